What follows belongs to an exercise in optimizing a design on an open flow for small area; a production flow would make more cautious choices. In this exercise RTL edits were held to simulation tests only and were not proved equivalent to the original. Order is by start time. A run may have started before the one above it ended, and the first run may already hold edits. The series may have gaps, and a smaller design here may also do less where the tests do not look. The flow treats the clock pin as an ideal source, which a real chip does not have. Power figures rest on the tool's default switching activity, not on a simulated workload.

[design/flow/run.sh]
#!/bin/bash
# synth_recipe.tcl (not shown) runs the flow's synth.tcl, then flattens the netlist and writes it again
# the make line also repeats each setting of config.mk as NAME=value (left out here)
make -C /OpenROAD-flow-scripts/flow DESIGN_CONFIG=/design/flow/config.mk WORK_HOME=/design/flow/orfs CLKGATE_MAP_FILE= SYNTH_SCRIPT=/design/flow/synth_recipe.tcl finish
[design/flow/config.mk]
export PLATFORM = sky130hd
export DESIGN_NAME = obstacledodger
export DESIGN_NICKNAME = obstacledodger
export VERILOG_FILES = /design/flow/design.v
export SDC_FILE = /design/flow/constraint.sdc
export NUM_CORES = 4
export LEC_CHECK = 0
export CAP_MARGIN = 20
export CORE_MARGIN = 2
export CORE_UTILIZATION = 40
export SLEW_MARGIN = 20
[design/flow/design.v]
module delay_counter(clock, resetn, enable, go, tick);
	parameter DELAY = 11'd1666;  
	input clock, resetn, enable;
	output go;
	output tick;
	reg [10:0] delay;
	always @(posedge clock)
	begin
		if (!resetn) begin
				delay <= DELAY;
			end
		else if (enable) begin
			if (delay == 11'd0) begin
				delay <= DELAY;
			end
			else begin
				delay <= delay - 11'd1;
			end
		end
	end
	assign go = (delay == 11'd0) ? 1'b1 : 1'b0;
	assign tick = resetn & enable & (delay == 11'd1);
endmodule
module frame_counter(clock, resetn, step, next, tick);
	parameter FRAME = 4'b1110;  
	input clock, resetn, step;
	output next;
	output tick;
	reg [3:0] frame;
	always @(posedge clock)
	begin
		if (!resetn) begin
			frame <= FRAME;
		end
		else if (step) begin
			if (frame == 4'd0) begin
				frame <= FRAME;
			end
			else begin
				frame <= frame - 4'd1;
			end
		end
	end
	assign next = (frame == 4'd0) ? 1'b1 : 1'b0;
	assign tick = resetn & step & (frame == 4'd1);
endmodule
module obs_datapath(clock, resetn, draw, x, y, colour);
	input clock, resetn, draw;
	output [7:0] x;
	output [6:0] y;
	output reg [2:0] colour;
	reg down;
	reg [4:0] counter;
	reg [7:0] temp_x, orig_x;
	reg [6:0] temp_y, orig_y;
	wire next, frame, frame_tick, next_level;
	delay_counter d1(
		.clock(clock),
		.resetn(resetn),
		.enable(draw),  
		.go(frame),  
		.tick(frame_tick)
		);
	frame_counter f1(
		.clock(clock),
		.resetn(resetn),
		.step(frame_tick),
		.next(next_level),
		.tick(next)
		);
	always @(posedge clock) begin
		if (!resetn) begin
			temp_x <= 8'd60;  
			temp_y <= 7'd0;
			orig_x <= 8'd60;
			orig_y <= 7'd0;
			colour <= 3'd0;  
			down <= 1'b1;
		end
		else if (next) begin  
			colour <= (colour == 3'd0) ? 3'd1 : 3'd0;
			temp_x <= orig_x;
			temp_y <= orig_y;
			if (down) begin
				orig_y <= orig_y + 7'd1;
			end
			else begin
				orig_y <= orig_y - 7'd1;
			end
			if (temp_y >= 7'd104) begin
				down <= 1'b0;
			end
			if (temp_y <= 7'd0) begin
				down <= 1'b1;
			end
		end
	end
	always @(posedge clock) begin
		if (!resetn) begin
			counter <= 5'd0;
		end
		else if (draw) begin
			counter <= counter + 5'd1;
		end
	end
	assign x = temp_x + counter[4];
	assign y = temp_y + counter[3:0];
endmodule
module datapath(clock, resetn, draw, setoff, finish, x, y, colour);
	input clock, resetn, draw, setoff;
	output reg finish;
	output reg [7:0] x;
	output reg [6:0] y;
	output reg [2:0] colour;
	reg [3:0] counter;
	reg [7:0] temp_x, orig_x;
	reg [6:0] temp_y, orig_y;
	reg [1:0] which;
	wire [7:0] obs_x0;
	wire [6:0] obs_y0;
	wire [7:0] obs_x1;
	wire [6:0] obs_y1;
	wire [7:0] obs_x2;
	wire [6:0] obs_y2;
	wire [2:0] obs_colour0;
	wire [2:0] obs_colour1;
	wire [2:0] obs_colour2;
	wire next, frame, frame_tick, next_level;
	delay_counter d1(
		.clock(clock),
		.resetn(resetn),
		.enable(setoff),  
		.go(frame),      
		.tick(frame_tick)
		);
	frame_counter f1(
		.clock(clock),
		.resetn(resetn),
		.step(frame_tick),
		.next(next_level),
		.tick(next)
		);
	obs_datapath od0(
		.clock(clock),
		.resetn(resetn),
		.draw(draw),
		.x(obs_x0),
		.y(obs_y0),
		.colour(obs_colour0)
		);
	obs_datapath od1(
		.clock(clock),
		.resetn(resetn),
		.draw(draw),
		.x(obs_x1),
		.y(obs_y1),
		.colour(obs_colour1)
		);
	obs_datapath od2(
		.clock(clock),
		.resetn(resetn),
		.draw(draw),
		.x(obs_x2),
		.y(obs_y2),
		.colour(obs_colour2)
		);
	always @(posedge clock) begin
		if (!resetn) begin
			temp_x <= 8'd10;  
			temp_y <= 7'd58;
			orig_x <= 8'd10;
			orig_y <= 7'd58;
			finish <= 1'b0;
			colour <= 3'd2;
			which <= 2'd0;
		end
		else if (next) begin  
			temp_x <= orig_x;
			temp_y <= orig_y;
			finish <= 1'b0;
			orig_x <= orig_x + 8'd1;
			colour <= (colour == 3'd0) ? ((which == 2'd1) ? obs_colour0 : 3'd2) : 3'd0;
			if (colour == 3'd0) begin
				which <= which + 2'd1;
			end
		end
	end
	always @(posedge clock) begin
		if (!resetn) begin
			counter <= 4'd0;
		end
		else if (draw) begin
			counter <= counter + 4'd1;
		end
	end
	always @(posedge clock) begin
		case (which)
			2'd0: begin
				x <= temp_x + counter[1:0];
				y <= temp_y + counter[3:2];
			end
			2'd1: begin
				x <= obs_x0;
				y <= obs_y0;
			end
			2'd2: begin
				x <= obs_x1;
				y <= obs_y1;
			end
			2'd3: begin
				x <= obs_x2;
				y <= obs_y2;
			end
		endcase
	end
endmodule
module control(clock, resetn, ld, finish, writeEnable, draw, setoff);
	input clock, resetn, ld, finish;  
	output reg writeEnable;
	output reg draw, setoff;
	reg [1:0] current_state, next_state; 
	localparam  S_BEGIN 				= 2'd0,
				S_LOAD_VALS      		= 2'd1,
				S_PLOT   				= 2'd2,
				S_PLOT_FINISH   		= 2'd3;
	always@(*)
	begin: state_table 
			case (current_state)
				S_BEGIN: next_state = ld ? S_LOAD_VALS : S_BEGIN;
				S_LOAD_VALS: next_state = ld ? S_LOAD_VALS : S_PLOT; 
				S_PLOT: next_state = finish ? S_PLOT_FINISH : S_PLOT;
				S_PLOT_FINISH: next_state = ~resetn ? S_BEGIN : S_PLOT_FINISH; 
			default: next_state = S_BEGIN;
		endcase
	end  
	always @(*)
	begin: enable_signals
		writeEnable = 1'b0;
		draw = 1'b0;
		setoff = 1'b0;
		case (current_state)
			S_BEGIN:begin
				writeEnable = 1'b1;
				draw = 1'b1;
				setoff = 1'b0;
			end
			S_PLOT: begin
				writeEnable = 1'b1;
				draw = 1'b1;
				setoff = 1'b1;
			end
			S_PLOT_FINISH: begin
				writeEnable = 1'b0;
				draw = 1'b0;
			end
		endcase
	end
	always@(posedge clock)
	begin: state_FFs
		if(!resetn)
			current_state <= S_BEGIN;
		else
			current_state <= next_state;
	end  
endmodule
module obstacledodger
	(
		CLOCK_50,						 
		resetn,							 
		start_n,						 
		x,
		y,
		colour,
		plot
	);
	input			CLOCK_50;				 
	input			resetn;
	input			start_n;
	output	[7:0]	x;
	output	[6:0]	y;
	output	[2:0]	colour;
	output			plot;
	wire writeEn;
	assign plot = writeEn;
	wire draw;
	wire finish;
	wire setoff;
	datapath d1(.clock(CLOCK_50), 
				.resetn(resetn),
				.draw(draw), 
				.setoff(setoff),
				.finish(finish), 
				.x(x), 
				.y(y), 
				.colour(colour)
				);
	control c1(.clock(CLOCK_50),
			  .resetn(resetn),
			  .ld(~start_n),
			  .finish(finish),
			  .writeEnable(writeEn),
			  .draw(draw),
			  .setoff(setoff)
			  );
endmodule
[design/flow/constraint.sdc]
create_clock -name core_clock -period 10.0 [get_ports {CLOCK_50}]
set_input_delay 2.0000 -clock core_clock [delete_from_list [all_inputs] [get_ports {CLOCK_50}]]
set_output_delay 2.0000 -clock core_clock [all_outputs]
set_load 0.01 [all_outputs]
==> summary.txt, run 1 <==
Synthesis
  – Cell count after synthesis: between 900 and 1000
  – Seq cells post-synth: ~160
  – Post-synth top cells: dfxtp_1 (162), nand2_1 (108), nor2_1 (86)
  – Synth async-reset ratio: 0%
  – Cell taking the most area after synthesis: dfxtp_1
  – Post-synth EDFFs: 0
  – YS warnings: 5
  – Most frequent cell after synthesis: dfxtp_1
  – Synth top area cells: dfxtp_1 (40%), ha_1 (8.6%), xnor2_1 (5.2%), nand2_1 (5.0%), a21oi_1 (4.2%)
  – Distinct cells, synth: 63
  – Post-synth top flop: dfxtp_1
  – Post-synthesis average cell area: roughly 9.0 sq um
  – Post-synthesis sequential area ratio: 39.9%
  – Cell Area, Synth: approximately 8100 sq um
  – Synthesized Nets: around 1000
  – Post-synth top area share: about two fifths

Route
  – DRC errors left: 0
  – Detailed-route via count: a little over 6000
  – Drt initial violations: between 200 and 300
  – Routed wire length: around 16000 um
  – Pre-antenna DRT Iters: 5
  – ANT nets after route: 0
  – Routed len/inst: ~13 um
  – Routed vias/inst: roughly 5

Critical path
  – Worst EP required: approximately 10 ns
  – CP Launch Type: input pin
  – WS Path Type: input pin to flop
  – Endpoint class of the critical path: flop
  – CP Max Fanout: 52
  – Critical path arrival: 4.67 ns

CTS
  – Post_cts resized: 0
  – H-tree depth: 4
  – Max clock buf depth: 2
  – Worst-path clk slew: about 0.060 ns
  – Clk sinks: ~160
  – Setup Fix Bufs, Post-CTS: 0
  – TritonCTS Buffers: 17
  – Worst-Skew Late Latency: 0.43 ns
  – Hold buffer count at cts: 0
  – Root cell of the clock tree: clkbuf_16
  – CTS tree: done

GRT
  – First-pass GRT wire length: between 20000 and 30000 um
  – Initial antenna violation count: 0
  – GRT Overall Usage: ~15%
  – Vias in the first global route: about 6000
  – Largest net degree at the start of global routing: between 50 and 60
  – Gr ovfl total: 0

Placed design
  – Detailed placer's ending HPWL: 10600 um
  – Placed inst area: approximately 8500 sq um
  – Gpl congestion: roughly 0.74
  – # port buffers: 20

Timing
  – Final Hold Viols: 0
  – Slew HR: between 40% and 50%
  – Fmax: roughly 0.23 GHz
  – Slew @ Worst Pin: around 0.8 ns
  – Unrepaired setup endpoints after global routing: false
  – Final setup viols: 0
  – Setup TNS: 0 ns
  – Final min period: approximately 4.3 ns
  – Final Slew Violations: 0
  – Final period util: between 40% and 50%
  – Skew final: roughly 0.009 ns

Cells and area
  – FILL cells: roughly 1900
  – Layout cells sized above 1: between 5 and 6%
  – Design area: roughly 9200 sq um
  – Fin nets: about 980
  – Diode count: 0
  – P&R area growth vs syn: 12.8%

Die
  – Die W: between 100 and 150 um
  – Initial core utilization: approximately two fifths
  – I/O pin cnt: 22
  – Die ar.: 21500 sq um
  – Row cnt: 52
  – CORE AREA: approximately 20000 sq um
  – Die Ht: 147 um

Power and ir drop
  – Pwr Density: about 170 nW/um^2
  – P_leak: about 3.8 nW
  – Peak supply drop: between 0.1 and 0.15 mV

Run
  – Max_cap viols: 0

Outcome
  – Status: timing/DRC/antenna clean

Min path
  – Worst hold path class: flop to flop
registers in the layout, indices dropped and copies added, names as in the netlist, 8 cells and up, named ones only:
signal,count
d1.orig_x,8
d1.d1.delay,11
d1.x,8
d1.od1.d1.delay,11
d1.od2.d1.delay,11
d1.od0.d1.delay,11
d1.temp_x,8
power by group:
part           total (W)  leakage (nW)  switching [W]  internal, W
Combinational   0.000116          2.21      0.0000632    0.0000531
Sequential      0.000699          1.31      0.0000276     0.000672
Clock           0.000698         0.306       0.000276     0.000421
Total            0.00151          3.83       0.000367      0.00115
worst max-delay path, cell delays in order:
cell and delay, ns:
buf_2 0.07, buf_4 0.46, or4bb_1 0.56, nor4_1 0.43, nand3_1 0.46, or4_1 0.59, nand3_1 0.07
routing by layer:
layer / global-route usage (%) / share of wire (%) / vias to the layer above
met5: 0 / 0 / -
met4: 4.66 / 1.1 / 0
met3: 4.06 / 2.9 / 19
met2: 23.4 / 42 / 61
met1: 21.1 / 54 / 2836
li1: - / - / 3207
cell type report:
cell class / count / area (sq um) / share of cell area, %
Clock buffer: 17 / 425 / 4.64
Clock inverter: 15 / 205 / 2.24
Multi-Input combinational cell: 680 / 4630 / 50.5
Sequential cell: 162 / 3240 / 35.4
Timing Repair Buffer: 23 / 218 / 2.38
Tap cell: 270 / 338 / 3.69
Inverter: 29 / 109 / 1.19
placed cells by master (no fill, tap or decap), types with 3 or more instances in the layout:
master	netlist	final
a211o_1	8	8
a211oi_1	13	13
a21o_1	13	13
a21oi_1	68	68
a222oi_1	4	4
and2_1	5	5
and3_1	10	10
and4_1	5	5
buf_4	1	3
bufinv_16	0	4
clkbuf_16	0	17
clkdlybuf4s50_1	0	19
clkinv_2	0	3
dfxtp_1	162	162
fa_1	7	7
ha_1	56	56
inv_1	27	27
inv_6	0	4
mux2i_1	27	27
nand2_1	108	108
nand2b_1	17	17
nand3_1	20	20
nand4_1	13	13
nor2_1	86	86
nor2b_1	12	12
nor3_1	4	4
nor4_1	19	19
o211ai_1	11	11
o21ai_0	24	24
o21bai_1	12	12
or3_1	10	10
or4_1	9	9
or4_4	4	4
xnor2_1	48	48
xor2_1	29	29
stage by stage:
stage	instances	power [W]	setup slack [ns]	hold WS, ns	utilization [%]
global route	1196	0.00158	5.42	0.467	45.6
finish	1196	0.00151	5.70	0.447	45.6
CTS	1196	0.00153	5.68	0.451	45.6
floorplan	905	0.000799	6.22	0.415	-
global placement	1164	0.000829	5.26	0.442	42.5
detailed placement	1164	0.000830	5.24	0.426	42.5
logic make-up (layout without fill, tap and decap cells):
| kind of cell | Yosys count | after routing | synth area share, % |
|---|---|---|---|
| muxes | 28 | 28 | 3.46 |
| buffers and inverters | 63 | 84 | 3.17 |
| AOI/OAI and AO/OA | 175 | 175 | 14.0 |
| and+or+nand+nor | 336 | 336 | 20.8 |
| other | 1 | 1 | 0.0461 |
| DFF | 162 | 162 | 39.9 |
| xor gates and xnor gates | 77 | 77 | 8.30 |
| adders and majority gates | 63 | 63 | 10.3 |
worst paths after layout:
check | end | slack, ns | cells after the start | start
max reg2reg | d1.colour[0] | 7.08 | 6 | flop
min reg2reg | d1.y[1] | 0.45 | 1 | d1.counter[3]
max | d1.od1.orig_y[5] | 5.70 | 7 | resetn
min | d1.y[1] | 0.45 | 1 | d1.counter[3]
==> run 2: changes to the inputs <==
==> design/flow/design.v (replaced) <==
module obstacledodger
	(
		CLOCK_50,						 
		resetn,							 
		start_n,						 
		x,
		y,
		colour,
		plot
	);
	input			CLOCK_50;				 
	input			resetn;
	input			start_n;
	output	[7:0]	x;
	output	[6:0]	y;
	output	[2:0]	colour;
	output			plot;
	localparam [14:0] P_FIRST  = 15'd23336;   
	localparam [14:0] P_PERIOD = 15'd25004;   
	reg rst_d, ld_d;
	always @(posedge CLOCK_50) begin
		rst_d <= resetn;
		ld_d  <= ~start_n;
	end
	reg  [1:0] st;
	wire [1:0] st_n;
	assign st_n[0] = rst_d & ld_d & ~st[1];
	assign st_n[1] = rst_d & (st[1] | (st[0] & ~ld_d));
	always @(posedge CLOCK_50) st <= st_n;
	assign plot = ~st_n[0];
	wire draw   = ~st[0];
	wire setoff = st[1];
	reg [14:0] pc, oc;
	wire tick_p = setoff & (pc == 15'd0);
	wire tick_o = draw   & (oc == 15'd0);
	always @(posedge CLOCK_50) begin
		if (!rst_d)
			pc <= P_FIRST;
		else if (setoff)
			pc <= (pc == 15'd0) ? P_PERIOD : pc - 15'd1;
		if (!rst_d)
			oc <= P_FIRST;
		else if (draw)
			oc <= (oc == 15'd0) ? P_PERIOD : oc - 15'd1;
	end
	reg [4:0] cnt;
	always @(posedge CLOCK_50) begin
		if (!rst_d)
			cnt <= 5'd0;
		else if (draw)
			cnt <= cnt + 5'd1;
	end
	reg [6:0] ty;
	reg s, down, ocol;
	wire ozero = (ty == 7'd0) & down & ~ocol;    
	always @(posedge CLOCK_50) begin
		if (!rst_d) begin
			ty   <= 7'd0;
			s    <= 1'b1;
			down <= 1'b1;
			ocol <= 1'b0;
		end else if (tick_o) begin
			ocol <= ~ocol;
			if (!ozero)
				ty <= s ? ty + 7'd1 : ty - 7'd1;
			s <= down;
			if (ty >= 7'd104)
				down <= 1'b0;
			if (ty == 7'd0)
				down <= 1'b1;
		end
	end
	reg [7:0] tx;
	reg first, b;
	reg [1:0] wh;
	reg b_n;
	reg [1:0] wh_n;
	always @(*) begin
		b_n  = b;
		wh_n = wh;
		if (!rst_d) begin
			b_n  = 1'b1;
			wh_n = 2'd0;
		end else if (tick_p) begin
			if (b)
				b_n = 1'b0;
			else begin
				wh_n = wh + 2'd1;
				b_n  = (wh == 2'd1) ? ocol : 1'b1;
			end
		end
	end
	always @(posedge CLOCK_50) begin
		b  <= b_n;
		wh <= wh_n;
		if (!rst_d) begin
			tx    <= 8'd10;
			first <= 1'b1;
		end else if (tick_p) begin
			if (!first)
				tx <= tx + 8'd1;
			first <= 1'b0;
		end
	end
	assign colour = {1'b0, b_n & (wh_n != 2'd2), b_n & (wh_n == 2'd2)};
	wire pl = (wh == 2'd0);
	assign x = pl ? tx + {6'd0, cnt[1:0]} : 8'd60 + {7'd0, cnt[4]};
	assign y = pl ? 7'd58 + {5'd0, cnt[3:2]} : ty + {3'd0, cnt[3:0]};
endmodule
==> run 2 against run 1 <==
- still clean on timing, DRC and antenna
- design area decreased by 58%
- synthesized area decreased by 58%
- sequential share of layout area decreased by 3.6 points
- via count decreased by 58%
- largest cell class unchanged
- highest routed layer unchanged
==> summary.txt, run 2 <==
Route
  – Drt initial violations: 90 (was 298)
  – Routed len/inst: 12.3 um (was 13.0 um)
  – Routed vias/inst: 5.04 (was 5.12)
  – Routed wire length: 6350 um (was 15500 um)
  – Pre-antenna DRT Iters: 4 (was 5)
  – Detailed-route via count: 2601 (was 6123)
  – DRC errors left: 0 (unchanged)
  – ANT nets after route: 0 (unchanged)

CTS
  – Worst-path clk slew: 0.07 ns (was 0.06 ns)
  – Post_cts resized: 0 (unchanged)
  – Max clock buf depth: 2 (unchanged)
  – H-tree depth: 3 (was 4)
  – Root cell of the clock tree: clkbuf_8 (was clkbuf_16)
  – Worst-Skew Late Latency: 0.33 ns (was 0.43 ns)
  – CTS tree: done (unchanged)
  – Hold buffer count at cts: 0 (unchanged)
  – TritonCTS Buffers: 9 (was 17)
  – Setup Fix Bufs, Post-CTS: 0 (unchanged)
  – Clk sinks: 61 (was 162)

Die
  – CORE AREA: 8220 sq um (was 20100 sq um)
  – Die W: 96.0 um (was 147 um)
  – Die Ht: 96.0 um (was 147 um)
  – Initial core utilization: 41.2% (was 40.4%)
  – I/O pin cnt: 22 (unchanged)
  – Row cnt: 33 (was 52)
  – Die ar.: 9210 sq um (was 21500 sq um)

Cells and area
  – Fin nets: 432 (was 979)
  – P&R area growth vs syn: 13.5% (was 12.8%)
  – Largest regs: oc: 15 flops, pc: 15 flops, tx: 8 flops
  – Register area: 1220 sq um (was 3240 sq um)
  – FILL cells: 793 (was 1932)
  – Layout cells sized above 1: 7.54% (was 5.29%)
  – Diode count: 0 (unchanged)
  – Most frequent cells in the layout: dfxtp_1 (61), nor2_1 (46), nand2_1 (35) (was dfxtp_1 (162), nand2_1 (108), nor2_1 (86))
  – Commonest non-fill, non-tap cell in the layout: dfxtp_1 (unchanged)
  – Multi-input logic area: 2030 sq um (was 4630 sq um)
  – Non-Filler Instances: 516 (was 1196)

Critical path
  – WS Path Type: flop to primary output (was input pin to flop)
  – CP Launch Type: flop (was input pin)
  – Slowest stage delay, CP: 0.56 ns (was 0.59 ns)
  – Endpoint class of the critical path: primary output (was flop)
  – Critical path arrival: 2.86 ns (was 4.67 ns)
  – Worst EP required: 8.00 ns (was 10.37 ns)
  – Crit path cell chain: nor4_4, nand3_1, nor3_2, nand2_1, o221ai_1, clkdlybuf4s50_1 (was buf_2, buf_4, or4bb_1, nor4_1, nand3_1, or4_1, nand3_1)
  – CP Max Fanout: 11 (was 52)
  – Slowest cell on crit path: clkdlybuf4s50_1 (was or4_1)

Synthesis
  – Post-synth top cells: dfxtp_1 (61), nor2_1 (46), nand2_1 (35) (was dfxtp_1 (162), nand2_1 (108), nor2_1 (86))
  – Seq cells post-synth: 61 (was 162)
  – Most frequent cell after synthesis: dfxtp_1 (unchanged)
  – Post-synthesis average cell area: 8.67 sq um (was 8.98 sq um)
  – Cell count after synthesis: 390 (was 905)
  – YS warnings: 1 (was 5)
  – Synth top area cells: dfxtp_1 (36%), ha_1 (7.0%), xnor2_1 (7.0%), nor2_1 (5.1%), xor2_1 (4.4%) (was dfxtp_1 (40%), ha_1 (8.6%), xnor2_1 (5.2%), nand2_1 (5.0%), a21oi_1 (4.2%))
  – Simple-gate share of the synthesized area: 26.1% (was 20.8%)
  – Post-synth top flop: dfxtp_1 (unchanged)
  – Post-synth top area share: 36.1% (was 39.9%)
  – Post-synth EDFFs: 0 (unchanged)
  – Cell taking the most area after synthesis: dfxtp_1 (unchanged)
  – Post-synthesis compound-gate area fraction: 9.91% (was 14.0%)
  – Largest family of logic cells by synthesized area: simple AND/OR/NAND/NOR gates (unchanged)
  – XOR/XNOR Fraction of Synth Area: 11.4% (was 8.30%)
  – Distinct cells, synth: 52 (was 63)
  – Cell Area, Synth: 3380 sq um (was 8130 sq um)
  – Post-synthesis sequential area ratio: 36.1% (was 39.9%)
  – Post-synthesis mux area share: 3.66% (was 3.46%)
  – Synthesized Nets: 415 (was 971)
  – Synth async-reset ratio: 0% (unchanged)
  – Post-Synth Adder-Cell Area: 8.80% (was 10.3%)

Timing
  – Final Slew Violations: 0 (unchanged)
  – Final min period: 4.86 ns (was 4.30 ns)
  – Fmax: 0.206 GHz (was 0.233 GHz)
  – Slew HR: 47.8% (was 46.4%)
  – Min Hold Slack: 0.492 ns (was 0.447 ns)
  – Final period util: 48.6% (was 43.0%)
  – Final Hold Viols: 0 (unchanged)
  – Setup TNS: 0 ns (unchanged)
  – Final setup viols: 0 (unchanged)
  – Unrepaired setup endpoints after global routing: false (unchanged)
  – Slew @ Worst Pin: 0.773 ns (was 0.802 ns)
  – Skew final: 0.00732 ns (was 0.00924 ns)

GRT
  – Most Used Layer, Global Route: met2 (unchanged)
  – Vias in the first global route: 2428 (was 5836)
  – Gr ovfl total: 0 (unchanged)
  – Met3 global-route usage: 3.99% (was 4.06%)
  – GR Util met1: 21.0% (was 21.1%)
  – Initial antenna violation count: 0 (unchanged)
  – GRT Overall Usage: 15.5% (was 15.3%)
  – First-pass GRT wire length: 11100 um (was 27200 um)
  – Largest net degree at the start of global routing: 33 (was 53)
  – GR Util met2: 23.5% (was 23.4%)

Placed design
  – # port buffers: 20 (unchanged)
  – Inst Count DP: 501 (was 1164)
  – Detailed placer's ending HPWL: 4550 um (was 10600 um)
  – Gpl congestion: 0.755 (was 0.739)

Run
  – Max_cap viols: 0 (unchanged)

Power and ir drop
  – Peak supply drop: 0.0772 mV (was 0.124 mV)
  – Pwr Density: 131 nW/um^2 (was 165 nW/um^2)
  – P_leak: 1.48 nW (was 3.83 nW)

Outcome
  – Status: timing/DRC/antenna clean (unchanged)

Min path
  – Worst hold path class: flop to flop (unchanged)
==> run 2: layer usage <==
metal / up-vias / part of all wire, %
li1: 1383 / -
met4: 0 / 1.1
met2: 35 / 43
met3: 8 / 3.3
met5: - / 0
met1: 1175 / 53
==> run 2: cell families (layout without fill, tap and decap cells) <==
family / count (synthesis) / in the layout
compound gates: 54 / 54
xor+xnor: 44 / 44
fa+ha+maj: 22 / 22
buf+inv: 34 / 55
flops: 61 / 61
mux: 12 / 12
other cells: 1 / 1
simple gates: 162 / 162
==> run 2: area by class of cell <==
class / instances / area share (%)
timing repair buffer: 21 / 5.41
inverter: 19 / 1.86
tap: 105 / 3.42
clock inverter: 6 / 1.43
sequential: 61 / 31.8
multi-input combinational: 295 / 52.8
clock buffer: 9 / 3.23
==> run 2: per-stage QoR <==
step,utilization (%),instance area [sq um],total power [W],worst slack [ns]
detailed placement,44.5,3660,0.000306,5.52
CTS,46.7,3840,0.000511,5.14
global route,46.7,3840,0.000531,4.91
finish,46.7,3840,0.000502,5.14
global placement,44.5,3660,0.000305,5.59
floorplan,-,3380,0.000293,6.27
==> run 2: final timing paths <==
path | start | to | slack (ns) | cells past startpoint
max | pc[4] | colour[1] | 5.14 | 6
max reg2reg | pc[4] | tx[3] | 7.60 | 5
min reg2reg | oc[14] | oc[14] | 0.49 | 2
min | oc[14] | oc[14] | 0.49 | 2
==> run 2: where the power goes <==
group          total [W]  switching (W)  leakage [nW]  internal (W)
sequential      0.000262      0.0000110         0.495      0.000251
clock           0.000202      0.0000908        0.0984      0.000111
combinational  0.0000387      0.0000200         0.891     0.0000188
total           0.000502       0.000122          1.48      0.000381
==> run 2: critical path, delay by kind of cell (launching register included) <==
family                 cells  cell delay [ns]
buffers and inverters      1             0.56
AND/OR/NAND/NOR            4             1.39
AO/OA/AOI/OAI              1             0.20
flip-flops                 1             0.37
==> run 3: changes to the inputs <==
--- a/design/flow/design.v
+++ b/design/flow/design.v
@@ -16,6 +16,4 @@
 	output	[2:0]	colour;
 	output			plot;
-	localparam [14:0] P_FIRST  = 15'd23336;   
-	localparam [14:0] P_PERIOD = 15'd25004;   
 	reg rst_d, ld_d;
 	always @(posedge CLOCK_50) begin
@@ -31,16 +29,22 @@
 	wire draw   = ~st[0];
 	wire setoff = st[1];
+	localparam [14:0] T_END = 15'h7739;
+	localparam [14:0] T_RST = 15'h363a;
 	reg [14:0] pc, oc;
-	wire tick_p = setoff & (pc == 15'd0);
-	wire tick_o = draw   & (oc == 15'd0);
+	wire pc_end = (pc == T_END);
+	wire oc_end = (oc == T_END);
+	wire tick_p = setoff & pc_end;
+	wire tick_o = draw   & oc_end;
+	wire [14:0] pc_step = pc_end ? 15'd0 : {pc[13:0], ~(pc[14] ^ pc[13])};
+	wire [14:0] oc_step = oc_end ? 15'd0 : {oc[13:0], ~(oc[14] ^ oc[13])};
 	always @(posedge CLOCK_50) begin
+		if (!rst_d || !setoff)
+			pc <= T_RST;
+		else
+			pc <= pc_step;
 		if (!rst_d)
-			pc <= P_FIRST;
-		else if (setoff)
-			pc <= (pc == 15'd0) ? P_PERIOD : pc - 15'd1;
-		if (!rst_d)
-			oc <= P_FIRST;
+			oc <= T_RST;
 		else if (draw)
-			oc <= (oc == 15'd0) ? P_PERIOD : oc - 15'd1;
+			oc <= oc_step;
 	end
 	reg [4:0] cnt;
==> run 3 against run 2 <==
- worst hold slack got worse by 0.044 ns
- critical endpoint unchanged
- clock power rose by about 10%
- register-to-register slack got worse by 0.13 ns
- first-iteration DRC count fell by 29%
- design area fell by 9.2%
- largest cell class unchanged
- fmax fell by 6.6%
- sequential share of layout area rose by 3.2 points
- flip-flop and latch count did not move
==> summary.txt, run 3 <==
Outcome
  – Status: timing/DRC/antenna clean (unchanged)

CTS
  – TritonCTS Buffers: 9 (unchanged)
  – Worst-Skew Late Latency: 0.34 ns (was 0.33 ns)
  – CTS tree: done (unchanged)
  – Max clock buf depth: 2 (unchanged)
  – Setup Fix Bufs, Post-CTS: 0 (unchanged)
  – Clk sinks: 61 (unchanged)
  – Root cell of the clock tree: clkbuf_8 (unchanged)
  – Worst-path clk slew: 0.07 ns (about the same)
  – H-tree depth: 3 (unchanged)
  – Hold buffer count at cts: 0 (unchanged)
  – Post_cts resized: 0 (unchanged)

Route
  – Routed wire length: 5510 um (was 6350 um)
  – Routed vias/inst: 5.05 (was 5.04)
  – DRC errors left: 0 (unchanged)
  – Detailed-route via count: 2248 (was 2601)
  – Routed len/inst: 12.4 um (was 12.3 um)
  – Pre-antenna DRT Iters: 5 (was 4)
  – Drt initial violations: 64 (was 90)
  – ANT nets after route: 0 (unchanged)

Power and ir drop
  – P_int: 0.000387 W (was 0.000381 W)
  – Pwr Density: 149 nW/um^2 (was 131 nW/um^2)
  – Clock Power Share: 43.1% (was 40.2%)
  – Net Sw Power: 0.000130 W (was 0.000122 W)
  – Seq pwr share: 50.6% (was 52.1%)
  – P_leak: 1.43 nW (was 1.48 nW)
  – Comb pwr share: 6.3% (was 7.7%)
  – Peak supply drop: 0.0932 mV (was 0.0772 mV)
  – Switch share: 25.2% (was 24.2%)
  – Pwr Total: 0.000518 W (was 0.000502 W)

Critical path
  – Worst Setup EP: colour[1] (unchanged)
  – Worst R2R Path Depth: 5 (unchanged)
  – Critical path arrival: 3.20 ns (was 2.86 ns)
  – CP Launch Type: flop (unchanged)
  – R2R Setup Slk: 7.47 ns (was 7.60 ns)
  – CP Max Fanout: 13 (was 11)
  – Endpoint class of the critical path: primary output (unchanged)
  – Reg2reg start: pc[1] (was pc[4])
  – WS Path Type: flop to primary output (unchanged)
  – Worst EP required: 8.00 ns (about the same)
  – Reg-to-reg critical path endpoint: tx[5] (was tx[3])
  – Beginning of the critical path: pc[1] (was pc[4])

Synthesis
  – YS warnings: 1 (unchanged)
  – Post-synthesis average cell area: 9.27 sq um (was 8.67 sq um)
  – Post-synth top flop: dfxtp_1 (unchanged)
  – Post-synth EDFFs: 0 (unchanged)
  – Synth async-reset ratio: 0% (unchanged)
  – Post-synth top area share: 41.0% (was 36.1%)
  – Post-synth top cells: dfxtp_1 (61), nor2_1 (31), nand2_1 (21) (was dfxtp_1 (61), nor2_1 (46), nand2_1 (35))
  – Seq cells post-synth: 61 (unchanged)
  – Synth top area cells: dfxtp_1 (41%), ha_1 (6.3%), mux2i_1 (5.0%), nor2_1 (3.9%), xor2_1 (3.8%) (was dfxtp_1 (36%), ha_1 (7.0%), xnor2_1 (7.0%), nor2_1 (5.1%), xor2_1 (4.4%))
  – Cell taking the most area after synthesis: dfxtp_1 (unchanged)
  – Cell Area, Synth: 2980 sq um (was 3380 sq um)
  – Cell count after synthesis: 321 (was 390)
  – Synthesized Nets: 342 (was 415)
  – Post-synthesis sequential area ratio: 41.0% (was 36.1%)
  – Most frequent cell after synthesis: dfxtp_1 (unchanged)
  – Distinct cells, synth: 48 (was 52)

Placed design
  – # port buffers: 20 (unchanged)
  – Detailed placer's ending HPWL: 3830 um (was 4550 um)
  – Gpl congestion: 0.738 (was 0.755)

Timing
  – Final min period: 5.20 ns (was 4.86 ns)
  – Fmax: 0.192 GHz (was 0.206 GHz)
  – Final Slew Violations: 0 (unchanged)
  – Unrepaired setup endpoints after global routing: false (unchanged)
  – Setup TNS: 0 ns (unchanged)
  – Final setup viols: 0 (unchanged)
  – Final period util: 52.0% (was 48.6%)
  – Slew HR: 41.0% (was 47.8%)
  – Final Hold Viols: 0 (unchanged)
  – Slew @ Worst Pin: 0.883 ns (was 0.773 ns)
  – Skew final: 0.00843 ns (was 0.00732 ns)

Run
  – Max_cap viols: 0 (unchanged)

Die
  – Initial core utilization: 41.3% (was 41.2%)
  – Die W: 90.3 um (was 96.0 um)
  – Row cnt: 31 (was 33)
  – Die ar.: 8150 sq um (was 9210 sq um)
  – I/O pin cnt: 22 (unchanged)
  – CORE AREA: 7210 sq um (was 8220 sq um)
  – Die Ht: 90.3 um (was 96.0 um)

Cells and area
  – P&R area growth vs syn: 17.1% (was 13.5%)
  – Commonest non-fill, non-tap cell in the layout: dfxtp_1 (unchanged)
  – Largest regs: oc: 15 flops, pc: 15 flops, tx: 8 flops (unchanged)
  – Layout cells sized above 1: 7.51% (was 7.54%)
  – FILL cells: 724 (was 793)
  – Diode count: 0 (unchanged)
  – Most frequent cells in the layout: dfxtp_1 (61), nor2_1 (31), nand2_1 (21) (was dfxtp_1 (61), nor2_1 (46), nand2_1 (35))
  – Fin nets: 362 (was 432)

Min path
  – Worst hold path class: flop to flop (unchanged)

GRT
  – Vias in the first global route: 2175 (was 2428)
  – GRT Overall Usage: 14.8% (was 15.5%)
  – First-pass GRT wire length: 9920 um (was 11100 um)
  – Largest net degree at the start of global routing: 36 (was 33)
  – Initial antenna violation count: 0 (unchanged)
  – Gr ovfl total: 0 (unchanged)
[run 3: cell types whose count changed after synthesis, moves of 5 or more]
cell     before  now
xnor2_1      27   11
nor2_1       46   31
a221o_1       1    6
mux2i_1       9   15
nor3_1       10    5
a21o_1        3   10
a21oi_1      15   10
nand2_1      35   21
and2_1        3    9
nand3_1      18   11
[run 3: worst max-delay path, stage by stage (launching register included)]
cell	delay [ns]
dfxtp_1	0.31
or4b_1	0.54
or4_4	0.65
or3_1	0.41
a41oi_1	0.27
and2_1	0.15
clkdlybuf4s50_1	0.53
[run 3: logic make-up after synthesis]
family,Yosys count,share of synthesized area [%]
other,1,0.126
buffers and inverters,28,3.66
muxes,17,5.80
xor gates and xnor gates,24,7.06
adders and majority gates,18,8.32
DFF,61,41.0
and+or+nand+nor,115,20.7
AOI/OAI and AO/OA,57,13.3
[run 3: per-stage QoR]
step	area (sq um)	hold slack, ns	std cells	utilization, %	setup WS [ns]
after global placement	3250	0.425	428	45.1	5.21
after detailed placement	3250	0.432	428	45.1	5.16
final	3480	0.449	445	48.3	4.80
after CTS	3460	0.451	444	47.9	4.77
after floorplan	2980	0.409	321	-	5.82
after global routing	3480	0.468	445	48.3	4.63
[run 3: routing by layer]
metal	vias to the layer above	global-route usage [%]	part of all wire, %
met5	-	0	0
met4	0	5.13	0.80
li1	1175	-	-
met1	1035	18.9	50
met2	33	23.2	45
met3	5	5.18	4.3
[run 3: area by class of cell]
cell class              instances  area, sq um  area share [%]
multi-input cells             232         1650            47.3
repair buffers                 21          228            6.54
well taps                      99          124            3.55
inverters                      16         60.1            1.72
clock inverters                 7         81.3            2.33
flip-flops and latches         61         1220            35.0
clock buffers                   9          124            3.55
[run 3: worst min path at each step]
stage	from	to	slack (ns)	cells after the start
2_1_floorplan	pc[11]	pc[12]	0.41	1
4_1_cts	pc[11]	pc[12]	0.45	1
3_3_place_gp	pc[2]	pc[3]	0.43	1
5_1_grt	pc[6]	pc[7]	0.47	1
6_report	pc[11]	pc[12]	0.45	1
3_5_place_dp	pc[11]	pc[12]	0.43	1
[run 3: power by group through the flow]
stage | combinational, W | sequential (W) | clock, W
finish | 0.0000326 | 0.000262 | 0.000223
global route | 0.0000366 | 0.000264 | 0.000242
CTS | 0.0000320 | 0.000262 | 0.000230
detailed placement | 0.0000316 | 0.000267 | 0
global placement | 0.0000311 | 0.000267 | 0
floorplan | 0.0000246 | 0.000263 | 0
==> run 4: changes to the inputs <==
--- a/design/flow/config.mk
+++ b/design/flow/config.mk
@@ -9,3 +9,5 @@
 export CORE_MARGIN = 2
 export CORE_UTILIZATION = 40
+export CTS_BUF_LIST = sky130_fd_sc_hd__clkbuf_2 sky130_fd_sc_hd__clkbuf_4
+export CTS_CLUSTER_SIZE = 30
 export SLEW_MARGIN = 20
==> run 4 against run 3 <==
- synthesized area is the same
- combinational power is essentially flat
- largest power group unchanged
- critical path type unchanged
- still clean
- setup slack lost 0.086 ns
- critical path depth is the same
- fmax shrank 1.6%
- global-route usage grew 0.12 points
- design area shrank 1.6%
==> summary.txt, run 4 <==
Outcome
  – Status: timing/DRC/antenna clean (unchanged)

Placed design
  – # port buffers: 20 (unchanged)
  – Gpl congestion: 0.738 (unchanged)
  – Inst Count DP: 428 (unchanged)
  – Detailed placer's ending HPWL: 3830 um (unchanged)

Synthesis
  – Post-synth top flop: dfxtp_1 (unchanged)
  – YS warnings: 1 (unchanged)
  – Synth async-reset ratio: 0% (unchanged)
  – Cell taking the most area after synthesis: dfxtp_1 (unchanged)
  – Post-synth top area share: 41.0% (unchanged)
  – Distinct cells, synth: 48 (unchanged)
  – Post-synthesis average cell area: 9.27 sq um (unchanged)
  – Seq cells post-synth: 61 (unchanged)
  – Most frequent cell after synthesis: dfxtp_1 (unchanged)
  – Cell Area, Synth: 2980 sq um (unchanged)
  – Post-synthesis sequential area ratio: 41.0% (unchanged)
  – Post-synth top cells: dfxtp_1 (61), nor2_1 (31), nand2_1 (21) (unchanged)
  – Synth top area cells: dfxtp_1 (41%), ha_1 (6.3%), mux2i_1 (5.0%), nor2_1 (3.9%), xor2_1 (3.8%) (unchanged)
  – Cell count after synthesis: 321 (unchanged)
  – Synthesized Nets: 342 (unchanged)
  – Post-synth EDFFs: 0 (unchanged)

Run
  – Max_cap viols: 0 (unchanged)

CTS
  – Hold buffer count at cts: 0 (unchanged)
  – Clk sinks: 61 (unchanged)
  – Worst-path clk slew: 0.12 ns (was 0.07 ns)
  – Setup Fix Bufs, Post-CTS: 0 (unchanged)
  – H-tree depth: 3 (unchanged)
  – TritonCTS Buffers: 9 (unchanged)
  – Max clock buf depth: 2 (unchanged)
  – CTS tree: done (unchanged)
  – Worst-Skew Late Latency: 0.41 ns (was 0.34 ns)
  – Post_cts resized: 0 (unchanged)
  – Root cell of the clock tree: clkbuf_4 (was clkbuf_8)

Critical path
  – Worst EP required: 8.00 ns (about the same)
  – Beginning of the critical path: pc[1] (unchanged)
  – Reg-to-reg critical path endpoint: tx[5] (unchanged)
  – CP Launch Type: flop (unchanged)
  – WS Path Type: flop to primary output (unchanged)
  – Reg2reg start: pc[1] (unchanged)
  – Endpoint class of the critical path: primary output (unchanged)
  – CP Max Fanout: 13 (unchanged)
  – R2R Setup Slk: 7.45 ns (was 7.47 ns)
  – Worst Setup EP: colour[1] (unchanged)
  – Critical path arrival: 3.29 ns (was 3.20 ns)
  – Worst R2R Path Depth: 5 (unchanged)

GRT
  – Vias in the first global route: 2167 (was 2175)
  – First-pass GRT wire length: 9930 um (was 9920 um)
  – Largest net degree at the start of global routing: 36 (unchanged)
  – Gr ovfl total: 0 (unchanged)
  – GRT Overall Usage: 14.9% (was 14.8%)
  – Initial antenna violation count: 0 (unchanged)

Route
  – Pre-antenna DRT Iters: 4 (was 5)
  – Detailed-route via count: 2269 (was 2248)
  – Met2 wire len: 2530 um (was 2500 um)
  – ANT nets after route: 0 (unchanged)
  – Routed len/inst: 12.3 um (was 12.4 um)
  – Routed vias/inst: 5.10 (was 5.05)
  – Metal3 WL: 186 um (was 235 um)
  – Top sig layer: met4 (unchanged)
  – Routed wire length: 5490 um (was 5510 um)
  – Met1 Wirelength: 2720 um (was 2730 um)
  – Drt initial violations: 62 (was 64)
  – DRC errors left: 0 (unchanged)

Cells and area
  – Largest regs: oc: 15 flops, pc: 15 flops, tx: 8 flops (unchanged)
  – FILL cells: 721 (was 724)
  – Commonest non-fill, non-tap cell in the layout: dfxtp_1 (unchanged)
  – Diode count: 0 (unchanged)
  – Non-Filler Instances: 445 (unchanged)
  – Most frequent cells in the layout: dfxtp_1 (61), nor2_1 (31), nand2_1 (21) (unchanged)
  – P&R area growth vs syn: 15.2% (was 17.1%)
  – Fin nets: 362 (unchanged)
  – Layout cells sized above 1: 7.51% (unchanged)

Timing
  – Setup TNS: 0 ns (unchanged)
  – Final setup viols: 0 (unchanged)
  – Final min period: 5.29 ns (was 5.20 ns)
  – Fmax: 0.189 GHz (was 0.192 GHz)
  – Final Hold Viols: 0 (unchanged)
  – Final Slew Violations: 0 (unchanged)
  – Slew HR: 40.6% (was 41.0%)
  – Final period util: 52.9% (was 52.0%)
  – Slew @ Worst Pin: 0.889 ns (was 0.883 ns)
  – Skew final: 0.0156 ns (was 0.00843 ns)
  – Unrepaired setup endpoints after global routing: false (unchanged)

Power and ir drop
  – P_leak: 1.40 nW (was 1.43 nW)
  – Switch share: 26.4% (was 25.2%)
  – Seq pwr share: 55.2% (was 50.6%)
  – Net Sw Power: 0.000125 W (was 0.000130 W)
  – Comb pwr share: 6.9% (was 6.3%)
  – Clock Power Share: 37.9% (was 43.1%)
  – Pwr Density: 138 nW/um^2 (was 149 nW/um^2)
  – P_int: 0.000349 W (was 0.000387 W)
  – Peak supply drop: 0.0963 mV (was 0.0932 mV)

Min path
  – Worst hold path class: flop to flop (unchanged)

Die
  – CORE AREA: 7210 sq um (unchanged)
  – Die Ht: 90.3 um (unchanged)
  – I/O pin cnt: 22 (unchanged)
  – Die ar.: 8150 sq um (unchanged)
  – Row cnt: 31 (unchanged)
  – Die W: 90.3 um (unchanged)
  – Initial core utilization: 41.3% (unchanged)
[run 4: cell counts after synthesis]
No cell type changed its count.
[run 4: critical path: stages, from the launching register on]
cell and delay, ns:
dfxtp_1 0.33, or4b_1 0.54, or4_4 0.65, or3_1 0.41
a41oi_1 0.27, and2_1 0.15, clkdlybuf4s50_1 0.53
[run 4: area by class of cell]
class	count	area (sq um)	area share, %
Multi-Input combinational cell	232	1650	48.0
Sequential cell	61	1220	35.6
Timing Repair Buffer	21	228	6.64
Tap cell	99	124	3.61
Clock inverter	7	81.3	2.37
Clock buffer	9	67.6	1.97
Inverter	16	60.1	1.75
[run 4: how the worst min path moves through the flow]
stage                       from     end  slack, ns  cells after the start
after global placement     pc[2]   pc[3]       0.43                      1
after floorplan           pc[11]  pc[12]       0.41                      1
after CTS                 pc[11]  pc[12]       0.46                      1
after detailed placement  pc[11]  pc[12]       0.43                      1
after global routing       pc[6]   pc[7]       0.48                      1
final                      pc[0]   pc[1]       0.45                      1
[run 4: metal layers]
layer	track usage (%)	up-vias
li1	-	1179
met1	18.8	1055
met2	23.2	31
met3	6.18	4
met4	4.74	0
met5	0	-
[run 4: cells by family (layout without fill, tap and decap cells)]
logic type	count (synthesis)	after routing	synth area share, %
AOI/OAI and AO/OA	57	57	13.3
adders and majority gates	18	18	8.32
buffers and inverters	28	53	3.66
other	1	1	0.126
xor gates and xnor gates	24	24	7.06
DFF	61	61	41.0
muxes	17	17	5.80
and+or+nand+nor	115	115	20.7
[run 4: power groups by stage]
stage                     combinational [W]  sequential [W]  clock [W]
after floorplan                   0.0000246        0.000263          0
after global placement            0.0000311        0.000267          0
after detailed placement          0.0000316        0.000267          0
after CTS                         0.0000320        0.000262   0.000188
after global routing              0.0000366        0.000264   0.000197
final                             0.0000326        0.000262   0.000180
[run 4: metrics by stage]
| step | setup WS (ns) | total power (W) | hold slack, ns | utilization, % | instance area [sq um] |
|---|---|---|---|---|---|
| final | 4.71 | 0.000474 | 0.451 | 47.5 | 3430 |
| after detailed placement | 5.16 | 0.000299 | 0.432 | 45.1 | 3250 |
| after floorplan | 5.82 | 0.000288 | 0.409 | - | 2980 |
| after global placement | 5.21 | 0.000298 | 0.425 | 45.1 | 3250 |
| after global routing | 4.51 | 0.000497 | 0.479 | 47.5 | 3430 |
| after CTS | 4.65 | 0.000481 | 0.463 | 47.1 | 3400 |
==> run 5: changes to the inputs <==
==> design/flow/flow/run.sh (new file) <==
#!/bin/bash
# Standard ORFS layout with smaller port buffers and a clock tree without
# dummy loads. Each tool's full output stays in orfs/logs/; make's own
# output goes to flow.log here.
set -euo pipefail
export CTS_ARGS="-sink_clustering_enable -repair_clock_nets -dont_use_dummy_load -buf_list {sky130_fd_sc_hd__clkbuf_2 sky130_fd_sc_hd__clkbuf_4} -sink_clustering_size 30"
export BUFFER_PORTS_ARGS="-buffer_cell sky130_fd_sc_hd__buf_1"
bash standard.sh finish > flow.log 2>&1
==> design/flow/standard.sh (new file) <==
#!/bin/bash
# synth_recipe.tcl (not shown) runs the flow's synth.tcl, then flattens the netlist and writes it again
# the make line also repeats each setting of config.mk as NAME=value (left out here)
make -C /OpenROAD-flow-scripts/flow DESIGN_CONFIG=/design/flow/config.mk WORK_HOME=/design/flow/orfs CLKGATE_MAP_FILE= SYNTH_SCRIPT=/design/flow/synth_recipe.tcl "${@:-finish}"
--- a/design/flow/config.mk
+++ b/design/flow/config.mk
@@ -9,5 +9,3 @@
 export CORE_MARGIN = 2
 export CORE_UTILIZATION = 40
-export CTS_BUF_LIST = sky130_fd_sc_hd__clkbuf_2 sky130_fd_sc_hd__clkbuf_4
-export CTS_CLUSTER_SIZE = 30
 export SLEW_MARGIN = 20
removed: design/flow/run.sh
==> run 5 against run 4 <==
- utilization is 2.9 points lower
- via count is 0.66% higher
- first-iteration DRC count is 87% higher
- die area stayed put
- largest power group unchanged
==> summary.txt, run 5 <==
Power and ir drop
  – Switch share: 24.4% (was 26.4%)
  – Pwr Total: 0.000407 W (was 0.000474 W)
  – Clock Power Share: 28.4% (was 37.9%)
  – Net Sw Power: 0.0000991 W (was 0.000125 W)
  – Pwr Density: 126 nW/um^2 (was 138 nW/um^2)
  – P_leak: 1.31 nW (was 1.40 nW)
  – P_int: 0.000307 W (was 0.000349 W)
  – Peak supply drop: 0.0778 mV (was 0.0963 mV)
  – Seq pwr share: 64.4% (was 55.2%)
  – Comb pwr share: 7.2% (was 6.9%)

Placed design
  – Gpl congestion: 0.747 (was 0.738)
  – Detailed placer's ending HPWL: 3850 um (was 3830 um)
  – # port buffers: 20 (unchanged)
  – Inst Count DP: 428 (unchanged)

Critical path
  – CP Max Fanout: 13 (unchanged)
  – Worst EP required: 8.00 ns (about the same)
  – Critical path arrival: 2.85 ns (was 3.29 ns)
  – Slowest stage delay, CP: 0.65 ns (about the same)
  – Endpoint class of the critical path: primary output (unchanged)
  – CP Launch Type: flop (unchanged)
  – Crit path cell chain: or4b_1, or4_4, or3_1, a41oi_1, and2_1, buf_1 (was or4b_1, or4_4, or3_1, a41oi_1, and2_1, clkdlybuf4s50_1)
  – WS Path Type: flop to primary output (unchanged)
  – Slowest cell on crit path: or4_4 (unchanged)

Route
  – DRC errors left: 0 (unchanged)
  – Drt initial violations: 116 (was 62)
  – Routed vias/inst: 5.21 (was 5.10)
  – Routed len/inst: 12.4 um (was 12.3 um)
  – ANT nets after route: 0 (unchanged)
  – Pre-antenna DRT Iters: 4 (unchanged)
  – Detailed-route via count: 2284 (was 2269)
  – Routed wire length: 5450 um (was 5490 um)

CTS
  – Post_cts resized: 0 (unchanged)
  – Max clock buf depth: 2 (unchanged)
  – Worst-Skew Late Latency: 0.41 ns (about the same)
  – Hold buffer count at cts: 0 (unchanged)
  – H-tree depth: 3 (unchanged)
  – CTS tree: done (unchanged)
  – Setup Fix Bufs, Post-CTS: 0 (unchanged)
  – Worst-path clk slew: 0.12 ns (about the same)
  – Clk sinks: 61 (unchanged)
  – Root cell of the clock tree: clkbuf_4 (unchanged)
  – TritonCTS Buffers: 9 (unchanged)

Timing
  – Final period util: 48.5% (was 52.9%)
  – Final Slew Violations: 0 (unchanged)
  – Slew @ Worst Pin: 0.877 ns (was 0.889 ns)
  – Final setup viols: 0 (unchanged)
  – Final min period: 4.85 ns (was 5.29 ns)
  – Slew HR: 41.4% (was 40.6%)
  – Setup TNS: 0 ns (unchanged)
  – Fmax: 0.206 GHz (was 0.189 GHz)
  – Skew final: 0.0496 ns (was 0.0156 ns)
  – Final Hold Viols: 0 (unchanged)
  – Unrepaired setup endpoints after global routing: false (unchanged)

GRT
  – First-pass GRT wire length: 9610 um (was 9930 um)
  – Largest net degree at the start of global routing: 36 (unchanged)
  – Gr ovfl total: 0 (unchanged)
  – Initial antenna violation count: 0 (unchanged)
  – GRT Overall Usage: 14.3% (was 14.9%)
  – Vias in the first global route: 2103 (was 2167)

Cells and area
  – Fin nets: 362 (unchanged)
  – Layout cells sized above 1: 5.60% (was 7.51%)
  – Largest regs: oc: 15 flops, pc: 15 flops, tx: 8 flops (unchanged)
  – Diode count: 0 (unchanged)
  – Core Util, Final: 44.7% (was 47.5%)
  – P&R area growth vs syn: 8.24% (was 15.2%)
  – Commonest non-fill, non-tap cell in the layout: dfxtp_1 (unchanged)
  – Most frequent cells in the layout: dfxtp_1 (61), nor2_1 (31), nand2_1 (21) (unchanged)
  – Non-Filler Instances: 438 (was 445)

Outcome
  – Status: timing/DRC/antenna clean (unchanged)

Synthesis
  – Seq cells post-synth: 61 (unchanged)
  – Post-synth top area share: 41.0% (unchanged)
  – Post-synth top flop: dfxtp_1 (unchanged)
  – Post-synth EDFFs: 0 (unchanged)
  – Synth top area cells: dfxtp_1 (41%), ha_1 (6.3%), mux2i_1 (5.0%), nor2_1 (3.9%), xor2_1 (3.8%) (unchanged)
  – Post-synthesis sequential area ratio: 41.0% (unchanged)
  – Synthesized Nets: 342 (unchanged)
  – Cell Area, Synth: 2980 sq um (unchanged)
  – Post-synth top cells: dfxtp_1 (61), nor2_1 (31), nand2_1 (21) (unchanged)
  – Synth async-reset ratio: 0% (unchanged)
  – Cell taking the most area after synthesis: dfxtp_1 (unchanged)
  – Cell count after synthesis: 321 (unchanged)
  – YS warnings: 1 (unchanged)
  – Distinct cells, synth: 48 (unchanged)
  – Most frequent cell after synthesis: dfxtp_1 (unchanged)
  – Post-synthesis average cell area: 9.27 sq um (unchanged)

Run
  – Max_cap viols: 0 (unchanged)

Min path
  – Worst hold path class: flop to flop (unchanged)

Die
  – Die ar.: 8150 sq um (unchanged)
  – I/O pin cnt: 22 (unchanged)
  – Initial core utilization: 41.3% (unchanged)
  – CORE AREA: 7210 sq um (unchanged)
  – Die Ht: 90.3 um (unchanged)
  – Row cnt: 31 (unchanged)
  – Die W: 90.3 um (unchanged)
## run 5: power groups by stage
stage               Sequential, W  Clock, W  Combinational (W)
global route             0.000264  0.000131          0.0000339
detailed placement       0.000267         0          0.0000284
global placement         0.000267         0          0.0000278
floorplan                0.000263         0          0.0000246
CTS                      0.000262  0.000122          0.0000287
finish                   0.000262  0.000115          0.0000294
## run 5: worst max-delay path, delay by kind of cell (launching register included)
kind	cells	cell delay, ns
and+or+nand+nor	4	1.75
DFF	1	0.32
AOI/OAI and AO/OA	1	0.27
buffers and inverters	1	0.14
## run 5: path summary, 6_finish.rpt
check | startpoint | cells after the start | end | slack (ns)
setup / recovery | pc[1] | 6 | colour[1] | 5.15
hold / removal | pc[3] | 1 | pc[4] | 0.44
setup reg to reg | pc[1] | 5 | tx[5] | 7.50
hold reg to reg | pc[3] | 1 | pc[4] | 0.44
## run 5: stage by stage
step | instance area [sq um] | hold slack, ns | setup WS, ns
floorplan | 2980 | 0.409 | 5.82
finish | 3220 | 0.443 | 5.15
detailed placement | 3130 | 0.425 | 5.54
CTS | 3190 | 0.449 | 5.11
global placement | 3130 | 0.421 | 5.59
global route | 3220 | 0.468 | 4.98
## run 5: cell families after synthesis
| logic type | count (synthesis) | share of synthesized area (%) |
|---|---|---|
| adder cells (fa/ha/maj) | 18 | 8.32 |
| AND/OR/NAND/NOR | 115 | 20.7 |
| flip-flops | 61 | 41.0 |
| XOR/XNOR | 24 | 7.06 |
| AO/OA/AOI/OAI | 57 | 13.3 |
| other | 1 | 0.126 |
| buffers and inverters | 28 | 3.66 |
| multiplexers | 17 | 5.80 |
## run 5: layer usage
layer / share of wire, % / wire length (um) / track usage [%]
met5: 0 / 0 / 0
met4: 1.0 / 57 / 3.85
met3: 4.0 / 219 / 5.34
met2: 43 / 2370 / 22.2
met1: 51 / 2810 / 18.9
## run 5: final cells by class
cell class | instances | area [sq um]
sequential | 61 | 1220
timing repair buffer | 21 | 103
clock buffer | 9 | 67.6
tap | 99 | 124
inverter | 16 | 60.1
multi-input combinational | 232 | 1650
fill | 741 | 3990
==> run 6: changes to the inputs <==
--- a/design/flow/design.v
+++ b/design/flow/design.v
@@ -29,22 +29,23 @@
 	wire draw   = ~st[0];
 	wire setoff = st[1];
-	localparam [14:0] T_END = 15'h7739;
-	localparam [14:0] T_RST = 15'h363a;
-	reg [14:0] pc, oc;
-	wire pc_end = (pc == T_END);
-	wire oc_end = (oc == T_END);
+	localparam [14:0] P_S0  = 15'h244d;
+	localparam [14:0] P_END = 15'h7034;    
+	reg [14:0] pc;
+	wire pc_end = (pc == P_END);
 	wire tick_p = setoff & pc_end;
-	wire tick_o = draw   & oc_end;
-	wire [14:0] pc_step = pc_end ? 15'd0 : {pc[13:0], ~(pc[14] ^ pc[13])};
-	wire [14:0] oc_step = oc_end ? 15'd0 : {oc[13:0], ~(oc[14] ^ oc[13])};
+	wire pc_ld  = ~setoff | pc_end;
 	always @(posedge CLOCK_50) begin
-		if (!rst_d || !setoff)
-			pc <= T_RST;
-		else
-			pc <= pc_step;
-		if (!rst_d)
-			oc <= T_RST;
-		else if (draw)
-			oc <= oc_step;
+		pc[14:1] <= pc_ld ? P_S0[14:1] : pc[13:0];
+		pc[0]    <= setoff & (pc_end | ~(pc[14] ^ pc[13]));
+	end
+	localparam [14:0] O_S0  = 15'h0125;
+	localparam [14:0] O_END = 15'h6847;    
+	reg [14:0] oc;
+	wire oc_end = (oc == O_END);
+	wire tick_o = draw & oc_end;
+	wire oc_ld  = ~resetn | tick_o;
+	always @(posedge CLOCK_50) begin
+		oc[14:1] <= oc_ld ? O_S0[14:1] : draw ? oc[13:0] : oc[14:1];
+		oc[0]    <= resetn & (draw ? (oc_end | ~(oc[14] ^ oc[13])) : oc[0]);
 	end
 	reg [4:0] cnt;
@@ -56,20 +57,20 @@
 	end
 	reg [6:0] ty;
-	reg s, down, ocol;
-	wire ozero = (ty == 7'd0) & down & ~ocol;    
+	reg s, down;
+	wire ty0  = (ty == 7'd0);
+	wire z    = ty0 & ~s & down;            
+	wire ocol = ~ty[0] & ~z;
 	always @(posedge CLOCK_50) begin
 		if (!rst_d) begin
 			ty   <= 7'd0;
-			s    <= 1'b1;
+			s    <= 1'b0;
 			down <= 1'b1;
-			ocol <= 1'b0;
 		end else if (tick_o) begin
-			ocol <= ~ocol;
-			if (!ozero)
+			if (!z)
 				ty <= s ? ty + 7'd1 : ty - 7'd1;
 			s <= down;
 			if (ty >= 7'd104)
 				down <= 1'b0;
-			if (ty == 7'd0)
+			if (ty0)
 				down <= 1'b1;
 		end
==> design/flow/flow/run.sh (replaced) <==
#!/bin/bash
# Standard ORFS layout with smaller port buffers and a clock tree without
# dummy loads. Each tool's full output stays in orfs/logs/; make's own
# output goes to flow.log here.
set -euo pipefail
export CTS_ARGS="-sink_clustering_enable -repair_clock_nets -dont_use_dummy_load -buf_list {sky130_fd_sc_hd__clkbuf_2 sky130_fd_sc_hd__clkbuf_4} -sink_clustering_size 40 -sink_clustering_max_diameter 100"
export BUFFER_PORTS_ARGS="-buffer_cell sky130_fd_sc_hd__buf_1"
bash standard.sh finish > flow.log 2>&1
--- a/design/flow/config.mk
+++ b/design/flow/config.mk
@@ -8,4 +8,4 @@
 export CAP_MARGIN = 20
 export CORE_MARGIN = 2
-export CORE_UTILIZATION = 40
+export CORE_UTILIZATION = 65
 export SLEW_MARGIN = 20
==> run 6 against run 5 <==
- via count is 3.9% lower
- synthesized cell count grew 0.31%
- critical path depth stayed put
- setup slack better by 0.22 ns
- worst hold slack lost 0.0034 ns
- synthesized area shrank 0.13%
- fmax rose by 4.8%
- sequential share of layout area increased by 0.56 points
- utilization up 27 points
- combinational power hardly changed
- register-to-register slack better by 0.41 ns
- critical path type unchanged
==> summary.txt, run 6 <==
Synthesis
  – Seq cells post-synth: 60 (was 61)
  – Post-synthesis average cell area: 9.23 sq um (was 9.27 sq um)
  – Cell Area, Synth: 2970 sq um (was 2980 sq um)
  – Post-synth top cells: dfxtp_1 (60), nor2_1 (36), nand2_1 (23) (was dfxtp_1 (61), nor2_1 (31), nand2_1 (21))
  – Post-synth EDFFs: 0 (unchanged)
  – Post-synth top area share: 40.4% (was 41.0%)
  – Post-synth top flop: dfxtp_1 (unchanged)
  – Distinct cells, synth: 47 (was 48)
  – Most frequent cell after synthesis: dfxtp_1 (unchanged)
  – Cell count after synthesis: 322 (was 321)
  – Post-synthesis sequential area ratio: 40.4% (was 41.0%)
  – Synth top area cells: dfxtp_1 (40%), mux2i_1 (7.4%), ha_1 (6.3%), xnor2_1 (5.0%), nor2_1 (4.5%) (was dfxtp_1 (41%), ha_1 (6.3%), mux2i_1 (5.0%), nor2_1 (3.9%), xor2_1 (3.8%))
  – YS warnings: 1 (unchanged)
  – Cell taking the most area after synthesis: dfxtp_1 (unchanged)
  – Synth async-reset ratio: 0% (unchanged)
  – Synthesized Nets: 343 (was 342)

CTS
  – CTS tree: done (unchanged)
  – Setup Fix Bufs, Post-CTS: 0 (unchanged)
  – Root cell of the clock tree: clkbuf_4 (unchanged)
  – TritonCTS Buffers: 9 (unchanged)
  – Max clock buf depth: 2 (unchanged)
  – H-tree depth: 3 (unchanged)
  – Post_cts resized: 0 (unchanged)
  – Hold buffer count at cts: 0 (unchanged)
  – Worst-path clk slew: 0.10 ns (was 0.12 ns)
  – Clk sinks: 60 (was 61)
  – Worst-Skew Late Latency: 0.38 ns (was 0.41 ns)

Cells and area
  – P&R area growth vs syn: 5.05% (was 8.24%)
  – Core Util, Final: 71.2% (was 44.7%)
  – Largest regs: oc: 15 flops, pc: 15 flops, tx: 8 flops (unchanged)
  – Commonest non-fill, non-tap cell in the layout: dfxtp_1 (unchanged)
  – Layout cells sized above 1: 6.51% (was 5.60%)
  – Fin nets: 361 (was 362)
  – Most frequent cells in the layout: dfxtp_1 (60), nor2_1 (36), nand2_1 (23) (was dfxtp_1 (61), nor2_1 (31), nand2_1 (21))
  – Diode count: 0 (unchanged)

Timing
  – Final Hold Viols: 0 (unchanged)
  – Slew @ Worst Pin: 0.677 ns (was 0.877 ns)
  – Final Slew Violations: 0 (unchanged)
  – Setup TNS: 0 ns (unchanged)
  – Fmax: 0.216 GHz (was 0.206 GHz)
  – Final setup viols: 0 (unchanged)
  – Final min period: 4.63 ns (was 4.85 ns)
  – Skew final: 0.0318 ns (was 0.0496 ns)
  – Unrepaired setup endpoints after global routing: false (unchanged)
  – Slew HR: 54.8% (was 41.4%)
  – Final period util: 46.3% (was 48.5%)

Power and ir drop
  – P_leak: 1.28 nW (was 1.31 nW)
  – Pwr Density: 128 nW/um^2 (was 126 nW/um^2)
  – Pwr Total: 0.000398 W (was 0.000407 W)
  – Peak supply drop: 0.0957 mV (was 0.0778 mV)

Die
  – Die W: 71.6 um (was 90.3 um)
  – I/O pin cnt: 22 (unchanged)
  – Initial core utilization: 67.8% (was 41.3%)
  – Die Ht: 71.6 um (was 90.3 um)
  – Die ar.: 5130 sq um (was 8150 sq um)
  – CORE AREA: 4380 sq um (was 7210 sq um)
  – Row cnt: 24 (was 31)

GRT
  – Initial antenna violation count: 0 (unchanged)
  – First-pass GRT wire length: 9070 um (was 9610 um)
  – Gr ovfl total: 0 (unchanged)
  – Largest net degree at the start of global routing: 23 (was 36)
  – GRT Overall Usage: 22.6% (was 14.3%)
  – Vias in the first global route: 2086 (was 2103)

Route
  – Pre-antenna DRT Iters: 4 (unchanged)
  – Detailed-route via count: 2194 (was 2284)
  – Routed len/inst: 13.2 um (was 12.4 um)
  – ANT nets after route: 0 (unchanged)
  – Drt initial violations: 84 (was 116)
  – Routed wire length: 5140 um (was 5450 um)
  – Routed vias/inst: 5.63 (was 5.21)
  – DRC errors left: 0 (unchanged)

Critical path
  – WS Path Type: flop to primary output (unchanged)
  – Endpoint class of the critical path: primary output (unchanged)
  – Critical path arrival: 2.63 ns (was 2.85 ns)
  – CP Max Fanout: 13 (unchanged)
  – CP Launch Type: flop (unchanged)
  – Worst EP required: 8.00 ns (about the same)

Run
  – Max_cap viols: 0 (unchanged)

Min path
  – Worst hold path class: flop to flop (unchanged)

Outcome
  – Status: timing/DRC/antenna clean (unchanged)

Placed design
  – # port buffers: 20 (unchanged)
  – Detailed placer's ending HPWL: 3620 um (was 3850 um)
  – Gpl congestion: 0.828 (was 0.747)
-- run 6: cell count changes after synthesis, moves of 3 or more --
| cell | previous run | this run |
|---|---|---|
| a21o_1 | 10 | 3 |
| mux2i_1 | 15 | 22 |
| a221o_1 | 6 | 0 |
| xnor2_1 | 11 | 17 |
| nor2_1 | 31 | 36 |
| a22oi_1 | 4 | 0 |
| a31oi_1 | 3 | 0 |
| nor3b_1 | 3 | 0 |
| or2_2 | 2 | 5 |
| xor2_1 | 13 | 10 |
-- run 6: where the power goes --
group	internal, W	switching, W
combinational	0.0000137	0.0000158
clock	0.0000417	0.0000710
sequential	0.000247	0.00000892
-- run 6: cells by family after synthesis --
kind of cell | share of synthesized area, %
buf+inv | 4.08
other cells | 0.126
mux | 8.16
fa+ha+maj | 8.33
xor+xnor | 7.95
simple gates | 24.3
compound gates | 6.65
flops | 40.4
-- run 6: layer usage --
| metal | track usage [%] | part of all wire, % |
|---|---|---|
| met5 | 0 | 0 |
| met4 | 10.1 | 2.0 |
| met3 | 4.64 | 3.0 |
| met2 | 36.3 | 45 |
| met1 | 29.5 | 50 |
-- run 6: area by class of cell --
cell class | count | area [sq um]
multi-input cells | 233 | 1650
inverters | 15 | 56.3
well taps | 52 | 65.1
clock buffers | 9 | 67.6
repair buffers | 21 | 82.6
flip-flops and latches | 60 | 1200
fillers | 370 | 1260
-- run 6: final timing paths --
path | startpoint | to | slack (ns) | cells past startpoint
hold / removal | pc[12] | pc[13] | 0.44 | 1
setup reg to reg | pc[9] | wh[1] | 7.91 | 5
setup / recovery | pc[9] | colour[1] | 5.37 | 6
hold reg to reg | pc[12] | pc[13] | 0.44 | 1
-- run 6: per-stage QoR --
stage | setup WS, ns | instances | cell area (sq um) | hold slack (ns)
2_1_floorplan | 6.36 | 322 | 2970 | 0.402
3_3_place_gp | 6.01 | 381 | 3060 | 0.410
3_5_place_dp | 5.82 | 381 | 3060 | 0.423
4_1_cts | 5.36 | 390 | 3120 | 0.443
5_1_grt | 5.06 | 390 | 3120 | 0.462
6_report | 5.37 | 390 | 3120 | 0.440
-- run 6: worst max-delay path, stage by stage (launching register included) --
cell and delay [ns]:
dfxtp_1 0.32, nor4b_1 0.34, nand4_1 0.46, nor3_1 0.55
nand2_1 0.18, o221ai_1 0.20, buf_1 0.18
==> run 7: changes to the inputs <==
==> design/flow/flow/run.sh (replaced) <==
#!/bin/bash
# Standard ORFS layout with smaller port buffers and a clock tree without
# dummy loads. Each tool's full output stays in orfs/logs/; make's own
# output goes to flow.log here.
set -euo pipefail
export CTS_ARGS="-sink_clustering_enable -repair_clock_nets -dont_use_dummy_load -buf_list {sky130_fd_sc_hd__clkbuf_2 sky130_fd_sc_hd__clkbuf_4} -sink_clustering_size 30"
export BUFFER_PORTS_ARGS="-buffer_cell sky130_fd_sc_hd__buf_1"
bash standard.sh finish > flow.log 2>&1
--- a/design/flow/config.mk
+++ b/design/flow/config.mk
@@ -8,4 +8,4 @@
 export CAP_MARGIN = 20
 export CORE_MARGIN = 2
-export CORE_UTILIZATION = 65
+export CORE_UTILIZATION = 40
 export SLEW_MARGIN = 20
==> run 7 against run 6 <==
- first-iteration DRC count down 20%
- largest cell class unchanged
- fmax up 3.3%
- wire length down 2.4%
- critical path depth unchanged
- register-to-register slack worse by 0.25 ns
- setup slack better by 0.15 ns
- still clean
- critical path type unchanged
==> summary.txt, run 7 <==
Outcome
  – Status: timing/DRC/antenna clean (unchanged)

Synthesis
  – Seq cells post-synth: 60 (unchanged)
  – Post-synth top cells: dfxtp_1 (60), nor2_1 (36), nand2_1 (23) (unchanged)
  – XOR/XNOR Fraction of Synth Area: 7.95% (unchanged)
  – Cell count after synthesis: 322 (unchanged)
  – Post-synthesis average cell area: 9.23 sq um (unchanged)
  – Synth top area cells: dfxtp_1 (40%), mux2i_1 (7.4%), ha_1 (6.3%), xnor2_1 (5.0%), nor2_1 (4.5%) (unchanged)
  – Post-synth top area share: 40.4% (unchanged)
  – Post-synthesis compound-gate area fraction: 6.65% (unchanged)
  – YS warnings: 1 (unchanged)
  – Distinct cells, synth: 47 (unchanged)
  – Cell taking the most area after synthesis: dfxtp_1 (unchanged)
  – Post-synthesis mux area share: 8.16% (unchanged)
  – Post-synth EDFFs: 0 (unchanged)
  – Cell Area, Synth: 2970 sq um (unchanged)
  – Synthesized Nets: 343 (unchanged)
  – Synth async-reset ratio: 0% (unchanged)
  – Largest family of logic cells by synthesized area: simple AND/OR/NAND/NOR gates (unchanged)
  – Simple-gate share of the synthesized area: 24.3% (unchanged)
  – Post-synthesis sequential area ratio: 40.4% (unchanged)
  – Most frequent cell after synthesis: dfxtp_1 (unchanged)
  – Post-Synth Adder-Cell Area: 8.33% (unchanged)
  – Post-synth top flop: dfxtp_1 (unchanged)

CTS
  – Post_cts resized: 0 (unchanged)
  – Root cell of the clock tree: clkbuf_4 (unchanged)
  – Worst-path clk slew: 0.08 ns (was 0.10 ns)
  – Worst-Skew Late Latency: 0.39 ns (was 0.38 ns)
  – Max clock buf depth: 2 (unchanged)
  – Clk sinks: 60 (unchanged)
  – H-tree depth: 3 (unchanged)
  – Hold buffer count at cts: 0 (unchanged)
  – CTS tree: done (unchanged)
  – TritonCTS Buffers: 9 (unchanged)
  – Setup Fix Bufs, Post-CTS: 0 (unchanged)

Cells and area
  – Diode count: 0 (unchanged)
  – Layout cells sized above 1: 6.23% (was 6.51%)
  – Design area: 3170 sq um (was 3120 sq um)
  – P&R area growth vs syn: 6.78% (was 5.05%)
  – Largest regs: oc: 15 flops, pc: 15 flops, tx: 8 flops (unchanged)
  – FILL cells: 736 (was 370)
  – Most frequent cells in the layout: dfxtp_1 (60), nor2_1 (36), nand2_1 (23) (unchanged)
  – Commonest non-fill, non-tap cell in the layout: dfxtp_1 (unchanged)
  – Core Util, Final: 44.0% (was 71.2%)
  – Fin nets: 360 (was 361)

Critical path
  – Worst EP required: 8.00 ns (about the same)
  – Slowest stage delay, CP: 0.52 ns (was 0.55 ns)
  – CP Max Fanout: 13 (unchanged)
  – Crit path cell chain: nor4b_1, nand4_1, nor3_1, nand2_1, o221ai_1, buf_1 (unchanged)
  – Slowest cell on crit path: nor3_1 (unchanged)
  – Reg2reg start: st[0] (was pc[9])
  – Beginning of the critical path: pc[9] (unchanged)
  – Crit path buffers/inverters: 1 (unchanged)
  – R2R Setup Slk: 7.66 ns (was 7.91 ns)
  – WS Path Type: flop to primary output (unchanged)
  – Critical path arrival: 2.48 ns (was 2.63 ns)
  – CP top delay family: simple AND/OR/NAND/NOR gates (unchanged)
  – Endpoint class of the critical path: primary output (unchanged)
  – CP Launch Type: flop (unchanged)

Die
  – I/O pin cnt: 22 (unchanged)
  – Die ar.: 8140 sq um (was 5130 sq um)
  – Die W: 90.2 um (was 71.6 um)
  – CORE AREA: 7210 sq um (was 4380 sq um)
  – Initial core utilization: 41.2% (was 67.8%)
  – Row cnt: 31 (was 24)
  – Die Ht: 90.2 um (was 71.6 um)

Placed design
  – Detailed placer's ending HPWL: 3640 um (was 3620 um)
  – Placed inst area: 3110 sq um (was 3060 sq um)
  – # port buffers: 20 (unchanged)
  – Pre-CTS WS: 5.94 ns (was 5.82 ns)
  – Gpl congestion: 0.817 (was 0.828)

Route
  – Pre-antenna DRT Iters: 4 (unchanged)
  – Routed wire length: 5020 um (was 5140 um)
  – Drt initial violations: 67 (was 84)
  – DRC errors left: 0 (unchanged)
  – Routed len/inst: 11.5 um (was 13.2 um)
  – Detailed-route via count: 2093 (was 2194)
  – ANT nets after route: 0 (unchanged)
  – Routed vias/inst: 4.80 (was 5.63)

GRT
  – Vias in the first global route: 1970 (was 2086)
  – Initial antenna violation count: 0 (unchanged)
  – Gr ovfl total: 0 (unchanged)
  – Largest net degree at the start of global routing: 23 (unchanged)
  – First-pass GRT wire length: 8910 um (was 9070 um)
  – GRT Overall Usage: 13.5% (was 22.6%)

Timing
  – Setup TNS: 0 ns (unchanged)
  – Final min period: 4.48 ns (was 4.63 ns)
  – Slew HR: 29.5% (was 54.8%)
  – Slew @ Worst Pin: 1.06 ns (was 0.677 ns)
  – Skew final: 0.0235 ns (was 0.0318 ns)
  – Fmax: 0.223 GHz (was 0.216 GHz)
  – Unrepaired setup endpoints after global routing: false (unchanged)
  – Final worst setup slack: 5.52 ns (was 5.37 ns)
  – Final Slew Violations: 0 (unchanged)
  – Final period util: 44.8% (was 46.3%)
  – Final setup viols: 0 (unchanged)
  – Min Hold Slack: 0.421 ns (was 0.440 ns)
  – Final Hold Viols: 0 (unchanged)

Min path
  – Worst hold path class: flop to flop (unchanged)
  – Hold path startpoint: pc[12] (unchanged)

Power and ir drop
  – P_leak: 1.27 nW (was 1.28 nW)
  – Pwr Density: 126 nW/um^2 (was 128 nW/um^2)
  – Peak supply drop: 0.0844 mV (was 0.0957 mV)

Run
  – Max_cap viols: 0 (unchanged)
[run 7: final timing paths]
check,end,cells after the start
setup / recovery,colour[1],6
hold / removal,pc[13],1
setup reg to reg,ty[6],5
hold reg to reg,pc[13],1
[run 7: cells by family (layout without fill, tap and decap cells)]
family                   Yosys count  count (layout)
AO/OA/AOI/OAI                     33              33
XOR/XNOR                          27              27
adder cells (fa/ha/maj)           18              18
buffers and inverters             29              44
flip-flops                        60              60
multiplexers                      24              24
other                              1               1
AND/OR/NAND/NOR                  130             130
[run 7: layout make-up]
type                            instances  area, sq um  area share (%)
Timing Repair Buffer                   20         75.1            2.37
Multi-Input combinational cell        233         1650            52.0
Sequential cell                        60         1200            37.8
Clock buffer                            9         67.6            2.13
Tap cell                               99          124            3.90
Inverter                               15         56.3            1.77
[run 7: power by group]
part           internal, W  total (W)  leakage, nW  switching (W)
Sequential        0.000247   0.000258        0.490      0.0000108
Clock            0.0000418   0.000114       0.0414      0.0000720
Combinational    0.0000135  0.0000267        0.741      0.0000132
[run 7: metrics by stage]
stage	power, W	std cells
6_report	0.000398	436
2_1_floorplan	0.000284	322
3_3_place_gp	0.000290	427
4_1_cts	0.000406	436
3_5_place_dp	0.000291	427
5_1_grt	0.000421	436
[run 7: per-layer routing]
metal	share of wire, %	wire length, um	global-route usage [%]	vias up
li1	-	-	-	1127
met1	52	2590	17.3	920
met2	43	2140	20.5	37
met3	3.9	198	5.20	9
met4	1.9	95	5.26	0
met5	0	0	0	-
==> run 8: changes to the inputs <==
==> design/flow/flow/run.sh (replaced) <==
#!/bin/bash
# Layout flow: the standard synthesis, its combinational logic re-mapped
# for area (registers untouched, equivalence proven), then the standard
# ORFS layout with smaller port buffers and a clock tree without dummy
# loads. Each tool writes its full output to a log of its own here (and
# ORFS's step logs stay in orfs/logs/).
set -euo pipefail
HERE=$(pwd)
F=$HERE/flow
R=$HERE/orfs/results/$FLOW_PLATFORM/obstacledodger/base
LIB=$FLOW_HOME/platforms/sky130hd/lib/sky130_fd_sc_hd__tt_025C_1v80.lib
export CTS_ARGS="-sink_clustering_enable -repair_clock_nets -dont_use_dummy_load -buf_list {sky130_fd_sc_hd__clkbuf_2 sky130_fd_sc_hd__clkbuf_4} -sink_clustering_size 30"
export BUFFER_PORTS_ARGS="-buffer_cell sky130_fd_sc_hd__buf_1"

bash standard.sh synth > synth.log 2>&1

cp "$R/1_2_yosys.v" "$HERE/std_synth.v"
subst() {
  sed -e "s#@LIB@#$LIB#g" -e "s#@ABC@#$F/remap.abc#g" -e "s#@TOP@#$FLOW_TOP#g" \
      -e "s#@IN@#$HERE/std_synth.v#g" -e "s#@OUT@#$HERE/remap.v#g" -e "s#@CONB@#$F/conb.v#g" "$1" > "$2"
}
subst "$F/remap.ys.in" "$HERE/remap.ys"
subst "$F/eq.ys.in" "$HERE/eq.ys"
if yosys -s "$HERE/remap.ys" > remap.log 2>&1 && yosys -s "$HERE/eq.ys" > eq.log 2>&1; then
  sleep 1
  cp "$HERE/remap.v" "$R/1_2_yosys.v"
  echo "remapped netlist in use" >> remap.log
else
  echo "remap not proven; keeping the standard netlist" >> remap.log
fi

bash standard.sh finish > finish.log 2>&1
==> design/flow/flow/conb.v (new file) <==
module sky130_fd_sc_hd__conb_1(output HI, output LO); assign HI = 1'b1; assign LO = 1'b0; endmodule
==> design/flow/flow/eq.ys.in (new file) <==
# Prove the re-mapped netlist equivalent to the standard synthesis, with
# the flip-flops paired by name.
read_liberty -ignore_miss_func @LIB@
read_verilog -overwrite @CONB@
read_verilog @IN@
rename @TOP@ gold
read_verilog @OUT@
rename @TOP@ gate
flatten gold gate
hierarchy -check
proc
opt_clean
equiv_make gold gate eq
hierarchy -top eq
equiv_simple -seq 2
equiv_induct -seq 2
equiv_status -assert
==> design/flow/flow/remap.abc (new file) <==
strash
ifraig
dc2
strash
&get -n
&st
&syn2
&dch
&nf -R 1000
&st
&syn2
&dch
&nf -R 1000
&st
&syn2
&dch
&nf -R 1000
&put
topo
==> design/flow/flow/remap.ys.in (new file) <==
# Re-map the combinational logic of the standard synthesis with an
# area-oriented ABC script. Flip-flops (and tie cells) are kept as black
# boxes, so every register keeps its instance name, cell type and nets.
read_liberty -ignore_miss_func @LIB@
blackbox sky130_fd_sc_hd__dfxtp_1 sky130_fd_sc_hd__conb_1
read_verilog @IN@
hierarchy -top @TOP@
flatten
opt_clean -purge
abc -script @ABC@ -liberty @LIB@ -dont_use *probe* -dont_use *lpflow*
opt_clean -purge
hilomap -singleton -hicell sky130_fd_sc_hd__conb_1 HI -locell sky130_fd_sc_hd__conb_1 LO
insbuf -buf sky130_fd_sc_hd__buf_4 A X
splitnets
opt_clean -purge
select @TOP@
stat -liberty @LIB@
write_verilog -noattr -nohex -nodec -selected @OUT@
==> run 8 against run 7 <==
- register-to-register slack lost 0.26 ns
- first-iteration DRC count up 64%
- fmax up 1.1%
- worst hold slack improved by 0.023 ns
- critical path depth rose by 2
- total power decreased by 0.56%
- largest cell class unchanged
- synthesized area decreased by 14%
- largest power group unchanged
- combinational power down 25%
- clock skew fell by 0.0014 ns
- count of clock-buffer cells in the layout is the same
==> summary.txt, run 8 <==
Outcome
  – Status: timing/DRC/antenna clean (unchanged)

Route
  – Routed wire length: 5010 um (was 5020 um)
  – DRC errors left: 0 (unchanged)
  – Drt initial violations: 110 (was 67)
  – ANT nets after route: 0 (unchanged)
  – Routed len/inst: 12.2 um (was 11.5 um)
  – Pre-antenna DRT Iters: 4 (unchanged)
  – Detailed-route via count: 2097 (was 2093)
  – Routed vias/inst: 5.10 (was 4.80)

Synthesis
  – YS warnings: 1 (unchanged)
  – Synthesized Nets: 309 (was 343)
  – Post-synthesis average cell area: 8.39 sq um (was 9.23 sq um)
  – Cell Area, Synth: 2570 sq um (was 2970 sq um)
  – Cell count after synthesis: 306 (was 322)

Die
  – Die ar.: 7070 sq um (was 8140 sq um)
  – Die Ht: 84.1 um (was 90.2 um)
  – Row cnt: 29 (was 31)
  – I/O pin cnt: 22 (unchanged)
  – CORE AREA: 6280 sq um (was 7210 sq um)
  – Initial core utilization: 40.9% (was 41.2%)
  – Die W: 84.1 um (was 90.2 um)

Power and ir drop
  – Seq pwr share: 64.9% (was 64.7%)
  – Switch share: 24.6% (was 24.1%)
  – P_leak: 1.04 nW (was 1.27 nW)
  – Net Sw Power: 0.0000976 W (was 0.0000961 W)
  – Pwr Total: 0.000396 W (was 0.000398 W)
  – Peak supply drop: 0.0673 mV (was 0.0844 mV)
  – Comb pwr share: 5.1% (was 6.7%)
  – Clock Power Share: 30.0% (was 28.6%)
  – P_int: 0.000299 W (was 0.000302 W)
  – Pwr Density: 142 nW/um^2 (was 126 nW/um^2)

Cells and area
  – Largest regs: oc: 15 flops, pc: 15 flops, tx: 8 flops (unchanged)
  – FILL cells: 658 (was 736)
  – Fin nets: 339 (was 360)
  – Layout cells sized above 1: 2.69% (was 6.23%)
  – Commonest non-fill, non-tap cell in the layout: dfxtp_1 (unchanged)
  – Most frequent cells in the layout: dfxtp_1 (60), nor2_1 (45), nand2_1 (38) (was dfxtp_1 (60), nor2_1 (36), nand2_1 (23))
  – P&R area growth vs syn: 9.02% (was 6.78%)
  – Diode count: 0 (unchanged)
  – Non-Filler Instances: 411 (was 436)

CTS
  – Post_cts resized: 0 (unchanged)
  – Worst-Skew Late Latency: 0.38 ns (was 0.39 ns)
  – Max clock buf depth: 2 (unchanged)
  – Worst-path clk slew: 0.09 ns (was 0.08 ns)
  – Clk sinks: 60 (unchanged)
  – Setup Fix Bufs, Post-CTS: 0 (unchanged)
  – H-tree depth: 3 (unchanged)
  – TritonCTS Buffers: 9 (unchanged)
  – Hold buffer count at cts: 0 (unchanged)
  – CTS tree: done (unchanged)
  – Root cell of the clock tree: clkbuf_4 (unchanged)

Critical path
  – WS Path Type: flop to primary output (unchanged)
  – Worst R2R Path Depth: 7 (was 5)
  – CP Max Fanout: 10 (was 13)
  – Critical path arrival: 2.43 ns (was 2.48 ns)
  – Endpoint class of the critical path: primary output (unchanged)
  – CP Launch Type: flop (unchanged)
  – Worst EP required: 8.00 ns (about the same)

GRT
  – Gr ovfl total: 0 (unchanged)
  – Vias in the first global route: 1980 (was 1970)
  – Initial antenna violation count: 0 (unchanged)
  – GRT Overall Usage: 15.5% (was 13.5%)
  – First-pass GRT wire length: 8910 um (unchanged)
  – Largest net degree at the start of global routing: 31 (was 23)

Timing
  – Final Slew Violations: 0 (unchanged)
  – Skew final: 0.0221 ns (was 0.0235 ns)
  – Final min period: 4.43 ns (was 4.48 ns)
  – Slew @ Worst Pin: 0.949 ns (was 1.06 ns)
  – Setup TNS: 0 ns (unchanged)
  – Final setup viols: 0 (unchanged)
  – Fmax: 0.226 GHz (was 0.223 GHz)
  – Unrepaired setup endpoints after global routing: false (unchanged)
  – Min Hold Slack: 0.444 ns (was 0.421 ns)
  – Slew HR: 36.6% (was 29.5%)
  – Final Hold Viols: 0 (unchanged)
  – Final period util: 44.3% (was 44.8%)

Placed design
  – Detailed placer's ending HPWL: 3420 um (was 3640 um)
  – Gpl congestion: 0.776 (was 0.817)
  – Inst Count DP: 402 (was 427)
  – # port buffers: 20 (unchanged)

Run
  – Max_cap viols: 0 (unchanged)

Min path
  – Worst hold path class: flop to flop (unchanged)
  – Worst hold stages: 2 (was 1)
## run 8: final timing paths
check | startpoint | end | slack, ns
worst min-delay path | first | first | 0.44
worst max-delay path | ty[0] | y[6] | 5.57
worst max register to register | st[0] | ty[6] | 7.40
worst min register to register | first | first | 0.44
## run 8: layer usage
layer	track usage [%]	part of all wire, %	up-vias
met4	7.48	2.1	0
met3	3.66	3.5	10
li1	-	-	1113
met2	23.3	43	34
met5	0	0	-
met1	20.9	51	940
## run 8: critical path, stage by stage, from the launching register on
cell	delay, ns
dfxtp_1	0.52
nand2_1	0.16
o21ai_0	0.32
maj3_1	0.28
maj3_1	0.24
nand3_1	0.13
xor2_1	0.17
nor2_1	0.08
buf_1	0.15
## run 8: through the flow
stage | instance area [sq um] | utilization, % | setup WS [ns]
detailed placement | 2730 | 43.5 | 5.97
floorplan | 2570 | - | 6.21
finish | 2800 | 44.6 | 5.57
CTS | 2800 | 44.6 | 5.54
global route | 2800 | 44.6 | 5.29
global placement | 2730 | 43.5 | 6.04
## run 8: power groups by stage
| stage | clock [W] | sequential, W | combinational [W] |
|---|---|---|---|
| after floorplan | 0 | 0.000260 | 0.0000163 |
| after global placement | 0 | 0.000263 | 0.0000198 |
| after global routing | 0.000132 | 0.000259 | 0.0000233 |
| after detailed placement | 0 | 0.000263 | 0.0000203 |
| after CTS | 0.000123 | 0.000257 | 0.0000203 |
| final | 0.000119 | 0.000257 | 0.0000200 |
## run 8: final cells by class
type,count,area [sq um],share of cell area (%)
clock buffers,9,67.6,2.42
inverters,7,26.3,0.939
multi-input cells,238,1330,47.6
flip-flops and latches,60,1200,42.9
well taps,77,96.3,3.44
repair buffers,20,75.1,2.68
==> run 9: changes to the inputs <==
--- a/design/flow/flow/run.sh
+++ b/design/flow/flow/run.sh
@@ -10,5 +10,5 @@
 R=$HERE/orfs/results/$FLOW_PLATFORM/obstacledodger/base
 LIB=$FLOW_HOME/platforms/sky130hd/lib/sky130_fd_sc_hd__tt_025C_1v80.lib
-export CTS_ARGS="-sink_clustering_enable -repair_clock_nets -dont_use_dummy_load -buf_list {sky130_fd_sc_hd__clkbuf_2 sky130_fd_sc_hd__clkbuf_4} -sink_clustering_size 30"
+export CTS_ARGS="-sink_clustering_enable -repair_clock_nets -dont_use_dummy_load -buf_list {sky130_fd_sc_hd__clkbuf_4 sky130_fd_sc_hd__clkbuf_8} -sink_clustering_size 60 -sink_clustering_max_diameter 300"
 export BUFFER_PORTS_ARGS="-buffer_cell sky130_fd_sc_hd__buf_1"
 
==> design/flow/flow/remap.abc (replaced) <==
strash
ifraig
dc2
strash
&get -n
&st
&syn2
&dch
&nf -R 1000 -p
&st
&syn2
&dch
&nf -R 1000 -p -a
&put
topo
==> run 9 against run 8 <==
- critical path type unchanged
- design area about the same
- wire length decreased by 5.4%
- combinational power increased by 2%
- die area decreased by 2.2%
- utilization increased by 2.2 points
- sequential share of layout area about the same
- largest cell class unchanged
- flip-flop and latch count unchanged
- synthesized area decreased by 2.3%
==> summary.txt, run 9 <==
Outcome
  – Status: timing/DRC/antenna clean (unchanged)

GRT
  – Initial antenna violation count: 0 (unchanged)
  – First-pass GRT wire length: 7950 um (was 8910 um)
  – Most Used Layer, Global Route: met2 (unchanged)
  – Gr ovfl total: 0 (unchanged)
  – Largest net degree at the start of global routing: 17 (was 31)
  – Vias in the first global route: 1685 (was 1980)
  – GR Util met2: 21.1% (was 23.3%)
  – Met3 global-route usage: 5.67% (was 3.66%)
  – GR Util met1: 18.7% (was 20.9%)
  – GRT Overall Usage: 14.4% (was 15.5%)

Route
  – Detailed-route via count: 2011 (was 2097)
  – Drt initial violations: 83 (was 110)
  – ANT nets after route: 0 (unchanged)
  – Routed vias/inst: 5.10 (about the same)
  – Pre-antenna DRT Iters: 4 (unchanged)
  – Routed wire length: 4740 um (was 5010 um)
  – Routed len/inst: 12.0 um (was 12.2 um)
  – DRC errors left: 0 (unchanged)

Critical path
  – Endpoint class of the critical path: primary output (unchanged)
  – CP Launch Type: flop (unchanged)
  – R2R Setup Slk: 7.45 ns (was 7.40 ns)
  – Critical path arrival: 2.34 ns (was 2.43 ns)
  – Worst EP required: 8.00 ns (about the same)
  – CP Max Fanout: 7 (was 10)
  – Worst Setup EP: y[5] (was y[6])
  – Reg-to-reg critical path endpoint: ty[2] (was ty[6])
  – Reg2reg start: st[0] (unchanged)
  – Beginning of the critical path: cnt[1] (was ty[0])
  – WS Path Type: flop to primary output (unchanged)
  – Worst R2R Path Depth: 8 (was 7)

Placed design
  – Detailed placer's ending HPWL: 3280 um (was 3420 um)
  – Gpl congestion: 0.762 (was 0.776)
  – # port buffers: 20 (unchanged)

Die
  – Row cnt: 28 (was 29)
  – I/O pin cnt: 22 (unchanged)
  – CORE AREA: 5990 sq um (was 6280 sq um)
  – Die ar.: 6920 sq um (was 7070 sq um)
  – Die W: 83.2 um (was 84.1 um)
  – Die Ht: 83.2 um (was 84.1 um)
  – Initial core utilization: 41.9% (was 40.9%)

Min path
  – Worst hold stages: 1 (was 2)
  – Worst hold path class: flop to flop (unchanged)

CTS
  – Hold buffer count at cts: 0 (unchanged)
  – Worst-path clk slew: 0.06 ns (was 0.09 ns)
  – H-tree depth: 3 (unchanged)
  – CTS tree: done (unchanged)
  – TritonCTS Buffers: 9 (unchanged)
  – Clk sinks: 60 (unchanged)
  – Setup Fix Bufs, Post-CTS: 0 (unchanged)
  – Max clock buf depth: 2 (unchanged)
  – Root cell of the clock tree: clkbuf_8 (was clkbuf_4)
  – Worst-Skew Late Latency: 0.33 ns (was 0.38 ns)
  – Post_cts resized: 0 (unchanged)

Timing
  – Skew final: 0.0161 ns (was 0.0221 ns)
  – Final setup viols: 0 (unchanged)
  – Final period util: 43.4% (was 44.3%)
  – Fmax: 0.231 GHz (was 0.226 GHz)
  – Unrepaired setup endpoints after global routing: false (unchanged)
  – Slew @ Worst Pin: 0.838 ns (was 0.949 ns)
  – Slew HR: 44.1% (was 36.6%)
  – Setup TNS: 0 ns (unchanged)
  – Final Slew Violations: 0 (unchanged)
  – Final Hold Viols: 0 (unchanged)
  – Min Hold Slack: 0.432 ns (was 0.444 ns)
  – Final min period: 4.34 ns (was 4.43 ns)

Cells and area
  – Most frequent cells in the layout: dfxtp_1 (60), nor2_1 (38), nand2_1 (31) (was dfxtp_1 (60), nor2_1 (45), nand2_1 (38))
  – Diode count: 0 (unchanged)
  – FILL cells: 612 (was 658)
  – Commonest non-fill, non-tap cell in the layout: dfxtp_1 (unchanged)
  – Layout cells sized above 1: 3.13% (was 2.69%)
  – Fin nets: 324 (was 339)
  – P&R area growth vs syn: 11.7% (was 9.02%)
  – Largest regs: oc: 15 flops, pc: 15 flops, tx: 8 flops (unchanged)

Synthesis
  – Post-synthesis average cell area: 8.65 sq um (was 8.39 sq um)
  – YS warnings: 1 (unchanged)
  – Cell Area, Synth: 2510 sq um (was 2570 sq um)
  – Synthesized Nets: 293 (was 309)
  – Cell count after synthesis: 290 (was 306)

Power and ir drop
  – P_leak: 1.05 nW (was 1.04 nW)
  – Pwr Density: 156 nW/um^2 (was 142 nW/um^2)
  – Pwr Total: 0.000436 W (was 0.000396 W)
  – Peak supply drop: 0.0721 mV (was 0.0673 mV)

Run
  – Max_cap viols: 0 (unchanged)
## run 9: cell count changes in the layout (fill, tap and decap cells not counted), sizes merged, moves of 2 or more
cell,before,now
a21oi,25,21
nand2,38,31
xor2,5,7
nor2b,4,8
a31oi,2,4
nor3b,3,0
nor2,45,38
nor4bb,2,0
clkinv,7,5
## run 9: critical path: stages (launching register included)
cell     delay, ns
dfxtp_1       0.36
nor2_1        0.14
o21ai_0       0.17
maj3_1        0.42
maj3_1        0.42
a21o_1        0.20
a21o_1        0.17
buf_1         0.12
## run 9: power by group
part	leakage [nW]	switching, W	internal (W)	total [W]
sequential	0.490	0.00000869	0.000247	0.000256
combinational	0.492	0.0000109	0.00000964	0.0000205
clock	0.0647	0.0000795	0.0000798	0.000159
## run 9: layer usage
layer | part of all wire (%) | vias up
met5 | 0 | -
met4 | 1.2 | 0
met3 | 4.2 | 6
met2 | 43 | 25
met1 | 52 | 912
li1 | - | 1068
## run 9: per-stage QoR
stage          cell area (sq um)  worst slack, ns  std cells  utilization (%)
2_1_floorplan               2510             6.22        290                -
3_3_place_gp                2680             6.07        385             44.7
3_5_place_dp                2680             6.01        385             44.7
4_1_cts                     2800             5.65        394             46.7
5_1_grt                     2800             5.47        394             46.7
6_report                    2800             5.66        394             46.7
## run 9: worst min-delay path by stage
stage                from  endpoint  slack [ns]
detailed placement  first     first        0.43
floorplan           pc[2]     pc[3]        0.41
finish              pc[1]     pc[2]        0.43
global placement    pc[1]     pc[2]        0.43
global route        pc[1]     pc[2]        0.44
CTS                 pc[1]     pc[2]        0.43
## run 9: area by class of cell
cell class	count	area, sq um	share of cell area (%)
clock buffers	9	124	4.42
inverters	5	18.8	0.670
multi-input cells	224	1280	45.7
flip-flops and latches	60	1200	42.9
well taps	75	93.8	3.35
repair buffers	21	82.6	2.95
==> run 10: changes to the inputs <==
--- a/design/flow/flow/run.sh
+++ b/design/flow/flow/run.sh
@@ -1,7 +1,8 @@
 #!/bin/bash
 # Layout flow: the standard synthesis, its combinational logic re-mapped
-# for area (registers untouched, equivalence proven), then the standard
-# ORFS layout with smaller port buffers and a clock tree without dummy
-# loads. Each tool writes its full output to a log of its own here (and
+# for area (registers untouched, equivalence proven), the standard ORFS
+# floorplan and placement with small port buffers, a one-buffer clock tree
+# (flow/cts.tcl), then the standard ORFS routing and finishing.
+# Each tool writes its full output to a log of its own in this folder (and
 # ORFS's step logs stay in orfs/logs/).
 set -euo pipefail
@@ -10,5 +11,4 @@
 R=$HERE/orfs/results/$FLOW_PLATFORM/obstacledodger/base
 LIB=$FLOW_HOME/platforms/sky130hd/lib/sky130_fd_sc_hd__tt_025C_1v80.lib
-export CTS_ARGS="-sink_clustering_enable -repair_clock_nets -dont_use_dummy_load -buf_list {sky130_fd_sc_hd__clkbuf_4 sky130_fd_sc_hd__clkbuf_8} -sink_clustering_size 60 -sink_clustering_max_diameter 300"
 export BUFFER_PORTS_ARGS="-buffer_cell sky130_fd_sc_hd__buf_1"
 
@@ -30,3 +30,12 @@
 fi
 
+bash standard.sh place > place.log 2>&1
+
+sleep 1
+DONT_USE=$(make -s -C "$FLOW_HOME" DESIGN_CONFIG="$HERE/config.mk" WORK_HOME="$HERE/orfs" print-DONT_USE_CELLS 2>/dev/null | sed 's/^DONT_USE_CELLS: //') || true
+RESULTS_DIR="$R" LIB_FILE="$LIB" PLATFORM_DIR="$FLOW_HOME/platforms/sky130hd" \
+DONT_USE_CELLS="${DONT_USE:-sky130_fd_sc_hd__probe_p_8 sky130_fd_sc_hd__probec_p_8}" \
+CLK_BUF=${CLK_BUF:-sky130_fd_sc_hd__clkbuf_16} CLK_K=${CLK_K:-2} CLK_PORT=CLOCK_50 \
+  openroad -no_init -exit "$F/cts.tcl" > cts.log 2>&1
+
 bash standard.sh finish > finish.log 2>&1
==> design/flow/flow/cts.tcl (new file) <==
# Clock tree for a small design: the registers are split into CLK_K
# clusters (k-means on their placement), and one clock buffer at the centre
# of each cluster drives its clock pins; the clock port drives only these
# buffers. Every register is one buffer away from the port. Used in place of
# ORFS's H-tree. Reads 3_place, writes 4_1_cts.
set R $::env(RESULTS_DIR)
read_liberty $::env(LIB_FILE)
read_db $R/3_place.odb
read_sdc $R/3_place.sdc
source $::env(PLATFORM_DIR)/setRC.tcl
set_dont_use $::env(DONT_USE_CELLS)

set block [ord::get_db_block]
set dbu [$block getDbUnitsPerMicron]
set K $::env(CLK_K)

# register clock pins and their positions (um)
set regs {}
foreach inst [$block getInsts] {
  if {[string match "sky130_fd_sc_hd__df*" [[$inst getMaster] getName]]} {
    set loc [$inst getLocation]
    lappend regs [list [$inst getName] [expr {[lindex $loc 0] / double($dbu)}] [expr {[lindex $loc 1] / double($dbu)}]]
  }
}
set n [llength $regs]

# k-means, seeded by x order
set sorted [lsort -real -index 1 $regs]
set cent {}
for {set k 0} {$k < $K} {incr k} {
  set r [lindex $sorted [expr {int(($k + 0.5) * $n / $K)}]]
  lappend cent [list [lindex $r 1] [lindex $r 2]]
}
for {set it 0} {$it < 50} {incr it} {
  set assign {}
  foreach r $regs {
    set best 0; set bd 1e30
    for {set k 0} {$k < $K} {incr k} {
      set c [lindex $cent $k]
      set d [expr {pow([lindex $r 1] - [lindex $c 0], 2) + pow([lindex $r 2] - [lindex $c 1], 2)}]
      if {$d < $bd} { set bd $d; set best $k }
    }
    lappend assign $best
  }
  set new {}
  for {set k 0} {$k < $K} {incr k} {
    set sx 0; set sy 0; set m 0
    foreach r $regs a $assign {
      if {$a == $k} { set sx [expr {$sx + [lindex $r 1]}]; set sy [expr {$sy + [lindex $r 2]}]; incr m }
    }
    if {$m > 0} { lappend new [list [expr {$sx / $m}] [expr {$sy / $m}]] } else { lappend new [lindex $cent $k] }
  }
  set cent $new
}

for {set k 0} {$k < $K} {incr k} {
  set pins {}
  foreach r $regs a $assign {
    if {$a == $k} { lappend pins [get_pins "[lindex $r 0]/CLK"] }
  }
  if {[llength $pins] == 0} { continue }
  set c [lindex $cent $k]
  puts "cluster $k: [llength $pins] registers, buffer at ([lindex $c 0], [lindex $c 1])"
  insert_buffer -buffer_cell $::env(CLK_BUF) -net $::env(CLK_PORT) -load_pins $pins \
    -location [list [lindex $c 0] [lindex $c 1]] -buffer_name clkbuf_leaf_$k -net_name clknet_leaf_$k
}
foreach inst [$block getInsts] {
  if {[string match "clkbuf_leaf_*" [$inst getName]]} {
    foreach it [$inst getITerms] {
      set net [$it getNet]
      if {$net != "NULL"} { $net setSigType CLOCK; puts "clock net [$net getName]" }
    }
  }
}

set_propagated_clock [all_clocks]
detailed_placement
check_placement -verbose
estimate_parasitics -placement
report_clock_skew
report_checks -path_delay min -format full_clock_expanded
report_checks -path_delay max
report_check_types -max_slew -max_capacitance -violators

write_db $R/4_1_cts.odb
write_sdc -no_timestamp $R/4_cts.sdc
==> run 10 against run 9 <==
- clock skew is 0.0025 ns higher
- die area stayed put
- global-route usage is 1.9 points lower
- cell count is 1.8% lower
- setup slack better by 0.14 ns
- clock power is 39% lower
- sequential share of layout area is 1.2 points higher
- non-clock buffer count stayed put
- sequential power hardly changed
- synthesized cell count stayed put
- fmax is 3.4% higher
- largest cell class unchanged
==> summary.txt, run 10 <==
Outcome
  – Status: timing/DRC/antenna clean (unchanged)

Critical path
  – Worst EP required: 8.00 ns (about the same)
  – WS Path Type: flop to primary output (unchanged)
  – Worst R2R Path Depth: 8 (unchanged)
  – CP Launch Type: flop (unchanged)
  – Crit path buffers/inverters: 1 (unchanged)
  – CP Max Fanout: 9 (was 7)
  – Critical path arrival: 2.19 ns (was 2.34 ns)
  – Reg-to-reg critical path endpoint: ty[2] (unchanged)
  – Most frequent CP cell: maj3_1
  – Slowest stage delay, CP: 0.48 ns (was 0.42 ns)
  – Endpoint class of the critical path: primary output (unchanged)
  – Slowest cell on crit path: dfxtp_1 (was maj3_1)
  – CP top delay family: adder cells (unchanged)
  – R2R Setup Slk: 7.43 ns (was 7.45 ns)
  – Reg2reg start: st[0] (unchanged)
  – Crit path cell chain: nand2_1, o21ai_0, maj3_1, maj3_1, nand3_1, xor2_1, nor2_1, buf_1 (was nor2_1, o21ai_0, maj3_1, maj3_1, a21o_1, a21o_1, buf_1)

Cells and area
  – P&R area growth vs syn: 8.73% (was 11.7%)
  – Layout cells sized above 1: 0.962% (was 3.13%)
  – Most frequent cells in the layout: dfxtp_1 (60), nor2_1 (38), nand2_1 (31) (unchanged)
  – FILL cells: 615 (was 612)
  – Diode count: 0 (unchanged)
  – Core Util, Final: 45.5% (was 46.7%)
  – Commonest non-fill, non-tap cell in the layout: dfxtp_1 (unchanged)
  – Largest regs: oc: 15 flops, pc: 15 flops, tx: 8 flops (unchanged)
  – Fin nets: 317 (was 324)

Timing
  – Slew HR: 44.6% (was 44.1%)
  – Final min period: 4.19 ns (was 4.34 ns)
  – Skew final: 0.0187 ns (was 0.0161 ns)
  – Unrepaired setup endpoints after global routing: false (unchanged)
  – Final period util: 41.9% (was 43.4%)
  – Setup TNS: 0 ns (unchanged)
  – Final setup viols: 0 (unchanged)
  – Final Slew Violations: 0 (unchanged)
  – Final Hold Viols: 0 (unchanged)
  – Fmax: 0.238 GHz (was 0.231 GHz)
  – Slew @ Worst Pin: 0.830 ns (was 0.838 ns)

CTS
  – Worst-Skew Late Latency: 0.18 ns (was 0.33 ns)
  – Worst-path clk slew: 0.12 ns (was 0.06 ns)

Placed design
  – Detailed placer's ending HPWL: 3280 um (unchanged)
  – # port buffers: 20 (unchanged)
  – Gpl congestion: 0.762 (unchanged)

GRT
  – First-pass GRT wire length: 7730 um (was 7950 um)
  – Gr ovfl total: 0 (unchanged)
  – GRT Overall Usage: 12.6% (was 14.4%)
  – Initial antenna violation count: 0 (unchanged)
  – Vias in the first global route: 1641 (was 1685)
  – Largest net degree at the start of global routing: 37 (was 17)

Min path
  – Worst hold stages: 2 (was 1)
  – Hold path startpoint: first (was pc[1])
  – Worst Hold End: first (was pc[2])
  – Worst hold path class: flop to flop (unchanged)

Die
  – Die Ht: 83.2 um (unchanged)
  – Die ar.: 6920 sq um (unchanged)
  – Row cnt: 28 (unchanged)
  – CORE AREA: 5990 sq um (unchanged)
  – Die W: 83.2 um (unchanged)
  – Initial core utilization: 41.9% (unchanged)
  – I/O pin cnt: 22 (unchanged)

Route
  – Drt initial violations: 45 (was 83)
  – DRC errors left: 0 (unchanged)
  – Pre-antenna DRT Iters: 5 (was 4)
  – Routed len/inst: 11.8 um (was 12.0 um)
  – Detailed-route via count: 2005 (was 2011)
  – Routed vias/inst: 5.18 (was 5.10)
  – Routed wire length: 4550 um (was 4740 um)
  – ANT nets after route: 0 (unchanged)

Power and ir drop
  – Net Sw Power: 0.0000787 W (was 0.0000990 W)
  – Clock Power Share: 25.9% (was 36.6%)
  – Switch share: 21.1% (was 22.7%)
  – P_int: 0.000294 W (was 0.000337 W)
  – Pwr Density: 137 nW/um^2 (was 156 nW/um^2)
  – Seq pwr share: 68.6% (was 58.7%)
  – Peak supply drop: 0.163 mV (was 0.0721 mV)
  – P_leak: 1.01 nW (was 1.05 nW)
  – Comb pwr share: 5.5% (was 4.7%)

Synthesis
  – Cell Area, Synth: 2510 sq um (unchanged)
  – Cell count after synthesis: 290 (unchanged)
  – Synthesized Nets: 293 (unchanged)
  – YS warnings: 1 (unchanged)
  – Post-synthesis average cell area: 8.65 sq um (unchanged)

Run
  – Max_cap viols: 0 (unchanged)
[run 10: how the worst max path moves through the flow]
stage / start / to / slack (ns) / depth (start not counted)
after floorplan: ty[1] / y[5] / 6.22 / 6
after global placement: ty[0] / y[6] / 6.07 / 8
after detailed placement: ty[0] / y[6] / 6.01 / 8
after global routing: ty[0] / y[6] / 5.63 / 8
final: ty[0] / y[6] / 5.81 / 8
[run 10: power groups by stage]
stage | sequential (W) | clock, W | combinational [W]
after floorplan | 0.000259 | 0 | 0.0000157
after global placement | 0.000261 | 0 | 0.0000206
after detailed placement | 0.000261 | 0 | 0.0000208
after global routing | 0.000257 | 0.000110 | 0.0000235
final | 0.000255 | 0.0000964 | 0.0000205
[run 10: worst reg2reg max path, stage by stage (launching register included)]
cell	delay, ns
dfxtp_1	0.60
clkinv_1	0.21
nand2_1	0.10
nor3_1	0.14
nand3_1	0.29
a31oi_1	0.63
a21boi_0	0.30
o21ai_0	0.11
a21oi_1	0.11
[run 10: stage by stage]
stage / hold WS [ns] / cells / power [W] / worst slack, ns / cell area [sq um]
detailed placement: 0.434 / 385 / 0.000282 / 6.01 / 2680
global placement: 0.429 / 385 / 0.000282 / 6.07 / 2680
finish: 0.450 / 387 / 0.000372 / 5.81 / 2730
global route: 0.474 / 387 / 0.000390 / 5.63 / 2730
floorplan: 0.410 / 290 / 0.000275 / 6.22 / 2510
[run 10: final cells by class]
cell class	count	area [sq um]	share of cell area, %
Timing Repair Buffer	21	82.6	3.03
Multi-Input combinational cell	224	1280	46.9
Inverter	5	18.8	0.688
Tap cell	75	93.8	3.44
Sequential cell	60	1200	44.1
Clock buffer	2	50.0	1.84
[run 10: per-layer routing]
| layer | wire length, um | part of all wire [%] | global-route usage [%] | up-vias |
|---|---|---|---|---|
| met5 | 0 | 0 | 0 | - |
| met4 | 29 | 0.64 | 0.596 | 0 |
| met3 | 129 | 2.8 | 0.895 | 2 |
| met2 | 1990 | 44 | 21.3 | 27 |
| met1 | 2400 | 53 | 18.5 | 917 |
| li1 | - | - | - | 1059 |
==> run 11: changes to the inputs <==
--- a/design/flow/flow/run.sh
+++ b/design/flow/flow/run.sh
@@ -36,5 +36,5 @@
 RESULTS_DIR="$R" LIB_FILE="$LIB" PLATFORM_DIR="$FLOW_HOME/platforms/sky130hd" \
 DONT_USE_CELLS="${DONT_USE:-sky130_fd_sc_hd__probe_p_8 sky130_fd_sc_hd__probec_p_8}" \
-CLK_BUF=${CLK_BUF:-sky130_fd_sc_hd__clkbuf_16} CLK_K=${CLK_K:-2} CLK_PORT=CLOCK_50 \
+CLK_BUF=${CLK_BUF:-sky130_fd_sc_hd__buf_12} CLK_K=${CLK_K:-2} CLK_PORT=CLOCK_50 \
   openroad -no_init -exit "$F/cts.tcl" > cts.log 2>&1
 
==> run 11 against run 10 <==
- still clean
- critical path depth did not move
- synthesized cell count is the same
- wire length is 0.62% higher
- sequential power barely moved
- critical path type unchanged
- largest cell class unchanged
- largest power group unchanged
==> summary.txt, run 11 <==
Placed design
  – # port buffers: 20 (unchanged)
  – Detailed placer's ending HPWL: 3280 um (unchanged)
  – Placed inst area: 2680 sq um (unchanged)
  – Gpl congestion: 0.762 (unchanged)

Die
  – Row cnt: 28 (unchanged)
  – CORE AREA: 5990 sq um (unchanged)
  – Die ar.: 6920 sq um (unchanged)
  – Die W: 83.2 um (unchanged)
  – Die Ht: 83.2 um (unchanged)
  – I/O pin cnt: 22 (unchanged)
  – Initial core utilization: 41.9% (unchanged)

Cells and area
  – Fin nets: 317 (unchanged)
  – Design area: 2720 sq um (was 2730 sq um)
  – FILL cells: 616 (was 615)
  – Largest regs: oc: 15 flops, pc: 15 flops, tx: 8 flops (unchanged)
  – P&R area growth vs syn: 8.33% (was 8.73%)
  – Commonest non-fill, non-tap cell in the layout: dfxtp_1 (unchanged)
  – Layout cells sized above 1: 0.962% (unchanged)
  – Most frequent cells in the layout: dfxtp_1 (60), nor2_1 (38), nand2_1 (31) (unchanged)
  – Diode count: 0 (unchanged)

Run
  – Max_cap viols: 0 (unchanged)

GRT
  – Gr ovfl total: 0 (unchanged)
  – GRT Overall Usage: 12.6% (unchanged)
  – Initial antenna violation count: 0 (unchanged)
  – First-pass GRT wire length: 7730 um (unchanged)
  – Largest net degree at the start of global routing: 37 (unchanged)
  – Vias in the first global route: 1641 (unchanged)

Min path
  – Worst hold path class: flop to flop (unchanged)

Critical path
  – WS Path Type: flop to primary output (unchanged)
  – Critical path arrival: 2.17 ns (was 2.19 ns)
  – Slowest cell on crit path: dfxtp_1 (unchanged)
  – CP Launch Type: flop (unchanged)
  – CP Max Fanout: 9 (unchanged)
  – Crit path cell chain: nand2_1, o21ai_0, maj3_1, maj3_1, nand3_1, xor2_1, nor2_1, buf_1 (unchanged)
  – Most frequent CP cell: maj3_1 (unchanged)
  – Endpoint class of the critical path: primary output (unchanged)
  – Worst EP required: 8.00 ns (about the same)
  – Slowest stage delay, CP: 0.48 ns (about the same)

Power and ir drop
  – P_int: 0.000289 W (was 0.000294 W)
  – P_leak: 1.00 nW (was 1.01 nW)
  – Switch share: 21.5% (was 21.1%)
  – Peak supply drop: 0.162 mV (was 0.163 mV)
  – Comb pwr share: 5.6% (was 5.5%)
  – Net Sw Power: 0.0000792 W (was 0.0000787 W)
  – Clock Power Share: 25.1% (was 25.9%)
  – Seq pwr share: 69.3% (was 68.6%)
  – Pwr Density: 136 nW/um^2 (was 137 nW/um^2)

Synthesis
  – YS warnings: 1 (unchanged)
  – Post-synthesis average cell area: 8.65 sq um (unchanged)
  – Cell count after synthesis: 290 (unchanged)
  – Cell Area, Synth: 2510 sq um (unchanged)
  – Synthesized Nets: 293 (unchanged)

Timing
  – Final Slew Violations: 0 (unchanged)
  – Skew final: 0.0169 ns (was 0.0187 ns)
  – Slew @ Worst Pin: 0.829 ns (was 0.830 ns)
  – Final setup viols: 0 (unchanged)
  – Unrepaired setup endpoints after global routing: false (unchanged)
  – Setup TNS: 0 ns (unchanged)
  – Fmax: 0.240 GHz (was 0.238 GHz)
  – Final min period: 4.17 ns (was 4.19 ns)
  – Slew HR: 44.6% (about the same)
  – Final Hold Viols: 0 (unchanged)
  – Final period util: 41.7% (was 41.9%)

CTS
  – Worst-path clk slew: 0.12 ns (about the same)
  – Worst-Skew Late Latency: 0.15 ns (was 0.18 ns)

Route
  – Drt initial violations: 45 (unchanged)
  – ANT nets after route: 0 (unchanged)
  – Pre-antenna DRT Iters: 4 (was 5)
  – Routed vias/inst: 5.18 (about the same)
  – Detailed-route via count: 2003 (was 2005)
  – Routed wire length: 4580 um (was 4550 um)
  – DRC errors left: 0 (unchanged)
  – Routed len/inst: 11.8 um (about the same)

Outcome
  – Status: timing/DRC/antenna clean (unchanged)
-- run 11: cell types whose count changed in the layout (fill, tap and decap cells not counted) --
cell,delta
buf_12,+2
clkbuf_16,-2
-- run 11: final timing paths --
| check | cells past startpoint | slack [ns] | end | from |
|---|---|---|---|---|
| worst max-delay path | 8 | 5.83 | y[6] | ty[0] |
| worst min-delay path | 2 | 0.45 | first | first |
| worst max register to register | 8 | 7.43 | ty[2] | st[0] |
| worst min register to register | 2 | 0.45 | first | first |
-- run 11: power groups by stage --
stage                     clock (W)  sequential [W]  combinational, W
after floorplan                   0        0.000259         0.0000157
after global placement            0        0.000261         0.0000206
after detailed placement          0        0.000261         0.0000208
after global routing       0.000105        0.000257         0.0000235
final                     0.0000924        0.000255         0.0000206
-- run 11: critical path, delay by kind of cell (launching register included) --
family	cells	cell delay [ns]
AND/OR/NAND/NOR	3	0.36
adder cells (fa/ha/maj)	2	0.53
XOR/XNOR	1	0.17
buffers and inverters	1	0.15
AO/OA/AOI/OAI	1	0.34
flip-flops	1	0.48
-- run 11: cell type report --
type | instances | area (sq um) | area share (%)
clock buffers | 2 | 40.0 | 1.47
inverters | 5 | 18.8 | 0.691
well taps | 75 | 93.8 | 3.45
flip-flops and latches | 60 | 1200 | 44.2
multi-input cells | 224 | 1280 | 47.1
repair buffers | 21 | 82.6 | 3.04
-- run 11: per-stage QoR --
| step | worst slack (ns) | power, W | hold slack [ns] | util [%] | std cells |
|---|---|---|---|---|---|
| floorplan | 6.22 | 0.000275 | 0.410 | - | 290 |
| global placement | 6.07 | 0.000282 | 0.429 | 44.7 | 385 |
| detailed placement | 6.01 | 0.000282 | 0.434 | 44.7 | 385 |
| global route | 5.65 | 0.000385 | 0.475 | 45.3 | 387 |
| finish | 5.83 | 0.000368 | 0.451 | 45.3 | 387 |
-- run 11: per-layer routing --
layer	wire length (um)	vias to the layer above	track usage (%)
met1	2400	917	18.5
met5	0	-	0
met3	127	2	0.895
met2	2020	25	21.3
li1	-	1059	-
met4	29	0	0.596
==> run 12: changes to the inputs <==
==> design/flow/design.v (replaced) <==
module obstacledodger(CLOCK_50, resetn, start_n, x, y, colour, plot);
	input CLOCK_50, resetn, start_n;
	output [7:0] x; output [6:0] y; output [2:0] colour; output plot;
	localparam [1:0]  M_ST = 2'd0;
	localparam        M_RD = 1'b1;
	localparam        M_LD = 1'b1;
	localparam [14:0] M_PC = 15'd10922;
	localparam [14:0] M_OC = 15'd10922;
	localparam [4:0]  M_CN = 5'd21;
	localparam [6:0]  M_TY = 7'd0;
	localparam        M_S  = 1'b1;
	localparam        M_DN = 1'b0;
	localparam [7:0]  M_TX = 8'd170;
	localparam        M_FI = 1'b0;
	localparam        M_B  = 1'b0;
	localparam [1:0]  M_WH = 2'd2;
	reg rd_w, ld_w; reg [1:0] st_w; reg [14:0] pc_w, oc_w; reg [4:0] cn_w; reg [6:0] ty_w;
	reg s_w, dn_w, fi_w, b_w; reg [7:0] tx_w; reg [1:0] wh_w;
	wire rst_d = rd_w ^ M_RD, ld_d = ld_w ^ M_LD;
	wire [1:0] st = st_w ^ M_ST; wire [14:0] pc = pc_w ^ M_PC, oc = oc_w ^ M_OC;
	wire [4:0] cnt = cn_w ^ M_CN; wire [6:0] ty = ty_w ^ M_TY; wire s = s_w ^ M_S, down = dn_w ^ M_DN;
	wire [7:0] tx = tx_w ^ M_TX; wire first = fi_w ^ M_FI, b = b_w ^ M_B; wire [1:0] wh = wh_w ^ M_WH;
	wire [1:0] st_n;
	assign st_n[0] = rst_d & ld_d & ~st[1];
	assign st_n[1] = rst_d & (st[1] | (st[0] & ~ld_d));
	assign plot = ~st_n[0];
	wire draw = ~st[0], setoff = st[1];
	localparam [14:0] P_S0 = 15'h244d, P_END = 15'h7034;
	wire pc_end = (pc == P_END);
	wire tick_p = setoff & pc_end;
	wire pc_ld = ~setoff | pc_end;
	wire [14:0] pc_n;
	assign pc_n[14:1] = pc_ld ? P_S0[14:1] : pc[13:0];
	assign pc_n[0] = setoff & (pc_end | ~(pc[14] ^ pc[13]));
	localparam [14:0] O_S0 = 15'h0125, O_END = 15'h6847;
	wire oc_end = (oc == O_END);
	wire tick_o = draw & oc_end;
	wire oc_ld = ~resetn | tick_o;
	wire [14:0] oc_n;
	assign oc_n[14:1] = oc_ld ? O_S0[14:1] : draw ? oc[13:0] : oc[14:1];
	assign oc_n[0] = resetn & (draw ? (oc_end | ~(oc[14] ^ oc[13])) : oc[0]);
	wire [4:0] cnt_n = !rst_d ? 5'd0 : cnt + {4'd0, draw};
	wire ty0 = (ty == 7'd0);
	wire z = ty0 & ~s & down;
	wire ocol = ~ty[0] & ~z;
	wire [6:0] ty_n = !rst_d ? 7'd0 : (tick_o & ~z) ? (s ? ty + 7'd1 : ty - 7'd1) : ty;
	wire s_n = !rst_d ? 1'b0 : tick_o ? down : s;
	wire down_n = !rst_d ? 1'b1 : tick_o ? (ty0 ? 1'b1 : (ty >= 7'd104) ? 1'b0 : down) : down;
	wire b_n = !rst_d ? 1'b1 : tick_p ? (b ? 1'b0 : ((wh == 2'd1) ? ocol : 1'b1)) : b;
	wire [1:0] wh_n = !rst_d ? 2'd0 : (tick_p & ~b) ? wh + 2'd1 : wh;
	wire [7:0] tx_n = !rst_d ? 8'd10 : (tick_p & ~first) ? tx + 8'd1 : tx;
	wire first_n = !rst_d ? 1'b1 : tick_p ? 1'b0 : first;
	always @(posedge CLOCK_50) begin
		rd_w <= resetn ^ M_RD; ld_w <= ~start_n ^ M_LD; st_w <= st_n ^ M_ST;
		pc_w <= pc_n ^ M_PC; oc_w <= oc_n ^ M_OC; cn_w <= cnt_n ^ M_CN; ty_w <= ty_n ^ M_TY;
		s_w <= s_n ^ M_S; dn_w <= down_n ^ M_DN; b_w <= b_n ^ M_B; wh_w <= wh_n ^ M_WH;
		tx_w <= tx_n ^ M_TX; fi_w <= first_n ^ M_FI;
	end
	assign colour = {1'b0, b_n & (wh_n != 2'd2), b_n & (wh_n == 2'd2)};
	wire pl = (wh == 2'd0);
	assign x = pl ? tx + {6'd0, cnt[1:0]} : 8'd60 + {7'd0, cnt[4]};
	assign y = pl ? 7'd58 + {5'd0, cnt[3:2]} : ty + {3'd0, cnt[3:0]};
endmodule
==> design/flow/flow/run.sh (replaced) <==
#!/bin/bash
# Layout flow: the standard synthesis, its combinational logic re-mapped
# for area (registers untouched, equivalence proven), the standard ORFS
# floorplan and placement with small port buffers, a clock tree of CLK_K
# buffers driven by the clock port (flow/cts.tcl), then the standard ORFS
# routing and finishing.
# Each tool writes its full output to a log of its own in this folder (and
# ORFS's step logs stay in orfs/logs/).
set -euo pipefail
HERE=$(pwd)
F=$HERE/flow
R=$HERE/orfs/results/$FLOW_PLATFORM/obstacledodger/base
LIB=$FLOW_HOME/platforms/sky130hd/lib/sky130_fd_sc_hd__tt_025C_1v80.lib
export BUFFER_PORTS_ARGS="-buffer_cell sky130_fd_sc_hd__buf_1"

bash standard.sh synth > synth.log 2>&1

cp "$R/1_2_yosys.v" "$HERE/std_synth.v"
subst() {  # template, output, abc script, tag
  sed -e "s#@LIB@#$LIB#g" -e "s#@ABC@#$3#g" -e "s#@TOP@#$FLOW_TOP#g" \
      -e "s#@IN@#$HERE/std_synth.v#g" -e "s#@OUT@#$HERE/remap_$4.v#g" -e "s#@CONB@#$F/conb.v#g" "$1" > "$2"
}
# Try each ABC script; keep the smallest result whose equivalence is proven.
: > remap.log
results=""
for abc in "$F"/remap_*.abc; do
  tag=$(basename "$abc" .abc | sed 's/remap_//')
  subst "$F/remap.ys.in" "$HERE/remap_$tag.ys" "$abc" "$tag"
  if yosys -s "$HERE/remap_$tag.ys" > "remap_$tag.log" 2>&1; then
    area=$(grep "Chip area for module" "remap_$tag.log" | tail -1 | awk '{print $NF}')
    echo "script $tag: area $area" >> remap.log
    results="$results$area $tag\n"
  fi
done
chosen=""
for tag in $(printf "$results" | sort -n | awk '{print $2}'); do
  subst "$F/eq.ys.in" "$HERE/eq_$tag.ys" "" "$tag"
  if yosys -s "$HERE/eq_$tag.ys" > "eq_$tag.log" 2>&1; then
    chosen=$tag; break
  fi
  echo "script $tag: equivalence not proven" >> remap.log
done
if [[ -n "$chosen" ]]; then
  sleep 1
  cp "$HERE/remap_$chosen.v" "$R/1_2_yosys.v"
  echo "remapped netlist in use: script $chosen" >> remap.log
else
  echo "no remap proven; keeping the standard netlist" >> remap.log
fi

bash standard.sh place > place.log 2>&1

sleep 1
DONT_USE=$(make -s -C "$FLOW_HOME" DESIGN_CONFIG="$HERE/config.mk" WORK_HOME="$HERE/orfs" print-DONT_USE_CELLS 2>/dev/null | sed 's/^DONT_USE_CELLS: //') || true
RESULTS_DIR="$R" LIB_FILE="$LIB" PLATFORM_DIR="$FLOW_HOME/platforms/sky130hd" \
DONT_USE_CELLS="${DONT_USE:-sky130_fd_sc_hd__probe_p_8 sky130_fd_sc_hd__probec_p_8}" \
CLK_BUF=${CLK_BUF:-sky130_fd_sc_hd__clkbuf_16} CLK_K=${CLK_K:-2} CLK_PORT=CLOCK_50 \
  openroad -no_init -exit "$F/cts.tcl" > cts.log 2>&1

bash standard.sh finish > finish.log 2>&1
==> design/flow/flow/remap_1.abc (new file) <==
strash
ifraig
dc2
strash
&get -n
&st
&syn2
&dch
&nf -R 1000
&st
&syn2
&dch
&nf -R 1000
&st
&syn2
&dch
&nf -R 1000
&put
topo
==> design/flow/flow/remap_2.abc (new file) <==
strash
ifraig
dc2
strash
&get -n
&st
&syn2
&dch
&nf -R 1000 -p
&st
&syn2
&dch
&nf -R 1000 -p -a
&put
topo
==> design/flow/flow/remap_3.abc (new file) <==
strash
balance
rewrite
refactor
balance
rewrite
rewrite -z
balance
refactor -z
rewrite -z
balance
balance
resub -K 6
rewrite
resub -K 6 -N 2
refactor
resub -K 8
balance
resub -K 8 -N 2
rewrite
resub -K 10
rewrite -z
resub -K 10 -N 2
balance
resub -K 12
refactor -z
resub -K 12 -N 2
rewrite -z
balance
&get -n
&st
&syn2
&dch
&nf -R 1000 -p
&put
topo
==> design/flow/flow/remap_4.abc (new file) <==
strash
ifraig
dc2
strash
&get -n
&st
&syn2
&dch
&nf -R 1000 -p -a
&put
topo
removed: design/flow/flow/remap.abc
==> run 12 against run 11 <==
- still clean on timing, DRC and antenna
- non-clock buffer count did not move
- die area decreased by 1.1%
- setup slack got worse by 0.042 ns
- first-iteration DRC count is 40% higher
- clock power increased by 3.7%
- register-to-register slack worse by 0.14 ns
- wire length shrank 4.2%
- clock skew is 0.0052 ns higher
- highest routed layer unchanged
==> summary.txt, run 12 <==
Outcome
  – Status: timing/DRC/antenna clean (unchanged)

Min path
  – Worst hold stages: 1 (was 2)
  – Worst Hold End: pc_w[2] (was first)
  – Worst hold path class: flop to flop (unchanged)
  – Hold path startpoint: pc_w[1] (was first)

Placed design
  – Gpl congestion: 0.735 (was 0.762)
  – # port buffers: 20 (unchanged)
  – Detailed placer's ending HPWL: 3150 um (was 3280 um)

Cells and area
  – Diode count: 0 (unchanged)
  – Fin nets: 323 (was 317)
  – P&R area growth vs syn: 8.83% (was 8.33%)
  – Commonest non-fill, non-tap cell in the layout: dfxtp_1 (unchanged)
  – Most frequent cells in the layout: dfxtp_1 (60), nor2_1 (43), nand2_1 (42) (was dfxtp_1 (60), nor2_1 (38), nand2_1 (31))
  – Layout cells sized above 1: 0.943% (was 0.962%)
  – Register area: 1200 sq um (unchanged)
  – FILL cells: 611 (was 616)
  – Multi-input logic area: 1250 sq um (was 1280 sq um)
  – Largest regs: oc_w: 15 flops, pc_w: 15 flops, tx_w: 8 flops (was oc: 15 flops, pc: 15 flops, tx: 8 flops)

Route
  – Routed len/inst: 11.2 um (was 11.8 um)
  – Pre-antenna DRT Iters: 4 (unchanged)
  – Routed wire length: 4390 um (was 4580 um)
  – Drt initial violations: 63 (was 45)
  – Routed vias/inst: 5.01 (was 5.18)
  – ANT nets after route: 0 (unchanged)
  – Detailed-route via count: 1967 (was 2003)
  – DRC errors left: 0 (unchanged)

Critical path
  – CP Launch Type: flop (unchanged)
  – Worst R2R Path Depth: 11 (was 8)
  – Reg-to-reg critical path endpoint: tx_w[7] (was ty[2])
  – Slowest cell on crit path: dfxtp_1 (unchanged)
  – Crit path cell chain: nor2b_1, maj3_1, o21ai_0, o21ai_0, nand3_1, xor2_1, nor2_1, buf_1 (was nand2_1, o21ai_0, maj3_1, maj3_1, nand3_1, xor2_1, nor2_1, buf_1)
  – R2R Setup Slk: 7.29 ns (was 7.43 ns)
  – Slowest stage delay, CP: 0.46 ns (was 0.48 ns)
  – Beginning of the critical path: ty_w[0] (was ty[0])
  – Worst EP required: 8.00 ns (about the same)
  – CP Max Fanout: 9 (unchanged)
  – Critical path arrival: 2.21 ns (was 2.17 ns)
  – Most frequent CP cell: o21ai_0 (was maj3_1)
  – WS Path Type: flop to primary output (unchanged)
  – Reg2reg start: pc_w[13] (was st[0])
  – Endpoint class of the critical path: primary output (unchanged)

Timing
  – Final min period: 4.21 ns (was 4.17 ns)
  – Final Hold Viols: 0 (unchanged)
  – Setup TNS: 0 ns (unchanged)
  – Slew @ Worst Pin: 0.937 ns (was 0.829 ns)
  – Final setup viols: 0 (unchanged)
  – Unrepaired setup endpoints after global routing: false (unchanged)
  – Final period util: 42.1% (was 41.7%)
  – Final Slew Violations: 0 (unchanged)
  – Skew final: 0.0221 ns (was 0.0169 ns)
  – Slew HR: 37.4% (was 44.6%)
  – Fmax: 0.237 GHz (was 0.240 GHz)

Die
  – Die Ht: 82.7 um (was 83.2 um)
  – CORE AREA: 5960 sq um (was 5990 sq um)
  – Die W: 82.7 um (was 83.2 um)
  – Die ar.: 6840 sq um (was 6920 sq um)
  – Row cnt: 28 (unchanged)
  – Initial core utilization: 41.6% (was 41.9%)
  – I/O pin cnt: 22 (unchanged)

GRT
  – Gr ovfl total: 0 (unchanged)
  – Vias in the first global route: 1711 (was 1641)
  – Initial antenna violation count: 0 (unchanged)
  – Largest net degree at the start of global routing: 36 (was 37)
  – GRT Overall Usage: 13.2% (was 12.6%)
  – First-pass GRT wire length: 7530 um (was 7730 um)

Synthesis
  – Post-synthesis average cell area: 8.37 sq um (was 8.65 sq um)
  – Cell Area, Synth: 2480 sq um (was 2510 sq um)
  – Synthesized Nets: 299 (was 293)
  – YS warnings: 1 (unchanged)
  – Cell count after synthesis: 296 (was 290)

CTS
  – Worst-Skew Late Latency: 0.18 ns (was 0.15 ns)
  – Worst-path clk slew: 0.12 ns (about the same)

Power and ir drop
  – Pwr Density: 138 nW/um^2 (was 136 nW/um^2)
  – P_leak: 0.964 nW (was 1.00 nW)
  – Pwr Total: 0.000373 W (was 0.000368 W)
  – Peak supply drop: 0.133 mV (was 0.162 mV)

Run
  – Max_cap viols: 0 (unchanged)
-- run 12: worst max path at each step --
stage	to	slack, ns	cells past startpoint
after floorplan	y[6]	6.22	7
after global placement	y[6]	6.06	8
after detailed placement	y[6]	5.99	8
after global routing	y[6]	5.43	8
final	y[6]	5.79	8
-- run 12: metrics by stage --
step / util (%) / cell area [sq um] / hold slack, ns / instances / setup slack [ns]
global route: 45.3 / 2700 / 0.417 / 393 / 5.43
global placement: 44.5 / 2650 / 0.368 / 391 / 6.06
detailed placement: 44.5 / 2650 / 0.372 / 391 / 5.99
finish: 45.3 / 2700 / 0.395 / 393 / 5.79
floorplan: - / 2480 / 0.353 / 296 / 6.22
-- run 12: routing by layer --
layer | vias up | GRT usage [%] | routed length (um)
met3 | 2 | 0.761 | 115
met5 | - | 0 | 0
met4 | 0 | 0.820 | 31
met2 | 21 | 23.5 | 1900
li1 | 1068 | - | -
met1 | 876 | 18.4 | 2340
-- run 12: area by class of cell --
class | count | share of cell area, %
timing repair buffer | 21 | 3.06
clock buffer | 2 | 1.86
tap | 75 | 3.48
multi-input combinational | 230 | 46.4
sequential | 60 | 44.5
inverter | 5 | 0.696
-- run 12: critical path, delay by kind of cell (launching register included) --
kind	cells	cell delay [ns]
compound gates	2	0.48
fa+ha+maj	1	0.25
xor+xnor	1	0.16
simple gates	3	0.53
buf+inv	1	0.15
flops	1	0.46
-- run 12: report_power, final --
part | switching, W | internal (W)
registers | 0.00000785 | 0.000248
clock network | 0.0000586 | 0.0000372
logic | 0.0000123 | 0.00000930
total | 0.0000788 | 0.000294
==> run 13: changes to the inputs <==
==> design/flow/flow/run.sh (replaced) <==
#!/bin/bash
# Layout flow: the standard synthesis, its combinational logic re-mapped
# for area (registers untouched, equivalence proven), the standard ORFS
# floorplan and placement with small port buffers, a clock tree of 2 to 4
# buffers driven by the clock port (flow/cts.tcl), then the standard ORFS
# routing and finishing.
# Each tool writes its full output to a log of its own in this folder (and
# ORFS's step logs stay in orfs/logs/).
set -euo pipefail
HERE=$(pwd)
F=$HERE/flow
R=$HERE/orfs/results/$FLOW_PLATFORM/obstacledodger/base
LIB=$FLOW_HOME/platforms/sky130hd/lib/sky130_fd_sc_hd__tt_025C_1v80.lib
export BUFFER_PORTS_ARGS="-buffer_cell sky130_fd_sc_hd__buf_1"

bash standard.sh synth > synth.log 2>&1

cp "$R/1_2_yosys.v" "$HERE/std_synth.v"
subst() {  # template, output, abc script, tag
  sed -e "s#@LIB@#$LIB#g" -e "s#@ABC@#$3#g" -e "s#@TOP@#$FLOW_TOP#g" \
      -e "s#@IN@#$HERE/std_synth.v#g" -e "s#@OUT@#$HERE/remap_$4.v#g" -e "s#@CONB@#$F/conb.v#g" "$1" > "$2"
}
# Try each ABC script (four at a time); keep the smallest result whose
# equivalence with the standard synthesis is proven.
: > remap.log
for abc in "$F"/remap_*.abc; do
  tag=$(basename "$abc" .abc | sed 's/remap_//')
  subst "$F/remap.ys.in" "$HERE/remap_$tag.ys" "$abc" "$tag"
done
ls "$HERE"/remap_*.ys | xargs -P 4 -I{} sh -c 'timeout 600 yosys -s {} > {}.log 2>&1 || true'
results=""
for abc in "$F"/remap_*.abc; do
  tag=$(basename "$abc" .abc | sed 's/remap_//')
  area=$(grep "Chip area for module" "$HERE/remap_$tag.ys.log" 2>/dev/null | tail -1 | awk '{print $NF}')
  if [[ -n "$area" && -s "$HERE/remap_$tag.v" ]] && grep -q "End of script" "$HERE/remap_$tag.ys.log"; then
    echo "script $tag: area $area" >> remap.log
    results="$results$area $tag\n"
  else
    echo "script $tag: failed" >> remap.log
  fi
done
chosen=""
for tag in $(printf "$results" | sort -n | awk '{print $2}'); do
  subst "$F/eq.ys.in" "$HERE/eq_$tag.ys" "" "$tag"
  if timeout 600 yosys -s "$HERE/eq_$tag.ys" > "eq_$tag.log" 2>&1; then
    chosen=$tag; break
  fi
  echo "script $tag: equivalence not proven" >> remap.log
done
if [[ -n "$chosen" ]]; then
  sleep 1
  cp "$HERE/remap_$chosen.v" "$R/1_2_yosys.v"
  echo "remapped netlist in use: script $chosen" >> remap.log
else
  echo "no remap proven; keeping the standard netlist" >> remap.log
fi

bash standard.sh place > place.log 2>&1

sleep 1
DONT_USE=$(make -s -C "$FLOW_HOME" DESIGN_CONFIG="$HERE/config.mk" WORK_HOME="$HERE/orfs" print-DONT_USE_CELLS 2>/dev/null | sed 's/^DONT_USE_CELLS: //') || true
export RESULTS_DIR="$R" LIB_FILE="$LIB" PLATFORM_DIR="$FLOW_HOME/platforms/sky130hd"
export DONT_USE_CELLS="${DONT_USE:-sky130_fd_sc_hd__probe_p_8 sky130_fd_sc_hd__probec_p_8}"
export CLK_PORT=CLOCK_50 CLK_SLEW_NS=${CLK_SLEW_NS:-0.12}
export CLK_BUFS="sky130_fd_sc_hd__clkbuf_4 sky130_fd_sc_hd__clkbuf_8 sky130_fd_sc_hd__buf_12 sky130_fd_sc_hd__clkbuf_16"
: > cts_try.log
best_k=""; best_a=""
for k in 2 3 4; do
  CLK_K=$k CLK_DRY=1 openroad -no_init -exit "$F/cts.tcl" > "cts_try_$k.log" 2>&1 || true
  line=$(grep "^cts K=" "cts_try_$k.log" | tail -1 || true)
  echo "$line" >> cts_try.log
  a=$(echo "$line" | sed -n 's/.*area=\([0-9.]*\) ok=1.*/\1/p')
  if [[ -n "$a" ]] && { [[ -z "$best_a" ]] || awk "BEGIN{exit !($a < $best_a)}"; }; then best_k=$k; best_a=$a; fi
done
echo "chosen K=${best_k:-4}" >> cts_try.log
CLK_K=${best_k:-4} openroad -no_init -exit "$F/cts.tcl" > cts.log 2>&1

bash standard.sh finish > finish.log 2>&1
==> design/flow/flow/cts.tcl (replaced) <==
# Clock tree for a small design, in place of ORFS's H-tree: the registers
# are split into CLK_K clusters of near-equal size (capacity-limited
# k-means on their placement); one clock buffer at the centre of each
# cluster drives its clock pins, and the clock port drives only these
# buffers, so every register is one buffer away from the port. Each
# buffer is the smallest of CLK_BUFS whose estimated clock-pin slew stays
# under CLK_SLEW_NS. Reads 3_place; writes 4_1_cts, or with CLK_DRY set
# only reports "cts K=<k> area=<um2> ok=<0|1>".
set R $::env(RESULTS_DIR)
read_liberty $::env(LIB_FILE)
read_db $R/3_place.odb
read_sdc $R/3_place.sdc
source $::env(PLATFORM_DIR)/setRC.tcl
set_dont_use $::env(DONT_USE_CELLS)

set block [ord::get_db_block]
set dbu [$block getDbUnitsPerMicron]
set K $::env(CLK_K)
set bufs $::env(CLK_BUFS)
set target $::env(CLK_SLEW_NS)

set regs {}
foreach inst [$block getInsts] {
  if {[string match "sky130_fd_sc_hd__df*" [[$inst getMaster] getName]]} {
    set loc [$inst getLocation]
    lappend regs [list [$inst getName] [expr {[lindex $loc 0] / double($dbu)}] [expr {[lindex $loc 1] / double($dbu)}]]
  }
}
set n [llength $regs]
set cap [expr {($n + $K - 1) / $K}]

proc dist2 {r c} {
  return [expr {pow([lindex $r 1] - [lindex $c 0], 2) + pow([lindex $r 2] - [lindex $c 1], 2)}]
}

# seeds: registers spread in x order
set sorted [lsort -real -index 1 $regs]
set cent {}
for {set k 0} {$k < $K} {incr k} {
  set r [lindex $sorted [expr {int(($k + 0.5) * $n / $K)}]]
  lappend cent [list [lindex $r 1] [lindex $r 2]]
}
for {set it 0} {$it < 30} {incr it} {
  # capacity-limited assignment: closest (register, cluster) pairs first
  set pairs {}
  for {set i 0} {$i < $n} {incr i} {
    for {set k 0} {$k < $K} {incr k} {
      lappend pairs [list [dist2 [lindex $regs $i] [lindex $cent $k]] $i $k]
    }
  }
  set pairs [lsort -real -index 0 $pairs]
  set assign [lrepeat $n -1]
  set size [lrepeat $K 0]
  foreach p $pairs {
    lassign $p d i k
    if {[lindex $assign $i] >= 0 || [lindex $size $k] >= $cap} { continue }
    lset assign $i $k
    lset size $k [expr {[lindex $size $k] + 1}]
  }
  set new {}
  for {set k 0} {$k < $K} {incr k} {
    set sx 0; set sy 0; set m 0
    foreach r $regs a $assign {
      if {$a == $k} { set sx [expr {$sx + [lindex $r 1]}]; set sy [expr {$sy + [lindex $r 2]}]; incr m }
    }
    if {$m > 0} { lappend new [list [expr {$sx / $m}] [expr {$sy / $m}]] } else { lappend new [lindex $cent $k] }
  }
  set cent $new
}

set leaves {}
for {set k 0} {$k < $K} {incr k} {
  set pins {}
  foreach r $regs a $assign {
    if {$a == $k} { lappend pins [get_pins "[lindex $r 0]/CLK"] }
  }
  if {[llength $pins] == 0} { continue }
  set c [lindex $cent $k]
  puts "cluster $k: [llength $pins] registers, buffer at ([lindex $c 0], [lindex $c 1])"
  insert_buffer -buffer_cell [lindex $bufs end] -net $::env(CLK_PORT) -load_pins $pins \
    -location [list [lindex $c 0] [lindex $c 1]] -buffer_name clkbuf_leaf_$k -net_name clknet_leaf_$k
  lappend leaves [list $k $pins]
}
set leaf_insts {}
foreach inst [$block getInsts] {
  if {[string match "clkbuf_leaf_*" [$inst getName]]} {
    lappend leaf_insts $inst
    foreach it [$inst getITerms] {
      set net [$it getNet]
      if {$net != "NULL"} { $net setSigType CLOCK }
    }
  }
}

set_propagated_clock [all_clocks]
detailed_placement
estimate_parasitics -placement

proc worst_slew {pins} {
  set w 0
  foreach p $pins {
    set s [get_property $p slew_max]
    if {$s > $w} { set w $s }
  }
  return $w
}

# smallest buffer per cluster that keeps the estimated slew under target
set total 0
set ok 1
foreach inst $leaf_insts {
  set name [$inst getName]
  set pins [get_pins -of_objects [get_nets -of_objects [get_pins $name/X]] -filter "direction == input"]
  set chosen ""
  foreach b $bufs {
    replace_cell [get_cells $name] $b
    estimate_parasitics -placement
    set w [worst_slew $pins]
    puts "  $name with $b: worst slew [format %.4f $w]"
    if {$w <= $target} { set chosen $b; break }
  }
  if {$chosen == ""} { set ok 0; set chosen [lindex $bufs end]; replace_cell [get_cells $name] $chosen }
  set total [expr {$total + [[[$block findInst $name] getMaster] getWidth] * [[[$block findInst $name] getMaster] getHeight] / double($dbu * $dbu)}]
}
detailed_placement
estimate_parasitics -placement
puts "cts K=$K area=[format %.3f $total] ok=$ok worst=[format %.4f [worst_slew [get_pins -hierarchical */CLK]]]"

if {[info exists ::env(CLK_DRY)] && $::env(CLK_DRY) != ""} { exit }

check_placement -verbose
report_clock_skew
report_checks -path_delay min -format full_clock_expanded
report_checks -path_delay max
report_check_types -max_slew -max_capacitance -violators

write_db $R/4_1_cts.odb
write_sdc -no_timestamp $R/4_cts.sdc
--- a/design/flow/flow/remap.ys.in
+++ b/design/flow/flow/remap.ys.in
@@ -9,4 +9,5 @@
 opt_clean -purge
 abc -script @ABC@ -liberty @LIB@ -dont_use *probe* -dont_use *lpflow*
+select -assert-none t:$*
 opt_clean -purge
 hilomap -singleton -hicell sky130_fd_sc_hd__conb_1 HI -locell sky130_fd_sc_hd__conb_1 LO
==> design/flow/flow/remap_5.abc (new file) <==
strash
balance
resub -K 6
rewrite
resub -K 6 -N 2
refactor
resub -K 8
balance
resub -K 8 -N 2
rewrite
resub -K 10
rewrite -z
resub -K 10 -N 2
balance
resub -K 12
refactor -z
resub -K 12 -N 2
rewrite -z
balance
&get -n
&st
&deepsyn -T 20
&dch -f
&nf -R 1000 -p
&put
topo
==> design/flow/flow/remap_6.abc (new file) <==
strash
balance
resub -K 6
rewrite
resub -K 6 -N 2
refactor
resub -K 8
balance
resub -K 8 -N 2
rewrite
resub -K 10
rewrite -z
resub -K 10 -N 2
balance
resub -K 12
refactor -z
resub -K 12 -N 2
rewrite -z
balance
&get -n
&st
&deepsyn -T 20
&dch -f
&nf -R 1000 -p
&put
topo
==> design/flow/flow/remap_7.abc (new file) <==
strash
balance
resub -K 6
rewrite
resub -K 6 -N 2
refactor
resub -K 8
balance
resub -K 8 -N 2
rewrite
resub -K 10
rewrite -z
resub -K 10 -N 2
balance
resub -K 12
refactor -z
resub -K 12 -N 2
rewrite -z
balance
&get -n
&st
&deepsyn -T 60
&dch -f
&nf -R 1000 -p
&put
topo
==> design/flow/flow/remap_8.abc (new file) <==
strash
balance
resub -K 6
rewrite
resub -K 6 -N 2
refactor
resub -K 8
balance
resub -K 8 -N 2
rewrite
resub -K 10
rewrite -z
resub -K 10 -N 2
balance
resub -K 12
refactor -z
resub -K 12 -N 2
rewrite -z
balance
&get -n
&st
&deepsyn -T 60 -S 42
&dch -f
&nf -R 1000 -p
&put
topo
==> design/flow/flow/remap_9.abc (new file) <==
strash
&get -n
&st
&deepsyn -T 60
&dch -f
&nf -R 1000 -p
&put
topo
==> run 13 against run 12 <==
- sequential power hardly changed
- setup slack worse by 0.072 ns
- design area is 2.7% lower
- clock skew is 0.0095 ns higher
- critical path type unchanged
- cell count is 2.0% lower
- non-clock buffer count is 1 lower
- critical endpoint unchanged
==> summary.txt, run 13 <==
Cells and area
  – Non-Filler Instances: 385 (was 393)
  – Multi-input logic area: 1190 sq um (was 1250 sq um)
  – Most frequent cells in the layout: dfxtp_1 (60), nor2_1 (44), nand2_1 (38) (was dfxtp_1 (60), nor2_1 (43), nand2_1 (42))
  – Largest regs: oc_w: 15 flops, pc_w: 15 flops, tx_w: 8 flops (unchanged)
  – Register area: 1200 sq um (unchanged)
  – Layout cells sized above 1: 0.645% (was 0.943%)
  – Commonest non-fill, non-tap cell in the layout: dfxtp_1 (unchanged)
  – Diode count: 0 (unchanged)
  – P&R area growth vs syn: 8.54% (was 8.83%)
  – Fin nets: 315 (was 323)
  – FILL cells: 597 (was 611)

Critical path
  – Beginning of the critical path: ty_w[1] (was ty_w[0])
  – Critical path arrival: 2.28 ns (was 2.21 ns)
  – Reg2reg start: oc_w[1] (was pc_w[13])
  – Worst R2R Path Depth: 10 (was 11)
  – Reg-to-reg critical path endpoint: ty_w[6] (was tx_w[7])
  – R2R Setup Slk: 7.14 ns (was 7.29 ns)
  – Worst Setup EP: y[6] (unchanged)
  – Endpoint class of the critical path: primary output (unchanged)
  – Worst EP required: 8.00 ns (about the same)
  – CP Max Fanout: 9 (unchanged)
  – WS Path Type: flop to primary output (unchanged)
  – CP Launch Type: flop (unchanged)

Placed design
  – Gpl congestion: 0.743 (was 0.735)
  – Detailed placer's ending HPWL: 3140 um (was 3150 um)
  – Inst Count DP: 383 (was 391)
  – # port buffers: 20 (unchanged)

GRT
  – Gr ovfl total: 0 (unchanged)
  – First-pass GRT wire length: 7510 um (was 7530 um)
  – Vias in the first global route: 1681 (was 1711)
  – Initial antenna violation count: 0 (unchanged)
  – Largest net degree at the start of global routing: 31 (was 36)
  – GRT Overall Usage: 13.5% (was 13.2%)

Timing
  – Setup TNS: 0 ns (unchanged)
  – Skew final: 0.0316 ns (was 0.0221 ns)
  – Slew @ Worst Pin: 0.992 ns (was 0.937 ns)
  – Final setup viols: 0 (unchanged)
  – Fmax: 0.233 GHz (was 0.237 GHz)
  – Final Slew Violations: 0 (unchanged)
  – Unrepaired setup endpoints after global routing: false (unchanged)
  – Final Hold Viols: 0 (unchanged)
  – Slew HR: 33.8% (was 37.4%)
  – Min Hold Slack: 0.398 ns (was 0.395 ns)
  – Final period util: 42.8% (was 42.1%)
  – Final min period: 4.28 ns (was 4.21 ns)

Synthesis
  – Post-synthesis average cell area: 8.37 sq um (about the same)
  – YS warnings: 1 (unchanged)
  – Synthesized Nets: 292 (was 299)
  – Cell count after synthesis: 289 (was 296)
  – Cell Area, Synth: 2420 sq um (was 2480 sq um)

Die
  – Die W: 81.8 um (was 82.7 um)
  – CORE AREA: 5890 sq um (was 5960 sq um)
  – Initial core utilization: 41.1% (was 41.6%)
  – Die Ht: 81.8 um (was 82.7 um)
  – Row cnt: 28 (unchanged)
  – Die ar.: 6680 sq um (was 6840 sq um)
  – I/O pin cnt: 22 (unchanged)

Route
  – Drt initial violations: 89 (was 63)
  – Routed vias/inst: 4.90 (was 5.01)
  – Met1 Wirelength: 2260 um (was 2340 um)
  – Routed len/inst: 11.2 um (about the same)
  – Detailed-route via count: 1885 (was 1967)
  – Top sig layer: met4 (unchanged)
  – Met2 wire len: 1900 um (about the same)
  – Routed wire length: 4300 um (was 4390 um)
  – ANT nets after route: 0 (unchanged)
  – DRC errors left: 0 (unchanged)
  – Metal3 WL: 93 um (was 115 um)
  – Pre-antenna DRT Iters: 4 (unchanged)

Power and ir drop
  – Pwr Total: 0.000368 W (was 0.000373 W)
  – Clock Power Share: 25.7% (about the same)
  – Seq pwr share: 69.5% (was 68.5%)
  – Switch share: 21.2% (was 21.1%)
  – Peak supply drop: 0.0838 mV (was 0.133 mV)
  – P_int: 0.000290 W (was 0.000294 W)
  – Pwr Density: 140 nW/um^2 (was 138 nW/um^2)
  – Comb pwr share: 4.8% (was 5.8%)
  – Net Sw Power: 0.0000780 W (was 0.0000788 W)
  – P_leak: 0.925 nW (was 0.964 nW)

Min path
  – Worst hold path class: flop to flop (unchanged)

CTS
  – Worst-Skew Late Latency: 0.17 ns (was 0.18 ns)
  – Worst-path clk slew: 0.11 ns (was 0.12 ns)

Outcome
  – Status: timing/DRC/antenna clean (unchanged)

Run
  – Max_cap viols: 0 (unchanged)
run 13: cell types whose count changed in the layout (fill, tap and decap cells not counted), sizes merged, moves of 4 or more:
cell    previous run  this run
nand2b             3        12
nor2b             19        12
o211ai             6         1
a211oi             4         0
a21oi             22        26
nand2             42        38
run 13: worst min-delay path by stage:
stage | cells after the start | to | startpoint
after floorplan | 1 | pc_w[5] | pc_w[4]
after global placement | 1 | pc_w[5] | pc_w[4]
after detailed placement | 1 | pc_w[9] | pc_w[8]
after global routing | 1 | pc_w[9] | pc_w[8]
final | 1 | pc_w[2] | pc_w[1]
run 13: per-layer routing:
layer	vias up	track usage (%)
li1	1026	-
met1	839	19.6
met2	17	23.2
met3	3	0.659
met4	0	1.17
met5	-	0
run 13: cell type report:
cell class | count | area share [%]
Clock buffer | 2 | 1.72
Inverter | 5 | 0.715
Tap cell | 75 | 3.57
Multi-Input combinational cell | 223 | 45.4
Timing Repair Buffer | 20 | 2.86
Sequential cell | 60 | 45.8
run 13: power by group through the flow:
stage | clock (W) | combinational (W) | sequential, W
finish | 0.0000947 | 0.0000177 | 0.000256
detailed placement | 0 | 0.0000179 | 0.000261
floorplan | 0 | 0.0000140 | 0.000259
global route | 0.000107 | 0.0000205 | 0.000257
global placement | 0 | 0.0000178 | 0.000261
run 13: per-stage QoR:
stage                     setup WS, ns  area (sq um)  utilization, %
after floorplan                   6.14          2420               -
after global placement            5.97          2580            43.8
after detailed placement          5.91          2580            43.8
after global routing              5.36          2630            44.6
final                             5.72          2630            44.6
run 13: critical path, cell delays in order (launching register included):
cell and delay (ns):
dfxtp_1 0.49, xor2_1 0.24, a21oi_1 0.13, nor2b_1 0.15, or3_1 0.36, o21ai_0 0.12, nand2b_1 0.17, nand2b_1 0.12
xor2_1 0.15, nor2_1 0.05, buf_1 0.14
==> run 14: changes to the inputs <==
--- a/design/flow/config.mk
+++ b/design/flow/config.mk
@@ -8,4 +8,5 @@
 export CAP_MARGIN = 20
 export CORE_MARGIN = 2
-export CORE_UTILIZATION = 40
+export CORE_UTILIZATION = 70
+export PLACE_DENSITY = 0.8
 export SLEW_MARGIN = 20
==> run 14 against run 13 <==
- still clean
- setup slack worse by 0.015 ns
- synthesized cell count stayed put
- utilization is 33 points higher
- combinational power is 12% higher
- fmax is 0.34% lower
- sequential share of layout area is 0.60 points higher
- sequential power hardly changed
- total power is 1.2% lower
- design area is 1.3% lower
- worst hold slack worse by 0.0013 ns
- first-iteration DRC count is 27% higher
- count of clock-buffer cells in the layout stayed put
- critical endpoint is now colour[1]
- largest cell class unchanged
==> summary.txt, run 14 <==
Outcome
  – Status: timing/DRC/antenna clean (unchanged)

Power and ir drop
  – Pwr Density: 140 nW/um^2 (about the same)
  – Peak supply drop: 0.192 mV (was 0.0838 mV)
  – P_leak: 0.927 nW (was 0.925 nW)
  – Pwr Total: 0.000364 W (was 0.000368 W)

Route
  – Routed wire length: 4340 um (was 4300 um)
  – Routed vias/inst: 5.53 (was 4.90)
  – DRC errors left: 0 (unchanged)
  – Drt initial violations: 113 (was 89)
  – Routed len/inst: 12.2 um (was 11.2 um)
  – Detailed-route via count: 1975 (was 1885)
  – Pre-antenna DRT Iters: 4 (unchanged)
  – ANT nets after route: 0 (unchanged)

Synthesis
  – Cell Area, Synth: 2420 sq um (unchanged)
  – Synthesized Nets: 292 (unchanged)
  – YS warnings: 1 (unchanged)
  – Post-synthesis average cell area: 8.37 sq um (unchanged)
  – Cell count after synthesis: 289 (unchanged)

Critical path
  – Beginning of the critical path: pc_w[13] (was ty_w[1])
  – Slowest stage delay, CP: 0.35 ns (was 0.49 ns)
  – Worst EP required: 8.00 ns (about the same)
  – CP Max Fanout: 4 (was 9)
  – Worst R2R Path Depth: 10 (unchanged)
  – CP top delay family: simple AND/OR/NAND/NOR gates (unchanged)
  – Reg-to-reg critical path endpoint: ty_w[6] (unchanged)
  – Slowest cell on crit path: dfxtp_1 (unchanged)
  – Endpoint class of the critical path: primary output (unchanged)
  – Critical path arrival: 2.30 ns (was 2.28 ns)
  – Crit path cell chain: nor4_1, nand4_1, nor3_1, nand2_1, nor2_1, nand2_1, o21ai_0, clkinv_1, a21oi_1, buf_1 (was xor2_1, a21oi_1, nor2b_1, or3_1, o21ai_0, nand2b_1, nand2b_1, xor2_1, nor2_1, buf_1)
  – Crit path buffers/inverters: 2 (was 1)
  – Reg2reg start: oc_w[13] (was oc_w[1])
  – Most frequent CP cell: nand2_1
  – CP Launch Type: flop (unchanged)
  – R2R Setup Slk: 7.09 ns (was 7.14 ns)
  – WS Path Type: flop to primary output (unchanged)

GRT
  – GRT Overall Usage: 23.1% (was 13.5%)
  – Largest net degree at the start of global routing: 31 (unchanged)
  – GR Util met1: 31.3% (was 19.6%)
  – Vias in the first global route: 1803 (was 1681)
  – Gr ovfl total: 0 (unchanged)
  – Initial antenna violation count: 0 (unchanged)
  – Most Used Layer, Global Route: met2 (unchanged)
  – Met3 global-route usage: 1.44% (was 0.659%)
  – GR Util met2: 42.5% (was 23.2%)
  – First-pass GRT wire length: 7710 um (was 7510 um)

Cells and area
  – Layout cells sized above 1: 0.965% (was 0.645%)
  – Multi-input logic area: 1190 sq um (unchanged)
  – Most frequent cells in the layout: dfxtp_1 (60), nor2_1 (44), nand2_1 (38) (unchanged)
  – Core Util, Final: 77.7% (was 44.6%)
  – FILL cells: 268 (was 597)
  – Diode count: 0 (unchanged)
  – Fin nets: 316 (was 315)
  – P&R area growth vs syn: 7.14% (was 8.54%)
  – Largest regs: oc_w: 15 flops, pc_w: 15 flops, tx_w: 8 flops (unchanged)
  – Register area: 1200 sq um (unchanged)
  – Commonest non-fill, non-tap cell in the layout: dfxtp_1 (unchanged)
  – Design area: 2590 sq um (was 2630 sq um)

Die
  – I/O pin cnt: 22 (unchanged)
  – CORE AREA: 3340 sq um (was 5890 sq um)
  – Die Ht: 62.8 um (was 81.8 um)
  – Die ar.: 3940 sq um (was 6680 sq um)
  – Die W: 62.8 um (was 81.8 um)
  – Initial core utilization: 72.5% (was 41.1%)
  – Row cnt: 21 (was 28)

CTS
  – Worst-path clk slew: 0.11 ns (about the same)
  – Worst-Skew Late Latency: 0.14 ns (was 0.17 ns)

Timing
  – Setup TNS: 0 ns (unchanged)
  – Final period util: 43.0% (was 42.8%)
  – Min Hold Slack: 0.397 ns (was 0.398 ns)
  – Final min period: 4.30 ns (was 4.28 ns)
  – Final Slew Violations: 0 (unchanged)
  – Slew @ Worst Pin: 0.646 ns (was 0.992 ns)
  – Final Hold Viols: 0 (unchanged)
  – Fmax: 0.233 GHz (about the same)
  – Unrepaired setup endpoints after global routing: false (unchanged)
  – Slew HR: 56.8% (was 33.8%)
  – Final setup viols: 0 (unchanged)
  – Skew final: 0.0107 ns (was 0.0316 ns)

Run
  – Max_cap viols: 0 (unchanged)

Placed design
  – Placed inst area: 2550 sq um (was 2580 sq um)
  – Detailed placer's ending HPWL: 3190 um (was 3140 um)
  – # port buffers: 20 (unchanged)
  – Gpl congestion: 0.882 (was 0.743)

Min path
  – Hold path startpoint: pc_w[1] (unchanged)
  – Worst hold path class: flop to flop (unchanged)
  – Worst Hold End: pc_w[2] (unchanged)
  – Worst hold stages: 1 (unchanged)
==> run 14: cell type report <==
class | instances | share of cell area [%]
well taps | 46 | 2.22
inverters | 5 | 0.724
flip-flops and latches | 60 | 46.4
clock buffers | 2 | 1.55
multi-input cells | 223 | 46.0
repair buffers | 21 | 3.19
==> run 14: worst max-delay path by stage <==
stage	end	slack, ns	depth (start not counted)
3_3_place_gp	y[6]	5.98	10
5_1_grt	colour[0]	5.40	11
2_1_floorplan	y[6]	6.14	9
6_report	colour[1]	5.70	10
3_5_place_dp	y[6]	5.89	10
==> run 14: worst reg2reg max path, delay by kind of cell (launching register included) <==
kind               cells  cell delay [ns]
DFF                    1             0.36
AOI/OAI and AO/OA      3             0.33
and+or+nand+nor        7             2.11
==> run 14: routing by layer <==
metal / up-vias / routed length, um
met5: - / 0
met4: 0 / 27
met3: 2 / 158
met2: 36 / 2080
met1: 910 / 2070
li1: 1027 / -
==> run 14: metrics by stage <==
| stage | setup slack, ns | instances |
|---|---|---|
| after floorplan | 6.14 | 289 |
| after global placement | 5.98 | 355 |
| after detailed placement | 5.89 | 355 |
| after global routing | 5.40 | 357 |
| final | 5.70 | 357 |
==> run 14: where the power goes <==
part | internal [W] | switching (W) | leakage, nW | total (W)
logic | 0.00000833 | 0.0000114 | 0.418 | 0.0000198
clock network | 0.0000327 | 0.0000573 | 0.0188 | 0.0000900
registers | 0.000247 | 0.00000704 | 0.490 | 0.000254
total | 0.000288 | 0.0000758 | 0.927 | 0.000364
==> run 15: changes to the inputs <==
==> design/flow/flow/remap_01.abc (new file) <==
strash
balance
rewrite
refactor
balance
rewrite
rewrite -z
balance
refactor -z
rewrite -z
balance
balance
resub -K 6
rewrite
resub -K 6 -N 2
refactor
resub -K 8
balance
resub -K 8 -N 2
rewrite
resub -K 10
rewrite -z
resub -K 10 -N 2
balance
resub -K 12
refactor -z
resub -K 12 -N 2
rewrite -z
balance
&get -n
&st
&syn2
&dch
&nf -R 1000 -p
&put
topo
==> design/flow/flow/remap_02.abc (new file) <==
strash
ifraig
dc2
strash
&get -n
&st
&syn2
&dch
&nf -R 1000
&st
&syn2
&dch
&nf -R 1000
&st
&syn2
&dch
&nf -R 1000
&put
topo
==> design/flow/flow/remap_03.abc (new file) <==
strash
balance
resub -K 6
rewrite
resub -K 6 -N 2
refactor
resub -K 8
balance
resub -K 8 -N 2
rewrite
resub -K 10
rewrite -z
resub -K 10 -N 2
balance
resub -K 12
refactor -z
resub -K 12 -N 2
rewrite -z
balance
&get -n
&st
&deepsyn -T 120 -S 11
&put
dch -f
amap -m -F 4 -A 8
topo
==> design/flow/flow/remap_04.abc (new file) <==
strash
balance
resub -K 6
rewrite
resub -K 6 -N 2
refactor
resub -K 8
balance
resub -K 8 -N 2
rewrite
resub -K 10
rewrite -z
resub -K 10 -N 2
balance
resub -K 12
refactor -z
resub -K 12 -N 2
rewrite -z
balance
&get -n
&st
&deepsyn -T 120 -S 13
&put
dch -f
amap -m -F 4 -A 8
topo
==> design/flow/flow/remap_05.abc (new file) <==
strash
balance
resub -K 6
rewrite
resub -K 6 -N 2
refactor
resub -K 8
balance
resub -K 8 -N 2
rewrite
resub -K 10
rewrite -z
resub -K 10 -N 2
balance
resub -K 12
refactor -z
resub -K 12 -N 2
rewrite -z
balance
&get -n
&st
&deepsyn -T 120 -S 14
&put
dch -f
amap -m -F 4 -A 8
topo
==> design/flow/flow/remap_06.abc (new file) <==
strash
balance
resub -K 6
rewrite
resub -K 6 -N 2
refactor
resub -K 8
balance
resub -K 8 -N 2
rewrite
resub -K 10
rewrite -z
resub -K 10 -N 2
balance
resub -K 12
refactor -z
resub -K 12 -N 2
rewrite -z
balance
&get -n
&st
&deepsyn -T 120 -S 18
&put
dch -f
amap -m -F 4 -A 8
topo
==> design/flow/flow/remap_07.abc (new file) <==
strash
balance
resub -K 6
rewrite
resub -K 6 -N 2
refactor
resub -K 8
balance
resub -K 8 -N 2
rewrite
resub -K 10
rewrite -z
resub -K 10 -N 2
balance
resub -K 12
refactor -z
resub -K 12 -N 2
rewrite -z
balance
&get -n
&st
&deepsyn -T 120 -S 21
&put
dch -f
amap -m -F 4 -A 8
topo
==> design/flow/flow/remap_08.abc (new file) <==
strash
balance
resub -K 6
rewrite
resub -K 6 -N 2
refactor
resub -K 8
balance
resub -K 8 -N 2
rewrite
resub -K 10
rewrite -z
resub -K 10 -N 2
balance
resub -K 12
refactor -z
resub -K 12 -N 2
rewrite -z
balance
&get -n
&st
&deepsyn -T 120 -S 22
&put
dch -f
amap -m -F 4 -A 8
topo
==> design/flow/flow/remap_09.abc (new file) <==
strash
balance
resub -K 6
rewrite
resub -K 6 -N 2
refactor
resub -K 8
balance
resub -K 8 -N 2
rewrite
resub -K 10
rewrite -z
resub -K 10 -N 2
balance
resub -K 12
refactor -z
resub -K 12 -N 2
rewrite -z
balance
&get -n
&st
&deepsyn -T 120 -S 23
&put
dch -f
amap -m -F 4 -A 8
topo
==> design/flow/flow/remap_10.abc (new file) <==
strash
balance
resub -K 6
rewrite
resub -K 6 -N 2
refactor
resub -K 8
balance
resub -K 8 -N 2
rewrite
resub -K 10
rewrite -z
resub -K 10 -N 2
balance
resub -K 12
refactor -z
resub -K 12 -N 2
rewrite -z
balance
&get -n
&st
&deepsyn -T 120 -S 24
&put
dch -f
amap -m -F 4 -A 8
topo
--- a/design/flow/config.mk
+++ b/design/flow/config.mk
@@ -8,5 +8,4 @@
 export CAP_MARGIN = 20
 export CORE_MARGIN = 2
-export CORE_UTILIZATION = 70
-export PLACE_DENSITY = 0.8
+export CORE_UTILIZATION = 40
 export SLEW_MARGIN = 20
removed: design/flow/flow/remap_1.abc
removed: design/flow/flow/remap_2.abc
removed: design/flow/flow/remap_3.abc
removed: design/flow/flow/remap_4.abc
removed: design/flow/flow/remap_5.abc
removed: design/flow/flow/remap_6.abc
removed: design/flow/flow/remap_7.abc
removed: design/flow/flow/remap_8.abc
removed: design/flow/flow/remap_9.abc
==> run 15 against run 14 <==
- fmax down 9.1%
- still clean
- via count down 1.4%
- sequential share of layout area up 0.45 points
- global-route usage down 8.9 points
- combinational power up 3%
- highest routed layer unchanged
- setup slack worse by 0.43 ns
- non-clock buffer count unchanged
- critical endpoint unchanged
- cell count up 9.8%
- largest power group unchanged
==> summary.txt, run 15 <==
Critical path
  – Critical path arrival: 2.73 ns (was 2.30 ns)
  – Most frequent CP cell: nor2_1 (was nand2_1)
  – Worst R2R Path Depth: 16 (was 10)
  – CP top delay family: simple AND/OR/NAND/NOR gates (unchanged)
  – Slowest stage delay, CP: 0.64 ns (was 0.35 ns)
  – R2R Setup Slk: 6.52 ns (was 7.09 ns)
  – Crit path cell chain: or4b_1, or4_1, nor2_1, nand2_1, nor2_1, nand2_1, o211ai_1, nor2_1, nor2_1, buf_1 (was nor4_1, nand4_1, nor3_1, nand2_1, nor2_1, nand2_1, o21ai_0, clkinv_1, a21oi_1, buf_1)
  – Worst EP required: 8.00 ns (about the same)
  – CP Launch Type: flop (unchanged)
  – Reg-to-reg critical path endpoint: tx_w[7] (was ty_w[6])
  – Crit path buffers/inverters: 1 (was 2)
  – Slowest cell on crit path: or4_1 (was dfxtp_1)
  – Worst Setup EP: colour[1] (unchanged)
  – WS Path Type: flop to primary output (unchanged)
  – Reg2reg start: pc_w[8] (was oc_w[13])
  – Endpoint class of the critical path: primary output (unchanged)
  – Beginning of the critical path: pc_w[8] (was pc_w[13])
  – CP Max Fanout: 6 (was 4)
  – Number of cells on the critical path: 10 (unchanged)

Min path
  – Worst hold path class: flop to flop (unchanged)
  – Hold path startpoint: pc_w[0] (was pc_w[1])

CTS
  – Worst-path clk slew: 0.11 ns (about the same)
  – Worst-Skew Late Latency: 0.17 ns (was 0.14 ns)

Power and ir drop
  – Comb pwr share: 5.5% (was 5.4%)
  – P_leak: 0.842 nW (was 0.927 nW)
  – Pwr Density: 144 nW/um^2 (was 140 nW/um^2)
  – P_int: 0.000290 W (was 0.000288 W)
  – Net Sw Power: 0.0000807 W (was 0.0000758 W)
  – Clock Power Share: 25.6% (was 24.7%)
  – Peak supply drop: 0.0990 mV (was 0.192 mV)
  – Switch share: 21.8% (was 20.8%)
  – Seq pwr share: 68.9% (was 69.8%)

Die
  – Die W: 80.7 um (was 62.8 um)
  – Die Ht: 80.7 um (was 62.8 um)
  – Row cnt: 27 (was 21)
  – I/O pin cnt: 22 (unchanged)
  – Die ar.: 6520 sq um (was 3940 sq um)
  – CORE AREA: 5610 sq um (was 3340 sq um)
  – Initial core utilization: 42.0% (was 72.5%)

Run
  – Max_cap viols: 0 (unchanged)

Timing
  – Unrepaired setup endpoints after global routing: false (unchanged)
  – Setup TNS: 0 ns (unchanged)
  – Final Hold Viols: 0 (unchanged)
  – Final min period: 4.73 ns (was 4.30 ns)
  – Skew final: 0.0360 ns (was 0.0107 ns)
  – Final period util: 47.3% (was 43.0%)
  – Final Slew Violations: 0 (unchanged)
  – Fmax: 0.211 GHz (was 0.233 GHz)
  – Slew HR: 38.7% (was 56.8%)
  – Final setup viols: 0 (unchanged)
  – Slew @ Worst Pin: 0.916 ns (was 0.646 ns)

Route
  – Met2 wire len: 1820 um (was 2080 um)
  – Routed len/inst: 11.3 um (was 12.2 um)
  – Drt initial violations: 90 (was 113)
  – Metal3 WL: 157 um (was 158 um)
  – DRC errors left: 0 (unchanged)
  – Routed vias/inst: 4.97 (was 5.53)
  – Detailed-route via count: 1947 (was 1975)
  – Routed wire length: 4440 um (was 4340 um)
  – Top sig layer: met4 (unchanged)
  – ANT nets after route: 0 (unchanged)
  – Pre-antenna DRT Iters: 4 (unchanged)
  – Met1 Wirelength: 2420 um (was 2070 um)

GRT
  – Initial antenna violation count: 0 (unchanged)
  – GRT Overall Usage: 14.2% (was 23.1%)
  – First-pass GRT wire length: 7730 um (was 7710 um)
  – Vias in the first global route: 1753 (was 1803)
  – Gr ovfl total: 0 (unchanged)
  – Largest net degree at the start of global routing: 31 (unchanged)

Cells and area
  – P&R area growth vs syn: 8.92% (was 7.14%)
  – Layout cells sized above 1: 0.938% (was 0.965%)
  – Diode count: 0 (unchanged)
  – Largest regs: oc_w: 15 flops, pc_w: 15 flops, tx_w: 8 flops (unchanged)
  – Most frequent cells in the layout: dfxtp_1 (60), nor2_1 (58), clkinv_1 (49) (was dfxtp_1 (60), nor2_1 (44), nand2_1 (38))
  – Commonest non-fill, non-tap cell in the layout: dfxtp_1 (unchanged)
  – Fin nets: 325 (was 316)
  – Core Util, Final: 45.8% (was 77.7%)

Synthesis
  – Synthesized Nets: 301 (was 292)
  – Post-synthesis average cell area: 7.91 sq um (was 8.37 sq um)
  – YS warnings: 1 (unchanged)
  – Cell count after synthesis: 298 (was 289)
  – Cell Area, Synth: 2360 sq um (was 2420 sq um)

Placed design
  – # port buffers: 20 (unchanged)
  – Gpl congestion: 0.718 (was 0.882)
  – Detailed placer's ending HPWL: 3290 um (was 3190 um)

Outcome
  – Status: timing/DRC/antenna clean (unchanged)
-- run 15: per-layer routing --
| layer | GRT usage, % | up-vias |
|---|---|---|
| li1 | - | 1079 |
| met1 | 20.7 | 829 |
| met2 | 23.9 | 35 |
| met3 | 0.889 | 4 |
| met4 | 1.53 | 0 |
| met5 | 0 | - |
-- run 15: stage by stage --
step	total power (W)	area [sq um]	worst slack, ns	cells	hold WS, ns
after floorplan	0.000274	2360	5.72	298	0.361
after global placement	0.000281	2520	5.59	390	0.374
after detailed placement	0.000281	2520	5.50	390	0.377
after global routing	0.000385	2570	5.09	392	0.408
final	0.000371	2570	5.27	392	0.372
-- run 15: worst min path at each step --
stage | depth (start not counted) | slack [ns] | to
2_1_floorplan | 1 | 0.36 | pc_w[11]
3_3_place_gp | 1 | 0.37 | pc_w[1]
3_5_place_dp | 1 | 0.38 | pc_w[7]
5_1_grt | 1 | 0.41 | pc_w[1]
6_report | 1 | 0.37 | pc_w[1]
-- run 15: final cells by class --
class,instances,area [sq um]
Multi-Input combinational cell,188,963
Tap cell,72,90.1
Clock buffer,2,45.0
Sequential cell,60,1200
Timing Repair Buffer,21,82.6
Inverter,49,184
Fill cell,597,3040
-- run 15: power by group through the flow --
| stage | sequential, W | combinational, W | clock (W) |
|---|---|---|---|
| finish | 0.000255 | 0.0000204 | 0.0000950 |
| global route | 0.000257 | 0.0000238 | 0.000105 |
| detailed placement | 0.000261 | 0.0000204 | 0 |
| global placement | 0.000261 | 0.0000201 | 0 |
| floorplan | 0.000259 | 0.0000157 | 0 |
-- run 15: worst reg2reg max path: stages, from the launching register on --
cell and delay, ns:
dfxtp_1 0.33, or4b_1 0.50, or4_1 0.64, nor2_1 0.24, clkinv_1 0.12, nor2_1 0.16
nand2_1 0.10, nor2_1 0.15, clkinv_1 0.10, nor2_1 0.14, clkinv_1 0.10, nor2_1 0.14
clkinv_1 0.09, nor2_1 0.17, nand2_1 0.12, nor2_1 0.17, o211ai_1 0.11
==> run 16: changes to the inputs <==
--- a/design/flow/design.v
+++ b/design/flow/design.v
@@ -2,17 +2,17 @@
 	input CLOCK_50, resetn, start_n;
 	output [7:0] x; output [6:0] y; output [2:0] colour; output plot;
-	localparam [1:0]  M_ST = 2'd0;
+	localparam [1:0]  M_ST = 2'd1;
 	localparam        M_RD = 1'b1;
 	localparam        M_LD = 1'b1;
-	localparam [14:0] M_PC = 15'd10922;
-	localparam [14:0] M_OC = 15'd10922;
-	localparam [4:0]  M_CN = 5'd21;
+	localparam [14:0] M_PC = 15'd10954;
+	localparam [14:0] M_OC = 15'd10938;
+	localparam [4:0]  M_CN = 5'd29;
 	localparam [6:0]  M_TY = 7'd0;
 	localparam        M_S  = 1'b1;
 	localparam        M_DN = 1'b0;
-	localparam [7:0]  M_TX = 8'd170;
+	localparam [7:0]  M_TX = 8'd175;
 	localparam        M_FI = 1'b0;
 	localparam        M_B  = 1'b0;
-	localparam [1:0]  M_WH = 2'd2;
+	localparam [1:0]  M_WH = 2'd0;
 	reg rd_w, ld_w; reg [1:0] st_w; reg [14:0] pc_w, oc_w; reg [4:0] cn_w; reg [6:0] ty_w;
 	reg s_w, dn_w, fi_w, b_w; reg [7:0] tx_w; reg [1:0] wh_w;
==> run 16 against run 15 <==
- total power down 0.15%
- via count up 3.9%
- largest power group unchanged
- synthesized cell count decreased by 2.0%
- global-route usage grew 0.30 points
- sequential share of layout area grew 0.37 points
- design area decreased by 0.78%
- highest routed layer unchanged
- largest cell class unchanged
- critical path type unchanged
==> summary.txt, run 16 <==
GRT
  – Gr ovfl total: 0 (unchanged)
  – Initial antenna violation count: 0 (unchanged)
  – Vias in the first global route: 1811 (was 1753)
  – Largest net degree at the start of global routing: 31 (unchanged)
  – GRT Overall Usage: 14.5% (was 14.2%)
  – First-pass GRT wire length: 7910 um (was 7730 um)

Placed design
  – # port buffers: 20 (unchanged)
  – Inst Count DP: 383 (was 390)
  – Detailed placer's ending HPWL: 3330 um (was 3290 um)
  – Gpl congestion: 0.771 (was 0.718)

Cells and area
  – Most frequent cells in the layout: dfxtp_1 (60), nor2_1 (58), clkinv_1 (41) (was dfxtp_1 (60), nor2_1 (58), clkinv_1 (49))
  – Non-Filler Instances: 385 (was 392)
  – Largest regs: oc_w: 15 flops, pc_w: 15 flops, tx_w: 8 flops (unchanged)
  – Layout cells sized above 1: 0.639% (was 0.938%)
  – P&R area growth vs syn: 8.65% (was 8.92%)
  – Fin nets: 318 (was 325)
  – Commonest non-fill, non-tap cell in the layout: dfxtp_1 (unchanged)
  – Diode count: 0 (unchanged)

Critical path
  – R2R Setup Slk: 7.13 ns (was 6.52 ns)
  – Endpoint class of the critical path: primary output (unchanged)
  – Slowest stage delay, CP: 0.59 ns (was 0.64 ns)
  – Crit path cell chain: nor2_1, nand3_1, or4_1, or2_0, nor2_1, clkinv_1, nor2_1, o21ai_0, a21oi_1, and3_1, buf_1 (was or4b_1, or4_1, nor2_1, nand2_1, nor2_1, nand2_1, o211ai_1, nor2_1, nor2_1, buf_1)
  – Critical path arrival: 2.58 ns (was 2.73 ns)
  – WS Path Type: flop to primary output (unchanged)
  – Most frequent CP cell: nor2_1 (unchanged)
  – Reg2reg start: pc_w[8] (unchanged)
  – Worst R2R Path Depth: 14 (was 16)
  – Worst EP required: 8.00 ns (about the same)
  – CP Launch Type: flop (unchanged)
  – CP Max Fanout: 5 (was 6)
  – Reg-to-reg critical path endpoint: tx_w[7] (unchanged)
  – Beginning of the critical path: pc_w[8] (unchanged)
  – Slowest cell on crit path: or4_1 (unchanged)

Power and ir drop
  – Peak supply drop: 0.164 mV (was 0.0990 mV)
  – Seq pwr share: 68.9% (about the same)
  – Comb pwr share: 5.9% (was 5.5%)
  – Clock Power Share: 25.2% (was 25.6%)
  – P_leak: 0.871 nW (was 0.842 nW)
  – Switch share: 21.4% (was 21.8%)
  – P_int: 0.000291 W (was 0.000290 W)
  – Net Sw Power: 0.0000792 W (was 0.0000807 W)
  – Pwr Density: 145 nW/um^2 (was 144 nW/um^2)

Route
  – Routed len/inst: 11.7 um (was 11.3 um)
  – Routed wire length: 4490 um (was 4440 um)
  – ANT nets after route: 0 (unchanged)
  – Drt initial violations: 82 (was 90)
  – Routed vias/inst: 5.25 (was 4.97)
  – DRC errors left: 0 (unchanged)
  – Pre-antenna DRT Iters: 4 (unchanged)
  – Detailed-route via count: 2022 (was 1947)

CTS
  – Worst-Skew Late Latency: 0.17 ns (about the same)
  – Worst-path clk slew: 0.11 ns (about the same)

Timing
  – Final period util: 45.8% (was 47.3%)
  – Slew HR: 52.3% (was 38.7%)
  – Final min period: 4.58 ns (was 4.73 ns)
  – Fmax: 0.218 GHz (was 0.211 GHz)
  – Final Slew Violations: 0 (unchanged)
  – Unrepaired setup endpoints after global routing: false (unchanged)
  – Setup TNS: 0 ns (unchanged)
  – Final setup viols: 0 (unchanged)
  – Final Hold Viols: 0 (unchanged)
  – Skew final: 0.0354 ns (was 0.0360 ns)
  – Slew @ Worst Pin: 0.709 ns (was 0.916 ns)

Min path
  – Hold path startpoint: pc_w[3] (was pc_w[0])
  – Worst hold stages: 1 (unchanged)
  – Worst hold path class: flop to flop (unchanged)
  – Worst Hold End: pc_w[4] (was pc_w[1])

Die
  – Die ar.: 6490 sq um (was 6520 sq um)
  – Die Ht: 80.5 um (was 80.7 um)
  – Die W: 80.5 um (was 80.7 um)
  – CORE AREA: 5570 sq um (was 5610 sq um)
  – Initial core utilization: 42.0% (about the same)
  – I/O pin cnt: 22 (unchanged)
  – Row cnt: 27 (unchanged)

Run
  – Max_cap viols: 0 (unchanged)

Outcome
  – Status: timing/DRC/antenna clean (unchanged)

Synthesis
  – Cell count after synthesis: 292 (was 298)
  – Synthesized Nets: 295 (was 301)
  – YS warnings: 1 (unchanged)
  – Cell Area, Synth: 2340 sq um (was 2360 sq um)
  – Post-synthesis average cell area: 8.03 sq um (was 7.91 sq um)
[run 16: worst max-delay path by stage]
stage / slack, ns / cells past startpoint / endpoint
after floorplan: 5.92 / 10 / colour[0]
after global placement: 5.70 / 11 / colour[0]
after detailed placement: 5.63 / 11 / colour[0]
after global routing: 5.09 / 11 / colour[0]
final: 5.42 / 11 / colour[0]
[run 16: cell type report]
cell class | count | area [sq um]
fillers | 581 | 3030
flip-flops and latches | 60 | 1200
multi-input cells | 190 | 981
inverters | 41 | 154
well taps | 72 | 90.1
repair buffers | 20 | 75.1
clock buffers | 2 | 45.0
[run 16: power groups by stage]
stage                     combinational, W  sequential [W]   clock, W
final                            0.0000217        0.000255  0.0000934
after floorplan                  0.0000168        0.000258          0
after detailed placement         0.0000218        0.000261          0
after global placement           0.0000217        0.000260          0
after global routing             0.0000249        0.000256   0.000104
[run 16: worst max-delay path: cells and delay by family (launching register included)]
family	cells	cell delay [ns]
AO/OA/AOI/OAI	2	0.31
buffers and inverters	2	0.26
AND/OR/NAND/NOR	7	1.52
flip-flops	1	0.33
[run 16: routing by layer]
metal,part of all wire (%),vias to the layer above,global-route usage (%)
met2,45,39,26.6
met1,50,923,19.5
met4,0.56,0,0.847
li1,-,1058,-
met5,0,-,0
met3,3.7,2,0.787
[run 16: through the flow]
stage	util [%]	area [sq um]	total power, W	hold slack [ns]	setup WS [ns]
2_1_floorplan	-	2340	0.000275	0.361	5.92
3_3_place_gp	44.9	2500	0.000282	0.371	5.70
3_5_place_dp	44.9	2500	0.000282	0.376	5.63
5_1_grt	45.7	2550	0.000386	0.412	5.09
6_report	45.7	2550	0.000370	0.380	5.42
==> run 17: changes to the inputs <==
--- a/design/flow/flow/run.sh
+++ b/design/flow/flow/run.sh
@@ -62,5 +62,5 @@
 export RESULTS_DIR="$R" LIB_FILE="$LIB" PLATFORM_DIR="$FLOW_HOME/platforms/sky130hd"
 export DONT_USE_CELLS="${DONT_USE:-sky130_fd_sc_hd__probe_p_8 sky130_fd_sc_hd__probec_p_8}"
-export CLK_PORT=CLOCK_50 CLK_SLEW_NS=${CLK_SLEW_NS:-0.12}
+export CLK_PORT=CLOCK_50 CLK_SLEW_NS=${CLK_SLEW_NS:-0.125}
 export CLK_BUFS="sky130_fd_sc_hd__clkbuf_4 sky130_fd_sc_hd__clkbuf_8 sky130_fd_sc_hd__buf_12 sky130_fd_sc_hd__clkbuf_16"
 : > cts_try.log
==> run 17 against run 16 <==
- still clean
- clock skew down 0.030 ns
- count of clock-buffer cells in the layout unchanged
- synthesized area up 0.16%
- highest routed layer unchanged
- wire length up 0.51%
- combinational power down 3%
- first-iteration DRC count up 29%
- flip-flop and latch count unchanged
- setup slack better by 0.033 ns
==> summary.txt, run 17 <==
Min path
  – Worst hold path class: flop to flop (unchanged)

Critical path
  – CP Launch Type: flop (unchanged)
  – Slowest stage delay, CP: 0.61 ns (was 0.59 ns)
  – Worst EP required: 8.00 ns (about the same)
  – WS Path Type: flop to primary output (unchanged)
  – Critical path arrival: 2.55 ns (was 2.58 ns)
  – Slowest cell on crit path: or4_1 (unchanged)
  – Crit path cell chain: nor2_1, nand3_1, or4_1, or2_0, nor2_1, clkinv_1, nor2_1, o21ai_0, a21oi_1, and3_1, buf_1 (unchanged)
  – Endpoint class of the critical path: primary output (unchanged)
  – Most frequent CP cell: nor2_1 (unchanged)
  – CP Max Fanout: 5 (unchanged)

Route
  – Routed len/inst: 11.7 um (about the same)
  – Detailed-route via count: 1980 (was 2022)
  – Routed wire length: 4510 um (was 4490 um)
  – Drt initial violations: 106 (was 82)
  – Routed vias/inst: 5.14 (was 5.25)
  – ANT nets after route: 0 (unchanged)
  – DRC errors left: 0 (unchanged)
  – Pre-antenna DRT Iters: 4 (unchanged)

Power and ir drop
  – Peak supply drop: 0.0956 mV (was 0.164 mV)
  – P_leak: 0.858 nW (was 0.871 nW)
  – Pwr Density: 144 nW/um^2 (was 145 nW/um^2)

Timing
  – Final min period: 4.55 ns (was 4.58 ns)
  – Slew @ Worst Pin: 0.712 ns (was 0.709 ns)
  – Setup TNS: 0 ns (unchanged)
  – Fmax: 0.220 GHz (was 0.218 GHz)
  – Unrepaired setup endpoints after global routing: false (unchanged)
  – Final period util: 45.5% (was 45.8%)
  – Final worst setup slack: 5.45 ns (was 5.42 ns)
  – Skew final: 0.00506 ns (was 0.0354 ns)
  – Slew HR: 52.3% (about the same)
  – Final Hold Viols: 0 (unchanged)
  – Final setup viols: 0 (unchanged)
  – Final Slew Violations: 0 (unchanged)

Cells and area
  – Design area: 2540 sq um (was 2550 sq um)
  – Layout cells sized above 1: 0.639% (unchanged)
  – P&R area growth vs syn: 8.42% (was 8.65%)
  – Largest regs: oc_w: 15 flops, pc_w: 15 flops, tx_w: 8 flops (unchanged)
  – Diode count: 0 (unchanged)
  – Most frequent cells in the layout: dfxtp_1 (60), nor2_1 (50), clkinv_1 (43) (was dfxtp_1 (60), nor2_1 (58), clkinv_1 (41))
  – Core Util, Final: 45.7% (about the same)
  – Commonest non-fill, non-tap cell in the layout: dfxtp_1 (unchanged)
  – Fin nets: 318 (unchanged)

Die
  – Die Ht: 80.6 um (was 80.5 um)
  – Die W: 80.6 um (was 80.5 um)
  – Die ar.: 6500 sq um (was 6490 sq um)
  – CORE AREA: 5570 sq um (unchanged)
  – Initial core utilization: 42.1% (was 42.0%)
  – Row cnt: 27 (unchanged)
  – I/O pin cnt: 22 (unchanged)

Synthesis
  – Synthesized Nets: 295 (unchanged)
  – YS warnings: 1 (unchanged)
  – Post-synthesis average cell area: 8.04 sq um (was 8.03 sq um)
  – Cell count after synthesis: 292 (unchanged)
  – Cell Area, Synth: 2350 sq um (was 2340 sq um)

Outcome
  – Status: timing/DRC/antenna clean (unchanged)

GRT
  – Vias in the first global route: 1816 (was 1811)
  – Largest net degree at the start of global routing: 31 (unchanged)
  – Gr ovfl total: 0 (unchanged)
  – GRT Overall Usage: 14.8% (was 14.5%)
  – First-pass GRT wire length: 8050 um (was 7910 um)
  – Initial antenna violation count: 0 (unchanged)

Placed design
  – Gpl congestion: 0.787 (was 0.771)
  – Placed inst area: 2500 sq um (about the same)
  – Pre-CTS WS: 5.65 ns (was 5.63 ns)
  – # port buffers: 20 (unchanged)
  – Detailed placer's ending HPWL: 3360 um (was 3330 um)

CTS
  – Worst-path clk slew: 0.11 ns (about the same)
  – Worst-Skew Late Latency: 0.14 ns (was 0.17 ns)

Run
  – Max_cap viols: 0 (unchanged)
## run 17: metrics by stage
step                hold slack (ns)  cells  total power, W
global route                  0.428    385        0.000381
finish                        0.405    385        0.000365
detailed placement            0.388    383        0.000282
floorplan                     0.361    292        0.000275
global placement              0.373    383        0.000281
## run 17: metal layers
metal,up-vias,wire (um),GRT usage [%]
li1,1056,-,-
met1,899,2360,21.9
met2,22,1970,24.5
met3,3,121,0.674
met4,0,53,1.86
met5,-,0,0
## run 17: final timing paths
path	startpoint	to	slack (ns)	depth (start not counted)
worst max-delay path	pc_w[8]	colour[0]	5.45	11
worst min-delay path	pc_w[8]	pc_w[9]	0.41	1
worst max register to register	pc_w[8]	tx_w[7]	7.09	15
worst min register to register	pc_w[8]	pc_w[9]	0.41	1
## run 17: worst max-delay path: cells and delay by family (launching register included)
family          cells  cell delay, ns
buf+inv             2            0.27
compound gates      2            0.27
flops               1            0.33
simple gates        7            1.55
## run 17: layout make-up
class | count | area [sq um]
inverters | 43 | 161
clock buffers | 2 | 40.0
fillers | 574 | 3030
flip-flops and latches | 60 | 1200
repair buffers | 20 | 75.1
well taps | 72 | 90.1
multi-input cells | 188 | 977
## run 17: where the power goes
part	internal [W]	switching, W
Sequential	0.000247	0.00000741
Combinational	0.00000807	0.0000130
Clock	0.0000327	0.0000567
Total	0.000288	0.0000772
==> run 18: changes to the inputs <==
==> design/flow/flow/remap_11.abc (new file) <==
strash
balance
resub -K 6
rewrite
resub -K 6 -N 2
refactor
resub -K 8
balance
resub -K 8 -N 2
rewrite
resub -K 10
rewrite -z
resub -K 10 -N 2
balance
resub -K 12
refactor -z
resub -K 12 -N 2
rewrite -z
balance
&get -n
&st
&deepsyn -T 120 -S 31
&put
dch -f
amap -m -F 4 -A 8
topo
==> design/flow/flow/remap_12.abc (new file) <==
strash
balance
resub -K 6
rewrite
resub -K 6 -N 2
refactor
resub -K 8
balance
resub -K 8 -N 2
rewrite
resub -K 10
rewrite -z
resub -K 10 -N 2
balance
resub -K 12
refactor -z
resub -K 12 -N 2
rewrite -z
balance
&get -n
&st
&deepsyn -T 120 -S 32
&put
dch -f
amap -m -F 4 -A 8
topo
==> design/flow/flow/remap_13.abc (new file) <==
strash
balance
resub -K 6
rewrite
resub -K 6 -N 2
refactor
resub -K 8
balance
resub -K 8 -N 2
rewrite
resub -K 10
rewrite -z
resub -K 10 -N 2
balance
resub -K 12
refactor -z
resub -K 12 -N 2
rewrite -z
balance
&get -n
&st
&deepsyn -T 120 -S 33
&put
dch -f
amap -m -F 4 -A 8
topo
==> design/flow/flow/remap_14.abc (new file) <==
strash
balance
resub -K 6
rewrite
resub -K 6 -N 2
refactor
resub -K 8
balance
resub -K 8 -N 2
rewrite
resub -K 10
rewrite -z
resub -K 10 -N 2
balance
resub -K 12
refactor -z
resub -K 12 -N 2
rewrite -z
balance
&get -n
&st
&deepsyn -T 120 -S 34
&put
dch -f
amap -m -F 4 -A 8
topo
==> design/flow/flow/remap_15.abc (new file) <==
strash
balance
resub -K 6
rewrite
resub -K 6 -N 2
refactor
resub -K 8
balance
resub -K 8 -N 2
rewrite
resub -K 10
rewrite -z
resub -K 10 -N 2
balance
resub -K 12
refactor -z
resub -K 12 -N 2
rewrite -z
balance
&get -n
&st
&deepsyn -T 120 -S 35
&put
dch -f
amap -m -F 4 -A 8
topo
==> design/flow/flow/remap_16.abc (new file) <==
strash
balance
resub -K 6
rewrite
resub -K 6 -N 2
refactor
resub -K 8
balance
resub -K 8 -N 2
rewrite
resub -K 10
rewrite -z
resub -K 10 -N 2
balance
resub -K 12
refactor -z
resub -K 12 -N 2
rewrite -z
balance
&get -n
&st
&deepsyn -T 120 -S 36
&put
dch -f
amap -m -F 4 -A 8
topo
==> design/flow/flow/remap_17.abc (new file) <==
strash
balance
resub -K 6
rewrite
resub -K 6 -N 2
refactor
resub -K 8
balance
resub -K 8 -N 2
rewrite
resub -K 10
rewrite -z
resub -K 10 -N 2
balance
resub -K 12
refactor -z
resub -K 12 -N 2
rewrite -z
balance
&get -n
&st
&deepsyn -T 120 -S 37
&put
dch -f
amap -m -F 4 -A 8
topo
==> design/flow/flow/remap_18.abc (new file) <==
strash
balance
resub -K 6
rewrite
resub -K 6 -N 2
refactor
resub -K 8
balance
resub -K 8 -N 2
rewrite
resub -K 10
rewrite -z
resub -K 10 -N 2
balance
resub -K 12
refactor -z
resub -K 12 -N 2
rewrite -z
balance
&get -n
&st
&deepsyn -T 120 -S 38
&put
dch -f
amap -m -F 4 -A 8
topo
==> run 18 against run 17 <==
- synthesized cell count fell by 0.34%
- setup slack gained 0.041 ns
- cell count shrank 0.26%
- flip-flop and latch count is the same
- critical endpoint unchanged
==> summary.txt, run 18 <==
GRT
  – Gr ovfl total: 0 (unchanged)
  – Largest net degree at the start of global routing: 31 (unchanged)
  – Initial antenna violation count: 0 (unchanged)
  – GRT Overall Usage: 13.9% (was 14.8%)
  – Vias in the first global route: 1718 (was 1816)
  – First-pass GRT wire length: 7580 um (was 8050 um)

Run
  – Max_cap viols: 0 (unchanged)

Route
  – Drt initial violations: 80 (was 106)
  – Pre-antenna DRT Iters: 4 (unchanged)
  – Top sig layer: met4 (unchanged)
  – Routed wire length: 4410 um (was 4510 um)
  – Routed vias/inst: 5.05 (was 5.14)
  – Met1 Wirelength: 2370 um (was 2360 um)
  – DRC errors left: 0 (unchanged)
  – Routed len/inst: 11.5 um (was 11.7 um)
  – Met2 wire len: 1840 um (was 1970 um)
  – ANT nets after route: 0 (unchanged)
  – Metal3 WL: 149 um (was 121 um)
  – Detailed-route via count: 1940 (was 1980)

Critical path
  – Endpoint class of the critical path: primary output (unchanged)
  – Crit path cell chain: clkinv_1, nand4b_1, or4_1, or2_0, nor2_1, nand2_1, a211oi_1, and3_1, buf_1 (was nor2_1, nand3_1, or4_1, or2_0, nor2_1, clkinv_1, nor2_1, o21ai_0, a21oi_1, and3_1, buf_1)
  – CP top delay family: simple AND/OR/NAND/NOR gates (unchanged)
  – Crit path buffers/inverters: 2 (unchanged)
  – Worst EP required: 8.00 ns (about the same)
  – Slowest cell on crit path: or4_1 (unchanged)
  – Slowest stage delay, CP: 0.61 ns (about the same)
  – Critical path arrival: 2.51 ns (was 2.55 ns)
  – WS Path Type: flop to primary output (unchanged)
  – CP Max Fanout: 5 (unchanged)
  – CP Launch Type: flop (unchanged)

Cells and area
  – Layout cells sized above 1: 0.641% (was 0.639%)
  – Diode count: 0 (unchanged)
  – P&R area growth vs syn: 8.44% (was 8.42%)
  – Core Util, Final: 45.5% (was 45.7%)
  – Commonest non-fill, non-tap cell in the layout: dfxtp_1 (unchanged)
  – Largest regs: oc_w: 15 flops, pc_w: 15 flops, tx_w: 8 flops (unchanged)
  – Most frequent cells in the layout: dfxtp_1 (60), nor2_1 (57), clkinv_1 (42) (was dfxtp_1 (60), nor2_1 (50), clkinv_1 (43))
  – Fin nets: 317 (was 318)

Power and ir drop
  – Pwr Total: 0.000367 W (was 0.000365 W)
  – Peak supply drop: 0.147 mV (was 0.0956 mV)
  – Pwr Density: 144 nW/um^2 (about the same)
  – P_leak: 0.844 nW (was 0.858 nW)

Placed design
  – Gpl congestion: 0.768 (was 0.787)
  – Pre-CTS WS: 5.66 ns (was 5.65 ns)
  – Detailed placer's ending HPWL: 3260 um (was 3360 um)
  – # port buffers: 20 (unchanged)

CTS
  – Worst-Skew Late Latency: 0.15 ns (was 0.14 ns)
  – Worst-path clk slew: 0.12 ns (was 0.11 ns)

Die
  – Die ar.: 6480 sq um (was 6500 sq um)
  – CORE AREA: 5570 sq um (unchanged)
  – Initial core utilization: 42.0% (was 42.1%)
  – Die W: 80.5 um (was 80.6 um)
  – I/O pin cnt: 22 (unchanged)
  – Row cnt: 27 (unchanged)
  – Die Ht: 80.5 um (was 80.6 um)

Timing
  – Final period util: 45.1% (was 45.5%)
  – Slew HR: 50.4% (was 52.3%)
  – Final Hold Viols: 0 (unchanged)
  – Slew @ Worst Pin: 0.737 ns (was 0.712 ns)
  – Unrepaired setup endpoints after global routing: false (unchanged)
  – Fmax: 0.222 GHz (was 0.220 GHz)
  – Final min period: 4.51 ns (was 4.55 ns)
  – Final Slew Violations: 0 (unchanged)
  – Skew final: 0.00906 ns (was 0.00506 ns)
  – Final setup viols: 0 (unchanged)
  – Setup TNS: 0 ns (unchanged)
  – Min Hold Slack: 0.402 ns (was 0.405 ns)
  – Final worst setup slack: 5.49 ns (was 5.45 ns)

Synthesis
  – YS warnings: 1 (unchanged)
  – Cell Area, Synth: 2340 sq um (was 2350 sq um)
  – Synthesized Nets: 294 (was 295)
  – Post-synthesis average cell area: 8.04 sq um (about the same)
  – Cell count after synthesis: 291 (was 292)

Outcome
  – Status: timing/DRC/antenna clean (unchanged)

Min path
  – Worst hold path class: flop to flop (unchanged)
[run 18: layer usage]
| layer | vias up | track usage [%] |
|---|---|---|
| met5 | - | 0 |
| met4 | 0 | 1.36 |
| met3 | 4 | 0.787 |
| met2 | 26 | 22.5 |
| met1 | 855 | 21.1 |
| li1 | 1055 | - |
[run 18: final timing paths]
kind | end | depth (start not counted) | startpoint | slack [ns]
max | colour[0] | 9 | pc_w[13] | 5.49
min reg2reg | pc_w[8] | 1 | pc_w[7] | 0.40
min | pc_w[8] | 1 | pc_w[7] | 0.40
max reg2reg | ty_w[6] | 14 | st_w[0] | 6.71
[run 18: layout make-up]
cell class | instances | area, sq um
inverter | 42 | 158
timing repair buffer | 20 | 75.1
clock buffer | 2 | 40.0
sequential | 60 | 1200
fill | 578 | 3040
tap | 72 | 90.1
multi-input combinational | 188 | 975
[run 18: report_power, final]
group / internal, W / switching, W / total (W) / leakage, nW
registers: 0.000247 / 0.00000720 / 0.000254 / 0.490
clock network: 0.0000327 / 0.0000587 / 0.0000914 / 0.0188
logic: 0.00000809 / 0.0000128 / 0.0000209 / 0.335
[run 18: per-stage QoR]
stage               std cells  area, sq um
global route              384         2540
floorplan                 291         2340
global placement          382         2500
detailed placement        382         2500
finish                    384         2540

==> port drivers added, routing unchanged <==
Ports are ideal in the flow. The routed layouts listed here were re-timed in OpenROAD.
Step 1 assumes that a clkbuf_16 drives the clock port and a buf_2 every other input.
Step 2 adds t to the input delays and takes it off the output delays; t is the mean of the earliest and latest rising clock arrival at the registers after step 1. Input paths then give back, and output paths get back, about the clock's delay inside the block.
a / b / c = no drivers / after step 1 / after step 2; a / b = the first two.
run | t, ns | slack for setup (ns) | worst setup path at the end | slew at the worst register clock pin (ns) | pins driven straight from the clock port
run 1 | 0.473 | 5.703 / 5.725 / 5.252 | input to register | 0.07 / 0.07 | 1
run 2 | 0.354 | 5.143 / 5.116 / 5.470 | register to output | 0.07 / 0.07 | 1
run 3 | 0.365 | 4.798 / 4.771 / 5.136 | register to output | 0.07 / 0.07 | 1
run 4 | 0.427 | 4.712 / 4.686 / 5.113 | register to output | 0.12 / 0.12 | 1
run 5 | 0.410 | 5.145 / 5.118 / 5.528 | register to output | 0.12 / 0.12 | 1
run 6 | 0.393 | 5.369 / 5.345 / 5.738 | register to output | 0.10 / 0.10 | 1
run 7 | 0.404 | 5.518 / 5.493 / 5.897 | register to output | 0.10 / 0.10 | 1
run 8 | 0.404 | 5.569 / 5.540 / 5.944 | register to output | 0.10 / 0.10 | 1
run 9 | 0.353 | 5.662 / 5.634 / 5.987 | register to output | 0.06 / 0.06 | 1
run 10 | 0.213 | 5.805 / 5.759 / 5.972 | register to output | 0.12 / 0.12 | 2
run 11 | 0.193 | 5.829 / 5.778 / 5.971 | register to output | 0.12 / 0.12 | 2
run 12 | 0.211 | 5.787 / 5.741 / 5.952 | register to output | 0.12 / 0.12 | 2
run 13 | 0.204 | 5.716 / 5.666 / 5.870 | register to output | 0.11 / 0.11 | 2
run 14 | 0.186 | 5.701 / 5.654 / 5.840 | register to output | 0.11 / 0.11 | 2
run 15 | 0.201 | 5.271 / 5.223 / 5.424 | register to output | 0.11 / 0.11 | 2
run 16 | 0.199 | 5.419 / 5.372 / 5.571 | register to output | 0.11 / 0.11 | 2
run 17 | 0.189 | 5.451 / 5.402 / 5.590 | register to output | 0.11 / 0.11 | 2
run 18 | 0.194 | 5.492 / 5.440 / 5.634 | register to output | 0.12 / 0.12 | 2
After both steps every run listed still meets setup and hold. The setup slack of run 1, which loses most, moves by +0.022 ns with the drivers and by -0.451 ns with both steps.
